This is an optimization exercise on Yosys and OpenROAD, whose aim is small area, not a production implementation.
The RTL was checked by simulation tests, not by an equivalence proof against the original design.
Order is by start time. A run may have started before the one above it ended, and the first run may already hold edits.
Some runs may be left out. An edit can pass the tests and still lose a function that they never use.
Power is estimated from default activity; no workload was simulated.

`config.mk`:
```
export PLATFORM = sky130hd
export DESIGN_NAME = SPI_Wrapper
export DESIGN_NICKNAME = SPI_Wrapper
export VERILOG_FILES = /design/flow/design.v
export SDC_FILE = /design/flow/constraint.sdc
export NUM_CORES = 4
export LEC_CHECK = 0
export CAP_MARGIN = 30
export CORE_MARGIN = 2
export CORE_UTILIZATION = 25
export SLEW_MARGIN = 40
```
`constraint.sdc`:
```
create_clock -name core_clock -period 10.0 [get_ports {clk}]
set_input_delay 2.0000 -clock core_clock [delete_from_list [all_inputs] [get_ports {clk}]]
set_output_delay 2.0000 -clock core_clock [all_outputs]
set_load 0.01 [all_outputs]
```
`design.v`:
```
module Single_port_Async_RAM #( parameter MEM_DEPTH=256,parameter ADDR_SIZE=8)
(input clk,rst_n,
 input  [ADDR_SIZE+1:0] din,  
 input rx_valid,
 output logic  [ADDR_SIZE-1:0] dout,
 output logic tx_valid
);
logic [ADDR_SIZE-1:0] RAM [0:MEM_DEPTH-1]; 
logic [1:0] Operation_Type;
assign Operation_Type = din[ADDR_SIZE+1:ADDR_SIZE];
logic [ADDR_SIZE-1:0]Write_Address,Read_Address;
logic [$clog2(ADDR_SIZE + 2):0] counter;
always @(posedge clk, negedge rst_n) 
begin
    if(rst_n == 0)
    begin
        dout <= 0;
        Read_Address <= 0;
        Write_Address <= 0;  
        tx_valid <= 0;
        counter <= 0;
    end
    else 
    begin
        if(tx_valid && counter < 8) begin
            counter <= counter + 1;
        end
        else if(tx_valid && counter >= 8) begin
            tx_valid <= 0;
            counter <= 0;
        end
        if(rx_valid) 
        begin
            case(Operation_Type)
                2'b00:
                begin
                    Write_Address <= din[ADDR_SIZE-1:0];  
                    dout <= 0;
                    tx_valid <= 0;
                    counter <= 0;
                end
                2'b01:
                begin
                    RAM[Write_Address] <= din[ADDR_SIZE-1:0];  
                    dout <= 0;
                    tx_valid <= 0;
                    counter <= 0;
                end
                2'b10:
                begin
                    Read_Address <= din[ADDR_SIZE-1:0];  
                    dout <= 0;
                    tx_valid <= 0;
                    counter <= 0;
                end
                2'b11: 
                begin
                    dout <= RAM[Read_Address];  
                    tx_valid <= 1;
                    counter <= 0;
                end
                default:
                begin
                    dout <= 0;
                    tx_valid <= 0;
                    counter <= 0;
                end  
            endcase
        end
    end
end
endmodule
module SPI_Slave_Interface #(parameter ADDR_SIZE =8)
  ( input MOSI,
    input SS_N,
    input tx_valid,
    input [ADDR_SIZE-1:0]tx_data,
    input clk,rst_n,
    output logic MISO,
    output logic rx_valid,
    output logic [ADDR_SIZE+1:0] rx_data
);
    logic [ADDR_SIZE+1:0] shift_reg ;
    logic [ADDR_SIZE-1:0] shift_reg_MISO;
    logic Has_Read_Address;
    logic [$clog2(ADDR_SIZE + 2):0] counter;
    assign rx_data = shift_reg;
    logic tx_valid_d;
     typedef enum  logic[2:0]
    { IDLE,
      CHK_CMD,
      WRITE,
      READ_DATA1,
      READ_DATA2,
      READ_ADD
    } state_t;
    state_t current_state,next_state;
  always_ff @(posedge clk , negedge rst_n) 
  begin
        if (!rst_n)
            current_state <= IDLE;
        else
            current_state <= next_state;           
    end
 always_ff @(posedge clk, negedge rst_n)
begin
    if (!rst_n)
    begin
        shift_reg <= 0;
        counter <= 0;
        shift_reg_MISO <= 0;
        tx_valid_d <= 0;
        Has_Read_Address <= 0;
    end
    else 
    begin
        tx_valid_d <= tx_valid;
        if(!SS_N && current_state !== IDLE)
        begin
            counter <= counter + 1;
            shift_reg <= {shift_reg[ADDR_SIZE:0], MOSI};  
            shift_reg_MISO <= {shift_reg_MISO[ADDR_SIZE-2:0], 1'b0};
        end  
        else
        begin
            counter <= 0;
        end
        if(~tx_valid_d && tx_valid)
            shift_reg_MISO <= tx_data;
        if(current_state == READ_ADD && next_state==IDLE)begin
            Has_Read_Address <= 1;
        end
        else begin
            Has_Read_Address<=Has_Read_Address;
        end
    end
end
always_comb
begin
    next_state = IDLE;
    rx_valid = 0;
    MISO = 0;
    case (current_state)
        IDLE:
        begin
            if (!SS_N)  
            begin
                next_state = CHK_CMD;
            end
            else
            begin
                next_state = IDLE;
            end
        end
        CHK_CMD:
        begin
            if (!MOSI)
            begin
                next_state = WRITE;
            end
            else
            begin
                if(Has_Read_Address)
                    next_state = READ_DATA1;
                else
                    next_state = READ_ADD;
            end
        end
        WRITE:
        begin
            if(counter == 10)
            begin
                next_state = IDLE;
                rx_valid = 1;
            end
            else
            begin
                next_state = WRITE;
            end
        end
        READ_ADD:
        begin
            if(counter == 10)
            begin
                rx_valid = 1;
                next_state = IDLE;
            end
            else
            begin
                next_state = READ_ADD;
            end
        end
        READ_DATA1:
        begin
            if(counter == 10)
            begin
                rx_valid = 1;
                next_state = READ_DATA2;
            end
            else
            begin
                next_state = READ_DATA1;
            end
        end
        READ_DATA2:
        begin
            if(tx_valid)
            begin
                next_state = READ_DATA2;
                MISO = shift_reg_MISO[ADDR_SIZE-1];
            end
            else
            begin
                next_state = IDLE;
            end
        end
        default:
        begin
            next_state = IDLE;
        end
    endcase
end
endmodule
module SPI_Wrapper #(parameter MEM_DEPTH=256,parameter ADDR_SIZE=8)
(   input clk,rst_n,
    input MOSI,
    output MISO,
    input SS_N
);
    logic [ADDR_SIZE-1:0] din;         
    logic [ADDR_SIZE-1:0] dout;        
    logic [ADDR_SIZE+1:0] rx_data;  
    logic rx_valid;     
    logic tx_valid;     
Single_port_Async_RAM #(
    .MEM_DEPTH (MEM_DEPTH ),
    .ADDR_SIZE (ADDR_SIZE )
)u_Single_port_Async_RAM(
    .clk      (clk      ),
    .rst_n    (rst_n    ),
    .din      (rx_data  ),
    .rx_valid (rx_valid ),
    .dout     (dout     ),
    .tx_valid (tx_valid )
);
SPI_Slave_Interface #(.ADDR_SIZE(ADDR_SIZE)
) u_SPI_Slave_Interface(
    .MOSI     (MOSI     ),
    .SS_N     (SS_N     ),
    .tx_valid (tx_valid ),
    .tx_data  (dout ),
    .clk      (clk      ),
    .rst_n    (rst_n    ),
    .MISO     (MISO     ),
    .rx_valid (rx_valid ),
    .rx_data  (rx_data  )
);
endmodule
```
`run.sh`:
```
#!/bin/bash
# synth_recipe.tcl (not shown) runs the flow's synth.tcl, then flattens the netlist and writes it again
# the make line also repeats each setting of config.mk as NAME=value (left out here)
make -C /OpenROAD-flow-scripts/flow DESIGN_CONFIG=/design/flow/config.mk WORK_HOME=/design/flow/orfs CLKGATE_MAP_FILE= SYNTH_SCRIPT=/design/flow/synth_recipe.tcl finish
```
==> flow_metrics.py, run 1 <==
metrics = {
    "detailed_routing": {
        "dr.pass1.iters": 9,
        "final_antenna_net_count": 0,
        "vias": 61100,
        "wl_mm": 501,
        "drt_iter0_drc": 14200,
        "drt-vias-per-instance": 6.34,
        "avgRoutedWirePerCell_um": 52.1,
        "drc_errors": 0,
    },
    "clock_tree": {
        "clk_pin_slew_ps": 60,
        "cts_tree": "built",
        "cts_buffers": 228,
        "cts_sinks": 2106,
        "cts_max_level": 4,
        "cts_setup_buffers": 0,
        "cts_root_buffer": "clkbuf_16",
        "hold_buffers": 0,
        "cts.repair.resized": 0,
        "insertion_delay_ps": 940,
        "max-clock-path-buffers": 3,
    },
    "floorplan": {
        "ioPinCount": 5,
        "dieArea_um2": 326000,
        "num_rows": 208,
        "start_util": 0.251,
        "die_y_um": 571,
        "die_w_um": 571,
        "core_area_um2": 321000,
    },
    "synthesis": {
        "post-synth-top-count-cell": "edfxtp_1",
        "async_reset_ff_frac": 0.0275,
        "yosysUniqueCellTypes": 76,
        "yosys.area.top_type_share": 0.765,
        "synth-compound-area-share": 0.131,
        "synthTopCellsByCount": "edfxtp_1, a22oi_1, nor2_1",
        "yosys.area_share.simple": 0.0608,
        "synth_top_family_by_area": "compound AO/OA/AOI/OAI gates",
        "synthXorXnorAreaFrac": 0.000653,
        "yosys_most_used_dff": "edfxtp_1",
        "yosys_warnings": 3,
        "synthMuxAreaShare": 0.00345,
        "synth_cells": 4904,
        "yosys-top-cells-area": "edfxtp_1, a22oi_1, nor2_1",
        "ys_seq_area_frac": 0.783,
        "synth_area_um2": 80400,
        "synth_seq_cells": 2106,
        "synthAdderAreaFrac": 0.000622,
        "syn_nets": 4912,
        "synth_top_cell_by_area": "edfxtp_1",
        "synth_edf_count": 2048,
        "syn_avg_cell_area_um2": 16.4,
    },
    "timing": {
        "finalSetupViolCount": 0,
        "tightest_slew_ps": 1070,
        "period_share": 0.629,
        "slew_violations": 0,
        "tns_ps": 0,
        "rsz0062_at_grt": "no",
        "relSlewSlack": 0.287,
        "hold_viol": 0,
        "period_needed_ps": 6290,
        "fmax_mhz": 159,
        "fin_skew_ps": 62.3,
    },
    "finish": {
        "drive_above_1_share": 0.200,
        "nets": 5094,
        "design_area_um2": 96700,
        "fin_util": 0.301,
        "largest_reg_flops": 2048,
        "fin_cells": 9629,
        "n_fill_cell": 31600,
        "area_growth_pct": 20.1,
    },
    "power": {
        "powerDensity_nw_per_um2": 221,
        "switching_share": 0.258,
        "internal-power_w": 0.0158,
        "p_comb_frac": 0.074,
        "p_switching_w": 0.00551,
        "ir_drop_mv": 0.209,
        "pwr-share-seq": 0.511,
        "clkPwrFrac": 0.415,
        "p_leak_nw": 28.6,
    },
    "worst_setup_path": {
        "critPathKind": "register to register",
        "rrSetupSlack_ps": 3710,
        "worstRegToRegCells": 13,
        "worst-path-max-fanout": 31,
        "critPathLaunchType": "register",
        "worstPathRequired_ps": 10880,
        "cp.arrival_ps": 7170,
        "end_kind": "register",
    },
    "global_routing": {
        "grt_start_max_net_pins": 130,
        "grt_pass1_wl_mm": 623,
        "gr-usage-all-layers": 0.299,
        "grt.overflow.total": 0,
        "grt_pass1_vias": 53900,
        "antenna_found_initial": 73,
    },
    "placed_design": {
        "post_dp_cell_area_um2": 88300,
        "dp_hpwl_mm": 349,
        "port_buffers": 4,
        "place.gp.congestion": 1.15,
        "dp.cells": 9148,
    },
    "min_path": {
        "hold_path_class": "register to register",
        "min_path_cells": 1,
    },
    "run_status": {
        "status": "timing/DRC/antenna clean",
    },
    "run": {
        "drv_cap": 0,
    },
}
-- metal layers --
metal / global-route usage / vias up / part of all wire
met5: 0.00750 / - / 0.0013
met4: 0.251 / 38 / 0.11
met3: 0.166 / 1694 / 0.16
met2: 0.396 / 6809 / 0.39
met1: 0.348 / 31700 / 0.34
li1: - / 20800 / -
-- worst max-delay path: stages, from the launching register on --
cell	delay (ps)
dfrtp_2	770
buf_4	310
buf_4	420
or4_1	200
buf_4	560
nor2_1	200
a2111oi_1	680
nand4_1	220
nor4_1	560
buf_4	250
nand4_1	170
or4_1	940
nor2_1	670
a211o_1	190
-- layout make-up --
| cell class | count | area [um2] | area share |
|---|---|---|---|
| flip-flops and latches | 2106 | 63000 | 0.652 |
| multi-input cells | 2423 | 17600 | 0.183 |
| clock buffers | 269 | 5900 | 0.0611 |
| well taps | 4305 | 5390 | 0.0557 |
| repair buffers | 306 | 2730 | 0.0282 |
| clock inverters | 153 | 1810 | 0.0187 |
| diodes | 46 | 115 | 0.00119 |
| inverters | 21 | 78.8 | 0.000816 |
-- cell usage in the layout (no fill, tap or decap), drive strengths merged, types with 76 or more instances in the layout --
| master | n |
|---|---|
| clkinv | 99 |
| o22ai | 214 |
| nand2 | 157 |
| edfxtp | 2048 |
| a22oi | 592 |
| a22o | 95 |
| a32oi | 97 |
| clkbuf | 272 |
| a222oi | 93 |
| a21oi | 76 |
| buf | 300 |
| nor2 | 432 |
-- logic make-up (layout without fill, tap and decap cells) --
family	count (synthesis)	after routing
AOI/OAI and AO/OA	1400	1400
adders and majority gates	4	4
other	0	46
and+or+nand+nor	987	987
muxes	26	26
DFF	2106	2106
xor gates and xnor gates	6	6
buffers and inverters	375	749
-- power groups by stage --
stage | Combinational [W] | Clock, W | Sequential (W)
final | 0.00157 | 0.00886 | 0.0109
after global routing | 0.00154 | 0.00917 | 0.0109
after CTS | 0.00145 | 0.00881 | 0.0109
after detailed placement | 0.00145 | 0 | 0.0111
after global placement | 0.00137 | 0 | 0.0111
after floorplan | 0.0000784 | 0 | 0.0115
-- path summary, 6_finish.rpt --
kind,from,endpoint
max in group asynchronous,rst_n,u_SPI_Slave_Interface.shift_reg[7]$_DFFE_PN0P_
min reg2reg,u_SPI_Slave_Interface.counter[0]$_DFF_PN0_,u_SPI_Slave_Interface.counter[0]$_DFF_PN0_
min in group asynchronous,rst_n,u_SPI_Slave_Interface.current_state[2]$_DFF_PN0_
max,u_Single_port_Async_RAM.Read_Address[6]$_DFFE_PN0P_,u_Single_port_Async_RAM.dout[7]$_DFFE_PN0P_
min,u_SPI_Slave_Interface.counter[0]$_DFF_PN0_,u_SPI_Slave_Interface.counter[0]$_DFF_PN0_
max reg2reg,u_Single_port_Async_RAM.Read_Address[6]$_DFFE_PN0P_,u_Single_port_Async_RAM.dout[7]$_DFFE_PN0P_
-- metrics by stage --
step | power (W) | setup slack (ps) | hold WS [ps]
floorplan | 0.0116 | 5970 | 352
detailed placement | 0.0125 | 4240 | 498
CTS | 0.0212 | 4200 | 507
finish | 0.0213 | 3710 | 497
global placement | 0.0125 | 3540 | 482
global route | 0.0216 | 4060 | 541
==> inputs of run 2 (changes only) <==
==> design.v (replaced) <==
module Single_port_Async_RAM #( parameter MEM_DEPTH=256,parameter ADDR_SIZE=8)
(input clk,rst_n,
 input  [ADDR_SIZE+1:0] din,       
 input rx_valid,
 output logic [ADDR_SIZE-1:0] rd_word,   
 output logic tx_valid,
 output logic tx_load
);
localparam RINGS = MEM_DEPTH / 8;
logic [1:0] Operation_Type;
assign Operation_Type = din[ADDR_SIZE+1:ADDR_SIZE];
logic [ADDR_SIZE-1:0] Write_Address, Read_Address;
logic [ADDR_SIZE-1:0] pend_addr, pend_data;
logic [ADDR_SIZE-1:0] rd_buf;
logic [2:0] head;             
logic [3:0] tcnt;             
logic [8*ADDR_SIZE-1:0] ring [0:RINGS-1];
logic [ADDR_SIZE-1:0] ring_in [0:RINGS-1];
wire commit = (head == pend_addr[2:0]);
genvar r;
generate
    for (r = 0; r < RINGS; r = r + 1) begin : g_ring
        assign ring_in[r] = (commit && pend_addr[ADDR_SIZE-1:3] == r)
                          ? pend_data : ring[r][8*ADDR_SIZE-1 -: ADDR_SIZE];
        always_ff @(posedge clk)
            ring[r] <= {ring[r][7*ADDR_SIZE-1:0], ring_in[r]};
    end
endgenerate
wire hit = (head == Read_Address[2:0]);
assign rd_word = hit ? ring_in[Read_Address[ADDR_SIZE-1:3]] : rd_buf;
always_ff @(posedge clk)
begin
    head <= head - 3'd1;
    rd_buf <= rd_word;
    if (rx_valid && Operation_Type == 2'b01)
    begin
        pend_addr <= Write_Address;
        pend_data <= din[ADDR_SIZE-1:0];
    end
end
assign tx_valid = (tcnt != 4'd0);
assign tx_load  = (tcnt == 4'd1);
always_ff @(posedge clk, negedge rst_n)
begin
    if (!rst_n)
    begin
        Read_Address <= 0;
        Write_Address <= 0;
        tcnt <= 0;
    end
    else
    begin
        if (rx_valid && Operation_Type == 2'b00)
            Write_Address <= din[ADDR_SIZE-1:0];
        if (rx_valid && Operation_Type == 2'b10)
            Read_Address <= din[ADDR_SIZE-1:0];
        if (rx_valid)
            tcnt <= (Operation_Type == 2'b11) ? 4'd1 : 4'd0;
        else if (tcnt == 4'd9)
            tcnt <= 0;
        else if (tcnt != 4'd0)
            tcnt <= tcnt + 4'd1;
    end
end
endmodule
module SPI_Slave_Interface #(parameter ADDR_SIZE =8)
  ( input MOSI,
    input SS_N,
    input tx_valid,
    input tx_load,
    input [ADDR_SIZE-1:0] tx_data,
    input clk,rst_n,
    output logic MISO,
    output logic rx_valid,
    output logic [ADDR_SIZE+1:0] rx_data
);
    logic [ADDR_SIZE+1:0] shift_reg;
    logic [ADDR_SIZE-1:0] shift_reg_MISO;
    logic Has_Read_Address;
    logic [3:0] counter;
    assign rx_data = shift_reg;
    localparam logic [2:0] IDLE = 3'd0, CHK_CMD = 3'd1, WRITE = 3'd2,
                           READ_DATA1 = 3'd3, READ_DATA2 = 3'd4, READ_ADD = 3'd5;
    logic [2:0] current_state, next_state;
    wire active = !SS_N && (current_state != IDLE);
    wire cnt10  = (counter == 4'd10);
    always_ff @(posedge clk)
        shift_reg <= {shift_reg[ADDR_SIZE:0], MOSI};
    always_ff @(posedge clk, negedge rst_n)
    begin
        if (!rst_n)
        begin
            current_state <= IDLE;
            counter <= 0;
            shift_reg_MISO <= 0;
            Has_Read_Address <= 0;
        end
        else
        begin
            current_state <= next_state;
            counter <= active ? counter + 4'd1 : 4'd0;
            if (tx_load)
                shift_reg_MISO <= tx_data;
            else if (active)
                shift_reg_MISO <= {shift_reg_MISO[ADDR_SIZE-2:0], 1'b0};
            if (current_state == READ_ADD && cnt10)
                Has_Read_Address <= 1;
        end
    end
    always_comb
    begin
        next_state = IDLE;
        rx_valid = 0;
        MISO = 0;
        case (current_state)
            IDLE:       next_state = !SS_N ? CHK_CMD : IDLE;
            CHK_CMD:    next_state = !MOSI ? WRITE : (Has_Read_Address ? READ_DATA1 : READ_ADD);
            WRITE:      begin rx_valid = cnt10; next_state = cnt10 ? IDLE : WRITE; end
            READ_ADD:   begin rx_valid = cnt10; next_state = cnt10 ? IDLE : READ_ADD; end
            READ_DATA1: begin rx_valid = cnt10; next_state = cnt10 ? READ_DATA2 : READ_DATA1; end
            READ_DATA2: begin
                            next_state = tx_valid ? READ_DATA2 : IDLE;
                            MISO = tx_valid & shift_reg_MISO[ADDR_SIZE-1];
                        end
            default:    next_state = IDLE;
        endcase
    end
endmodule
module SPI_Wrapper #(parameter MEM_DEPTH=256,parameter ADDR_SIZE=8)
(   input clk,rst_n,
    input MOSI,
    output MISO,
    input SS_N
);
    logic [ADDR_SIZE+1:0] rx_data;    
    logic rx_valid;                   
    logic tx_valid;                   
    logic tx_load;                    
    logic [ADDR_SIZE-1:0] rd_word;    
Single_port_Async_RAM #(
    .MEM_DEPTH (MEM_DEPTH ),
    .ADDR_SIZE (ADDR_SIZE )
) u_Single_port_Async_RAM (
    .clk      (clk      ),
    .rst_n    (rst_n    ),
    .din      (rx_data  ),
    .rx_valid (rx_valid ),
    .rd_word  (rd_word  ),
    .tx_valid (tx_valid ),
    .tx_load  (tx_load  )
);
SPI_Slave_Interface #(.ADDR_SIZE(ADDR_SIZE)
) u_SPI_Slave_Interface (
    .MOSI     (MOSI     ),
    .SS_N     (SS_N     ),
    .tx_valid (tx_valid ),
    .tx_load  (tx_load  ),
    .tx_data  (rd_word  ),
    .clk      (clk      ),
    .rst_n    (rst_n    ),
    .MISO     (MISO     ),
    .rx_valid (rx_valid ),
    .rx_data  (rx_data  )
);
endmodule
==> run 2 against run 1 <==
Compared with the run above: still clean on timing, DRC and antenna; clock-buffer cell count increased by 8; sequential cell count is 15 higher; clock power down about 20%.
==> flow_metrics.py, run 2 <==
metrics = {
    "run_status": {
        "status": "timing/DRC/antenna clean",
    },
    "floorplan": {
        "start_util": 0.252,
        "ioPinCount": 5,
        "num_rows": 163,
        "dieArea_um2": 203000,
        "die_y_um": 450,
        "die_w_um": 450,
        "core_area_um2": 198000,
    },
    "power": {
        "ir_drop_mv": 0.136,
        "p_leak_nw": 23.7,
        "switching_share": 0.200,
        "p_comb_frac": 0.008,
        "clkPwrFrac": 0.451,
        "internal-power_w": 0.0126,
        "p_switching_w": 0.00314,
        "pwr-share-seq": 0.541,
        "powerDensity_nw_per_um2": 265,
    },
    "synthesis": {
        "yosys.area.top_type_share": 0.832,
        "syn_nets": 3052,
        "async_reset_ff_frac": 0.0170,
        "synth_edf_count": 16,
        "synth_top_cell_by_area": "dfxtp_1",
        "syn_avg_cell_area_um2": 16.4,
        "yosys-top-cells-area": "dfxtp_1, mux2_2, dfrtp_1",
        "synthTopCellsByCount": "dfxtp_1, mux2_2, clkbuf_1",
        "synth_cells": 3042,
        "post-synth-top-count-cell": "dfxtp_1",
        "yosysUniqueCellTypes": 68,
        "ys_seq_area_frac": 0.860,
        "yosys_warnings": 4,
        "synth_seq_cells": 2121,
        "synth_area_um2": 49800,
        "yosys_most_used_dff": "dfxtp_1",
    },
    "timing": {
        "fmax_mhz": 225,
        "tns_ps": 0,
        "slew_violations": 0,
        "period_share": 0.444,
        "rsz0062_at_grt": "no",
        "period_needed_ps": 4440,
        "finalSetupViolCount": 0,
        "fin_skew_ps": 38.0,
        "relSlewSlack": 0.382,
        "worst_slack_ps": 5560,
        "hold_viol": 0,
        "tightest_slew_ps": 915,
    },
    "detailed_routing": {
        "avgRoutedWirePerCell_um": 17.6,
        "wl_mm": 106,
        "final_antenna_net_count": 0,
        "drt_iter0_drc": 1680,
        "vias": 22100,
        "dr.pass1.iters": 5,
        "drc_errors": 0,
        "drt-vias-per-instance": 3.69,
    },
    "clock_tree": {
        "cts_max_level": 4,
        "cts_buffers": 186,
        "clk_pin_slew_ps": 60,
        "hold_buffers": 0,
        "cts_sinks": 2121,
        "cts.repair.resized": 0,
        "cts_root_buffer": "clkbuf_16",
        "insertion_delay_ps": 790,
        "cts_tree": "built",
        "cts_setup_buffers": 0,
        "max-clock-path-buffers": 3,
    },
    "placed_design": {
        "port_buffers": 4,
        "dp_hpwl_mm": 69.6,
        "place.gp.congestion": 0.937,
        "preCtsSetupSlack_ps": 5970,
        "dp.cells": 5646,
    },
    "finish": {
        "final_common_cell": "dfxtp_1",
        "area_growth_pct": 19.3,
        "final_cell_mix": "dfxtp_1, mux2_2, clkbuf_16, a22o_1, nand2_1",
        "nets": 3204,
        "drive_above_1_share": 0.176,
        "largest_reg_flops": 2048,
        "fin_cells": 5990,
    },
    "global_routing": {
        "gr-usage-all-layers": 0.102,
        "grt_pass1_wl_mm": 151,
        "grt_pass1_vias": 21800,
        "grt.overflow.total": 0,
        "grt_start_max_net_pins": 41,
        "antenna_found_initial": 7,
    },
    "worst_setup_path": {
        "worstPathRequired_ps": 8000,
        "critPathLaunchType": "register",
        "cp.arrival_ps": 2440,
        "worst-path-max-fanout": 6,
        "end_kind": "primary output",
        "critPathKind": "register to primary output",
    },
    "run": {
        "drv_cap": 0,
    },
    "min_path": {
        "hold_path_class": "register to register",
    },
}
==> run 2: critical path, cell delays in order, from the launching register on <==
cell and delay [ps]:
dfrtp_1 440, inv_1 70, ha_1 220, nand2_1 170, and4_1 210, clkdlybuf4s50_1 560
==> run 2: metal layers <==
metal	vias to the layer above	wire length, um	global-route usage
met5	-	13	0
met4	2	3360	0.0385
met3	207	5580	0.0225
met2	642	44800	0.151
met1	10900	51900	0.145
li1	10400	-	-
==> run 2: path summary, 6_finish.rpt <==
kind                                                                        to                                      startpoint  slack (ps)  depth (start not counted)
setup / recovery                                                          MISO     u_Single_port_Async_RAM.tcnt[0]$_DFFE_PN0P_        5560                          5
hold / removal                    u_Single_port_Async_RAM.ring[19][50]$_DFF_P_    u_Single_port_Async_RAM.ring[19][42]$_DFF_P_         300                          0
setup reg to reg                     u_Single_port_Async_RAM.rd_buf[7]$_DFF_P_  u_Single_port_Async_RAM.pend_addr[1]$_DFFE_PP_        5860                          8
hold reg to reg                   u_Single_port_Async_RAM.ring[19][50]$_DFF_P_    u_Single_port_Async_RAM.ring[19][42]$_DFF_P_         300                          0
max in group asynchronous  u_Single_port_Async_RAM.Read_Address[1]$_DFFE_PN0P_                                           rst_n        8350                          1
min in group asynchronous     u_SPI_Slave_Interface.current_state[2]$_DFF_PN0_                                           rst_n        1210                          1
==> run 2: cell families after synthesis <==
group / count (synthesis) / share of synthesized area
compound gates: 213 / 0.0325
xor+xnor: 14 / 0.00292
fa+ha+maj: 6 / 0.00151
buf+inv: 133 / 0.0106
flops: 2121 / 0.860
mux: 269 / 0.0598
simple gates: 286 / 0.0329
==> run 2: layout make-up <==
| cell class | count | area (um2) |
|---|---|---|
| Inverter | 56 | 210 |
| Tap cell | 2640 | 3300 |
| Clock inverter | 65 | 803 |
| Antenna cell | 2 | 5.00 |
| Clock buffer | 277 | 5470 |
| Multi-Input combinational cell | 788 | 6480 |
| Sequential cell | 2121 | 42800 |
| Timing Repair Buffer | 41 | 323 |
| Fill cell | 19300 | 138000 |
==> run 2: metrics by stage <==
step,util,total power [W],hold slack (ps),cell area (um2)
2_1_floorplan,-,0.00877,310,49800
3_3_place_gp,0.269,0.00881,310,53100
3_5_place_dp,0.269,0.00882,312,53100
4_1_cts,0.301,0.0159,297,59400
5_1_grt,0.301,0.0162,296,59400
6_report,0.301,0.0157,300,59400
==> run 2: power by group through the flow <==
stage               sequential (W)  combinational, W  clock, W
floorplan                  0.00868         0.0000871         0
global placement           0.00869          0.000117         0
detailed placement         0.00870          0.000123         0
CTS                        0.00851          0.000124   0.00725
global route               0.00851          0.000138   0.00759
finish                     0.00851          0.000124   0.00709
==> inputs of run 3 (changes only) <==
--- a/config.mk
+++ b/config.mk
@@ -8,4 +8,7 @@
 export CAP_MARGIN = 30
 export CORE_MARGIN = 2
-export CORE_UTILIZATION = 25
+export CORE_UTILIZATION = 50
+export CTS_BUF_LIST = sky130_fd_sc_hd__clkbuf_4 sky130_fd_sc_hd__clkbuf_8
+export CTS_CLUSTER_DIAMETER = 50
+export CTS_CLUSTER_SIZE = 20
 export SLEW_MARGIN = 40
==> run 3 against run 2 <==
Compared with the run above: die area down 50%; synthesized cell count unchanged; register-to-register slack worse by 140 ps; design area down 8.6%.
==> flow_metrics.py, run 3 <==
metrics = {
    "placed_design": {
        "place.gp.congestion": 0.917,
        "port_buffers": 4,
        "preCtsSetupSlack_ps": 5760,
        "dp.cells": 4288,
        "dp_hpwl_mm": 70.2,
    },
    "finish": {
        "final_cell_mix": "dfxtp_1, mux2_2, clkbuf_8, a22o_1, nand2_1",
        "seqCellArea_um2": 42800,
        "nets": 3154,
        "fin_cells": 4508,
        "drive_above_1_share": 0.160,
        "final_common_cell": "dfxtp_1",
        "multi_input_area_um2": 6550,
        "largest_reg_flops": 2048,
        "n_fill_cell": 7757,
        "area_growth_pct": 9.08,
    },
    "detailed_routing": {
        "avgRoutedWirePerCell_um": 23.3,
        "wl_mm": 105,
        "dr.pass1.iters": 6,
        "final_antenna_net_count": 0,
        "drc_errors": 0,
        "vias": 21600,
        "drt-vias-per-instance": 4.79,
        "drt_iter0_drc": 1636,
    },
    "run": {
        "drv_cap": 0,
    },
    "clock_tree": {
        "hold_buffers": 0,
        "cts_buffers": 141,
        "cts_root_buffer": "clkbuf_8",
        "cts_sinks": 2121,
        "clk_pin_slew_ps": 110,
        "max-clock-path-buffers": 3,
        "cts_max_level": 4,
        "insertion_delay_ps": 870,
        "cts_tree": "built",
        "cts.repair.resized": 0,
        "cts_setup_buffers": 0,
    },
    "run_status": {
        "status": "timing/DRC/antenna clean",
    },
    "synthesis": {
        "yosys_most_used_dff": "dfxtp_1",
        "yosysUniqueCellTypes": 68,
        "ys_seq_area_frac": 0.860,
        "async_reset_ff_frac": 0.0170,
        "post-synth-top-count-cell": "dfxtp_1",
        "synthTopCellsByCount": "dfxtp_1, mux2_2, clkbuf_1",
        "synth_edf_count": 16,
        "synth_area_um2": 49800,
        "synth_top_cell_by_area": "dfxtp_1",
        "syn_nets": 3052,
        "yosys_warnings": 4,
        "syn_avg_cell_area_um2": 16.4,
        "yosys.area.top_type_share": 0.832,
        "synth_cells": 3042,
        "synth_seq_cells": 2121,
        "yosys-top-cells-area": "dfxtp_1, mux2_2, dfrtp_1",
    },
    "timing": {
        "worst_slack_ps": 5450,
        "period_share": 0.455,
        "finalSetupViolCount": 0,
        "slew_violations": 0,
        "fmax_mhz": 220,
        "relSlewSlack": 0.431,
        "tns_ps": 0,
        "fin_skew_ps": 34.7,
        "tightest_slew_ps": 850,
        "hold_viol": 0,
        "period_needed_ps": 4550,
        "rsz0062_at_grt": "no",
    },
    "floorplan": {
        "core_area_um2": 98600,
        "ioPinCount": 5,
        "die_y_um": 320,
        "dieArea_um2": 102000,
        "start_util": 0.505,
        "num_rows": 115,
        "die_w_um": 320,
    },
    "worst_setup_path": {
        "crit_path_end": "MISO",
        "critPathKind": "register to primary output",
        "worst-path-max-fanout": 6,
        "critPathLaunchType": "register",
        "rrSetupSlack_ps": 5720,
        "critPathLaunch": "u_Single_port_Async_RAM.tcnt[0]$_DFFE_PN0P_",
        "cp.arrival_ps": 2550,
        "worstPathRequired_ps": 8000,
        "worstRegToRegCells": 8,
        "end_kind": "primary output",
        "timing.rr.start": "u_Single_port_Async_RAM.pend_addr[1]$_DFFE_PP_",
        "reg2reg_to": "u_Single_port_Async_RAM.rd_buf[6]$_DFF_P_",
    },
    "min_path": {
        "hold_path_class": "register to register",
    },
    "power": {
        "p_leak_nw": 22.1,
        "ir_drop_mv": 0.152,
        "powerDensity_nw_per_um2": 238,
    },
    "global_routing": {
        "grt.overflow.total": 0,
        "grt_start_max_net_pins": 37,
        "gr-usage-all-layers": 0.209,
        "antenna_found_initial": 6,
        "grt_pass1_vias": 21800,
        "grt_pass1_wl_mm": 152,
    },
}
-- run 3: cell type report --
cell class / instances / area share
clock inverter: 52 / 0.0123
tap: 1287 / 0.0297
inverter: 56 / 0.00387
multi-input combinational: 788 / 0.121
sequential: 2121 / 0.788
timing repair buffer: 36 / 0.00512
antenna: 3 / 0.000138
clock buffer: 165 / 0.0400
-- run 3: report_power, final --
group | switching (W) | internal [W]
Combinational | 0.0000740 | 0.0000430
Sequential | 0.0000301 | 0.00847
Clock | 0.00255 | 0.00173
-- run 3: logic make-up (layout without fill, tap and decap cells) --
family | after synthesis | count (layout) | synth area share
DFF | 2121 | 2121 | 0.860
AOI/OAI and AO/OA | 213 | 213 | 0.0325
muxes | 269 | 269 | 0.0598
other | 0 | 3 | 0
and+or+nand+nor | 286 | 286 | 0.0329
xor gates and xnor gates | 14 | 14 | 0.00292
adders and majority gates | 6 | 6 | 0.00151
buffers and inverters | 133 | 309 | 0.0106
-- run 3: per-stage QoR --
step                      total power [W]   util  cell area (um2)  hold WS, ps
final                              0.0129  0.551            54300          301
after global routing               0.0134  0.551            54300          288
after CTS                          0.0130  0.551            54300          296
after detailed placement          0.00881  0.522            51400          312
after global placement            0.00880  0.521            51400          309
after floorplan                   0.00877      -            49800          310
-- run 3: how the worst min path moves through the flow --
stage / startpoint / to / slack, ps / cells past startpoint
2_1_floorplan: u_Single_port_Async_RAM.ring[0][2]$_DFF_P_ / u_Single_port_Async_RAM.ring[0][10]$_DFF_P_ / 310 / 0
3_3_place_gp: u_Single_port_Async_RAM.ring[21][20]$_DFF_P_ / u_Single_port_Async_RAM.ring[21][28]$_DFF_P_ / 310 / 0
3_5_place_dp: u_Single_port_Async_RAM.ring[0][4]$_DFF_P_ / u_Single_port_Async_RAM.ring[0][12]$_DFF_P_ / 310 / 0
4_1_cts: u_Single_port_Async_RAM.ring[8][47]$_DFF_P_ / u_Single_port_Async_RAM.ring[8][55]$_DFF_P_ / 300 / 0
5_1_grt: u_Single_port_Async_RAM.ring[5][7]$_DFF_P_ / u_Single_port_Async_RAM.ring[5][15]$_DFF_P_ / 290 / 0
6_report: u_Single_port_Async_RAM.ring[8][31]$_DFF_P_ / u_Single_port_Async_RAM.ring[8][39]$_DFF_P_ / 300 / 0
-- run 3: worst max-delay path, stage by stage (launching register included) --
cell	delay, ps
dfrtp_1	450
inv_1	70
ha_1	220
nand2_1	180
and4_1	230
clkdlybuf4s50_1	540
-- run 3: layer usage --
| metal | GRT usage | share of wire | up-vias | wire length [um] |
|---|---|---|---|---|
| li1 | - | - | 10200 | - |
| met1 | 0.300 | 0.48 | 10700 | 50500 |
| met2 | 0.318 | 0.44 | 559 | 46300 |
| met3 | 0.0390 | 0.051 | 173 | 5400 |
| met4 | 0.0714 | 0.029 | 0 | 3030 |
| met5 | 0 | 0 | - | 0 |
==> inputs of run 4 (changes only) <==
--- a/design.v
+++ b/design.v
@@ -7,35 +7,48 @@
  output logic tx_load
 );
-localparam RINGS = MEM_DEPTH / 8;
+localparam RINGS = MEM_DEPTH / 16;
+localparam W = ADDR_SIZE;
 logic [1:0] Operation_Type;
-assign Operation_Type = din[ADDR_SIZE+1:ADDR_SIZE];
-logic [ADDR_SIZE-1:0] Write_Address, Read_Address;
-logic [ADDR_SIZE-1:0] pend_addr, pend_data;
-logic [ADDR_SIZE-1:0] rd_buf;
-logic [2:0] head;             
+assign Operation_Type = din[W+1:W];
+logic [W-1:0] Write_Address, Read_Address;
+logic [W-1:0] pend_addr, pend_data;
+logic [W-1:0] word0;
+logic [W-1:0] rd_buf;
+logic [3:0] head;             
 logic [3:0] tcnt;             
-logic [8*ADDR_SIZE-1:0] ring [0:RINGS-1];
-logic [ADDR_SIZE-1:0] ring_in [0:RINGS-1];
-wire commit = (head == pend_addr[2:0]);
+logic [16*W-1:0] ring [0:RINGS-1];
+logic [W-1:0] tap_hi [0:RINGS-1];    
+logic [W-1:0] tap_lo [0:RINGS-1];    
+wire commit = (head == pend_addr[3:0]);
 genvar r;
 generate
     for (r = 0; r < RINGS; r = r + 1) begin : g_ring
-        assign ring_in[r] = (commit && pend_addr[ADDR_SIZE-1:3] == r)
-                          ? pend_data : ring[r][8*ADDR_SIZE-1 -: ADDR_SIZE];
+        assign tap_hi[r] = ring[r][16*W-1 -: W];
+        assign tap_lo[r] = ring[r][8*W-1 -: W];
         always_ff @(posedge clk)
-            ring[r] <= {ring[r][7*ADDR_SIZE-1:0], ring_in[r]};
+            ring[r] <= {ring[r][15*W-1:0],
+                        (commit && pend_addr[W-1:4] == r) ? pend_data : tap_hi[r]};
     end
 endgenerate
-wire hit = (head == Read_Address[2:0]);
-assign rd_word = hit ? ring_in[Read_Address[ADDR_SIZE-1:3]] : rd_buf;
+wire wa_zero = (Write_Address == 0);
+wire ra_zero = (Read_Address == 0);
+wire hit = (head[2:0] == Read_Address[2:0]);
+wire [W-1:0] tap = (head[3] == Read_Address[3]) ? tap_hi[Read_Address[W-1:4]]
+                                                 : tap_lo[Read_Address[W-1:4]];
+assign rd_word = ra_zero ? word0 :
+                 (pend_addr == Read_Address) ? pend_data :
+                 hit ? tap : rd_buf;
+wire wr = rx_valid && Operation_Type == 2'b01;
 always_ff @(posedge clk)
 begin
-    head <= head - 3'd1;
+    head <= head - 4'd1;
     rd_buf <= rd_word;
-    if (rx_valid && Operation_Type == 2'b01)
+    if (wr && !wa_zero)
     begin
         pend_addr <= Write_Address;
-        pend_data <= din[ADDR_SIZE-1:0];
+        pend_data <= din[W-1:0];
     end
+    if (wr && wa_zero)
+        word0 <= din[W-1:0];
 end
 assign tx_valid = (tcnt != 4'd0);
@@ -52,7 +65,7 @@
     begin
         if (rx_valid && Operation_Type == 2'b00)
-            Write_Address <= din[ADDR_SIZE-1:0];
+            Write_Address <= din[W-1:0];
         if (rx_valid && Operation_Type == 2'b10)
-            Read_Address <= din[ADDR_SIZE-1:0];
+            Read_Address <= din[W-1:0];
         if (rx_valid)
             tcnt <= (Operation_Type == 2'b11) ? 4'd1 : 4'd0;
==> config.mk (replaced) <==
export PLATFORM = sky130hd
export DESIGN_NAME = SPI_Wrapper
export DESIGN_NICKNAME = SPI_Wrapper
export VERILOG_FILES = /design/flow/design.v
export SDC_FILE = /design/flow/constraint.sdc
export NUM_CORES = 4
export LEC_CHECK = 0
export CAP_MARGIN = 10
export CORE_MARGIN = 2
export CORE_UTILIZATION = 60
export CTS_BUF_LIST = sky130_fd_sc_hd__clkbuf_16
export CTS_CLUSTER_DIAMETER = 50
export CTS_CLUSTER_SIZE = 40
export SLEW_MARGIN = 10
==> run 4 against run 3 <==
Compared with the run above: clock-buffer cell count shrank 22; cell count shrank 8.0%; synthesized cell count shrank 5.6%; design area grew 0.46%; hold slack lost 1.9 ps; sequential power grew 0.7%; sequential share of layout area grew 0.13 points; fmax grew 1.9%; clock power grew 38%; sequential cell count grew 9; highest routed layer unchanged; die area shrank 18%; first-iteration DRC count grew 14%; critical path type unchanged.
==> flow_metrics.py, run 4 <==
metrics = {
    "floorplan": {
        "num_rows": 104,
        "ioPinCount": 5,
        "start_util": 0.604,
        "die_w_um": 289,
        "dieArea_um2": 83300,
        "core_area_um2": 80400,
        "die_y_um": 289,
    },
    "worst_setup_path": {
        "worst-path-max-fanout": 6,
        "worstPathRequired_ps": 8000,
        "cp.arrival_ps": 2470,
        "end_kind": "primary output",
        "cpMaxStageDelayCell": "clkdlybuf4s50_1",
        "timing.rr.start": "u_Single_port_Async_RAM.Read_Address[7]$_DFFE_PN0P_",
        "critPathKind": "register to primary output",
        "reg2reg_to": "u_SPI_Slave_Interface.shift_reg_MISO[0]$_DFFE_PN0P_",
        "cp_cell_sequence": "inv_1 > ha_1 > and2_1 > nor4_1 > clkdlybuf4s50_1",
        "rrSetupSlack_ps": 6410,
        "worstRegToRegCells": 7,
        "critPathLaunchType": "register",
        "max_stage_delay_ps": 600,
    },
    "min_path": {
        "holdPathEnd": "u_Single_port_Async_RAM.ring[2][9]$_DFF_P_",
        "hold_path_class": "register to register",
        "min_path_cells": 0,
        "hp-start": "u_Single_port_Async_RAM.ring[2][1]$_DFF_P_",
    },
    "finish": {
        "final_common_cell": "dfxtp_1",
        "multi_input_area_um2": 5160,
        "nets": 2983,
        "area_growth_pct": 12.2,
        "final_cell_mix": "dfxtp_1, mux2_2, clkbuf_16, nand2_1, o21ai_0",
        "drive_above_1_share": 0.145,
        "largest_reg_flops": 2048,
        "seqCellArea_um2": 43100,
        "n_fill_cell": 5534,
    },
    "power": {
        "switching_share": 0.204,
        "p_leak_nw": 21.8,
        "internal-power_w": 0.0116,
        "p_comb_frac": 0.011,
        "pwr-share-seq": 0.586,
        "power_w": 0.0146,
        "clkPwrFrac": 0.404,
        "ir_drop_mv": 0.197,
        "p_switching_w": 0.00298,
        "powerDensity_nw_per_um2": 268,
    },
    "synthesis": {
        "yosysUniqueCellTypes": 76,
        "synthAdderAreaFrac": 0.00154,
        "syn_avg_cell_area_um2": 16.9,
        "post-synth-top-count-cell": "dfxtp_1",
        "synth_top_family_by_area": "multiplexers",
        "synthMuxAreaShare": 0.0429,
        "synth_area_um2": 48600,
        "ys_seq_area_frac": 0.886,
        "synth_edf_count": 24,
        "synth_top_cell_by_area": "dfxtp_1",
        "synth_seq_cells": 2130,
        "synthTopCellsByCount": "dfxtp_1, mux2_2, nand2_1",
        "yosys_most_used_dff": "dfxtp_1",
        "synthXorXnorAreaFrac": 0.00414,
        "async_reset_ff_frac": 0.0169,
        "synth_cells": 2873,
        "yosys.area.top_type_share": 0.852,
        "yosys_warnings": 5,
        "yosys.area_share.simple": 0.0259,
        "synth-compound-area-share": 0.0311,
        "yosys-top-cells-area": "dfxtp_1, mux2_2, dfrtp_1",
        "syn_nets": 2883,
    },
    "global_routing": {
        "grt_pass1_vias": 19600,
        "gr-usage-all-layers": 0.214,
        "grt_start_max_net_pins": 54,
        "grt.overflow.total": 0,
        "antenna_found_initial": 5,
        "grt_pass1_wl_mm": 127,
    },
    "timing": {
        "rsz0062_at_grt": "no",
        "hold_viol": 0,
        "period_needed_ps": 4470,
        "fin_skew_ps": 40.1,
        "period_share": 0.447,
        "tns_ps": 0,
        "finalSetupViolCount": 0,
        "slew_violations": 0,
        "worst_slack_ps": 5530,
        "relSlewSlack": 0.236,
        "tightest_slew_ps": 1140,
        "fmax_mhz": 224,
    },
    "detailed_routing": {
        "wl_met1_mm": 43.8,
        "drt_iter0_drc": 1864,
        "vias": 20400,
        "avgRoutedWirePerCell_um": 21.3,
        "drc_errors": 0,
        "met3_wirelength_mm": 5.03,
        "final_antenna_net_count": 0,
        "wl_met2_mm": 35.9,
        "wl_mm": 88.2,
        "drt-vias-per-instance": 4.91,
        "dr.pass1.iters": 6,
        "highest_layer": "met4",
    },
    "clock_tree": {
        "cts.repair.resized": 0,
        "cts_buffers": 137,
        "cts_tree": "built",
        "cts_root_buffer": "clkbuf_16",
        "cts_sinks": 2130,
        "insertion_delay_ps": 730,
        "cts_max_level": 4,
        "max-clock-path-buffers": 3,
        "hold_buffers": 0,
        "cts_setup_buffers": 0,
        "clk_pin_slew_ps": 100,
    },
    "placed_design": {
        "place.gp.congestion": 0.895,
        "dp_hpwl_mm": 58.0,
        "port_buffers": 4,
        "preCtsSetupSlack_ps": 6270,
    },
    "run_status": {
        "status": "timing/DRC/antenna clean",
    },
    "run": {
        "drv_cap": 0,
    },
}
-- run 4: through the flow --
stage | hold slack [ps] | area, um2 | utilization | std cells
final | 299 | 54500 | 0.678 | 4146
after global routing | 303 | 54500 | 0.678 | 4143
after CTS | 296 | 54500 | 0.678 | 4142
after detailed placement | 312 | 49800 | 0.619 | 3893
after global placement | 309 | 49800 | 0.619 | 3893
after floorplan | 310 | 48600 | - | 2873
-- run 4: cell type report --
class | count | share of cell area
multi-input combinational | 663 | 0.0945
sequential | 2130 | 0.790
clock buffer | 143 | 0.0656
tap | 1060 | 0.0243
clock inverter | 106 | 0.0213
timing repair buffer | 22 | 0.00321
antenna | 3 | 0.000138
inverter | 19 | 0.00131
-- run 4: metal layers --
layer / global-route usage / up-vias
met5: 0 / -
met4: 0.0923 / 0
met3: 0.0438 / 214
met2: 0.302 / 600
met1: 0.321 / 9850
li1: - / 9696
-- run 4: worst max-delay path, delay by kind of cell (launching register included) --
family | cells | cell delay [ps]
flops | 1 | 450
simple gates | 2 | 450
fa+ha+maj | 1 | 200
buf+inv | 2 | 670
-- run 4: worst max-delay path by stage --
stage,from,end,slack (ps),depth (start not counted)
4_1_cts,u_Single_port_Async_RAM.tcnt[0]$_DFFE_PN0P_,MISO,5480,5
3_5_place_dp,u_Single_port_Async_RAM.tcnt[0]$_DFFE_PN0P_,MISO,6270,5
6_report,u_Single_port_Async_RAM.tcnt[0]$_DFFE_PN0P_,MISO,5530,5
3_3_place_gp,u_Single_port_Async_RAM.tcnt[0]$_DFFE_PN0P_,MISO,6270,5
2_1_floorplan,u_Single_port_Async_RAM.tcnt[0]$_DFFE_PN0P_,MISO,6790,4
5_1_grt,u_Single_port_Async_RAM.tcnt[0]$_DFFE_PN0P_,MISO,5370,5
-- run 4: power by group through the flow --
stage                     Combinational, W  Sequential [W]  Clock [W]
after floorplan                   0.000117         0.00875          0
after global placement            0.000144         0.00876          0
after detailed placement          0.000153         0.00876          0
after CTS                         0.000155         0.00856    0.00601
after global routing              0.000175         0.00857    0.00635
final                             0.000155         0.00856    0.00590
-- run 4: logic make-up (layout without fill, tap and decap cells) --
| group | Yosys count | count (layout) |
|---|---|---|
| buffers and inverters | 80 | 290 |
| and+or+nand+nor | 232 | 232 |
| xor gates and xnor gates | 23 | 23 |
| muxes | 188 | 188 |
| adders and majority gates | 6 | 6 |
| other | 0 | 3 |
| AOI/OAI and AO/OA | 214 | 214 |
| DFF | 2130 | 2130 |
==> inputs of run 5 (changes only) <==
==> config.mk (replaced) <==
export PLATFORM = sky130hd
export DESIGN_NAME = SPI_Wrapper
export DESIGN_NICKNAME = SPI_Wrapper
export VERILOG_FILES = /design/flow/design.v
export SDC_FILE = /design/flow/constraint.sdc
export NUM_CORES = 4
export LEC_CHECK = 0
export CAP_MARGIN = 30
export CORE_MARGIN = 2
export CORE_UTILIZATION = 50
export CTS_BUF_LIST = sky130_fd_sc_hd__clkbuf_4 sky130_fd_sc_hd__clkbuf_8
export CTS_CLUSTER_DIAMETER = 50
export CTS_CLUSTER_SIZE = 20
export SLEW_MARGIN = 40
==> run 5 against run 4 <==
Compared with the run above: synthesized cell count stayed put; first-iteration DRC count is 15% lower; critical path depth stayed put; highest routed layer unchanged; wire length is 0.75% lower; critical endpoint unchanged; die area is 20% higher; still clean; hold slack better by 12 ps; clock power is 29% lower.
==> flow_metrics.py, run 5 <==
metrics = {
    "floorplan": {
        "start_util": 0.503,
        "die_w_um": 316,
        "ioPinCount": 5,
        "num_rows": 114,
        "core_area_um2": 96600,
        "die_y_um": 316,
        "dieArea_um2": 99700,
    },
    "global_routing": {
        "grt_start_max_net_pins": 56,
        "grt_pass1_vias": 20000,
        "gr-usage-all-layers": 0.177,
        "grtUsageMet1": 0.262,
        "grt_pass1_wl_mm": 128,
        "antenna_found_initial": 6,
        "top_usage_layer": "met1",
        "use_met3": 0.0380,
        "gr-usage-met2": 0.249,
        "grt.overflow.total": 0,
    },
    "finish": {
        "largest_reg_flops": 2048,
        "fin_util": 0.548,
        "drive_above_1_share": 0.142,
        "final_common_cell": "dfxtp_1",
        "final_cell_mix": "dfxtp_1, mux2_2, clkbuf_8, nand2_1, o21ai_0",
        "nets": 2987,
        "area_growth_pct": 8.78,
    },
    "synthesis": {
        "yosys-top-cells-area": "dfxtp_1, mux2_2, dfrtp_1",
        "synth_edf_count": 24,
        "yosys.area.top_type_share": 0.852,
        "syn_nets": 2883,
        "yosys_warnings": 5,
        "ys_seq_area_frac": 0.886,
        "yosysUniqueCellTypes": 76,
        "post-synth-top-count-cell": "dfxtp_1",
        "synth_cells": 2873,
        "syn_avg_cell_area_um2": 16.9,
        "async_reset_ff_frac": 0.0169,
        "synth_seq_cells": 2130,
        "synth_top_cell_by_area": "dfxtp_1",
        "synth_area_um2": 48600,
        "yosys_most_used_dff": "dfxtp_1",
        "synthTopCellsByCount": "dfxtp_1, mux2_2, nand2_1",
    },
    "timing": {
        "finalSetupViolCount": 0,
        "tightest_slew_ps": 884,
        "rsz0062_at_grt": "no",
        "period_share": 0.459,
        "period_needed_ps": 4590,
        "hold_viol": 0,
        "whs_ps": 311,
        "tns_ps": 0,
        "fmax_mhz": 218,
        "fin_skew_ps": 32.3,
        "relSlewSlack": 0.410,
        "slew_violations": 0,
    },
    "clock_tree": {
        "cts_buffers": 138,
        "cts.repair.resized": 0,
        "hold_buffers": 0,
        "max-clock-path-buffers": 3,
        "cts_max_level": 4,
        "cts_root_buffer": "clkbuf_8",
        "insertion_delay_ps": 840,
        "clk_pin_slew_ps": 110,
        "cts_sinks": 2130,
        "cts_setup_buffers": 0,
        "cts_tree": "built",
    },
    "worst_setup_path": {
        "worstPathRequired_ps": 8000,
        "cp.arrival_ps": 2590,
        "end_kind": "primary output",
        "critPathLaunch": "u_Single_port_Async_RAM.tcnt[0]$_DFFE_PN0P_",
        "crit_family": "buffers and inverters",
        "cp_cell_sequence": "inv_1 > ha_1 > and2_1 > nor4_1 > clkdlybuf4s50_1",
        "timing.rr.start": "u_Single_port_Async_RAM.Read_Address[5]$_DFFE_PN0P_",
        "path_buf_inv": 2,
        "worst-path-max-fanout": 6,
        "critPathLaunchType": "register",
        "max_stage_delay_ps": 600,
        "cpMaxStageDelayCell": "clkdlybuf4s50_1",
        "rrSetupSlack_ps": 6450,
        "critPathKind": "register to primary output",
    },
    "power": {
        "powerDensity_nw_per_um2": 244,
        "internal-power_w": 0.0102,
        "pwr-share-seq": 0.664,
        "clkPwrFrac": 0.323,
        "p_leak_nw": 20.8,
        "switching_share": 0.206,
        "p_comb_frac": 0.012,
        "ir_drop_mv": 0.204,
        "p_switching_w": 0.00266,
    },
    "run_status": {
        "status": "timing/DRC/antenna clean",
    },
    "placed_design": {
        "dp_hpwl_mm": 57.5,
        "port_buffers": 4,
        "place.gp.congestion": 0.915,
    },
    "run": {
        "drv_cap": 0,
    },
    "detailed_routing": {
        "avgRoutedWirePerCell_um": 20.3,
        "drt_iter0_drc": 1587,
        "drt-vias-per-instance": 4.69,
        "dr.pass1.iters": 5,
        "wl_mm": 87.6,
        "drc_errors": 0,
        "final_antenna_net_count": 0,
        "vias": 20300,
    },
    "min_path": {
        "hp-start": "u_Single_port_Async_RAM.ring[1][20]$_DFF_P_",
        "hold_path_class": "register to register",
    },
}
[run 5: final cells by class]
cell class              instances  area (um2)
fillers                      7591       43700
flip-flops and latches       2130       43100
multi-input cells             663        5200
clock buffers                 158        2120
diodes                          5        12.5
clock inverters                47         584
inverters                      19        71.3
well taps                    1276        1600
repair buffers                 25         220
[run 5: kinds of logic (layout without fill, tap and decap cells)]
family | after synthesis | count (layout) | synth area share
flip-flops | 2130 | 2130 | 0.886
AND/OR/NAND/NOR | 232 | 232 | 0.0259
AO/OA/AOI/OAI | 214 | 214 | 0.0311
multiplexers | 188 | 188 | 0.0429
buffers and inverters | 80 | 249 | 0.00862
XOR/XNOR | 23 | 23 | 0.00414
adder cells (fa/ha/maj) | 6 | 6 | 0.00154
other | 0 | 5 | 0
[run 5: per-stage QoR]
step	power (W)	instance area [um2]	setup WS, ps	cells
after floorplan	0.00886	48600	6790	2873
final	0.0129	52900	5410	4323
after global routing	0.0134	52900	5200	4320
after detailed placement	0.00892	50100	6260	4113
after global placement	0.00890	50000	6230	4108
after CTS	0.0130	52900	5290	4318
[run 5: power by group through the flow]
stage | sequential (W) | combinational, W | clock (W)
finish | 0.00857 | 0.000158 | 0.00417
global route | 0.00858 | 0.000181 | 0.00461
CTS | 0.00857 | 0.000158 | 0.00430
global placement | 0.00876 | 0.000145 | 0
floorplan | 0.00875 | 0.000117 | 0
detailed placement | 0.00876 | 0.000156 | 0
[run 5: worst reg2reg max path, delay by kind of cell (launching register included)]
family	cells	cell delay (ps)
buffers and inverters	1	570
and+or+nand+nor	3	1180
AOI/OAI and AO/OA	4	1000
DFF	1	770
[run 5: routing by layer]
| metal | part of all wire | routed length, um |
|---|---|---|
| met1 | 0.50 | 43700 |
| met2 | 0.41 | 35500 |
| met3 | 0.055 | 4820 |
| met4 | 0.040 | 3530 |
| met5 | 0 | 0 |
[run 5: worst paths after layout]
path | to | cells after the start
setup reg to reg | u_SPI_Slave_Interface.shift_reg_MISO[6]$_DFFE_PN0P_ | 8
hold / removal | u_Single_port_Async_RAM.ring[1][28]$_DFF_P_ | 0
max in group asynchronous | u_Single_port_Async_RAM.Read_Address[5]$_DFFE_PN0P_ | 2
setup / recovery | MISO | 5
hold reg to reg | u_Single_port_Async_RAM.ring[1][28]$_DFF_P_ | 0
min in group asynchronous | u_SPI_Slave_Interface.current_state[1]$_DFF_PN0_ | 2
==> inputs of run 6 (changes only) <==
==> flow/run.sh (new file) <==
#!/bin/bash
set -euo pipefail
export CTS_ARGS="-sink_clustering_enable -repair_clock_nets -dont_use_dummy_load -buf_list sky130_fd_sc_hd__clkbuf_8 -sink_clustering_size 20 -sink_clustering_max_diameter 50"
bash standard.sh finish > standard_flow.log 2>&1
==> standard.sh (new file) <==
#!/bin/bash
# synth_recipe.tcl (not shown) runs the flow's synth.tcl, then flattens the netlist and writes it again
# the make line also repeats each setting of config.mk as NAME=value (left out here)
make -C /OpenROAD-flow-scripts/flow DESIGN_CONFIG=/design/flow/config.mk WORK_HOME=/design/flow/orfs CLKGATE_MAP_FILE= SYNTH_SCRIPT=/design/flow/synth_recipe.tcl "${@:-finish}"
removed: run.sh
==> run 6 against run 5 <==
Compared with the run above: still clean on timing, DRC and antenna; utilization shrank 0.85 points; via count shrank 0.72%; wire length shrank 0.65%; sequential share of layout area grew 1.3 points; combinational power is essentially flat; sequential power is essentially flat; synthesized cell count is the same; design area shrank 1.5%; global-route usage shrank 0.099 points; register-to-register slack is essentially flat.
==> flow_metrics.py, run 6 <==
metrics = {
    "run_status": {
        "status": "timing/DRC/antenna clean",
    },
    "finish": {
        "nets": 2987,
        "fin_cells": 4253,
        "largest_reg_flops": 2048,
        "final_common_cell": "dfxtp_1",
        "drive_above_1_share": 0.122,
        "area_growth_pct": 7.10,
        "final_cell_mix": "dfxtp_1, mux2_2, clkbuf_8, nand2_1, o21ai_0",
    },
    "synthesis": {
        "ys_seq_area_frac": 0.886,
        "post-synth-top-count-cell": "dfxtp_1",
        "synth_cells": 2873,
        "synth_area_um2": 48600,
        "yosys-top-cells-area": "dfxtp_1, mux2_2, dfrtp_1",
        "synthAdderAreaFrac": 0.00154,
        "synth_top_cell_by_area": "dfxtp_1",
        "yosys_warnings": 5,
        "synth_seq_cells": 2130,
        "synth-compound-area-share": 0.0311,
        "syn_nets": 2883,
        "yosysUniqueCellTypes": 76,
        "synthMuxAreaShare": 0.0429,
        "async_reset_ff_frac": 0.0169,
        "synth_edf_count": 24,
        "yosys.area.top_type_share": 0.852,
        "synth_top_family_by_area": "multiplexers",
        "syn_avg_cell_area_um2": 16.9,
        "synthXorXnorAreaFrac": 0.00414,
        "yosys.area_share.simple": 0.0259,
        "yosys_most_used_dff": "dfxtp_1",
        "synthTopCellsByCount": "dfxtp_1, mux2_2, nand2_1",
    },
    "timing": {
        "rsz0062_at_grt": "no",
        "period_share": 0.456,
        "fin_skew_ps": 66.3,
        "finalSetupViolCount": 0,
        "whs_ps": 271,
        "relSlewSlack": 0.424,
        "fmax_mhz": 219,
        "tns_ps": 0,
        "period_needed_ps": 4560,
        "hold_viol": 0,
        "tightest_slew_ps": 861,
        "slew_violations": 0,
    },
    "global_routing": {
        "gr-usage-met2": 0.249,
        "gr-usage-all-layers": 0.176,
        "antenna_found_initial": 7,
        "use_met3": 0.0379,
        "top_usage_layer": "met1",
        "grt.overflow.total": 0,
        "grt_pass1_vias": 19800,
        "grt_pass1_wl_mm": 127,
        "grtUsageMet1": 0.261,
        "grt_start_max_net_pins": 56,
    },
    "power": {
        "ir_drop_mv": 0.171,
        "p_switching_w": 0.00243,
        "p_comb_frac": 0.013,
        "p_leak_nw": 20.5,
        "switching_share": 0.198,
        "pwr-share-seq": 0.698,
        "internal-power_w": 0.00984,
        "powerDensity_nw_per_um2": 236,
        "clkPwrFrac": 0.289,
    },
    "min_path": {
        "min_path_cells": 0,
        "holdPathEnd": "u_Single_port_Async_RAM.ring[7][91]$_DFF_P_",
        "hold_path_class": "register to register",
        "hp-start": "u_Single_port_Async_RAM.ring[7][83]$_DFF_P_",
    },
    "worst_setup_path": {
        "cp.arrival_ps": 2560,
        "reg2reg_to": "u_SPI_Slave_Interface.shift_reg_MISO[6]$_DFFE_PN0P_",
        "timing.rr.start": "u_Single_port_Async_RAM.Read_Address[4]$_DFFE_PN0P_",
        "end_kind": "primary output",
        "worstRegToRegCells": 8,
        "rrSetupSlack_ps": 6440,
        "critPathLaunch": "u_Single_port_Async_RAM.tcnt[0]$_DFFE_PN0P_",
        "critPathKind": "register to primary output",
        "critPathLaunchType": "register",
        "worst-path-max-fanout": 6,
        "worstPathRequired_ps": 8000,
    },
    "run": {
        "drv_cap": 0,
    },
    "floorplan": {
        "num_rows": 114,
        "die_y_um": 316,
        "dieArea_um2": 99700,
        "start_util": 0.503,
        "die_w_um": 316,
        "ioPinCount": 5,
        "core_area_um2": 96600,
    },
    "placed_design": {
        "dp.cells": 4113,
        "place.gp.congestion": 0.915,
        "port_buffers": 4,
        "dp_hpwl_mm": 57.5,
    },
    "clock_tree": {
        "hold_buffers": 0,
        "cts.repair.resized": 0,
        "cts_buffers": 138,
        "clk_pin_slew_ps": 100,
        "max-clock-path-buffers": 3,
        "insertion_delay_ps": 820,
        "cts_tree": "built",
        "cts_setup_buffers": 0,
        "cts_sinks": 2130,
        "cts_max_level": 4,
        "cts_root_buffer": "clkbuf_8",
    },
    "detailed_routing": {
        "vias": 20100,
        "wl_mm": 87.0,
        "drt_iter0_drc": 1610,
        "avgRoutedWirePerCell_um": 20.5,
        "drc_errors": 0,
        "final_antenna_net_count": 0,
        "drt-vias-per-instance": 4.73,
        "dr.pass1.iters": 5,
    },
}
[run 6: cell counts after synthesis]
Identical to the previous run, type by type.
[run 6: stage by stage]
step           cell area, um2  worst slack, ps  utilization  power, W
2_1_floorplan           48600             6790            -   0.00886
3_3_place_gp            50000             6230        0.518   0.00890
3_5_place_dp            50100             6260        0.519   0.00892
4_1_cts                 52000             5310        0.539    0.0124
5_1_grt                 52100             5230        0.539    0.0127
6_report                52100             5440        0.539    0.0123
[run 6: layer usage]
metal	wire length (um)	share of wire
met1	43400	0.50
met2	35500	0.41
met3	4730	0.054
met4	3410	0.039
met5	0	0
[run 6: power by group through the flow]
stage          clock network [W]  registers (W)  logic, W
2_1_floorplan                  0        0.00875  0.000117
3_3_place_gp                   0        0.00876  0.000145
3_5_place_dp                   0        0.00876  0.000156
4_1_cts                  0.00367        0.00857  0.000158
5_1_grt                  0.00397        0.00858  0.000181
6_report                 0.00354        0.00857  0.000158
[run 6: worst max path at each step]
stage          endpoint  cells after the start
2_1_floorplan      MISO                      4
3_3_place_gp       MISO                      5
3_5_place_dp       MISO                      5
4_1_cts            MISO                      5
5_1_grt            MISO                      5
6_report           MISO                      5
[run 6: kinds of logic (layout without fill, tap and decap cells)]
| kind of cell | Yosys count | after routing |
|---|---|---|
| flops | 2130 | 2130 |
| simple gates | 232 | 232 |
| compound gates | 214 | 214 |
| mux | 188 | 188 |
| buf+inv | 80 | 182 |
| xor+xnor | 23 | 23 |
| fa+ha+maj | 6 | 6 |
| other cells | 0 | 2 |
[run 6: cell type report]
cell class,count,area [um2]
Fill cell,7683,44500
Sequential cell,2130,43100
Multi-Input combinational cell,663,5200
Clock buffer,138,1900
Tap cell,1276,1600
Timing Repair Buffer,25,220
Inverter,19,71.3
Antenna cell,2,5.00
[run 6: critical path, stage by stage (launching register included)]
cell and delay, ps:
dfrtp_1 440, inv_1 70, ha_1 210, and2_1 170
nor4_1 280, clkdlybuf4s50_1 600
==> inputs of run 7 (changes only) <==
==> flow/run.sh (replaced) <==
#!/bin/bash
set -euo pipefail
export CTS_ARGS="-sink_clustering_enable -repair_clock_nets -dont_use_dummy_load -buf_list sky130_fd_sc_hd__clkbuf_16 -sink_clustering_size 35 -sink_clustering_max_diameter 60"
bash standard.sh finish > standard_flow.log 2>&1
--- a/config.mk
+++ b/config.mk
@@ -8,7 +8,4 @@
 export CAP_MARGIN = 30
 export CORE_MARGIN = 2
-export CORE_UTILIZATION = 50
-export CTS_BUF_LIST = sky130_fd_sc_hd__clkbuf_4 sky130_fd_sc_hd__clkbuf_8
-export CTS_CLUSTER_DIAMETER = 50
-export CTS_CLUSTER_SIZE = 20
+export CORE_UTILIZATION = 60
 export SLEW_MARGIN = 40
==> run 7 against run 6 <==
Compared with the run above: still clean on timing, DRC and antenna; design area is 0.53% higher; clock power is 14% higher; non-clock buffer count is 2 higher; synthesized cell count stayed put; die area is 16% lower; highest routed layer unchanged; synthesized area stayed put; power is 4.2% higher.
==> flow_metrics.py, run 7 <==
metrics = {
    "synthesis": {
        "yosys_most_used_dff": "dfxtp_1",
        "syn_nets": 2883,
        "syn_avg_cell_area_um2": 16.9,
        "yosysUniqueCellTypes": 76,
        "yosys.area.top_type_share": 0.852,
        "post-synth-top-count-cell": "dfxtp_1",
        "async_reset_ff_frac": 0.0169,
        "yosys-top-cells-area": "dfxtp_1, mux2_2, dfrtp_1",
        "synth_top_cell_by_area": "dfxtp_1",
        "synth_area_um2": 48600,
        "synthTopCellsByCount": "dfxtp_1, mux2_2, nand2_1",
        "synth_edf_count": 24,
        "ys_seq_area_frac": 0.886,
        "synth_cells": 2873,
        "yosys_warnings": 5,
        "synth_seq_cells": 2130,
    },
    "clock_tree": {
        "clk_pin_slew_ps": 120,
        "cts_buffers": 97,
        "cts_setup_buffers": 0,
        "cts.repair.resized": 0,
        "cts_tree": "built",
        "hold_buffers": 0,
        "insertion_delay_ps": 690,
        "cts_max_level": 3,
        "cts_root_buffer": "clkbuf_16",
        "cts_sinks": 2130,
        "max-clock-path-buffers": 3,
    },
    "power": {
        "p_leak_nw": 20.7,
        "clkPwrFrac": 0.317,
        "ir_drop_mv": 0.177,
        "p_comb_frac": 0.012,
        "p_switching_w": 0.00245,
        "internal-power_w": 0.0103,
        "powerDensity_nw_per_um2": 244,
        "switching_share": 0.192,
        "pwr-share-seq": 0.671,
    },
    "timing": {
        "period_share": 0.446,
        "slew_violations": 0,
        "finalSetupViolCount": 0,
        "period_needed_ps": 4460,
        "relSlewSlack": 0.402,
        "hold_viol": 0,
        "tightest_slew_ps": 895,
        "fin_skew_ps": 99.0,
        "rsz0062_at_grt": "no",
        "fmax_mhz": 224,
        "tns_ps": 0,
    },
    "detailed_routing": {
        "wl_mm": 87.2,
        "vias": 20000,
        "avgRoutedWirePerCell_um": 21.8,
        "drt_iter0_drc": 1638,
        "dr.pass1.iters": 8,
        "final_antenna_net_count": 0,
        "drc_errors": 0,
        "drt-vias-per-instance": 5.01,
    },
    "finish": {
        "nets": 2948,
        "final_cell_mix": "dfxtp_1, mux2_2, clkbuf_16, nand2_1, o21ai_0",
        "seqCellArea_um2": 43100,
        "multi_input_area_um2": 5210,
        "drive_above_1_share": 0.110,
        "n_fill_cell": 5691,
        "fin_util": 0.651,
        "area_growth_pct": 7.66,
        "largest_reg_flops": 2048,
        "final_common_cell": "dfxtp_1",
    },
    "run": {
        "drv_cap": 0,
    },
    "floorplan": {
        "num_rows": 104,
        "start_util": 0.604,
        "die_w_um": 289,
        "ioPinCount": 5,
        "core_area_um2": 80400,
        "dieArea_um2": 83300,
        "die_y_um": 289,
    },
    "worst_setup_path": {
        "critPathLaunch": "u_Single_port_Async_RAM.tcnt[0]$_DFFE_PN0P_",
        "critPathLaunchType": "register",
        "worstPathRequired_ps": 8000,
        "max_stage_delay_ps": 600,
        "crit_family": "buffers and inverters",
        "cp.arrival_ps": 2460,
        "path_buf_inv": 2,
        "timing.rr.start": "u_Single_port_Async_RAM.Read_Address[7]$_DFFE_PN0P_",
        "worst-path-max-fanout": 6,
        "critPathKind": "register to primary output",
        "end_kind": "primary output",
        "cp_cell_sequence": "inv_1 > ha_1 > and2_1 > nor4_1 > clkdlybuf4s50_1",
        "cpMaxStageDelayCell": "clkdlybuf4s50_1",
    },
    "run_status": {
        "status": "timing/DRC/antenna clean",
    },
    "global_routing": {
        "grt_pass1_wl_mm": 125,
        "antenna_found_initial": 0,
        "grt_start_max_net_pins": 54,
        "grt_pass1_vias": 19000,
        "grt.overflow.total": 0,
        "gr-usage-all-layers": 0.209,
    },
    "placed_design": {
        "place.gp.congestion": 0.895,
        "port_buffers": 4,
        "dp_hpwl_mm": 58.3,
    },
    "min_path": {
        "hp-start": "u_Single_port_Async_RAM.ring[14][93]$_DFF_P_",
        "hold_path_class": "register to register",
    },
}
==> run 7: cell counts after synthesis <==
No cell type changed its count.
==> run 7: power by group through the flow <==
stage / clock network, W / logic, W / registers [W]
floorplan: 0 / 0.000117 / 0.00875
global placement: 0 / 0.000144 / 0.00876
detailed placement: 0 / 0.000154 / 0.00876
CTS: 0.00414 / 0.000155 / 0.00857
global route: 0.00444 / 0.000176 / 0.00858
finish: 0.00405 / 0.000157 / 0.00857
==> run 7: per-stage QoR <==
step	instances	worst slack (ps)	hold slack [ps]	instance area (um2)	total power, W
2_1_floorplan	2873	6790	310	48600	0.00886
5_1_grt	3996	5400	251	52300	0.0132
3_3_place_gp	3893	6270	309	49800	0.00890
4_1_cts	3995	5490	259	52300	0.0129
6_report	3998	5540	252	52300	0.0128
3_5_place_dp	3898	6280	312	49900	0.00892
==> run 7: final timing paths <==
path                            slack [ps]                                             endpoint  depth (start not counted)
worst max register to register        6580  u_SPI_Slave_Interface.shift_reg_MISO[0]$_DFFE_PN0P_                          8
max in group asynchronous             7820  u_Single_port_Async_RAM.Read_Address[4]$_DFFE_PN0P_                          2
worst min-delay path                   250        u_Single_port_Async_RAM.ring[14][101]$_DFF_P_                          0
worst min register to register         250        u_Single_port_Async_RAM.ring[14][101]$_DFF_P_                          0
worst max-delay path                  5540                                                 MISO                          5
min in group asynchronous             1730     u_SPI_Slave_Interface.current_state[0]$_DFF_PN0_                          2
==> run 7: routing by layer <==
layer	global-route usage	vias to the layer above	routed length, um
met1	0.322	9804	43500
li1	-	9472	-
met3	0.0374	188	4900
met2	0.300	568	35800
met5	0	-	0
met4	0.0657	0	2960
==> run 7: cell families after synthesis <==
group / Yosys count / synth area share
adders and majority gates: 6 / 0.00154
AOI/OAI and AO/OA: 214 / 0.0311
xor gates and xnor gates: 23 / 0.00414
and+or+nand+nor: 232 / 0.0259
buffers and inverters: 80 / 0.00862
DFF: 2130 / 0.886
muxes: 188 / 0.0429
==> run 7: final cells by class <==
type                    count  share of cell area
flip-flops and latches   2130               0.823
multi-input cells         663              0.0995
clock buffers              97              0.0464
well taps                1060              0.0253
repair buffers             27             0.00449
inverters                  19             0.00136
diodes                      2           0.0000956
==> inputs of run 8 (changes only) <==
--- a/design.v
+++ b/design.v
@@ -89,5 +89,5 @@
 );
     logic [ADDR_SIZE+1:0] shift_reg;
-    logic [ADDR_SIZE-1:0] shift_reg_MISO;
+    logic [2:0] bit_cnt;
     logic Has_Read_Address;
     logic [3:0] counter;
@@ -99,5 +99,11 @@
     wire cnt10  = (counter == 4'd10);
     always_ff @(posedge clk)
+    begin
         shift_reg <= {shift_reg[ADDR_SIZE:0], MOSI};
+        if (tx_load)
+            bit_cnt <= 0;
+        else if (!SS_N)
+            bit_cnt <= bit_cnt + 3'd1;
+    end
     always_ff @(posedge clk, negedge rst_n)
     begin
@@ -106,5 +112,4 @@
             current_state <= IDLE;
             counter <= 0;
-            shift_reg_MISO <= 0;
             Has_Read_Address <= 0;
         end
@@ -113,8 +118,4 @@
             current_state <= next_state;
             counter <= active ? counter + 4'd1 : 4'd0;
-            if (tx_load)
-                shift_reg_MISO <= tx_data;
-            else if (active)
-                shift_reg_MISO <= {shift_reg_MISO[ADDR_SIZE-2:0], 1'b0};
             if (current_state == READ_ADD && cnt10)
                 Has_Read_Address <= 1;
@@ -134,5 +135,5 @@
             READ_DATA2: begin
                             next_state = tx_valid ? READ_DATA2 : IDLE;
-                            MISO = tx_valid & shift_reg_MISO[ADDR_SIZE-1];
+                            MISO = tx_valid & !tx_load & tx_data[~bit_cnt];
                         end
             default:    next_state = IDLE;
==> flow/run.sh (replaced) <==
#!/bin/bash
set -euo pipefail
export CTS_ARGS="-sink_clustering_enable -repair_clock_nets -dont_use_dummy_load -buf_list sky130_fd_sc_hd__clkbuf_8 -sink_clustering_size 20 -sink_clustering_max_diameter 50"
bash standard.sh finish > standard_flow.log 2>&1
--- a/config.mk
+++ b/config.mk
@@ -6,6 +6,7 @@
 export NUM_CORES = 4
 export LEC_CHECK = 0
+export ABC_AREA = 1
 export CAP_MARGIN = 30
 export CORE_MARGIN = 2
-export CORE_UTILIZATION = 60
+export CORE_UTILIZATION = 50
 export SLEW_MARGIN = 40
==> run 8 against run 7 <==
Compared with the run above: still clean on timing, DRC and antenna; sequential power shrank 0.5%; sequential cell count shrank 5; critical path depth grew 14; utilization shrank 11 points; critical path type unchanged.
==> flow_metrics.py, run 8 <==
metrics = {
    "run_status": {
        "status": "timing/DRC/antenna clean",
    },
    "global_routing": {
        "antenna_found_initial": 7,
        "gr-usage-all-layers": 0.184,
        "grt_start_max_net_pins": 34,
        "grt_pass1_wl_mm": 132,
        "grt.overflow.total": 0,
        "grt_pass1_vias": 20800,
    },
    "worst_setup_path": {
        "path_buf_inv": 3,
        "timing.rr.start": "u_Single_port_Async_RAM.pend_addr[3]$_DFFE_PP_",
        "worst-path-max-fanout": 8,
        "critPathLaunchType": "register",
        "cp.arrival_ps": 4190,
        "critPathKind": "register to primary output",
        "cp_cell_sequence": "inv_1 > nand2_1 > nor2_1 > buf_4 > nand2_1 > nand2_1 > nor2_1 > nand2_1 > o21bai_1 > nand3_1 > nand2_1 > nand2_1 > nand3_1 > nand3_1 > nand2_1 > nand2_1 > nand2_1 > nor2_1 > clkdlybuf4s50_1",
        "cpMaxStageDelayCell": "clkdlybuf4s50_1",
        "rrSetupSlack_ps": 6920,
        "end_kind": "primary output",
        "worstRegToRegCells": 5,
        "crit_top_cell": "nand2_1",
        "reg2reg_to": "u_Single_port_Async_RAM.ring[11][6]$_DFF_P_",
        "crit_family": "simple AND/OR/NAND/NOR gates",
        "max_stage_delay_ps": 580,
        "worstPathRequired_ps": 8000,
    },
    "placed_design": {
        "place.gp.congestion": 0.891,
        "dp_hpwl_mm": 59.4,
        "port_buffers": 4,
    },
    "power": {
        "powerDensity_nw_per_um2": 237,
        "p_leak_nw": 20.8,
        "ir_drop_mv": 0.144,
        "power_w": 0.0122,
    },
    "min_path": {
        "holdPathEnd": "u_Single_port_Async_RAM.ring[5][35]$_DFF_P_",
        "hp-start": "u_Single_port_Async_RAM.ring[5][27]$_DFF_P_",
        "min_path_cells": 0,
        "hold_path_class": "register to register",
    },
    "timing": {
        "fin_skew_ps": 110,
        "hold_viol": 0,
        "fmax_mhz": 162,
        "whs_ps": 252,
        "tns_ps": 0,
        "finalSetupViolCount": 0,
        "period_needed_ps": 6190,
        "rsz0062_at_grt": "no",
        "tightest_slew_ps": 866,
        "slew_violations": 0,
        "relSlewSlack": 0.421,
        "period_share": 0.619,
    },
    "floorplan": {
        "dieArea_um2": 98300,
        "die_y_um": 314,
        "num_rows": 113,
        "die_w_um": 314,
        "core_area_um2": 95000,
        "ioPinCount": 5,
        "start_util": 0.504,
    },
    "finish": {
        "largest_reg_flops": 2048,
        "fin_util": 0.542,
        "final_cell_mix": "dfxtp_1, nand2_1, o21ai_0, clkbuf_8, nor2_1",
        "final_common_cell": "dfxtp_1",
        "area_growth_pct": 7.35,
        "drive_above_1_share": 0.0561,
        "nets": 3399,
    },
    "run": {
        "drv_cap": 0,
    },
    "synthesis": {
        "yosys_most_used_dff": "dfxtp_1",
        "yosysUniqueCellTypes": 33,
        "post-synth-top-count-cell": "dfxtp_1",
        "synth_seq_cells": 2125,
        "syn_nets": 3283,
        "async_reset_ff_frac": 0.0132,
        "yosys.area.top_type_share": 0.866,
        "yosys_warnings": 5,
        "synth_top_cell_by_area": "dfxtp_1",
        "ys_seq_area_frac": 0.896,
        "syn_avg_cell_area_um2": 14.6,
        "synth_edf_count": 24,
        "synth_area_um2": 47900,
        "synthTopCellsByCount": "dfxtp_1, nand2_1, o21ai_0",
        "synth_cells": 3272,
        "yosys-top-cells-area": "dfxtp_1, nand2_1, o21ai_0",
    },
    "detailed_routing": {
        "drt-vias-per-instance": 4.54,
        "vias": 21100,
        "drt_iter0_drc": 1680,
        "final_antenna_net_count": 0,
        "wl_mm": 89.6,
        "drc_errors": 0,
        "dr.pass1.iters": 5,
        "avgRoutedWirePerCell_um": 19.2,
    },
    "clock_tree": {
        "cts_tree": "built",
        "insertion_delay_ps": 860,
        "cts_setup_buffers": 0,
        "cts_buffers": 137,
        "cts_root_buffer": "clkbuf_8",
        "cts.repair.resized": 0,
        "max-clock-path-buffers": 3,
        "hold_buffers": 0,
        "cts_sinks": 2125,
        "cts_max_level": 4,
        "clk_pin_slew_ps": 100,
    },
}
[run 8: cell count changes in the layout (fill, tap and decap cells not counted), sizes merged, moves of 26 or more]
cell    previous run  this run
a21oi             35         4
a22oi             27         1
clkbuf            97       137
inv               19        77
mux2             163         0
nand2             54       555
nand3             31        92
nor2              46       103
o21ai             41       177
[run 8: cells by family (layout without fill, tap and decap cells)]
kind of cell | after synthesis | count (layout) | synth area share
other cells | 0 | 4 | 0
xor+xnor | 13 | 13 | 0.00238
simple gates | 785 | 785 | 0.0659
compound gates | 212 | 212 | 0.0238
buf+inv | 130 | 244 | 0.0106
fa+ha+maj | 7 | 7 | 0.00183
flops | 2125 | 2125 | 0.896
[run 8: worst max path at each step]
stage / start / to / slack, ps / cells past startpoint
floorplan: u_Single_port_Async_RAM.Read_Address[7]$_DFFE_PN0P_ / MISO / 6070 / 18
global placement: u_Single_port_Async_RAM.Read_Address[5]$_DFFE_PN0P_ / MISO / 4530 / 17
detailed placement: u_Single_port_Async_RAM.Read_Address[5]$_DFFE_PN0P_ / MISO / 4700 / 19
CTS: u_Single_port_Async_RAM.Read_Address[5]$_DFFE_PN0P_ / MISO / 3870 / 19
global route: u_Single_port_Async_RAM.Read_Address[5]$_DFFE_PN0P_ / MISO / 3660 / 19
finish: u_Single_port_Async_RAM.Read_Address[5]$_DFFE_PN0P_ / MISO / 3810 / 19
[run 8: through the flow]
step,std cells,instance area [um2],setup WS (ps)
final,4655,51500,3810
after global routing,4654,51400,3660
after CTS,4651,51400,3870
after detailed placement,4514,49500,4700
after global placement,4514,49500,4530
after floorplan,3272,47900,6070
[run 8: power by group]
group	leakage (nW)	switching (W)	internal, W	total, W
registers	17.3	0.0000300	0.00850	0.00853
clock network	0.985	0.00231	0.00124	0.00355
logic	2.51	0.0000787	0.0000475	0.000126
[run 8: metal layers]
metal  share of wire  vias up  routed length (um)  track usage
met5               0        -                   0            0
met4           0.027        0                2390       0.0618
met3           0.049      156                4370       0.0388
met2            0.43      429               38500        0.275
met1            0.50    10200               44300        0.268
li1                -    10300                   -            -
[run 8: final cells by class]
class | count | area (um2)
Antenna cell | 4 | 10.0
Timing Repair Buffer | 29 | 228
Tap cell | 1265 | 1580
Multi-Input combinational cell | 1017 | 4530
Fill cell | 7808 | 43600
Sequential cell | 2125 | 42900
Clock buffer | 137 | 1890
Inverter | 78 | 293
==> inputs of run 9 (changes only) <==
==> run.sh (new file) <==
#!/bin/bash
# synth_recipe.tcl (not shown) runs the flow's synth.tcl, then flattens the netlist and writes it again
# the make line also repeats each setting of config.mk as NAME=value (left out here)
make -C /OpenROAD-flow-scripts/flow DESIGN_CONFIG=/design/flow/config.mk WORK_HOME=/design/flow/orfs CLKGATE_MAP_FILE= SYNTH_SCRIPT=/design/flow/synth_recipe.tcl finish
--- a/config.mk
+++ b/config.mk
@@ -10,3 +10,6 @@
 export CORE_MARGIN = 2
 export CORE_UTILIZATION = 50
+export CTS_BUF_LIST = sky130_fd_sc_hd__clkbuf_4 sky130_fd_sc_hd__clkbuf_8
+export CTS_CLUSTER_DIAMETER = 50
+export CTS_CLUSTER_SIZE = 20
 export SLEW_MARGIN = 40
removed: flow/run.sh
removed: standard.sh
==> run 9 against run 8 <==
Compared with the run above: still clean; register-to-register slack worse by 20 ps; sequential power hardly changed; synthesized cell count unchanged; worst setup slack got worse by 55 ps; critical path depth did not move; design area increased by 1.4%; non-clock buffer count unchanged; sequential share of layout area is 1.2 points lower; via count increased by 0.23%; utilization increased by 0.76 points; clock-buffer cell count grew 24; sequential cell count unchanged; largest power group unchanged.
==> flow_metrics.py, run 9 <==
metrics = {
    "worst_setup_path": {
        "worstPathRequired_ps": 8000,
        "rrSetupSlack_ps": 6900,
        "critPathKind": "register to primary output",
        "end_kind": "primary output",
        "critPathLaunchType": "register",
        "worst-path-max-fanout": 8,
        "cp.arrival_ps": 4250,
        "worstRegToRegCells": 5,
        "timing.rr.start": "u_Single_port_Async_RAM.pend_addr[3]$_DFFE_PP_",
        "reg2reg_to": "u_Single_port_Async_RAM.ring[11][7]$_DFF_P_",
    },
    "placed_design": {
        "place.gp.congestion": 0.891,
        "dp_hpwl_mm": 59.4,
        "post_dp_cell_area_um2": 49500,
        "preCtsSetupSlack_ps": 4700,
        "port_buffers": 4,
    },
    "synthesis": {
        "synth-compound-area-share": 0.0238,
        "yosys_warnings": 5,
        "yosys_most_used_dff": "dfxtp_1",
        "synth_seq_cells": 2125,
        "yosys-top-cells-area": "dfxtp_1, nand2_1, o21ai_0",
        "yosys.area_share.simple": 0.0659,
        "post-synth-top-count-cell": "dfxtp_1",
        "synthAdderAreaFrac": 0.00183,
        "synth_top_family_by_area": "simple AND/OR/NAND/NOR gates",
        "synthTopCellsByCount": "dfxtp_1, nand2_1, o21ai_0",
        "synthMuxAreaShare": 0,
        "ys_seq_area_frac": 0.896,
        "synth_cells": 3272,
        "syn_nets": 3283,
        "syn_avg_cell_area_um2": 14.6,
        "synth_area_um2": 47900,
        "synth_top_cell_by_area": "dfxtp_1",
        "synthXorXnorAreaFrac": 0.00238,
        "yosysUniqueCellTypes": 33,
        "async_reset_ff_frac": 0.0132,
        "synth_edf_count": 24,
        "yosys.area.top_type_share": 0.866,
    },
    "finish": {
        "area_growth_pct": 8.86,
        "n_fill_cell": 7747,
        "nets": 3399,
        "drive_above_1_share": 0.0747,
        "final_cell_mix": "dfxtp_1, nand2_1, o21ai_0, clkbuf_8, nor2_1",
        "seqCellArea_um2": 42900,
        "final_common_cell": "dfxtp_1",
        "design_area_um2": 52200,
        "multi_input_area_um2": 4530,
        "largest_reg_flops": 2048,
    },
    "timing": {
        "period_share": 0.625,
        "tightest_slew_ps": 851,
        "period_needed_ps": 6250,
        "relSlewSlack": 0.431,
        "hold_viol": 0,
        "tns_ps": 0,
        "slew_violations": 0,
        "worst_slack_ps": 3750,
        "fmax_mhz": 160,
        "fin_skew_ps": 45.9,
        "finalSetupViolCount": 0,
        "rsz0062_at_grt": "no",
    },
    "power": {
        "p_leak_nw": 21.2,
        "ir_drop_mv": 0.144,
        "powerDensity_nw_per_um2": 244,
    },
    "run": {
        "drv_cap": 0,
    },
    "clock_tree": {
        "cts_max_level": 4,
        "max-clock-path-buffers": 3,
        "clk_pin_slew_ps": 110,
        "cts_tree": "built",
        "cts.repair.resized": 0,
        "insertion_delay_ps": 850,
        "hold_buffers": 0,
        "cts_sinks": 2125,
        "cts_setup_buffers": 0,
        "cts_root_buffer": "clkbuf_8",
        "cts_buffers": 137,
    },
    "floorplan": {
        "num_rows": 113,
        "core_area_um2": 95000,
        "ioPinCount": 5,
        "dieArea_um2": 98300,
        "die_y_um": 314,
        "die_w_um": 314,
        "start_util": 0.504,
    },
    "global_routing": {
        "grt_start_max_net_pins": 34,
        "grt_pass1_vias": 21000,
        "antenna_found_initial": 8,
        "grt.overflow.total": 0,
        "grt_pass1_wl_mm": 133,
        "gr-usage-all-layers": 0.185,
    },
    "min_path": {
        "min_path_cells": 0,
        "hp-start": "u_Single_port_Async_RAM.ring[5][27]$_DFF_P_",
        "holdPathEnd": "u_Single_port_Async_RAM.ring[5][35]$_DFF_P_",
        "hold_path_class": "register to register",
    },
    "detailed_routing": {
        "avgRoutedWirePerCell_um": 19.0,
        "vias": 21200,
        "drc_errors": 0,
        "dr.pass1.iters": 5,
        "drt-vias-per-instance": 4.48,
        "wl_mm": 89.5,
        "drt_iter0_drc": 1593,
        "final_antenna_net_count": 0,
    },
    "run_status": {
        "status": "timing/DRC/antenna clean",
    },
}
[run 9: final cells by class]
class / count / area share
Inverter: 78 / 0.00561
Clock inverter: 44 / 0.00974
Clock buffer: 161 / 0.0404
Timing Repair Buffer: 29 / 0.00436
Sequential cell: 2125 / 0.823
Antenna cell: 1 / 0.0000480
Multi-Input combinational cell: 1017 / 0.0869
Tap cell: 1265 / 0.0303
[run 9: kinds of logic after synthesis]
logic type / Yosys count
flops: 2125
fa+ha+maj: 7
simple gates: 785
buf+inv: 130
xor+xnor: 13
compound gates: 212
[run 9: power by group]
group | leakage [nW] | switching, W | internal, W
clock | 1.35 | 0.00254 | 0.00154
sequential | 17.3 | 0.0000297 | 0.00850
combinational | 2.51 | 0.0000774 | 0.0000474
[run 9: worst max-delay path by stage]
stage                                                             start    to  cells past startpoint
global placement    u_Single_port_Async_RAM.Read_Address[5]$_DFFE_PN0P_  MISO                     17
detailed placement  u_Single_port_Async_RAM.Read_Address[5]$_DFFE_PN0P_  MISO                     19
floorplan           u_Single_port_Async_RAM.Read_Address[7]$_DFFE_PN0P_  MISO                     18
CTS                 u_Single_port_Async_RAM.Read_Address[5]$_DFFE_PN0P_  MISO                     19
finish              u_Single_port_Async_RAM.Read_Address[5]$_DFFE_PN0P_  MISO                     19
global route        u_Single_port_Async_RAM.Read_Address[5]$_DFFE_PN0P_  MISO                     19
[run 9: layer usage]
layer | share of wire | global-route usage | vias up
met2 | 0.43 | 0.276 | 439
li1 | - | - | 10400
met5 | 0 | 0 | -
met1 | 0.49 | 0.269 | 10200
met3 | 0.051 | 0.0396 | 137
met4 | 0.025 | 0.0609 | 0
[run 9: per-stage QoR]
step                      hold slack, ps   util  total power [W]  cells
after floorplan                      310      -          0.00880   3272
after global placement               309  0.521          0.00883   4514
after detailed placement             312  0.521          0.00885   4514
after CTS                            297  0.549           0.0129   4719
after global routing                 300  0.549           0.0132   4720
final                                309  0.549           0.0127   4720
[run 9: critical path: stages, from the launching register on]
cell and delay [ps]:
dfrtp_1 480, inv_1 160, nand2_1 130, nor2_1 560, buf_4 300, nand2_1 70
nand2_1 80, nor2_1 60, nand2_1 160, o21bai_1 100, nand3_1 130, nand2_1 80
nand2_1 60, nand3_1 70, nand3_1 90, nand2_1 60, nand2_1 50, nand2_1 40
nor2_1 190, clkdlybuf4s50_1 580
==> inputs of run 10 (changes only) <==
==> design.v (replaced) <==
module Single_port_Async_RAM #( parameter MEM_DEPTH=256,parameter ADDR_SIZE=8)
(input clk,rst_n,
 input  [ADDR_SIZE+1:0] din,        
 input rx_valid,
 input  [ADDR_SIZE+1:0] din_next,   
 input rx_next,
 output logic [ADDR_SIZE-1:0] rd_word    
);
localparam RINGS = MEM_DEPTH / 16;
localparam W = ADDR_SIZE;
logic [1:0] Operation_Type;
assign Operation_Type = din[W+1:W];
logic [W-1:0] Write_Address, Read_Address;
logic [W-1:0] pend_addr, pend_data;
logic [W-1:0] word0;
logic [W-1:0] rd_buf;
logic [3:0] head;             
logic [16*W-1:0] ring [0:RINGS-1];
logic [W-1:0] tap [0:RINGS-1];
wire commit = (head == pend_addr[3:0]);
genvar r;
generate
    for (r = 0; r < RINGS; r = r + 1) begin : g_ring
        assign tap[r] = ring[r][16*W-1 -: W];
        always_ff @(posedge clk)
            ring[r] <= {ring[r][15*W-1:0],
                        (commit && pend_addr[W-1:4] == r) ? pend_data : tap[r]};
    end
endgenerate
wire [W-1:0] ra = (rx_next && din_next[W+1:W] == 2'b10) ? din_next[W-1:0] : Read_Address;
wire wa_zero = (Write_Address == 0);
assign rd_word = (ra == 0) ? word0 :
                 (pend_addr == ra) ? pend_data :
                 (head == ra[3:0]) ? tap[ra[W-1:4]] : rd_buf;
wire wr = rx_valid && Operation_Type == 2'b01;
always_ff @(posedge clk)
begin
    head <= head - 4'd1;
    rd_buf <= rd_word;
    if (wr && !wa_zero)
    begin
        pend_addr <= Write_Address;
        pend_data <= din[W-1:0];
    end
    if (wr && wa_zero)
        word0 <= din[W-1:0];
end
always_ff @(posedge clk, negedge rst_n)
begin
    if (!rst_n)
    begin
        Read_Address <= 0;
        Write_Address <= 0;
    end
    else
    begin
        Read_Address <= ra;
        if (rx_valid && Operation_Type == 2'b00)
            Write_Address <= din[W-1:0];
    end
end
endmodule
module SPI_Slave_Interface #(parameter ADDR_SIZE =8)
  ( input MOSI,
    input SS_N,
    input [ADDR_SIZE-1:0] tx_data,    
    input clk,rst_n,
    output logic MISO,
    output logic rx_valid,
    output logic [ADDR_SIZE+1:0] rx_data,
    output logic rx_next,                     
    output logic [ADDR_SIZE+1:0] rx_data_next   
);
    logic [ADDR_SIZE+1:0] shift_reg;
    logic [2:0] bit_cnt;
    logic Has_Read_Address;
    logic [3:0] counter;
    assign rx_data = shift_reg;
    assign rx_data_next = {shift_reg[ADDR_SIZE:0], MOSI};
    localparam logic [2:0] IDLE = 3'd0, CHK_CMD = 3'd1, WRITE = 3'd2,
                           READ_DATA1 = 3'd3, READ_DATA2 = 3'd4, READ_ADD = 3'd5,
                           READ_NONE = 3'd6;
    logic [2:0] current_state, next_state;
    wire active = !SS_N && (current_state != IDLE);
    wire cnt10  = (counter == 4'd10);
    wire rd2    = (current_state == READ_DATA2);
    assign rx_next = active && (counter == 4'd9) &&
                     (current_state == WRITE || current_state == READ_ADD || current_state == READ_DATA1);
    always_ff @(posedge clk)
    begin
        shift_reg <= {shift_reg[ADDR_SIZE:0], MOSI};
        if (counter == 4'd0)
            bit_cnt <= 0;
        else if (!SS_N)
            bit_cnt <= bit_cnt + 3'd1;
    end
    always_ff @(posedge clk, negedge rst_n)
    begin
        if (!rst_n)
        begin
            current_state <= IDLE;
            counter <= 0;
            Has_Read_Address <= 0;
        end
        else
        begin
            current_state <= next_state;
            if (rd2)
                counter <= counter + 4'd1;
            else if (current_state == READ_DATA1 && cnt10)
                counter <= 4'd0;
            else
                counter <= active ? counter + 4'd1 : 4'd0;
            if (current_state == READ_ADD && cnt10)
                Has_Read_Address <= 1;
        end
    end
    always_comb
    begin
        next_state = IDLE;
        rx_valid = 0;
        MISO = 0;
        case (current_state)
            IDLE:       next_state = !SS_N ? CHK_CMD : IDLE;
            CHK_CMD:    next_state = !MOSI ? WRITE : (Has_Read_Address ? READ_DATA1 : READ_ADD);
            WRITE:      begin rx_valid = cnt10; next_state = cnt10 ? IDLE : WRITE; end
            READ_ADD:   begin rx_valid = cnt10; next_state = cnt10 ? IDLE : READ_ADD; end
            READ_DATA1: begin
                            rx_valid = cnt10;
                            next_state = !cnt10 ? READ_DATA1 :
                                         (shift_reg[ADDR_SIZE+1:ADDR_SIZE] == 2'b11) ? READ_DATA2 : READ_NONE;
                        end
            READ_DATA2: begin
                            next_state = (counter == 4'd9) ? IDLE : READ_DATA2;
                            MISO = (counter != 4'd0) && (counter != 4'd9) && tx_data[~bit_cnt];
                        end
            default:    next_state = IDLE;
        endcase
    end
endmodule
module SPI_Wrapper #(parameter MEM_DEPTH=256,parameter ADDR_SIZE=8)
(   input clk,rst_n,
    input MOSI,
    output MISO,
    input SS_N
);
    logic [ADDR_SIZE+1:0] rx_data;        
    logic rx_valid;                       
    logic [ADDR_SIZE+1:0] rx_data_next;   
    logic rx_next;                        
    logic [ADDR_SIZE-1:0] rd_word;        
Single_port_Async_RAM #(
    .MEM_DEPTH (MEM_DEPTH ),
    .ADDR_SIZE (ADDR_SIZE )
) u_Single_port_Async_RAM (
    .clk      (clk      ),
    .rst_n    (rst_n    ),
    .din      (rx_data  ),
    .rx_valid (rx_valid ),
    .din_next (rx_data_next),
    .rx_next  (rx_next  ),
    .rd_word  (rd_word  )
);
SPI_Slave_Interface #(.ADDR_SIZE(ADDR_SIZE)
) u_SPI_Slave_Interface (
    .MOSI     (MOSI     ),
    .SS_N     (SS_N     ),
    .tx_data  (rd_word  ),
    .clk      (clk      ),
    .rst_n    (rst_n    ),
    .MISO     (MISO     ),
    .rx_valid (rx_valid ),
    .rx_data  (rx_data  ),
    .rx_next  (rx_next  ),
    .rx_data_next (rx_data_next)
);
endmodule
==> flow/run.sh (new file) <==
#!/bin/bash
set -euo pipefail
export CTS_ARGS="-sink_clustering_enable -repair_clock_nets -dont_use_dummy_load -buf_list sky130_fd_sc_hd__clkbuf_8 -sink_clustering_size 20 -sink_clustering_max_diameter 50"
bash standard.sh finish > standard_flow.log 2>&1
==> standard.sh (new file) <==
#!/bin/bash
# synth_recipe.tcl (not shown) runs the flow's synth.tcl, then flattens the netlist and writes it again
# the make line also repeats each setting of config.mk as NAME=value (left out here)
make -C /OpenROAD-flow-scripts/flow DESIGN_CONFIG=/design/flow/config.mk WORK_HOME=/design/flow/orfs CLKGATE_MAP_FILE= SYNTH_SCRIPT=/design/flow/synth_recipe.tcl "${@:-finish}"
--- a/config.mk
+++ b/config.mk
@@ -10,6 +10,3 @@
 export CORE_MARGIN = 2
 export CORE_UTILIZATION = 50
-export CTS_BUF_LIST = sky130_fd_sc_hd__clkbuf_4 sky130_fd_sc_hd__clkbuf_8
-export CTS_CLUSTER_DIAMETER = 50
-export CTS_CLUSTER_SIZE = 20
 export SLEW_MARGIN = 40
removed: run.sh
==> run 10 against run 9 <==
Compared with the run above: power shrank 4.9%; synthesized cell count shrank 8.8%; sequential share of layout area rose by 3.0 points; largest cell class unchanged; fmax shrank 19%.
==> flow_metrics.py, run 10 <==
metrics = {
    "run_status": {
        "status": "timing/DRC/antenna clean",
    },
    "synthesis": {
        "yosys_most_used_dff": "dfxtp_1",
        "post-synth-top-count-cell": "dfxtp_1",
        "async_reset_ff_frac": 0.0113,
        "syn_nets": 2994,
        "yosys.area.top_type_share": 0.888,
        "synth_top_cell_by_area": "dfxtp_1",
        "synth_seq_cells": 2121,
        "synthTopCellsByCount": "dfxtp_1, nand2_1, o21ai_0",
        "yosysUniqueCellTypes": 38,
        "synth_edf_count": 24,
        "synth_cells": 2984,
        "ys_seq_area_frac": 0.916,
        "syn_avg_cell_area_um2": 15.7,
        "synth_area_um2": 46800,
        "yosys_warnings": 4,
        "yosys-top-cells-area": "dfxtp_1, nand2_1, edfxtp_1",
    },
    "worst_setup_path": {
        "cp_cell_sequence": "clkdlybuf4s50_1 > nor2_1 > nand2_1 > nor2_8 > nand2_4 > nand2_1 > nand2_1 > xor2_1 > nor3_1 > nand2_2 > nand2_1 > inv_1 > nand2_1 > nand2_1 > nand2_1 > nand2_1 > nand3_1 > nand2_1 > nand2_1 > nand2_1 > nor2_1 > clkdlybuf4s50_1",
        "end_kind": "primary output",
        "crit_family": "simple AND/OR/NAND/NOR gates",
        "cpMaxStageDelayCell": "clkdlybuf4s50_1",
        "crit_top_cell": "nand2_1",
        "worstPathRequired_ps": 8000,
        "worst-path-max-fanout": 16,
        "path_buf_inv": 3,
        "critPathKind": "input port to primary output",
        "max_stage_delay_ps": 580,
        "cp.arrival_ps": 5680,
        "critPathLaunchType": "input port",
    },
    "timing": {
        "finalSetupViolCount": 0,
        "tns_ps": 0,
        "rsz0062_at_grt": "no",
        "relSlewSlack": 0.455,
        "fmax_mhz": 130,
        "slew_violations": 0,
        "hold_viol": 0,
        "period_needed_ps": 7680,
        "period_share": 0.768,
        "tightest_slew_ps": 815,
        "fin_skew_ps": 107,
    },
    "power": {
        "clkPwrFrac": 0.292,
        "p_comb_frac": 0.007,
        "switching_share": 0.194,
        "ir_drop_mv": 0.119,
        "internal-power_w": 0.00977,
        "pwr-share-seq": 0.701,
        "p_leak_nw": 20.1,
        "powerDensity_nw_per_um2": 241,
        "p_switching_w": 0.00235,
    },
    "clock_tree": {
        "cts_setup_buffers": 0,
        "cts_buffers": 141,
        "cts_sinks": 2121,
        "cts_tree": "built",
        "clk_pin_slew_ps": 100,
        "insertion_delay_ps": 800,
        "cts_root_buffer": "clkbuf_8",
        "hold_buffers": 0,
        "cts_max_level": 4,
        "cts.repair.resized": 0,
        "max-clock-path-buffers": 3,
    },
    "global_routing": {
        "grt_pass1_vias": 18500,
        "gr-usage-all-layers": 0.152,
        "grt_pass1_wl_mm": 108,
        "antenna_found_initial": 7,
        "grt.overflow.total": 0,
        "grt_start_max_net_pins": 25,
    },
    "floorplan": {
        "start_util": 0.503,
        "die_w_um": 310,
        "die_y_um": 310,
        "ioPinCount": 5,
        "core_area_um2": 93000,
        "dieArea_um2": 96000,
        "num_rows": 112,
    },
    "detailed_routing": {
        "drt-vias-per-instance": 4.32,
        "drt_iter0_drc": 1213,
        "wl_mm": 71.1,
        "vias": 18900,
        "drc_errors": 0,
        "final_antenna_net_count": 0,
        "avgRoutedWirePerCell_um": 16.3,
        "dr.pass1.iters": 5,
    },
    "finish": {
        "fin_util": 0.540,
        "design_area_um2": 50200,
        "final_cell_mix": "dfxtp_1, nand2_1, o21ai_0, clkbuf_8, nor2_1",
        "final_common_cell": "dfxtp_1",
        "nets": 3120,
        "drive_above_1_share": 0.0627,
        "largest_reg_flops": 2048,
        "area_growth_pct": 7.47,
        "n_fill_cell": 7591,
    },
    "placed_design": {
        "port_buffers": 4,
        "post_dp_cell_area_um2": 48300,
        "place.gp.congestion": 0.843,
        "dp_hpwl_mm": 45.3,
    },
    "run": {
        "drv_cap": 0,
    },
    "min_path": {
        "hold_path_class": "register to register",
    },
}
run 10: cells by family after synthesis:
| group | after synthesis | synth area share |
|---|---|---|
| xor gates and xnor gates | 18 | 0.00337 |
| AOI/OAI and AO/OA | 173 | 0.0196 |
| adders and majority gates | 6 | 0.00161 |
| muxes | 4 | 0.000963 |
| DFF | 2121 | 0.916 |
| buffers and inverters | 90 | 0.00803 |
| and+or+nand+nor | 572 | 0.0507 |
run 10: final timing paths:
| check | slack, ps | end | start | cells past startpoint |
|---|---|---|---|---|
| min in group asynchronous | 1550 | u_Single_port_Async_RAM.Write_Address[0]$_DFFE_PN0P_ | rst_n | 2 |
| hold / removal | 210 | u_Single_port_Async_RAM.ring[9][33]$_DFF_P_ | u_Single_port_Async_RAM.ring[9][25]$_DFF_P_ | 0 |
| hold reg to reg | 210 | u_Single_port_Async_RAM.ring[9][33]$_DFF_P_ | u_Single_port_Async_RAM.ring[9][25]$_DFF_P_ | 0 |
| setup / recovery | 2320 | MISO | SS_N | 22 |
| max in group asynchronous | 8080 | u_Single_port_Async_RAM.Read_Address[7]$_DFF_PN0_ | rst_n | 2 |
| setup reg to reg | 6700 | u_Single_port_Async_RAM.ring[11][7]$_DFF_P_ | u_Single_port_Async_RAM.pend_addr[1]$_DFFE_PP_ | 5 |
run 10: area by class of cell:
type | instances | area (um2) | area share
sequential | 2121 | 42800 | 0.852
multi-input combinational | 773 | 3570 | 0.0711
clock buffer | 141 | 1940 | 0.0386
tap | 1254 | 1570 | 0.0312
inverter | 59 | 221 | 0.00441
timing repair buffer | 14 | 115 | 0.00229
antenna | 4 | 10.0 | 0.000199
run 10: per-stage QoR:
stage	hold WS (ps)	instances	setup WS (ps)	power, W
global route	202	4365	1950	0.0126
detailed placement	312	4221	2330	0.00877
floorplan	310	2984	4080	0.00874
CTS	210	4362	2320	0.0123
global placement	310	4221	2310	0.00876
finish	214	4366	2320	0.0121
run 10: power groups by stage:
| stage | Sequential [W] | Combinational, W | Clock, W |
|---|---|---|---|
| final | 0.00849 | 0.0000850 | 0.00354 |
| after global routing | 0.00850 | 0.0000949 | 0.00400 |
| after CTS | 0.00849 | 0.0000847 | 0.00369 |
| after detailed placement | 0.00869 | 0.0000842 | 0 |
| after global placement | 0.00868 | 0.0000778 | 0 |
| after floorplan | 0.00868 | 0.0000607 | 0 |
run 10: metal layers:
metal / track usage / share of wire
met1: 0.219 / 0.51
met2: 0.227 / 0.42
met3: 0.0323 / 0.038
met4: 0.0579 / 0.028
met5: 0 / 0
==> inputs of run 11 (changes only) <==
==> flow/run.sh (replaced) <==
#!/bin/bash
set -euo pipefail
export CTS_ARGS="-sink_clustering_enable -repair_clock_nets -dont_use_dummy_load -buf_list sky130_fd_sc_hd__clkbuf_4 -sink_clustering_size 12 -sink_clustering_max_diameter 40"
bash standard.sh finish > standard_flow.log 2>&1
==> run 11 against run 10 <==
Compared with the run above: worst setup slack got worse by 17 ps; register-to-register slack improved by 50 ps; via count rose by 2.6%; power fell by 2.4%; non-clock buffer count did not move; die area did not move; sequential share of layout area rose by 0.58 points; largest power group unchanged.
==> flow_metrics.py, run 11 <==
metrics = {
    "run_status": {
        "status": "timing/DRC/antenna clean",
    },
    "worst_setup_path": {
        "worstPathRequired_ps": 8000,
        "path_buf_inv": 3,
        "cp.arrival_ps": 5700,
        "critPathLaunchType": "input port",
        "max_stage_delay_ps": 580,
        "cp_cell_sequence": "clkdlybuf4s50_1 > nor2_1 > nand2_1 > nor2_8 > nand2_4 > nand2_1 > nand2_1 > xor2_1 > nor3_1 > nand2_2 > nand2_1 > inv_1 > nand2_1 > nand2_1 > nand2_1 > nand2_1 > nand3_1 > nand2_1 > nand2_1 > nand2_1 > nor2_1 > clkdlybuf4s50_1",
        "cpMaxStageDelayCell": "clkdlybuf4s50_1",
        "worst-path-max-fanout": 16,
        "critPathKind": "input port to primary output",
        "timing.rr.start": "u_Single_port_Async_RAM.pend_addr[1]$_DFFE_PP_",
        "end_kind": "primary output",
        "critPathLaunch": "SS_N",
        "crit_top_cell": "nand2_1",
        "crit_family": "simple AND/OR/NAND/NOR gates",
    },
    "timing": {
        "tns_ps": 0,
        "period_needed_ps": 7700,
        "fin_skew_ps": 135,
        "relSlewSlack": 0.463,
        "slew_violations": 0,
        "period_share": 0.770,
        "hold_viol": 0,
        "tightest_slew_ps": 803,
        "finalSetupViolCount": 0,
        "rsz0062_at_grt": "no",
        "fmax_mhz": 130,
    },
    "synthesis": {
        "ys_seq_area_frac": 0.916,
        "synth_cells": 2984,
        "yosys_warnings": 4,
        "synth_seq_cells": 2121,
        "synth_area_um2": 46800,
        "async_reset_ff_frac": 0.0113,
        "synth_edf_count": 24,
        "post-synth-top-count-cell": "dfxtp_1",
        "syn_avg_cell_area_um2": 15.7,
        "yosys.area.top_type_share": 0.888,
        "synth_top_cell_by_area": "dfxtp_1",
        "syn_nets": 2994,
        "yosys-top-cells-area": "dfxtp_1, nand2_1, edfxtp_1",
        "synthTopCellsByCount": "dfxtp_1, nand2_1, o21ai_0",
        "yosysUniqueCellTypes": 38,
        "yosys_most_used_dff": "dfxtp_1",
    },
    "detailed_routing": {
        "drt-vias-per-instance": 4.36,
        "drt_iter0_drc": 1012,
        "dr.pass1.iters": 5,
        "avgRoutedWirePerCell_um": 16.2,
        "drc_errors": 0,
        "wl_mm": 71.9,
        "final_antenna_net_count": 0,
        "vias": 19400,
    },
    "clock_tree": {
        "clk_pin_slew_ps": 110,
        "cts_max_level": 4,
        "cts_tree": "built",
        "cts_root_buffer": "clkbuf_4",
        "cts_setup_buffers": 0,
        "hold_buffers": 0,
        "cts.repair.resized": 0,
        "insertion_delay_ps": 1110,
        "max-clock-path-buffers": 3,
        "cts_buffers": 211,
        "cts_sinks": 2121,
    },
    "floorplan": {
        "num_rows": 112,
        "core_area_um2": 93000,
        "die_y_um": 310,
        "ioPinCount": 5,
        "start_util": 0.503,
        "die_w_um": 310,
        "dieArea_um2": 96000,
    },
    "finish": {
        "final_common_cell": "dfxtp_1",
        "design_area_um2": 49900,
        "final_cell_mix": "dfxtp_1, nand2_1, clkbuf_4, o21ai_0, nor2_1",
        "area_growth_pct": 6.74,
        "drive_above_1_share": 0.0834,
        "nets": 3190,
        "fin_util": 0.536,
        "largest_reg_flops": 2048,
    },
    "global_routing": {
        "grt_pass1_vias": 19200,
        "gr-usage-all-layers": 0.155,
        "antenna_found_initial": 6,
        "grt.overflow.total": 0,
        "grt_start_max_net_pins": 25,
        "grt_pass1_wl_mm": 110,
    },
    "placed_design": {
        "place.gp.congestion": 0.843,
        "dp_hpwl_mm": 45.3,
        "post_dp_cell_area_um2": 48300,
        "port_buffers": 4,
    },
    "power": {
        "powerDensity_nw_per_um2": 237,
        "p_leak_nw": 20.1,
        "ir_drop_mv": 0.109,
        "power_w": 0.0118,
    },
    "run": {
        "drv_cap": 0,
    },
    "min_path": {
        "hold_path_class": "register to register",
        "hp-start": "u_Single_port_Async_RAM.ring[9][25]$_DFF_P_",
    },
}
## run 11: layer usage
| metal | part of all wire | GRT usage | vias to the layer above |
|---|---|---|---|
| met2 | 0.43 | 0.229 | 371 |
| met3 | 0.045 | 0.0384 | 140 |
| met5 | 0 | 0 | - |
| li1 | - | - | 9651 |
| met1 | 0.50 | 0.218 | 9195 |
| met4 | 0.028 | 0.0640 | 0 |
## run 11: cell type report
class | instances | area [um2]
diodes | 11 | 27.5
clock buffers | 211 | 1580
fillers | 7690 | 43100
inverters | 59 | 221
multi-input cells | 773 | 3570
flip-flops and latches | 2121 | 42800
well taps | 1254 | 1570
repair buffers | 14 | 115
## run 11: cells by family after synthesis
family / synth area share
AOI/OAI and AO/OA: 0.0196
xor gates and xnor gates: 0.00337
adders and majority gates: 0.00161
buffers and inverters: 0.00803
DFF: 0.916
muxes: 0.000963
and+or+nand+nor: 0.0507
## run 11: power by group
part	internal [W]	switching [W]	leakage [nW]
clock	0.000968	0.00228	0.971
combinational	0.0000266	0.0000582	1.84
sequential	0.00847	0.0000202	17.2
## run 11: final timing paths
kind / cells past startpoint / end / slack, ps
setup reg to reg: 5 / u_Single_port_Async_RAM.ring[10][2]$_DFF_P_ / 6750
hold reg to reg: 0 / u_Single_port_Async_RAM.ring[9][33]$_DFF_P_ / 220
setup / recovery: 22 / MISO / 2300
max in group asynchronous: 2 / u_Single_port_Async_RAM.Read_Address[0]$_DFF_PN0_ / 8350
hold / removal: 0 / u_Single_port_Async_RAM.ring[9][33]$_DFF_P_ / 220
min in group asynchronous: 2 / u_SPI_Slave_Interface.counter[2]$_DFF_PN0_ / 1290
## run 11: worst register-to-register path, delay by kind of cell (launching register included)
kind | cells | cell delay [ps]
and+or+nand+nor | 3 | 1650
AOI/OAI and AO/OA | 1 | 740
DFF | 1 | 450
xor gates and xnor gates | 1 | 180
## run 11: metrics by stage
step           cells  worst slack (ps)  hold slack, ps
6_report        4443              2300             223
5_1_grt         4436              1950             188
4_1_cts         4432              2320             197
3_5_place_dp    4221              2330             312
3_3_place_gp    4221              2310             310
2_1_floorplan   2984              4080             310
==> inputs of run 12 (changes only) <==
==> flow/run.sh (replaced) <==
#!/bin/bash
set -euo pipefail
export CTS_ARGS="-sink_clustering_enable -repair_clock_nets -dont_use_dummy_load -buf_list sky130_fd_sc_hd__clkbuf_4 -sink_clustering_size 13 -sink_clustering_max_diameter 40"
bash standard.sh finish > standard_flow.log 2>&1
==> run 12 against run 11 <==
Compared with the run above: still clean; clock-buffer cell count is 11 lower; hold slack worse by 17 ps; sequential share of layout area grew 0.16 points; sequential cell count unchanged; synthesized area did not move; power decreased by 0.63%; synthesized cell count unchanged; wire length decreased by 0.43%; critical path depth up 2; non-clock buffer count is the same; clock power fell by 2%; design area down 0.19%; critical path type unchanged.
==> flow_metrics.py, run 12 <==
metrics = {
    "worst_setup_path": {
        "end_kind": "primary output",
        "critPathLaunchType": "input port",
        "cp.arrival_ps": 5710,
        "worst-path-max-fanout": 16,
        "worstPathRequired_ps": 8000,
        "critPathKind": "input port to primary output",
    },
    "global_routing": {
        "grt.overflow.total": 0,
        "grt_pass1_vias": 19100,
        "grt_start_max_net_pins": 25,
        "gr-usage-all-layers": 0.154,
        "grt_pass1_wl_mm": 110,
        "antenna_found_initial": 8,
    },
    "synthesis": {
        "syn_avg_cell_area_um2": 15.7,
        "yosys_most_used_dff": "dfxtp_1",
        "synth_edf_count": 24,
        "yosysUniqueCellTypes": 38,
        "yosys_warnings": 4,
        "synth_cells": 2984,
        "synth_seq_cells": 2121,
        "syn_nets": 2994,
        "async_reset_ff_frac": 0.0113,
        "post-synth-top-count-cell": "dfxtp_1",
        "synth_top_cell_by_area": "dfxtp_1",
        "yosys.area.top_type_share": 0.888,
        "yosys-top-cells-area": "dfxtp_1, nand2_1, edfxtp_1",
        "synth_area_um2": 46800,
        "ys_seq_area_frac": 0.916,
        "synthTopCellsByCount": "dfxtp_1, nand2_1, o21ai_0",
    },
    "finish": {
        "nets": 3179,
        "largest_reg_flops": 2048,
        "drive_above_1_share": 0.0802,
        "area_growth_pct": 6.54,
        "final_common_cell": "dfxtp_1",
        "fin_cells": 4427,
        "final_cell_mix": "dfxtp_1, nand2_1, clkbuf_4, o21ai_0, nor2_1",
    },
    "floorplan": {
        "core_area_um2": 93000,
        "dieArea_um2": 96000,
        "die_y_um": 310,
        "num_rows": 112,
        "die_w_um": 310,
        "start_util": 0.503,
        "ioPinCount": 5,
    },
    "power": {
        "p_leak_nw": 20.0,
        "powerDensity_nw_per_um2": 236,
        "ir_drop_mv": 0.110,
    },
    "placed_design": {
        "dp_hpwl_mm": 45.3,
        "port_buffers": 4,
        "dp.cells": 4221,
        "preCtsSetupSlack_ps": 2330,
        "place.gp.congestion": 0.843,
    },
    "clock_tree": {
        "cts_sinks": 2121,
        "cts_setup_buffers": 0,
        "hold_buffers": 0,
        "max-clock-path-buffers": 3,
        "cts.repair.resized": 0,
        "cts_tree": "built",
        "cts_root_buffer": "clkbuf_4",
        "clk_pin_slew_ps": 110,
        "cts_buffers": 200,
        "insertion_delay_ps": 1080,
        "cts_max_level": 4,
    },
    "timing": {
        "finalSetupViolCount": 0,
        "period_share": 0.771,
        "hold_viol": 0,
        "tns_ps": 0,
        "worst_slack_ps": 2290,
        "fmax_mhz": 130,
        "tightest_slew_ps": 809,
        "relSlewSlack": 0.459,
        "slew_violations": 0,
        "period_needed_ps": 7710,
        "fin_skew_ps": 150,
        "rsz0062_at_grt": "no",
    },
    "detailed_routing": {
        "drc_errors": 0,
        "drt-vias-per-instance": 4.36,
        "vias": 19300,
        "drt_iter0_drc": 1030,
        "avgRoutedWirePerCell_um": 16.2,
        "final_antenna_net_count": 0,
        "wl_mm": 71.6,
        "dr.pass1.iters": 5,
    },
    "run_status": {
        "status": "timing/DRC/antenna clean",
    },
    "min_path": {
        "hold_path_class": "register to register",
    },
    "run": {
        "drv_cap": 0,
    },
}
run 12: worst paths after layout:
path                       slack, ps                                            from                                                 to  depth (start not counted)
setup / recovery                2290                                            SS_N                                               MISO                         24
hold / removal                   210     u_Single_port_Async_RAM.ring[9][25]$_DFF_P_        u_Single_port_Async_RAM.ring[9][33]$_DFF_P_                          0
setup reg to reg                6720  u_Single_port_Async_RAM.pend_addr[1]$_DFFE_PP_        u_Single_port_Async_RAM.ring[11][2]$_DFF_P_                          5
hold reg to reg                  210     u_Single_port_Async_RAM.ring[9][25]$_DFF_P_        u_Single_port_Async_RAM.ring[9][33]$_DFF_P_                          0
max in group asynchronous       8320                                           rst_n  u_Single_port_Async_RAM.Read_Address[0]$_DFF_PN0_                          2
min in group asynchronous       1310                                           rst_n         u_SPI_Slave_Interface.counter[2]$_DFF_PN0_                          2
run 12: cell type report:
type                       instances  area (um2)
tap                             1254        1570
fill                            7720       43200
inverter                          59         221
timing repair buffer              14         115
clock buffer                     200        1500
sequential                      2121       42800
multi-input combinational        773        3570
antenna                            6        15.0
run 12: power breakdown:
group	internal [W]	switching (W)	leakage, nW
combinational	0.0000267	0.0000583	1.84
clock	0.000920	0.00226	0.920
sequential	0.00847	0.0000201	17.2
total	0.00942	0.00233	20.0
run 12: cell families (layout without fill, tap and decap cells):
logic type,after synthesis,count (layout),share of synthesized area
compound gates,173,173,0.0196
xor+xnor,18,18,0.00337
fa+ha+maj,6,6,0.00161
buf+inv,90,273,0.00803
flops,2121,2121,0.916
mux,4,4,0.000963
other cells,0,6,0
simple gates,572,572,0.0507
run 12: per-layer routing:
| layer | GRT usage | wire, um |
|---|---|---|
| met5 | 0 | 0 |
| met4 | 0.0604 | 1970 |
| met3 | 0.0377 | 3280 |
| met2 | 0.228 | 30200 |
| met1 | 0.219 | 36100 |
run 12: worst max-delay path, stage by stage:
cell and delay, ps:
clkdlybuf4s50_1 560, nor2_1 70, nand2_1 160, nor2_8 80
nand2_4 190, nand2_1 70, nand2_1 160, nand2_1 180
nor2_2 470, nand2_1 90, nand2_1 120, nor2_1 80
nand2_1 100, o21ai_1 70, nand2_1 60, nand2_1 60
nand2_1 70, nand3_1 60, nand3_1 100, nand2_1 70
nand2_1 60, nand2_1 50, nor2_1 160, clkdlybuf4s50_1 580
run 12: stage by stage:
stage / power, W / instance area [um2] / hold slack (ps) / utilization
after floorplan: 0.00874 / 46800 / 310 / -
after global placement: 0.00876 / 48300 / 310 / 0.519
after detailed placement: 0.00877 / 48300 / 312 / 0.519
after CTS: 0.0119 / 49800 / 175 / 0.535
after global routing: 0.0123 / 49800 / 179 / 0.535
final: 0.0118 / 49800 / 206 / 0.535
==> inputs of run 13 (changes only) <==
==> flow/run.sh (replaced) <==
#!/bin/bash
set -euo pipefail
export CTS_ARGS="-sink_clustering_enable -repair_clock_nets -dont_use_dummy_load -buf_list sky130_fd_sc_hd__clkbuf_4 -sink_clustering_size 12 -sink_clustering_max_diameter 40"
bash standard.sh finish > standard_flow.log 2>&1
==> run 13 against run 12 <==
Compared with the run above: clock-buffer cell count rose by 11; synthesized area is the same; sequential power about the same; die area stayed put; global-route usage up 0.054 points; first-iteration DRC count decreased by 1.7%; synthesized cell count stayed put; power grew 0.64%; via count up 0.32%; register-to-register slack improved by 30 ps; critical endpoint unchanged; highest routed layer unchanged.
==> flow_metrics.py, run 13 <==
metrics = {
    "clock_tree": {
        "hold_buffers": 0,
        "cts.repair.resized": 0,
        "cts_setup_buffers": 0,
        "cts_sinks": 2121,
        "cts_buffers": 211,
        "insertion_delay_ps": 1110,
        "max-clock-path-buffers": 3,
        "cts_root_buffer": "clkbuf_4",
        "cts_tree": "built",
        "cts_max_level": 4,
        "clk_pin_slew_ps": 110,
    },
    "floorplan": {
        "core_area_um2": 93000,
        "ioPinCount": 5,
        "start_util": 0.503,
        "dieArea_um2": 96000,
        "die_y_um": 310,
        "die_w_um": 310,
        "num_rows": 112,
    },
    "synthesis": {
        "yosys-top-cells-area": "dfxtp_1, nand2_1, edfxtp_1",
        "async_reset_ff_frac": 0.0113,
        "yosysUniqueCellTypes": 38,
        "yosys.area.top_type_share": 0.888,
        "ys_seq_area_frac": 0.916,
        "synth_top_cell_by_area": "dfxtp_1",
        "yosys_warnings": 4,
        "syn_avg_cell_area_um2": 15.7,
        "yosys_most_used_dff": "dfxtp_1",
        "synth_cells": 2984,
        "synth_area_um2": 46800,
        "syn_nets": 2994,
        "synth_seq_cells": 2121,
        "synth_edf_count": 24,
        "synthTopCellsByCount": "dfxtp_1, nand2_1, o21ai_0",
        "post-synth-top-count-cell": "dfxtp_1",
    },
    "power": {
        "switching_share": 0.200,
        "power_w": 0.0118,
        "p_leak_nw": 20.1,
        "powerDensity_nw_per_um2": 237,
        "p_switching_w": 0.00236,
        "ir_drop_mv": 0.109,
        "pwr-share-seq": 0.718,
        "clkPwrFrac": 0.275,
        "p_comb_frac": 0.007,
        "internal-power_w": 0.00947,
    },
    "placed_design": {
        "port_buffers": 4,
        "dp_hpwl_mm": 45.3,
        "place.gp.congestion": 0.843,
    },
    "global_routing": {
        "grt_start_max_net_pins": 25,
        "gr-usage-all-layers": 0.155,
        "grt.overflow.total": 0,
        "antenna_found_initial": 6,
        "grt_pass1_vias": 19200,
        "grt_pass1_wl_mm": 110,
    },
    "finish": {
        "largest_reg_flops": 2048,
        "area_growth_pct": 6.74,
        "final_cell_mix": "dfxtp_1, nand2_1, clkbuf_4, o21ai_0, nor2_1",
        "final_common_cell": "dfxtp_1",
        "drive_above_1_share": 0.0834,
        "n_fill_cell": 7690,
        "nets": 3190,
    },
    "worst_setup_path": {
        "end_kind": "primary output",
        "critPathKind": "input port to primary output",
        "worst-path-max-fanout": 16,
        "cp.arrival_ps": 5700,
        "critPathLaunchType": "input port",
        "worstPathRequired_ps": 8000,
    },
    "timing": {
        "rsz0062_at_grt": "no",
        "tns_ps": 0,
        "whs_ps": 223,
        "finalSetupViolCount": 0,
        "relSlewSlack": 0.463,
        "period_needed_ps": 7700,
        "hold_viol": 0,
        "fin_skew_ps": 135,
        "period_share": 0.770,
        "tightest_slew_ps": 803,
        "fmax_mhz": 130,
        "slew_violations": 0,
    },
    "run": {
        "drv_cap": 0,
    },
    "run_status": {
        "status": "timing/DRC/antenna clean",
    },
    "detailed_routing": {
        "drc_errors": 0,
        "avgRoutedWirePerCell_um": 16.2,
        "drt-vias-per-instance": 4.36,
        "vias": 19400,
        "final_antenna_net_count": 0,
        "drt_iter0_drc": 1012,
        "dr.pass1.iters": 5,
        "wl_mm": 71.9,
    },
    "min_path": {
        "hold_path_class": "register to register",
    },
}
## run 13: cell count changes in the layout (fill, tap and decap cells not counted), sizes merged
cell | previous run | this run
diode | 6 | 11
clkbuf | 200 | 211
## run 13: per-stage QoR
step                      area [um2]  setup WS, ps  cells   util
after floorplan                46800          4080   2984      -
after global placement         48300          2310   4221  0.519
after detailed placement       48300          2330   4221  0.519
after CTS                      49900          2320   4432  0.536
after global routing           49900          1950   4436  0.536
final                          49900          2300   4443  0.536
## run 13: metal layers
metal,vias to the layer above,share of wire,global-route usage
met1,9195,0.50,0.218
met4,0,0.028,0.0640
met5,-,0,0
met2,371,0.43,0.229
li1,9651,-,-
met3,140,0.045,0.0384
## run 13: power by group through the flow
| stage | Combinational, W | Clock, W | Sequential [W] |
|---|---|---|---|
| after floorplan | 0.0000607 | 0 | 0.00868 |
| after global placement | 0.0000778 | 0 | 0.00868 |
| after detailed placement | 0.0000842 | 0 | 0.00869 |
| after CTS | 0.0000847 | 0.00341 | 0.00849 |
| after global routing | 0.0000949 | 0.00375 | 0.00850 |
| final | 0.0000848 | 0.00325 | 0.00849 |
## run 13: cell type report
class,instances,area (um2),share of cell area
timing repair buffer,14,115,0.00231
inverter,59,221,0.00444
tap,1254,1570,0.0314
antenna,11,27.5,0.000552
sequential,2121,42800,0.858
clock buffer,211,1580,0.0317
multi-input combinational,773,3570,0.0716
## run 13: worst max-delay path: stages
cell and delay, ps:
clkdlybuf4s50_1 490, nor2_1 130, nand2_1 130, nor2_8 200, nand2_4 180, nand2_1 90, nand2_1 130, xor2_1 170
nor3_1 400, nand2_2 300, nand2_1 140, inv_1 40, nand2_1 60, nand2_1 50, nand2_1 90, nand2_1 60
nand3_1 90, nand2_1 70, nand2_1 60, nand2_1 50, nor2_1 160, clkdlybuf4s50_1 580
## run 13: logic make-up after synthesis
family | Yosys count | share of synthesized area
flops | 2121 | 0.916
simple gates | 572 | 0.0507
compound gates | 173 | 0.0196
buf+inv | 90 | 0.00803
xor+xnor | 18 | 0.00337
fa+ha+maj | 6 | 0.00161
mux | 4 | 0.000963
## run 13: final timing paths
path,to,slack (ps),startpoint,cells after the start
max in group asynchronous,u_Single_port_Async_RAM.Read_Address[0]$_DFF_PN0_,8350,rst_n,2
min reg2reg,u_Single_port_Async_RAM.ring[9][33]$_DFF_P_,220,u_Single_port_Async_RAM.ring[9][25]$_DFF_P_,0
max reg2reg,u_Single_port_Async_RAM.ring[10][2]$_DFF_P_,6750,u_Single_port_Async_RAM.pend_addr[1]$_DFFE_PP_,5
min in group asynchronous,u_SPI_Slave_Interface.counter[2]$_DFF_PN0_,1290,rst_n,2
max,MISO,2300,SS_N,22
min,u_Single_port_Async_RAM.ring[9][33]$_DFF_P_,220,u_Single_port_Async_RAM.ring[9][25]$_DFF_P_,0
==> inputs of run 14 (changes only) <==
--- a/config.mk
+++ b/config.mk
@@ -7,6 +7,6 @@
 export LEC_CHECK = 0
 export ABC_AREA = 1
-export CAP_MARGIN = 30
+export CAP_MARGIN = 20
 export CORE_MARGIN = 2
 export CORE_UTILIZATION = 50
-export SLEW_MARGIN = 40
+export SLEW_MARGIN = 20
==> run 14 against run 13 <==
Compared with the run above: register-to-register slack improved by 40 ps; largest power group unchanged; via count unchanged; non-clock buffer count unchanged; worst setup slack got worse by 4.4 ps; largest cell class unchanged; critical path depth unchanged; utilization about the same.
==> flow_metrics.py, run 14 <==
metrics = {
    "global_routing": {
        "grt_pass1_wl_mm": 110,
        "gr-usage-all-layers": 0.154,
        "grt.overflow.total": 0,
        "grt_pass1_vias": 19200,
        "antenna_found_initial": 5,
        "grt_start_max_net_pins": 25,
    },
    "detailed_routing": {
        "drc_errors": 0,
        "vias": 19400,
        "drt_iter0_drc": 940,
        "avgRoutedWirePerCell_um": 16.1,
        "drt-vias-per-instance": 4.36,
        "dr.pass1.iters": 6,
        "final_antenna_net_count": 0,
        "wl_mm": 71.5,
    },
    "worst_setup_path": {
        "end_kind": "primary output",
        "timing.rr.start": "u_Single_port_Async_RAM.pend_addr[1]$_DFFE_PP_",
        "worst-path-max-fanout": 16,
        "cp.arrival_ps": 5700,
        "critPathKind": "input port to primary output",
        "worstPathRequired_ps": 8000,
        "critPathLaunchType": "input port",
        "worstRegToRegCells": 5,
        "rrSetupSlack_ps": 6790,
        "reg2reg_to": "u_Single_port_Async_RAM.ring[11][3]$_DFF_P_",
    },
    "run_status": {
        "status": "timing/DRC/antenna clean",
    },
    "placed_design": {
        "place.gp.congestion": 0.843,
        "port_buffers": 4,
        "dp_hpwl_mm": 45.3,
        "preCtsSetupSlack_ps": 2360,
    },
    "synthesis": {
        "syn_avg_cell_area_um2": 15.7,
        "yosys-top-cells-area": "dfxtp_1, nand2_1, edfxtp_1",
        "synth_seq_cells": 2121,
        "yosys.area.top_type_share": 0.888,
        "synthTopCellsByCount": "dfxtp_1, nand2_1, o21ai_0",
        "synth_edf_count": 24,
        "yosysUniqueCellTypes": 38,
        "syn_nets": 2994,
        "async_reset_ff_frac": 0.0113,
        "yosys_most_used_dff": "dfxtp_1",
        "post-synth-top-count-cell": "dfxtp_1",
        "synth_cells": 2984,
        "yosys_warnings": 4,
        "synth_area_um2": 46800,
        "synth_top_cell_by_area": "dfxtp_1",
        "ys_seq_area_frac": 0.916,
    },
    "finish": {
        "nets": 3188,
        "area_growth_pct": 6.67,
        "largest_reg_flops": 2048,
        "n_fill_cell": 7670,
        "final_cell_mix": "dfxtp_1, nand2_1, clkbuf_4, o21ai_0, nor2_1",
        "drive_above_1_share": 0.0822,
        "final_common_cell": "dfxtp_1",
    },
    "timing": {
        "tns_ps": 0,
        "slew_violations": 0,
        "fmax_mhz": 130,
        "tightest_slew_ps": 913,
        "period_share": 0.770,
        "whs_ps": 219,
        "fin_skew_ps": 151,
        "finalSetupViolCount": 0,
        "worst_slack_ps": 2300,
        "relSlewSlack": 0.390,
        "period_needed_ps": 7700,
        "hold_viol": 0,
        "rsz0062_at_grt": "no",
    },
    "floorplan": {
        "die_w_um": 310,
        "start_util": 0.503,
        "core_area_um2": 93000,
        "ioPinCount": 5,
        "dieArea_um2": 96000,
        "die_y_um": 310,
        "num_rows": 112,
    },
    "min_path": {
        "hold_path_class": "register to register",
        "hp-start": "u_Single_port_Async_RAM.ring[4][26]$_DFF_P_",
        "holdPathEnd": "u_Single_port_Async_RAM.ring[4][34]$_DFF_P_",
        "min_path_cells": 0,
    },
    "clock_tree": {
        "cts_sinks": 2121,
        "clk_pin_slew_ps": 110,
        "cts_root_buffer": "clkbuf_4",
        "insertion_delay_ps": 1100,
        "cts_buffers": 209,
        "cts_max_level": 4,
        "hold_buffers": 0,
        "cts_tree": "built",
        "cts.repair.resized": 0,
        "cts_setup_buffers": 0,
        "max-clock-path-buffers": 3,
    },
    "power": {
        "ir_drop_mv": 0.127,
        "power_w": 0.0118,
        "powerDensity_nw_per_um2": 237,
        "p_leak_nw": 20.0,
    },
    "run": {
        "drv_cap": 0,
    },
}
==> run 14: cell counts after synthesis <==
No cell type changed its count.
==> run 14: worst max-delay path, cell delays in order <==
cell and delay, ps:
clkdlybuf4s50_1 480, nor2_1 130, nand2_1 120, nor2_8 200, nand2_4 180, nand2_1 90, nand2_1 130, xor2_1 170
nor3_1 420, nand2_2 310, nand2_1 150, inv_1 50, nand2_1 60, nand2_1 50, nand2_1 90, nand2_1 60
nand3_1 90, nand2_1 70, nand2_1 60, nand2_1 50, nor2_1 160, clkdlybuf4s50_1 580
==> run 14: cells by family (layout without fill, tap and decap cells) <==
family                     count (synthesis)  after routing  share of synthesized area
DFF                                     2121           2121                      0.916
and+or+nand+nor                          572            572                     0.0507
AOI/OAI and AO/OA                        173            173                     0.0196
buffers and inverters                     90            282                    0.00803
xor gates and xnor gates                  18             18                    0.00337
adders and majority gates                  6              6                    0.00161
muxes                                      4              4                   0.000963
other                                      0              7                          0
==> run 14: per-stage QoR <==
stage               area (um2)  instances  utilization
finish                   49900       4437        0.536
global route             49900       4434        0.536
CTS                      49900       4430        0.536
detailed placement       48300       4221        0.519
global placement         48300       4221        0.519
floorplan                46800       2984            -
==> run 14: worst max-delay path by stage <==
| stage | cells after the start | from | slack, ps | to |
|---|---|---|---|---|
| 3_5_place_dp | 22 | SS_N | 2360 | MISO |
| 6_report | 22 | SS_N | 2300 | MISO |
| 2_1_floorplan | 20 | SS_N | 4080 | MISO |
| 5_1_grt | 23 | SS_N | 1940 | MISO |
| 4_1_cts | 22 | SS_N | 2340 | MISO |
| 3_3_place_gp | 20 | SS_N | 2310 | MISO |
==> run 14: routing by layer <==
layer	GRT usage	vias up	part of all wire
li1	-	9660	-
met1	0.219	9193	0.51
met2	0.226	351	0.42
met3	0.0361	153	0.038
met4	0.0631	0	0.029
met5	0	-	0
==> run 14: cell type report <==
type,instances,area [um2],share of cell area
Multi-Input combinational cell,773,3560,0.0714
Clock buffer,209,1570,0.0315
Antenna cell,7,17.5,0.000351
Inverter,59,221,0.00444
Timing Repair Buffer,14,115,0.00231
Tap cell,1254,1570,0.0315
Sequential cell,2121,42800,0.859
==> run 14: where the power goes <==
group | internal [W] | total (W) | switching [W]
registers | 0.00847 | 0.00849 | 0.0000204
logic | 0.0000265 | 0.0000844 | 0.0000579
clock network | 0.000960 | 0.00322 | 0.00226
==> inputs of run 15 (changes only) <==
==> flow/run.sh (replaced) <==
#!/bin/bash
set -euo pipefail
rm -rf orfs_scripts
cp -r "$FLOW_HOME/scripts" orfs_scripts
cp flow/abc_area.script orfs_scripts/abc_area.script
export CTS_ARGS="-sink_clustering_enable -repair_clock_nets -dont_use_dummy_load -buf_list sky130_fd_sc_hd__clkbuf_4 -sink_clustering_size 12 -sink_clustering_max_diameter 40"
bash standard.sh SCRIPTS_DIR="$PWD/orfs_scripts" finish > standard_flow.log 2>&1
==> flow/abc_area.script (new file) <==
strash
&get -n
&fraig -x
&put
scorr
dc2
dretime
strash
&get -n
&dch -f
&nf -R 1000 -E 100 {D}
&put
--- a/config.mk
+++ b/config.mk
@@ -7,6 +7,6 @@
 export LEC_CHECK = 0
 export ABC_AREA = 1
-export CAP_MARGIN = 20
+export CAP_MARGIN = 30
 export CORE_MARGIN = 2
 export CORE_UTILIZATION = 50
-export SLEW_MARGIN = 20
+export SLEW_MARGIN = 40
==> run 15 against run 14 <==
Compared with the run above: first-iteration DRC count is 14% higher; die area decreased by 1.6%; clock skew shrank 10 ps; sequential power about the same; clock power about the same; utilization rose by 0.24 points; sequential share of layout area up 1.2 points; clock-buffer cell count shrank 5; still clean; global-route usage decreased by 0.22 points; highest routed layer unchanged; worst setup slack lost 1800 ps.
==> flow_metrics.py, run 15 <==
metrics = {
    "run_status": {
        "status": "timing/DRC/antenna clean",
    },
    "synthesis": {
        "syn_nets": 2603,
        "yosys_most_used_dff": "dfxtp_1",
        "synth_cells": 2593,
        "synth_seq_cells": 2121,
        "yosys_warnings": 4,
        "synth_edf_count": 24,
        "ys_seq_area_frac": 0.931,
        "yosysUniqueCellTypes": 37,
        "post-synth-top-count-cell": "dfxtp_1",
        "yosys.area.top_type_share": 0.902,
        "synth_area_um2": 46000,
        "synth_top_cell_by_area": "dfxtp_1",
        "syn_avg_cell_area_um2": 17.7,
        "yosys-top-cells-area": "dfxtp_1, mux2_1, edfxtp_1",
        "async_reset_ff_frac": 0.0113,
        "synthTopCellsByCount": "dfxtp_1, mux2_1, nand2_1",
    },
    "worst_setup_path": {
        "worst-path-max-fanout": 8,
        "end_kind": "primary output",
        "cp.arrival_ps": 7530,
        "rrSetupSlack_ps": 5820,
        "worstPathRequired_ps": 8000,
        "cp_cell_sequence": "clkdlybuf4s50_1 > nor2_1 > and4b_1 > mux2i_1 > nand2_1 > nor2_1 > a22oi_1 > nand3_1 > a221oi_1 > and3_1 > a31oi_1 > o21ai_0 > nand2_1 > o21ai_0 > o21ai_0 > mux2i_1 > o21ai_0 > a21oi_1 > nor4_1 > buf_4 > clkdlybuf4s50_1",
        "crit_top_cell": "o21ai_0",
        "critPathKind": "input port to primary output",
        "timing.rr.start": "u_SPI_Slave_Interface.counter[2]$_DFF_PN0_",
        "worstRegToRegCells": 14,
        "reg2reg_to": "u_Single_port_Async_RAM.rd_buf[0]$_DFF_P_",
        "critPathLaunchType": "input port",
        "cpMaxStageDelayCell": "nor4_1",
        "max_stage_delay_ps": 630,
    },
    "placed_design": {
        "post_dp_cell_area_um2": 47600,
        "dp_hpwl_mm": 43.5,
        "place.gp.congestion": 0.833,
        "port_buffers": 4,
    },
    "min_path": {
        "min_path_cells": 0,
        "hold_path_class": "register to register",
        "holdPathEnd": "u_Single_port_Async_RAM.ring[5][105]$_DFF_P_",
        "hp-start": "u_Single_port_Async_RAM.ring[5][97]$_DFF_P_",
    },
    "floorplan": {
        "core_area_um2": 91400,
        "num_rows": 111,
        "die_y_um": 307,
        "ioPinCount": 5,
        "die_w_um": 307,
        "start_util": 0.503,
        "dieArea_um2": 94400,
    },
    "finish": {
        "final_common_cell": "dfxtp_1",
        "drive_above_1_share": 0.0792,
        "nets": 2827,
        "area_growth_pct": 6.95,
        "design_area_um2": 49200,
        "fin_util": 0.538,
        "largest_reg_flops": 2048,
        "final_cell_mix": "dfxtp_1, clkbuf_4, mux2_1, nand2_1",
    },
    "detailed_routing": {
        "drc_errors": 0,
        "vias": 18000,
        "wl_mm": 69.5,
        "met3_wirelength_mm": 3.51,
        "wl_met2_mm": 29.1,
        "drt-vias-per-instance": 4.49,
        "dr.pass1.iters": 8,
        "wl_met1_mm": 34.5,
        "avgRoutedWirePerCell_um": 17.3,
        "highest_layer": "met4",
        "drt_iter0_drc": 1074,
        "final_antenna_net_count": 0,
    },
    "clock_tree": {
        "cts_setup_buffers": 0,
        "cts_buffers": 204,
        "hold_buffers": 0,
        "cts_root_buffer": "clkbuf_4",
        "cts_tree": "built",
        "clk_pin_slew_ps": 110,
        "cts.repair.resized": 0,
        "cts_max_level": 4,
        "insertion_delay_ps": 1110,
        "cts_sinks": 2121,
        "max-clock-path-buffers": 3,
    },
    "global_routing": {
        "antenna_found_initial": 9,
        "grt.overflow.total": 0,
        "grt_pass1_wl_mm": 106,
        "grt_start_max_net_pins": 25,
        "grt_pass1_vias": 17900,
        "gr-usage-all-layers": 0.152,
    },
    "timing": {
        "rsz0062_at_grt": "no",
        "fmax_mhz": 105,
        "hold_viol": 0,
        "relSlewSlack": 0.457,
        "period_needed_ps": 9530,
        "period_share": 0.953,
        "slew_violations": 0,
        "tightest_slew_ps": 812,
        "fin_skew_ps": 142,
        "tns_ps": 0,
        "finalSetupViolCount": 0,
    },
    "power": {
        "powerDensity_nw_per_um2": 239,
        "ir_drop_mv": 0.147,
        "p_leak_nw": 19.6,
    },
    "run": {
        "drv_cap": 0,
    },
}
==> run 15: cell types whose count changed after synthesis, sizes merged, moves of 10 or more <==
cell	change
a21oi	+25
clkbuf	-26
inv	-58
a222oi	+21
nand3	-30
o21ai	-104
clkinv	+19
mux2i	+10
nand2	-345
nor2	-31
mux2	+85
a22oi	+22
==> run 15: logic make-up (layout without fill, tap and decap cells) <==
| kind of cell | after synthesis | after routing | share of synthesized area |
|---|---|---|---|
| AO/OA/AOI/OAI | 149 | 149 | 0.0211 |
| XOR/XNOR | 15 | 15 | 0.00286 |
| adder cells (fa/ha/maj) | 6 | 6 | 0.00163 |
| buffers and inverters | 20 | 242 | 0.00163 |
| flip-flops | 2121 | 2121 | 0.931 |
| multiplexers | 100 | 100 | 0.0245 |
| other | 0 | 11 | 0 |
| AND/OR/NAND/NOR | 182 | 182 | 0.0175 |
==> run 15: worst max-delay path by stage <==
stage                     from   end  slack [ps]
after floorplan           SS_N  MISO        2870
after global placement    SS_N  MISO         750
after detailed placement  SS_N  MISO         650
after CTS                 SS_N  MISO         620
after global routing      SS_N  MISO         130
final                     SS_N  MISO         470
==> run 15: area by class of cell <==
type / count / area, um2
sequential: 2121 / 42800
fill: 7342 / 42200
multi-input combinational: 452 / 3120
clock buffer: 204 / 1530
tap: 1186 / 1480
timing repair buffer: 18 / 140
inverter: 20 / 75.1
antenna: 11 / 27.5
==> run 15: critical path, delay by kind of cell <==
kind	cells	cell delay, ps
buffers and inverters	3	1270
multiplexers	2	650
AND/OR/NAND/NOR	8	2520
AO/OA/AOI/OAI	8	1080
==> run 15: layer usage <==
metal	vias to the layer above	track usage
met5	-	0
met4	0	0.0697
met3	175	0.0381
met2	421	0.220
met1	8631	0.214
li1	8802	-
==> run 15: through the flow <==
step                      hold slack (ps)  setup WS, ps  total power [W]  std cells
final                                 182           470           0.0118       4012
after global routing                  153           134           0.0123       4008
after CTS                             163           619           0.0119       4001
after detailed placement              312           646          0.00876       3797
after global placement                310           751          0.00875       3797
after floorplan                       310          2870          0.00873       2593
==> run 15: power by group <==
| group | total, W | internal [W] | switching, W |
|---|---|---|---|
| clock | 0.00320 | 0.000938 | 0.00226 |
| sequential | 0.00850 | 0.00847 | 0.0000250 |
| combinational | 0.0000707 | 0.0000298 | 0.0000409 |
| total | 0.0118 | 0.00944 | 0.00232 |
==> inputs of run 16 (changes only) <==
==> flow/abc_area.script (replaced) <==
strash
&get -n
&fraig -x
&put
scorr
dc2
dretime
strash
&get -n
&dch -f
&nf -E 100 -Q 100 {D}
&put
==> run 16 against run 15 <==
Compared with the run above: sequential power barely moved; worst setup slack improved by 320 ps; non-clock buffer count is 19 higher; clock power barely moved.
==> flow_metrics.py, run 16 <==
metrics = {
    "finish": {
        "largest_reg_flops": 2048,
        "drive_above_1_share": 0.0873,
        "final_cell_mix": "dfxtp_1, clkbuf_4, nand2_1, o21ai_0, nor2_1",
        "fin_util": 0.540,
        "final_common_cell": "dfxtp_1",
        "nets": 2887,
        "area_growth_pct": 7.40,
        "seqCellArea_um2": 42800,
        "n_fill_cell": 7331,
        "multi_input_area_um2": 3080,
    },
    "global_routing": {
        "use_met3": 0.0380,
        "grt.overflow.total": 0,
        "gr-usage-all-layers": 0.157,
        "grt_start_max_net_pins": 25,
        "antenna_found_initial": 5,
        "grt_pass1_wl_mm": 109,
        "top_usage_layer": "met2",
        "grt_pass1_vias": 18200,
        "grtUsageMet1": 0.222,
        "gr-usage-met2": 0.232,
    },
    "worst_setup_path": {
        "path_buf_inv": 5,
        "max_stage_delay_ps": 670,
        "cp.arrival_ps": 7210,
        "critPathKind": "input port to primary output",
        "cp_cell_sequence": "clkdlybuf4s50_1 > nor2_1 > and4b_1 > mux2i_1 > buf_4 > clkinv_1 > nor4_2 > buf_4 > a22oi_1 > nand4_1 > nor2_1 > o31a_1 > o31ai_1 > mux4_2 > o21bai_1 > a311oi_1 > clkdlybuf4s50_1",
        "cpMaxStageDelayCell": "clkdlybuf4s50_1",
        "worstPathRequired_ps": 8000,
        "rrSetupSlack_ps": 5990,
        "critPathLaunchType": "input port",
        "worst-path-max-fanout": 12,
        "end_kind": "primary output",
        "crit_family": "buffers and inverters",
    },
    "clock_tree": {
        "clk_pin_slew_ps": 110,
        "cts_setup_buffers": 0,
        "insertion_delay_ps": 1090,
        "cts_buffers": 207,
        "cts_tree": "built",
        "cts_max_level": 4,
        "hold_buffers": 0,
        "cts_root_buffer": "clkbuf_4",
        "cts_sinks": 2121,
        "max-clock-path-buffers": 3,
        "cts.repair.resized": 0,
    },
    "synthesis": {
        "synth_top_cell_by_area": "dfxtp_1",
        "synth_edf_count": 24,
        "syn_nets": 2641,
        "yosys_warnings": 4,
        "yosysUniqueCellTypes": 41,
        "async_reset_ff_frac": 0.0113,
        "synth_area_um2": 45900,
        "ys_seq_area_frac": 0.932,
        "yosys-top-cells-area": "dfxtp_1, edfxtp_1, dfrtp_1",
        "synth_cells": 2631,
        "synthTopCellsByCount": "dfxtp_1, nand2_1, nor2_1, o21ai_0, a21oi_1",
        "yosys_most_used_dff": "dfxtp_1",
        "synth_seq_cells": 2121,
        "post-synth-top-count-cell": "dfxtp_1",
        "syn_avg_cell_area_um2": 17.5,
        "yosys.area.top_type_share": 0.903,
    },
    "detailed_routing": {
        "dr.pass1.iters": 7,
        "drc_errors": 0,
        "final_antenna_net_count": 0,
        "drt_iter0_drc": 1076,
        "avgRoutedWirePerCell_um": 17.6,
        "wl_mm": 71.8,
        "drt-vias-per-instance": 4.47,
        "vias": 18200,
    },
    "floorplan": {
        "dieArea_um2": 94300,
        "start_util": 0.503,
        "die_w_um": 307,
        "core_area_um2": 91400,
        "num_rows": 111,
        "ioPinCount": 5,
        "die_y_um": 307,
    },
    "timing": {
        "period_share": 0.921,
        "period_needed_ps": 9210,
        "fmax_mhz": 109,
        "fin_skew_ps": 137,
        "tns_ps": 0,
        "slew_violations": 0,
        "relSlewSlack": 0.431,
        "hold_viol": 0,
        "whs_ps": 241,
        "tightest_slew_ps": 852,
        "finalSetupViolCount": 0,
        "rsz0062_at_grt": "no",
    },
    "min_path": {
        "hold_path_class": "register to register",
    },
    "placed_design": {
        "dp_hpwl_mm": 45.7,
        "place.gp.congestion": 0.839,
        "port_buffers": 4,
    },
    "run": {
        "drv_cap": 0,
    },
    "run_status": {
        "status": "timing/DRC/antenna clean",
    },
    "power": {
        "powerDensity_nw_per_um2": 239,
        "p_leak_nw": 19.5,
        "ir_drop_mv": 0.129,
        "power_w": 0.0118,
    },
}
## run 16: cell types whose count changed after synthesis, sizes merged, moves of 5 or more
| cell | before | now |
|---|---|---|
| nand2 | 78 | 86 |
| a31oi | 5 | 0 |
| nor2 | 53 | 63 |
| a22o | 2 | 8 |
| mux2 | 89 | 40 |
| o21ai | 51 | 63 |
| o31ai | 0 | 7 |
| nor4 | 6 | 21 |
| a21oi | 32 | 51 |
## run 16: worst reg2reg max path: cells and delay by family (launching register included)
kind	cells	cell delay, ps
AND/OR/NAND/NOR	6	1620
buffers and inverters	3	740
AO/OA/AOI/OAI	3	710
flip-flops	1	460
multiplexers	1	250
## run 16: worst paths after layout
path / cells after the start / start / end
max: 17 / SS_N / MISO
min: 0 / u_Single_port_Async_RAM.ring[10][77]$_DFF_P_ / u_Single_port_Async_RAM.ring[10][85]$_DFF_P_
max reg2reg: 13 / u_SPI_Slave_Interface.current_state[2]$_DFF_PN0_ / u_Single_port_Async_RAM.rd_buf[5]$_DFF_P_
min reg2reg: 0 / u_Single_port_Async_RAM.ring[10][77]$_DFF_P_ / u_Single_port_Async_RAM.ring[10][85]$_DFF_P_
max in group asynchronous: 1 / rst_n / u_Single_port_Async_RAM.Read_Address[4]$_DFF_PN0_
min in group asynchronous: 1 / rst_n / u_SPI_Slave_Interface.counter[2]$_DFF_PN0_
## run 16: cell type report
class	count	share of cell area
Timing Repair Buffer	37	0.00573
Sequential cell	2121	0.868
Multi-Input combinational cell	486	0.0624
Clock buffer	207	0.0315
Inverter	24	0.00183
Tap cell	1186	0.0301
Antenna cell	9	0.000457
## run 16: per-stage QoR
stage | cells | setup slack, ps | cell area (um2)
after global routing | 4067 | 471 | 49300
after CTS | 4061 | 850 | 49300
after floorplan | 2631 | 1860 | 45900
final | 4070 | 787 | 49300
after global placement | 3854 | 822 | 47700
after detailed placement | 3854 | 850 | 47800
## run 16: kinds of logic after synthesis
logic type,count (synthesis),synth area share
flops,2121,0.932
simple gates,221,0.0218
compound gates,192,0.0269
mux,50,0.0123
buf+inv,24,0.00196
xor+xnor,17,0.00324
fa+ha+maj,6,0.00163
## run 16: metal layers
metal / wire, um / share of wire / vias to the layer above
met1: 35400 / 0.49 / 8678
met5: 0 / 0 / -
met3: 3300 / 0.046 / 162
li1: - / - / 8984
met4: 2190 / 0.030 / 0
met2: 30900 / 0.43 / 358
## run 16: power breakdown
part | internal, W | total, W | switching [W]
logic | 0.0000309 | 0.0000751 | 0.0000441
clock network | 0.000951 | 0.00321 | 0.00225
registers | 0.00847 | 0.00850 | 0.0000257
total | 0.00946 | 0.0118 | 0.00232
==> inputs of run 17 (changes only) <==
--- a/config.mk
+++ b/config.mk
@@ -10,3 +10,4 @@
 export CORE_MARGIN = 2
 export CORE_UTILIZATION = 50
+export GPL_TIMING_DRIVEN = 0
 export SLEW_MARGIN = 40
==> run 17 against run 16 <==
Compared with the run above: critical path depth is 1 higher; cell count is 0.54% higher; hold slack worse by 12 ps; global-route usage decreased by 1.1 points; wire length fell by 7.6%; power down 0.24%; clock power about the same; highest routed layer unchanged.
==> flow_metrics.py, run 17 <==
metrics = {
    "placed_design": {
        "preCtsSetupSlack_ps": -406,
        "dp_hpwl_mm": 40.6,
        "place.gp.congestion": 0.794,
        "dp.cells": 3872,
        "port_buffers": 4,
    },
    "finish": {
        "n_fill_cell": 7269,
        "final_common_cell": "dfxtp_1",
        "area_growth_pct": 7.91,
        "fin_util": 0.542,
        "nets": 2908,
        "largest_reg_flops": 2048,
        "final_cell_mix": "dfxtp_1, clkbuf_4, nand2_1, o21ai_0, nor2_1",
        "drive_above_1_share": 0.104,
        "fin_cells": 4092,
    },
    "run_status": {
        "status": "timing/DRC/antenna clean",
    },
    "worst_setup_path": {
        "critPathLaunchType": "input port",
        "rrSetupSlack_ps": 5240,
        "reg2reg_to": "u_Single_port_Async_RAM.rd_buf[5]$_DFF_P_",
        "cp.arrival_ps": 7780,
        "worstRegToRegCells": 14,
        "worst-path-max-fanout": 12,
        "crit_family": "buffers and inverters",
        "cp_cell_sequence": "clkdlybuf4s50_1 > nor2_1 > and4b_2 > mux2i_4 > clkinv_2 > nor4_2 > buf_2 > buf_2 > buf_2 > a22oi_1 > nand3_1 > nor2_1 > o31a_1 > o31ai_1 > mux4_2 > o21bai_1 > a311oi_1 > clkdlybuf4s50_1",
        "path_buf_inv": 6,
        "end_kind": "primary output",
        "critPathKind": "input port to primary output",
        "max_stage_delay_ps": 610,
        "timing.rr.start": "u_SPI_Slave_Interface.current_state[1]$_DFF_PN0_",
        "crit_top_cell": "buf_2",
        "cpMaxStageDelayCell": "clkdlybuf4s50_1",
        "worstPathRequired_ps": 8000,
    },
    "run": {
        "drv_cap": 0,
    },
    "floorplan": {
        "die_w_um": 307,
        "num_rows": 111,
        "core_area_um2": 91400,
        "dieArea_um2": 94300,
        "ioPinCount": 5,
        "start_util": 0.503,
        "die_y_um": 307,
    },
    "global_routing": {
        "gr-usage-all-layers": 0.146,
        "grt.overflow.total": 0,
        "grt_start_max_net_pins": 25,
        "grt_pass1_wl_mm": 104,
        "grt_pass1_vias": 18600,
        "antenna_found_initial": 3,
    },
    "timing": {
        "relSlewSlack": 0.431,
        "worst_slack_ps": 216,
        "slew_violations": 0,
        "tightest_slew_ps": 852,
        "tns_ps": 0,
        "period_needed_ps": 9780,
        "hold_viol": 0,
        "period_share": 0.978,
        "finalSetupViolCount": 0,
        "fin_skew_ps": 145,
        "fmax_mhz": 102,
    },
    "min_path": {
        "hold_path_class": "register to register",
        "min_path_cells": 0,
        "holdPathEnd": "u_Single_port_Async_RAM.ring[11][109]$_DFF_P_",
        "hp-start": "u_Single_port_Async_RAM.ring[11][101]$_DFF_P_",
    },
    "power": {
        "ir_drop_mv": 0.117,
        "p_leak_nw": 19.6,
        "powerDensity_nw_per_um2": 237,
    },
    "synthesis": {
        "synth_edf_count": 24,
        "post-synth-top-count-cell": "dfxtp_1",
        "synth_seq_cells": 2121,
        "async_reset_ff_frac": 0.0113,
        "synth_top_cell_by_area": "dfxtp_1",
        "synth_cells": 2631,
        "yosys.area.top_type_share": 0.903,
        "syn_nets": 2641,
        "yosys_warnings": 4,
        "synth_area_um2": 45900,
        "ys_seq_area_frac": 0.932,
        "yosysUniqueCellTypes": 41,
        "yosys-top-cells-area": "dfxtp_1, edfxtp_1, dfrtp_1",
        "syn_avg_cell_area_um2": 17.5,
        "yosys_most_used_dff": "dfxtp_1",
        "synthTopCellsByCount": "dfxtp_1, nand2_1, nor2_1, o21ai_0, a21oi_1",
    },
    "detailed_routing": {
        "drc_errors": 0,
        "final_antenna_net_count": 0,
        "drt_iter0_drc": 1022,
        "wl_mm": 66.3,
        "vias": 18200,
        "drt-vias-per-instance": 4.44,
        "avgRoutedWirePerCell_um": 16.2,
        "dr.pass1.iters": 7,
    },
    "clock_tree": {
        "cts_max_level": 4,
        "insertion_delay_ps": 1080,
        "cts_buffers": 203,
        "cts_tree": "built",
        "max-clock-path-buffers": 3,
        "cts_sinks": 2121,
        "clk_pin_slew_ps": 110,
        "cts_root_buffer": "clkbuf_4",
    },
}
==> run 17: layer usage <==
metal,up-vias,global-route usage,wire (um)
met5,-,0,0
met4,0,0.0587,1690
met3,132,0.0385,3270
met2,372,0.214,28200
met1,8648,0.207,33100
li1,9020,-,-
==> run 17: cell type report <==
cell class | instances | area (um2) | area share
Clock buffer | 203 | 1520 | 0.0307
Antenna cell | 10 | 25.0 | 0.000505
Multi-Input combinational cell | 486 | 3230 | 0.0651
Timing Repair Buffer | 62 | 377 | 0.00760
Inverter | 24 | 106 | 0.00215
Sequential cell | 2121 | 42800 | 0.864
Tap cell | 1186 | 1480 | 0.0299
==> run 17: kinds of logic after synthesis <==
family          after synthesis  share of synthesized area
compound gates              192                     0.0269
xor+xnor                     17                    0.00324
flops                      2121                      0.932
mux                          50                     0.0123
fa+ha+maj                     6                    0.00163
buf+inv                      24                    0.00196
simple gates                221                     0.0218
==> run 17: stage by stage <==
stage	instance area (um2)	hold slack, ps	power [W]
after global placement	47500	310	0.00875
after CTS	49500	212	0.0119
final	49600	229	0.0118
after global routing	49600	211	0.0123
after floorplan	45900	310	0.00873
after detailed placement	47900	312	0.00876
==> run 17: power by group <==
part | internal [W] | switching (W) | leakage, nW
Combinational | 0.0000304 | 0.0000377 | 1.42
Sequential | 0.00847 | 0.0000225 | 17.3
Clock | 0.000935 | 0.00225 | 0.934
==> run 17: how the worst max path moves through the flow <==
stage	endpoint	slack (ps)	from	cells after the start
5_1_grt	MISO	-6	SS_N	18
3_3_place_gp	MISO	-2570	SS_N	15
6_report	MISO	220	SS_N	18
2_1_floorplan	MISO	1860	SS_N	13
4_1_cts	MISO	40	SS_N	18
3_5_place_dp	MISO	-410	SS_N	18
==> run 17: what timing repair did <==
action,CTS,global route
endpoints found under the setup margin,1,1
hold buffers,0,0
resized for setup,6,3
setup buffers,0,7

[what the ideal ports hide]
The flow's constraints put no driver on any port. The routed layouts listed below were extracted and timed again, unchanged, in two steps. Step 1: set_driving_cell puts a clkbuf_16 on clk and a buf_2 on each other input, an assumption about the parent block. Step 2 adds t to the input delays and takes it off the output delays; t is the mean of the earliest and latest rising clock arrival at the registers after step 1. Input paths then give back, and output paths get back, about the clock's delay inside the block. a / b / c = no drivers / after step 1 / after step 2; a / b = the first two.
run	shift t [ns]	setup WS [ns]	slew at the worst register clock pin (ns)	worst data-port slew with drivers (ns)	cell pins on the clock port's net
run 1	1.022	3.706 / 3.706 / 3.706	0.07 / 0.07	0.06	1
run 2	0.844	5.561 / 5.487 / 5.865	0.08 / 0.08	0.03	1
run 3	0.912	5.447 / 5.383 / 5.716	0.12 / 0.12	0.03	1
run 4	0.780	5.533 / 5.463 / 6.243	0.10 / 0.10	0.03	1
run 5	0.878	5.406 / 5.343 / 6.221	0.12 / 0.12	0.03	1
run 6	0.841	5.441 / 5.377 / 6.218	0.12 / 0.12	0.03	1
run 7	0.709	5.544 / 5.476 / 6.184	0.12 / 0.12	0.03	1
run 8	0.864	3.809 / 3.748 / 4.612	0.12 / 0.12	0.03	1
run 9	0.883	3.754 / 3.692 / 4.575	0.12 / 0.12	0.03	1
run 10	0.820	2.318 / 2.289 / 2.289	0.11 / 0.11	0.03	1
run 11	1.104	2.301 / 2.272 / 2.272	0.12 / 0.12	0.03	1
run 12	1.059	2.293 / 2.261 / 2.261	0.13 / 0.13	0.03	1
run 13	1.104	2.301 / 2.272 / 2.272	0.12 / 0.12	0.03	1
run 14	1.081	2.297 / 2.266 / 2.266	0.12 / 0.12	0.04	1
run 15	1.103	0.470 / 0.442 / 0.442	0.12 / 0.12	0.04	1
run 16	1.083	0.787 / 0.758 / 0.758	0.13 / 0.13	0.04	1
run 17	1.070	0.216 / 0.195 / 0.195	0.12 / 0.12	0.03	1
After both steps every run listed still meets setup and hold. For run 12, which loses most, drivers alone change the setup slack by -0.032 ns; drivers and shift together by -0.032 ns.
